From an optimization exercise on the open Yosys and OpenROAD flow, aimed at small area and a short achievable clock period; shortcuts taken in it are not production practice.
Where RTL was checked, it was by simulation tests only, not by an equivalence proof against the original.
The runs stand in the order in which they began. Some may have run side by side, so a run need not build on the results above it, and the first need not be the original design.
Some runs may be left out. An edit can pass the tests and still lose a function that they never use.
The RTL of run 1 was laid out without a check of its function.

--- config.mk ---
export PLATFORM = sky130hd
export DESIGN_NAME = tawas
export DESIGN_NICKNAME = tawas
export VERILOG_FILES = /design/flow/design.v
export SDC_FILE = /design/flow/constraint.sdc
export NUM_CORES = 8
export LEC_CHECK = 0
export CAP_MARGIN = 30
export CORE_MARGIN = 2
export CORE_UTILIZATION = 40
export SETUP_SLACK_MARGIN = 1.5
export SLEW_MARGIN = 30
--- constraint.sdc ---
create_clock -name core_clock -period 6.5 [get_ports {clk}]
set_input_delay 1.3000 -clock core_clock [delete_from_list [all_inputs] [get_ports {clk}]]
set_output_delay 1.3000 -clock core_clock [all_outputs]
set_load 0.01 [all_outputs]
--- design.v ---
module tawas_fetch
(
    input clk,
    input rst,
    output ics,
    output [23:0] iaddr,
    input [31:0] idata,
    output thread_load_en,
    output [4:0] thread_load,
    output [4:0] thread_decode,
    output [4:0] thread_store,
    input [31:0] thread_mask,
    input [31:0] rcn_stall,
    input rcn_load_en,
    input [7:0] au_flags,
    input [23:0] pc_rtn,
    output rf_imm_en,
    output [2:0] rf_imm_reg,
    output [31:0] rf_imm,
    output ls_dir_en,
    output ls_dir_store,
    output [2:0] ls_dir_reg,
    output [31:0] ls_dir_addr,
    output au_op_en,
    output [14:0] au_op,
    output ls_op_en,
    output [14:0] ls_op
);
    wire pc_update_en;
    wire [4:0] pc_update_sel;
    wire [24:0] pc_update_addr;
    reg [24:0] pc[31:0];
    integer x1;
    always @ (posedge clk or posedge rst)
        if (rst)
            for (x1 = 0; x1 < 32; x1 = x1 + 1)
                pc[x1] <= x1;
        else if (pc_update_en)
            pc[pc_update_sel] <= pc_update_addr;
    reg [31:0] thread_busy;
    reg [31:0] thread_ready;
    reg [31:0] thread_done_mask;
    reg [31:0] s1_sel_mask;
    reg [4:0] s1_sel;
    reg s1_en;
    reg s3_en;
    wire thread_retire_en;
    wire [4:0] thread_retire;
    wire thread_abort_en;
    wire [4:0] thread_abort;
    integer x2;
    always @ *
    begin
        s1_sel_mask = 32'd0;
        s1_sel = 5'd0;
        s1_en = 1'b0;
        thread_done_mask = 32'd0;
        thread_ready = (~thread_busy) & thread_mask & (~rcn_stall);
        for (x2 = 0; x2 < 32; x2 = x2 + 1)
            if (!s1_en && thread_ready[x2])
            begin
                s1_sel_mask = (32'd1 << x2);
                s1_sel = x2;
                s1_en = 1'b1;
            end
        if (thread_retire_en)
            thread_done_mask = (32'd1 << thread_retire);
        if (thread_abort_en && s3_en)
            thread_done_mask = thread_done_mask | (32'd1 << thread_abort);
    end
    always @ (posedge clk or posedge rst)
        if (rst)
            thread_busy <= 32'd0;
        else
            thread_busy <= (thread_busy | s1_sel_mask) & ~thread_done_mask;
    reg s2_en;
    reg [4:0] s2_sel;
    reg [24:0] s2_pc;
    reg [4:0] s3_sel;
    reg [24:0] s3_pc;
    reg s4_en;
    reg [4:0] s4_sel;
    reg [24:0] s4_pc;
    wire s6_halt;
    reg s5_en;
    reg [4:0] s5_sel;
    reg s6_en;
    reg [4:0] s6_sel;
    reg [4:0] s7_sel;
    assign ics = s2_en;
    assign iaddr = s2_pc[23:0];
    reg [31:0] instr;
    always @ (posedge clk)
    begin
        s2_pc <= pc[s1_sel];
        s3_pc <= s2_pc;
        s4_pc <= s3_pc;
        s2_sel <= s1_sel;
        s3_sel <= s2_sel;
        s4_sel <= s3_sel;
        s5_sel <= s4_sel;
        s6_sel <= s5_sel;
        s7_sel <= s6_sel;
    end
    always @ (posedge clk)
        if (s3_en)
            instr <= idata;
    always @ (posedge clk or posedge rst)
        if (rst)
        begin
            s2_en <= 1'b0;
            s3_en <= 1'b0;
            s4_en <= 1'b0;
            s5_en <= 1'b0;
            s6_en <= 1'b0;
        end
        else
        begin
            s2_en <= s1_en;
            s3_en <= s2_en;
            s4_en <= s3_en && !thread_abort_en;
            s5_en <= s4_en && !s5_halt;
            s6_en <= s5_en;
        end
    wire [14:0] op_high = instr[29:15];
    wire [14:0] op_low = instr[14:0];
    wire [12:0] op_br = instr[27:15];
    wire op_high_vld = !instr[31] || !instr[30];
    wire op_high_au = (instr[31:30] == 2'b00);
    wire op_low_vld = !instr[31] || !instr[30] || !instr[29];
    wire op_low_au = !instr[30] || (instr[31:28] == 4'b1100);
    wire op_serial = !instr[31];
    wire op_br_vld = (instr[31:29] == 3'b110);
    wire op_is_br = op_br_vld && !op_br[12];
    wire [23:0] op_br_iaddr = s4_pc[23:0] + {{12{op_br[11]}}, op_br[11:0]};
    wire op_is_halt = op_br_vld && (op_br[12:0] == 13'd0);
    wire op_is_br_cond = op_br_vld && op_br[12];
    wire op_br_cond_true = (op_br[11]) ? !au_flags[op_br[10:8]] : au_flags[op_br[10:8]];
    wire [23:0] op_br_cond_iaddr = s4_pc[23:0] + {{16{op_br[7]}}, op_br[7:0]};
    wire op_is_rtn = op_br_vld && op_br[12] && (op_br[7:0] == 8'd1);
    wire op_is_imm = (instr[31:28] == 4'b1110);
    wire [2:0] op_imm_reg = instr[27:25];
    wire [31:0] op_imm = {{8{instr[24]}}, instr[23:0]};
    wire op_is_dir_ld = (instr[31:26] == 6'b111100);
    wire op_is_dir_st = (instr[31:26] == 6'b111101);
    wire [2:0] op_dir_reg = instr[25:23];
    wire [31:0] op_daddr = {{8{instr[22]}}, instr[21:0], 2'b00};
    wire op_is_jmp = (instr[31:24] == 8'b11111110);
    wire op_is_call = (instr[31:24] == 8'b11111111);
    wire [23:0] op_iaddr = instr[23:0];
    wire [24:0] pc_next = (op_serial && !s4_pc[24]) ? {1'b1, s4_pc[23:0]}
                                                    : {1'b0, s4_pc[23:0] + 24'b1};
    assign pc_update_en = s4_en;
    assign pc_update_sel = s4_sel;
    assign pc_update_addr = (op_is_call || op_is_jmp) ? {1'b0, op_iaddr} :
                            (op_is_rtn) ? {1'b0, pc_rtn} :
                            (op_is_br) ? {1'b0, op_br_iaddr} :
                            (op_is_br_cond && op_br_cond_true) ? {1'b0, op_br_cond_iaddr}
                                                               : pc_next;
    assign thread_load_en = s3_en && !thread_abort_en;
    assign thread_load = s3_sel;
    assign thread_decode = s4_sel;
    assign thread_store = s7_sel;
    assign thread_abort_en = rcn_load_en;
    assign thread_abort = s3_sel;
    assign s5_halt = op_is_halt;
    assign thread_retire_en = s6_en;
    assign thread_retire = s6_sel;
    assign rf_imm_en = s4_en && (op_is_imm || op_is_call);
    assign rf_imm_reg = (op_is_imm) ? op_imm_reg : 3'd7;
    assign rf_imm = (op_is_imm) ? op_imm : {8'd0, s4_pc + 24'b1};
    assign ls_dir_en = s4_en && (op_is_dir_ld || op_is_dir_st);
    assign ls_dir_store = op_is_dir_st;
    assign ls_dir_reg = op_dir_reg;
    assign ls_dir_addr = op_daddr;
    wire do_low = (op_serial) ? !s4_pc[24] : op_low_vld;
    wire do_high = (op_serial) ? s4_pc[24] : op_high_vld;
    assign au_op_en = s4_en && ((do_high && op_high_au) || (do_low && op_low_au));
    assign au_op = (do_high && op_high_au) ? op_high : op_low;
    assign ls_op_en = s4_en &&
                    ((do_high && !op_high_au) || (do_low && !op_low_au) || op_is_call);
    assign ls_op = (op_is_call) ? 15'h77F7 :
                   (do_high && !op_high_au) ? op_high : op_low;
endmodule
module tawas_regfile
(
    input clk,
    input rst,
    input thread_load_en,
    input [4:0] thread_load,
    output reg [31:0] reg0,
    output reg [31:0] reg1,
    output reg [31:0] reg2,
    output reg [31:0] reg3,
    output reg [31:0] reg4,
    output reg [31:0] reg5,
    output reg [31:0] reg6,
    output reg [31:0] reg7,
    output reg [7:0] au_flags,
    input [4:0] wb_thread,
    input wb_au_en,
    input [2:0] wb_au_reg,
    input [31:0] wb_au_data,
    input wb_au_flags_en,
    input [7:0] wb_au_flags,
    input wb_ptr_en,
    input [2:0] wb_ptr_reg,
    input [31:0] wb_ptr_data,
    input wb_store_en,
    input [2:0] wb_store_reg,
    input [31:0] wb_store_data,
    input rcn_load_en,
    input [4:0] rcn_load_thread,
    input [2:0] rcn_load_reg,
    input [31:0] rcn_load_data
);
    reg [31:0] regfile_0[31:0];
    reg [31:0] regfile_1[31:0];
    reg [31:0] regfile_2[31:0];
    reg [31:0] regfile_3[31:0];
    reg [31:0] regfile_4[31:0];
    reg [31:0] regfile_5[31:0];
    reg [31:0] regfile_6[31:0];
    reg [31:0] regfile_7[31:0];
    reg [7:0] regfile_au[31:0];
    always @ (posedge clk)
        if (thread_load_en)
        begin
            reg0 <= regfile_0[thread_load];
            reg1 <= regfile_1[thread_load];
            reg2 <= regfile_2[thread_load];
            reg3 <= regfile_3[thread_load];
            reg4 <= regfile_4[thread_load];
            reg5 <= regfile_5[thread_load];
            reg6 <= regfile_6[thread_load];
            reg7 <= regfile_7[thread_load];
            au_flags <= regfile_au[thread_load];
        end
    reg regfile_0_we;
    reg [4:0] regfile_0_sel;
    reg [31:0] regfile_0_data;
    always @ (posedge clk)
        if (wb_au_en && (wb_au_reg == 3'd0))
            {regfile_0_we, regfile_0_sel, regfile_0_data} <= {1'b1, wb_thread, wb_au_data};
        else if (wb_ptr_en && (wb_ptr_reg == 3'd0))
            {regfile_0_we, regfile_0_sel, regfile_0_data} <= {1'b1, wb_thread, wb_ptr_data};
        else if (wb_store_en && (wb_store_reg == 3'd0))
            {regfile_0_we, regfile_0_sel, regfile_0_data} <= {1'b1, wb_thread, wb_store_data};
        else if (rcn_load_en && (rcn_load_reg == 3'd0))
            {regfile_0_we, regfile_0_sel, regfile_0_data} <= {1'b1, rcn_load_thread, rcn_load_data};
        else
            regfile_0_we <= 1'b0;
    always @ (posedge clk)
        if (regfile_0_we)
            regfile_0[regfile_0_sel] <= regfile_0_data;
    reg regfile_1_we;
    reg [4:0] regfile_1_sel;
    reg [31:0] regfile_1_data;
    always @ (posedge clk)
        if (wb_au_en && (wb_au_reg == 3'd1))
            {regfile_1_we, regfile_1_sel, regfile_1_data} <= {1'b1, wb_thread, wb_au_data};
        else if (wb_ptr_en && (wb_ptr_reg == 3'd1))
            {regfile_1_we, regfile_1_sel, regfile_1_data} <= {1'b1, wb_thread, wb_ptr_data};
        else if (wb_store_en && (wb_store_reg == 3'd1))
            {regfile_1_we, regfile_1_sel, regfile_1_data} <= {1'b1, wb_thread, wb_store_data};
        else if (rcn_load_en && (rcn_load_reg == 3'd1))
            {regfile_1_we, regfile_1_sel, regfile_1_data} <= {1'b1, rcn_load_thread, rcn_load_data};
        else
            regfile_1_we <= 1'b0;
    always @ (posedge clk)
        if (regfile_1_we)
            regfile_1[regfile_1_sel] <= regfile_1_data;
    reg regfile_2_we;
    reg [4:0] regfile_2_sel;
    reg [31:0] regfile_2_data;
    always @ (posedge clk)
        if (wb_au_en && (wb_au_reg == 3'd2))
            {regfile_2_we, regfile_2_sel, regfile_2_data} <= {1'b1, wb_thread, wb_au_data};
        else if (wb_ptr_en && (wb_ptr_reg == 3'd2))
            {regfile_2_we, regfile_2_sel, regfile_2_data} <= {1'b1, wb_thread, wb_ptr_data};
        else if (wb_store_en && (wb_store_reg == 3'd2))
            {regfile_2_we, regfile_2_sel, regfile_2_data} <= {1'b1, wb_thread, wb_store_data};
        else if (rcn_load_en && (rcn_load_reg == 3'd2))
            {regfile_2_we, regfile_2_sel, regfile_2_data} <= {1'b1, rcn_load_thread, rcn_load_data};
        else
            regfile_2_we <= 1'b0;
    always @ (posedge clk)
        if (regfile_2_we)
            regfile_2[regfile_2_sel] <= regfile_2_data;
    reg regfile_3_we;
    reg [4:0] regfile_3_sel;
    reg [31:0] regfile_3_data;
    always @ (posedge clk)
        if (wb_au_en && (wb_au_reg == 3'd3))
            {regfile_3_we, regfile_3_sel, regfile_3_data} <= {1'b1, wb_thread, wb_au_data};
        else if (wb_ptr_en && (wb_ptr_reg == 3'd3))
            {regfile_3_we, regfile_3_sel, regfile_3_data} <= {1'b1, wb_thread, wb_ptr_data};
        else if (wb_store_en && (wb_store_reg == 3'd3))
            {regfile_3_we, regfile_3_sel, regfile_3_data} <= {1'b1, wb_thread, wb_store_data};
        else if (rcn_load_en && (rcn_load_reg == 3'd3))
            {regfile_3_we, regfile_3_sel, regfile_3_data} <= {1'b1, rcn_load_thread, rcn_load_data};
        else
            regfile_3_we <= 1'b0;
    always @ (posedge clk)
        if (regfile_3_we)
            regfile_3[regfile_3_sel] <= regfile_3_data;
    reg regfile_4_we;
    reg [4:0] regfile_4_sel;
    reg [31:0] regfile_4_data;
    always @ (posedge clk)
        if (wb_au_en && (wb_au_reg == 3'd4))
            {regfile_4_we, regfile_4_sel, regfile_4_data} <= {1'b1, wb_thread, wb_au_data};
        else if (wb_ptr_en && (wb_ptr_reg == 3'd4))
            {regfile_4_we, regfile_4_sel, regfile_4_data} <= {1'b1, wb_thread, wb_ptr_data};
        else if (wb_store_en && (wb_store_reg == 3'd4))
            {regfile_4_we, regfile_4_sel, regfile_4_data} <= {1'b1, wb_thread, wb_store_data};
        else if (rcn_load_en && (rcn_load_reg == 3'd4))
            {regfile_4_we, regfile_4_sel, regfile_4_data} <= {1'b1, rcn_load_thread, rcn_load_data};
        else
            regfile_4_we <= 1'b0;
    always @ (posedge clk)
        if (regfile_4_we)
            regfile_4[regfile_4_sel] <= regfile_4_data;
    reg regfile_5_we;
    reg [4:0] regfile_5_sel;
    reg [31:0] regfile_5_data;
    always @ (posedge clk)
        if (wb_au_en && (wb_au_reg == 3'd5))
            {regfile_5_we, regfile_5_sel, regfile_5_data} <= {1'b1, wb_thread, wb_au_data};
        else if (wb_ptr_en && (wb_ptr_reg == 3'd5))
            {regfile_5_we, regfile_5_sel, regfile_5_data} <= {1'b1, wb_thread, wb_ptr_data};
        else if (wb_store_en && (wb_store_reg == 3'd5))
            {regfile_5_we, regfile_5_sel, regfile_5_data} <= {1'b1, wb_thread, wb_store_data};
        else if (rcn_load_en && (rcn_load_reg == 3'd5))
            {regfile_5_we, regfile_5_sel, regfile_5_data} <= {1'b1, rcn_load_thread, rcn_load_data};
        else
            regfile_5_we <= 1'b0;
    always @ (posedge clk)
        if (regfile_5_we)
            regfile_5[regfile_5_sel] <= regfile_5_data;
    reg regfile_6_we;
    reg [4:0] regfile_6_sel;
    reg [31:0] regfile_6_data;
    always @ (posedge clk)
        if (wb_au_en && (wb_au_reg == 3'd6))
            {regfile_6_we, regfile_6_sel, regfile_6_data} <= {1'b1, wb_thread, wb_au_data};
        else if (wb_ptr_en && (wb_ptr_reg == 3'd6))
            {regfile_6_we, regfile_6_sel, regfile_6_data} <= {1'b1, wb_thread, wb_ptr_data};
        else if (wb_store_en && (wb_store_reg == 3'd6))
            {regfile_6_we, regfile_6_sel, regfile_6_data} <= {1'b1, wb_thread, wb_store_data};
        else if (rcn_load_en && (rcn_load_reg == 3'd6))
            {regfile_6_we, regfile_6_sel, regfile_6_data} <= {1'b1, rcn_load_thread, rcn_load_data};
        else
            regfile_6_we <= 1'b0;
    always @ (posedge clk)
        if (regfile_6_we)
            regfile_6[regfile_6_sel] <= regfile_6_data;
    reg regfile_7_we;
    reg [4:0] regfile_7_sel;
    reg [31:0] regfile_7_data;
    always @ (posedge clk)
        if (wb_au_en && (wb_au_reg == 3'd7))
            {regfile_7_we, regfile_7_sel, regfile_7_data} <= {1'b1, wb_thread, wb_au_data};
        else if (wb_ptr_en && (wb_ptr_reg == 3'd7))
            {regfile_7_we, regfile_7_sel, regfile_7_data} <= {1'b1, wb_thread, wb_ptr_data};
        else if (wb_store_en && (wb_store_reg == 3'd7))
            {regfile_7_we, regfile_7_sel, regfile_7_data} <= {1'b1, wb_thread, wb_store_data};
        else if (rcn_load_en && (rcn_load_reg == 3'd7))
            {regfile_7_we, regfile_7_sel, regfile_7_data} <= {1'b1, rcn_load_thread, rcn_load_data};
        else
            regfile_7_we <= 1'b0;
    always @ (posedge clk)
        if (regfile_7_we)
            regfile_7[regfile_7_sel] <= regfile_7_data;
    always @ (posedge clk)
        if (wb_au_flags_en)
            regfile_au[wb_thread] <= wb_au_flags;
endmodule
module tawas_au
(
    input clk,
    input rst,
    input [31:0] reg0,
    input [31:0] reg1,
    input [31:0] reg2,
    input [31:0] reg3,
    input [31:0] reg4,
    input [31:0] reg5,
    input [31:0] reg6,
    input [31:0] reg7,
    input [4:0] thread_decode,
    output [31:0] thread_mask,
    input rf_imm_en,
    input [2:0] rf_imm_reg,
    input [31:0] rf_imm,
    input au_op_en,
    input [14:0] au_op,
    output wb_au_en,
    output [2:0] wb_au_reg,
    output [31:0] wb_au_data,
    output wb_au_flags_en,
    output [7:0] wb_au_flags
);
    parameter RTL_VERSION = 32'hFFFFFFFF;
    reg [32:0] reg_a;
    reg [32:0] reg_b;
    always @ (posedge clk)
        if (rf_imm_en)
        begin
            reg_a <= {rf_imm[31], rf_imm};
            reg_b <= 33'd0;
        end
        else if (au_op_en)
        begin
            case (au_op[2:0])
            3'd0: reg_a <= {1'b0, reg0};
            3'd1: reg_a <= {1'b0, reg1};
            3'd2: reg_a <= {1'b0, reg2};
            3'd3: reg_a <= {1'b0, reg3};
            3'd4: reg_a <= {1'b0, reg4};
            3'd5: reg_a <= {1'b0, reg5};
            3'd6: reg_a <= {1'b0, reg6};
            default: reg_a <= {1'b0, reg7};
            endcase
            case (au_op[5:3])
            3'd0: reg_b <= {1'b0, reg0};
            3'd1: reg_b <= {1'b0, reg1};
            3'd2: reg_b <= {1'b0, reg2};
            3'd3: reg_b <= {1'b0, reg3};
            3'd4: reg_b <= {1'b0, reg4};
            3'd5: reg_b <= {1'b0, reg5};
            3'd6: reg_b <= {1'b0, reg6};
            default: reg_b <= {1'b0, reg7};
            endcase
        end
    reg rf_imm_en_d1;
    reg [2:0] rf_imm_reg_d1;
    reg [14:0] au_op_d1;
    reg [4:0] csr_thread_id;
    reg au_op_en_d1;
    always @ (posedge clk or posedge rst)
        if (rst) au_op_en_d1 <= 1'b0;
        else au_op_en_d1 <= au_op_en;
    always @ (posedge clk)
    begin
        rf_imm_en_d1 <= rf_imm_en;
        rf_imm_reg_d1 <= rf_imm_reg;
        au_op_d1 <= au_op;
        csr_thread_id <= thread_decode;
    end
    wire [4:0] sh_bits = (au_op_d1[11]) ? au_op_d1[7:3] : reg_b[4:0];
    wire [31:0] sh_lsl = (reg_a[31:0] << sh_bits);
    wire [31:0] sh_lsr = (reg_a[31:0] >> sh_bits);
    wire [31:0] sh_asr = (reg_a[31:0] >>> sh_bits);
    reg [2:0] wbreg_d2;
    reg [32:0] au_result_d2;
    reg [31:0] csr_thread_mask;
    reg [31:0] csr_ticks;
    reg [31:0] csr_scratch;
    assign thread_mask = csr_thread_mask;
    always @ (posedge clk or posedge rst)
        if (rst) csr_ticks <= 32'd0;
        else csr_ticks <= csr_ticks + 32'd1;
    always @ (posedge clk or posedge rst)
        if (rst)
        begin
            wbreg_d2 <= 3'd0;
            au_result_d2 <= 33'd0;
            csr_thread_mask <= 32'd1;
            csr_scratch <= 32'd0;
        end
        else if (rf_imm_en_d1)
        begin
            wbreg_d2 <= rf_imm_reg_d1;
            au_result_d2 <= reg_a;
        end
        else if (au_op_d1[14:13] == 2'b00)
        begin
            wbreg_d2 <= au_op_d1[8:6];
            case (au_op_d1[12:9])
            4'h0: au_result_d2 <= reg_a | reg_b;
            4'h1: au_result_d2 <= reg_a & reg_b;
            4'h2: au_result_d2 <= reg_a ^ reg_b;
            4'h3: au_result_d2 <= reg_a + reg_b;
            4'h4: au_result_d2 <= reg_a - reg_b;
            default: au_result_d2 <= 33'd0;
            endcase
        end
        else if (au_op_d1[14:11] == 4'b0100)
        begin
            wbreg_d2 <= au_op_d1[2:0];
            case (au_op_d1[10:6])
            5'h00: au_result_d2 <= ~reg_b;
            5'h01: au_result_d2 <= (~reg_b) + 33'd1;
            5'h02: au_result_d2 <= {{25{reg_b[7]}}, reg_b[7:0]};
            5'h03: au_result_d2 <= {{17{reg_b[15]}}, reg_b[15:0]};
            5'h04: au_result_d2 <= (|reg_b[31:5]) ? 33'd0 : {sh_lsl[31], sh_lsl};
            5'h05: au_result_d2 <= (|reg_b[31:5]) ? 33'd0 : {sh_lsr[31], sh_lsr};
            5'h06: au_result_d2 <= (|reg_b[31:5]) ? {33{reg_a[31]}}
                                                  : {sh_lsr[31], sh_asr};
            5'h1B:
                case (au_op_d1[5:3])
                3'd0: au_result_d2 <= {1'b0, RTL_VERSION};
                3'd1: au_result_d2 <= {28'd0, csr_thread_id};
                3'd2: au_result_d2 <= {1'b0, csr_thread_mask};
                3'd3: au_result_d2 <= {1'b0, csr_ticks};
                3'd7: au_result_d2 <= {1'b0, csr_scratch};
                default: au_result_d2 <= 33'd0;
                endcase
            5'h1D: au_result_d2 <= reg_a & reg_b;
            5'h1E: au_result_d2 <= reg_a - reg_b;
            5'h1F:
            begin
                au_result_d2 <= 33'd0;
                if (au_op_en_d1)
                case (au_op_d1[5:3])
                3'd2: csr_thread_mask <= reg_a[31:0];
                3'd7: csr_scratch <= reg_a[31:0];
                default: ;
                endcase
            end
            default: au_result_d2 <= 33'd0;
            endcase
        end
        else if (au_op_d1[14:11] == 4'b0101)
        begin
            wbreg_d2 <= au_op_d1[2:0];
            case (au_op_d1[10:8])
            3'h0: au_result_d2 <= {32'd0, reg_a[au_op_d1[7:3]]};
            3'h1: au_result_d2 <= (reg_a & ~(33'd1 << au_op_d1[7:3]));
            3'h2: au_result_d2 <= (reg_a | (33'd1 << au_op_d1[7:3]));
            3'h3: au_result_d2 <= (reg_a ^ (33'd1 << au_op_d1[7:3]));
            3'h4: au_result_d2 <= {sh_lsl[31], sh_lsl};
            3'h5: au_result_d2 <= {sh_lsr[31], sh_lsr};
            3'h6: au_result_d2 <= {sh_asr[31], sh_asr};
            default: au_result_d2 <= 33'd0;
            endcase
        end
        else if (au_op_d1[14:12] == 3'b011)
        begin
            wbreg_d2 <= au_op_d1[2:0];
            au_result_d2 <= reg_a - {{24{au_op_d1[11]}}, au_op_d1[11:3]};
        end
        else if (au_op_d1[14:13] == 2'b10)
        begin
            wbreg_d2 <= au_op_d1[2:0];
            au_result_d2 <= reg_a + {{23{au_op_d1[12]}}, au_op_d1[12:3]};
        end
        else if (au_op_d1[14:13] == 2'b11)
        begin
            wbreg_d2 <= au_op_d1[2:0];
            au_result_d2 <= {{23{au_op_d1[12]}}, au_op_d1[12:3]};
        end
    reg [32:0] au_result_d3;
    reg [2:0] wbreg_d3;
    always @ (posedge clk)
    begin
        wbreg_d3 <= wbreg_d2;
        au_result_d3 <= au_result_d2;
    end
    reg wb_en_d1;
    reg wb_en_d2;
    reg wb_en_d3;
    wire no_store_op = (au_op[14:8] == 7'b0100111) ||
                       (au_op[14:12] == 3'b011) ||
                       (au_op[14:8] == 7'b0101000);
    always @ (posedge clk or posedge rst)
        if (rst)
        begin
            wb_en_d1 <= 1'b0;
            wb_en_d2 <= 1'b0;
            wb_en_d3 <= 1'b0;
        end
        else
        begin
            wb_en_d1 <= rf_imm_en || (au_op_en && !no_store_op);
            wb_en_d2 <= wb_en_d1;
            wb_en_d3 <= wb_en_d2;
        end
    assign wb_au_en = wb_en_d3;
    assign wb_au_reg = wbreg_d3;
    assign wb_au_data = au_result_d3[31:0];
    wire au_flag_zero = (au_result_d3 == 33'd0);
    wire au_flag_neg = au_result_d3[31];
    wire au_flag_ovfl = au_result_d3[32];
    assign wb_au_flags_en = wb_en_d3;
    assign wb_au_flags = {5'd0, au_flag_ovfl, au_flag_neg, au_flag_zero};
endmodule
module tawas_ls
(
    input clk,
    input rst,
    input [31:0] reg0,
    input [31:0] reg1,
    input [31:0] reg2,
    input [31:0] reg3,
    input [31:0] reg4,
    input [31:0] reg5,
    input [31:0] reg6,
    input [31:0] reg7,
    input ls_dir_en,
    input ls_dir_store,
    input [2:0] ls_dir_reg,
    input [31:0] ls_dir_addr,
    input ls_op_en,
    input [14:0] ls_op,
    output reg dcs,
    output reg dwr,
    output reg [31:0] daddr,
    output reg [3:0] dmask,
    output reg [31:0] dout,
    input [31:0] din,
    output reg rcn_cs,
    output reg rcn_xch,
    output reg rcn_wr,
    output reg [31:0] rcn_addr,
    output reg [2:0] rcn_wbreg,
    output reg [3:0] rcn_mask,
    output reg [31:0] rcn_wdata,
    output wb_ptr_en,
    output [2:0] wb_ptr_reg,
    output [31:0] wb_ptr_data,
    output wb_store_en,
    output [2:0] wb_store_reg,
    output [31:0] wb_store_data
);
    wire ls_op_st = ls_op[14];
    wire ls_op_post_inc = ls_op[13];
    wire [1:0] ls_op_type = ls_op[12:11];
    wire [4:0] ls_op_off = ls_op[10:6];
    wire [2:0] ls_op_ptr = ls_op[5:3];
    wire [2:0] ls_op_reg = ls_op[2:0];
    wire wren = (ls_dir_en) ? ls_dir_store : ls_op_st;
    wire xchange = (ls_dir_en || !wren) ? 1'b0 : (ls_op_type == 2'b11);
    wire [2:0] wbreg = (ls_dir_en) ? ls_dir_reg : ls_op_reg;
    reg [31:0] addr;
    reg [31:0] addr_inc;
    wire [31:0] bus_addr = (ls_dir_en || ls_op_post_inc) ? addr : addr_inc;
    wire data_bus_en = (ls_dir_en || ls_op_en) && (!bus_addr[31]);
    wire rcn_bus_en = (ls_dir_en || ls_op_en) && (bus_addr[31]);
    always @ *
        if (ls_dir_en)
        begin
            addr = ls_dir_addr;
            addr_inc = 32'd0;
        end
        else
        begin
            case (ls_op_ptr)
            3'd0: addr = reg0;
            3'd1: addr = reg1;
            3'd2: addr = reg2;
            3'd3: addr = reg3;
            3'd4: addr = reg4;
            3'd5: addr = reg5;
            3'd6: addr = reg6;
            default: addr = reg7;
            endcase
            case (ls_op_type)
            2'd0: addr = addr;
            2'd1: addr = addr & 32'hFFFFFFFE;
            default: addr = addr & 32'hFFFFFFFC;
            endcase
            case (ls_op_type)
            2'd0: addr_inc = addr + {{27{ls_op_off[4]}}, ls_op_off};
            2'd1: addr_inc = addr + {{26{ls_op_off[4]}}, ls_op_off, 1'b0};
            default: addr_inc = addr + {{25{ls_op_off[4]}}, ls_op_off, 2'd0};
            endcase
        end
    reg [31:0] wdata;
    reg [3:0] wmask;
    always @ *
        if (ls_dir_en)
        begin
            case (ls_dir_reg)
            3'd0: wdata = reg0;
            3'd1: wdata = reg1;
            3'd2: wdata = reg2;
            3'd3: wdata = reg3;
            3'd4: wdata = reg4;
            3'd5: wdata = reg5;
            3'd6: wdata = reg6;
            default: wdata = reg7;
            endcase
            wmask = 4'hF;
        end
        else
        begin
            case (ls_op_reg)
            3'd0: wdata = reg0;
            3'd1: wdata = reg1;
            3'd2: wdata = reg2;
            3'd3: wdata = reg3;
            3'd4: wdata = reg4;
            3'd5: wdata = reg5;
            3'd6: wdata = reg6;
            default: wdata = reg7;
            endcase
            case (ls_op_type)
            2'd0:
            begin
                wdata = {4{wdata[7:0]}};
                case (bus_addr[1:0])
                2'd0: wmask = 4'b0001;
                2'd1: wmask = 4'b0010;
                2'd2: wmask = 4'b0100;
                default: wmask = 4'b1000;
                endcase
            end
            2'd1:
            begin
                wdata = {2{wdata[15:0]}};
                if (!bus_addr[1])
                    wmask = 4'b0011;
                else
                    wmask = 4'b1100;
            end
            default: wmask = 4'hF;
            endcase
        end
    always @ (posedge clk or posedge rst)
        if (rst)
        begin
            dcs <= 1'b0;
            rcn_cs <= 1'b0;
        end
        else
        begin
            dcs <= data_bus_en;
            rcn_cs <= rcn_bus_en;
        end
    always @ (posedge clk)
        if (data_bus_en)
        begin
            dwr <= wren;
            daddr <= bus_addr;
            dmask <= wmask;
            dout <= wdata;
        end
    always @ (posedge clk)
        if (rcn_bus_en)
        begin
            rcn_xch <= xchange;
            rcn_wr <= wren;
            rcn_addr <= bus_addr;
            rcn_wbreg <= wbreg;
            rcn_mask <= wmask;
            rcn_wdata <= wdata;
        end
    reg ld_d1;
    reg ld_d2;
    reg ld_d3;
    reg wbptr_d1;
    reg wbptr_d2;
    reg wbptr_d3;
    always @ (posedge clk or posedge rst)
        if (rst)
        begin
            ld_d1 <= 1'b0;
            ld_d2 <= 1'b0;
            ld_d3 <= 1'b0;
            wbptr_d1 <= 1'b0;
            wbptr_d2 <= 1'b0;
            wbptr_d3 <= 1'b0;
        end
        else
        begin
            ld_d1 <= data_bus_en && (!wren || xchange);
            ld_d2 <= ld_d1;
            ld_d3 <= ld_d2;
            wbptr_d1 <= ls_op_en && ls_op_post_inc;
            wbptr_d2 <= wbptr_d1;
            wbptr_d3 <= wbptr_d2;
        end
    reg [2:0] wbreg_d1;
    reg [2:0] wbreg_d2;
    reg [2:0] wbreg_d3;
    reg [3:0] wmask_d1;
    reg [3:0] wmask_d2;
    reg [3:0] wmask_d3;
    reg [31:0] data_in;
    reg [2:0] wbptr_reg_d1;
    reg [2:0] wbptr_reg_d2;
    reg [2:0] wbptr_reg_d3;
    reg [31:0] wbptr_addr_d1;
    reg [31:0] wbptr_addr_d2;
    reg [31:0] wbptr_addr_d3;
    always @ (posedge clk)
    begin
        wbreg_d1 <= wbreg;
        wbreg_d2 <= wbreg_d1;
        wbreg_d3 <= wbreg_d2;
        wmask_d1 <= wmask;
        wmask_d2 <= wmask_d1;
        wmask_d3 <= wmask_d2;
        data_in <= din;
        wbptr_reg_d1 <= ls_op_ptr;
        wbptr_reg_d2 <= wbptr_reg_d1;
        wbptr_reg_d3 <= wbptr_reg_d2;
        wbptr_addr_d1 <= addr_inc;
        wbptr_addr_d2 <= wbptr_addr_d1;
        wbptr_addr_d3 <= wbptr_addr_d2;
    end
    reg [31:0] data_in_final;
    always @ *
        if (wmask_d3 == 4'b1111)
            data_in_final = data_in;
        else if (wmask_d3[1:0] == 2'b11)
            data_in_final = {16'd0, data_in[15:0]};
        else if (wmask_d3[3:2] == 2'b11)
            data_in_final = {16'd0, data_in[31:16]};
        else if (wmask_d3[0])
            data_in_final = {24'd0, data_in[7:0]};
        else if (wmask_d3[1])
            data_in_final = {24'd0, data_in[15:8]};
        else if (wmask_d3[2])
            data_in_final = {24'd0, data_in[23:16]};
        else
            data_in_final = {24'd0, data_in[31:24]};
    assign wb_ptr_en = wbptr_d3;
    assign wb_ptr_reg = wbptr_reg_d3;
    assign wb_ptr_data = wbptr_addr_d3;
    assign wb_store_en = ld_d3;
    assign wb_store_reg = wbreg_d3;
    assign wb_store_data = data_in_final;
endmodule
module tawas_rcn_master
(
    input rst,
    input clk,
    input [68:0] rcn_in,
    output [68:0] rcn_out,
    input cs,
    input [4:0] seq,
    output busy,
    input wr,
    input [3:0] mask,
    input [23:0] addr,
    input [31:0] wdata,
    output rdone,
    output wdone,
    output [4:0] rsp_seq,
    output [3:0] rsp_mask,
    output [23:0] rsp_addr,
    output [31:0] rsp_data
);
    parameter MASTER_GROUP_8 = 0;
    reg [68:0] rin;
    reg [68:0] rout;
    assign rcn_out = rout;
    wire [2:0] my_id = MASTER_GROUP_8;
    wire my_resp = rin[68] && !rin[67] && (rin[65:63] == MASTER_GROUP_8);
    wire req_valid;
    wire [68:0] req;
    always @ (posedge clk or posedge rst)
        if (rst)
        begin
            rin <= 69'd0;
            rout <= 69'd0;
        end
        else
        begin
            rin <= rcn_in;
            rout <= (req_valid) ? req : (my_resp) ? 69'd0 : rin;
        end
    assign busy = rin[68] && !my_resp;
    assign req_valid = cs && !(rin[68] && !my_resp);
    assign req = {1'b1, 1'b1, wr, my_id, seq[4:2], mask, addr[23:2], seq[1:0], wdata};
    assign rdone = my_resp && !rin[66];
    assign wdone = my_resp && rin[66];
    assign rsp_seq = {rin[62:60], rin[33:32]};
    assign rsp_mask = rin[59:56];
    assign rsp_addr = {rin[55:34], 2'd0};
    assign rsp_data = rin[31:0];
endmodule
module tawas_rcn_master_buf
(
    input rst,
    input clk,
    input [68:0] rcn_in,
    output [68:0] rcn_out,
    input cs,
    input [4:0] seq,
    input wr,
    input [3:0] mask,
    input [23:0] addr,
    input [31:0] wdata,
    output full,
    output rdone,
    output wdone,
    output [4:0] rsp_seq,
    output [3:0] rsp_mask,
    output [23:0] rsp_addr,
    output [31:0] rsp_data
);
    parameter MASTER_GROUP_8 = 0;
    parameter DEPTH = 16;  
    reg [63:0] req_buf[(DEPTH - 1):0];
    reg [5:0] write_ptr;
    reg [5:0] read_ptr;
    reg [6:0] req_cnt;
    assign full = (req_cnt >= (DEPTH - 5));
    wire req_push = cs && (req_cnt != DEPTH);
    wire req_pop;
    always @ (posedge clk or posedge rst)
        if (rst)
            req_cnt <= 7'd0;
        else
            case ({req_push, req_pop})
            2'b10: req_cnt <= req_cnt + 7'd1;
            2'd01: req_cnt <= req_cnt - 7'd1;
            default: ;
            endcase
    always @ (posedge clk or posedge rst)
        if (rst)
            write_ptr <= 6'd0;
        else if (req_push)
            write_ptr <= (write_ptr == (DEPTH - 1)) ? 6'd0 : write_ptr + 6'd1;
    always @ (posedge clk or posedge rst)
        if (rst)
            read_ptr <= 6'd0;
        else if (req_pop)
            read_ptr <= (read_ptr == (DEPTH - 1)) ? 6'd0 : read_ptr + 6'd1;
    always @ (posedge clk)
        if (req_push)
            req_buf[write_ptr] <= {seq, wr, mask[3:0], addr[23:2], wdata[31:0]};
  wire req_vld = (req_cnt != 0);
  wire [63:0] req = req_buf[read_ptr][63:0];
  wire req_busy;
  assign req_pop = req_vld && !req_busy;
  tawas_rcn_master #(.MASTER_GROUP_8(MASTER_GROUP_8)) rcn_master
  (
      .rst(rst),
      .clk(clk),
      .rcn_in(rcn_in),
      .rcn_out(rcn_out),
      .cs(req_vld),
      .seq(req[63:59]),
      .busy(req_busy),
      .wr(req[58]),
      .mask(req[57:54]),
      .addr({req[53:32], 2'd0}),
      .wdata(req[31:0]),
      .rdone(rdone),
      .wdone(wdone),
      .rsp_seq(rsp_seq),
      .rsp_mask(rsp_mask),
      .rsp_addr(rsp_addr),
      .rsp_data(rsp_data)
  );
endmodule
module tawas_rcn
(
    input clk,
    input rst,
    input [4:0] thread_decode,
    output [31:0] rcn_stall,
    input rcn_cs,
    input rcn_xch,
    input rcn_wr,
    input [31:0] rcn_addr,
    input [2:0] rcn_wbreg,
    input [3:0] rcn_mask,
    input [31:0] rcn_wdata,
    output reg rcn_load_en,
    output reg [4:0] rcn_load_thread,
    output reg [2:0] rcn_load_reg,
    output reg [31:0] rcn_load_data,
    input [68:0] rcn_in,
    output [68:0] rcn_out
);
    parameter MASTER_GROUP_8 = 0;
    reg [4:0] seq;
    wire rdone;
    wire wdone;
    wire [4:0] rsp_seq;
    wire [3:0] rsp_mask;
    wire [31:0] rsp_data;
    wire master_full;
    always @ (posedge clk)
        seq <= thread_decode;
    tawas_rcn_master_buf #(.MASTER_GROUP_8(MASTER_GROUP_8)) rcn_master
    (
        .rst(rst),
        .clk(clk),
        .rcn_in(rcn_in),
        .rcn_out(rcn_out),
        .cs(rcn_cs),
        .seq(seq),
        .wr(rcn_wr),
        .mask(rcn_mask),
        .addr(rcn_addr[23:0]),
        .wdata(rcn_wdata),
        .full(master_full),
        .rdone(rdone),
        .wdone(wdone),
        .rsp_seq(rsp_seq),
        .rsp_mask(rsp_mask),
        .rsp_addr(),
        .rsp_data(rsp_data)
    );
    reg rdone_d1;
    reg rdone_d2;
    reg rdone_d3;
    reg wdone_d1;
    reg wdone_d2;
    reg wdone_d3;
    reg [4:0] rsp_seq_d1;
    reg [4:0] rsp_seq_d2;
    reg [4:0] rsp_seq_d3;
    always @ (posedge clk)
    begin
        rdone_d1 <= rdone;
        rdone_d2 <= rdone_d1;
        rdone_d3 <= rdone_d2;
        wdone_d1 <= wdone;
        wdone_d2 <= wdone_d1;
        wdone_d3 <= wdone_d2;
        rsp_seq_d1 <= rsp_seq;
        rsp_seq_d2 <= rsp_seq_d1;
        rsp_seq_d3 <= rsp_seq_d2;
    end
    reg [31:0] pending_stall;
    wire [31:0] set_pending_stall = (rcn_cs) ? (32'd1 << seq) : 32'd0;
    wire [31:0] clr_pending_stall = (rdone_d3 || wdone_d3) ? (32'd1 << rsp_seq_d3) : 32'd0;
    always @ (posedge clk or posedge rst)
        if (rst)
            pending_stall <= 32'd0;
        else
            pending_stall <= (pending_stall | set_pending_stall) & ~clr_pending_stall;
    assign rcn_stall = pending_stall | {32{master_full}};
    reg [2:0] wbreg[31:0];
    reg xch[31:0];
    always @ (posedge clk)
        if (rcn_cs)
        begin
            wbreg[seq] <= rcn_wbreg;
            xch[seq] <= rcn_wr && rcn_xch;
        end
    wire [31:0] rsp_data_adj = (rsp_mask[3:0] == 4'b1111) ? rsp_data[31:0] :
                               (rsp_mask[3:2] == 2'b11) ? {16'd0, rsp_data[31:16]} :
                               (rsp_mask[1:0] == 2'b11) ? {16'd0, rsp_data[15:0]} :
                               (rsp_mask[3]) ? {24'd0, rsp_data[31:24]} :
                               (rsp_mask[2]) ? {24'd0, rsp_data[23:16]} :
                               (rsp_mask[1]) ? {24'd0, rsp_data[15:8]} : {24'd0, rsp_data[7:0]};
    always @ *
    begin
        rcn_load_en = rdone || (wdone && xch[rsp_seq]);
        rcn_load_thread = rsp_seq;
        rcn_load_reg = wbreg[rsp_seq];
        rcn_load_data = rsp_data_adj;
    end
endmodule
module tawas
(
    input clk,
    input rst,
    output ics,
    output [23:0] iaddr,
    input [31:0] idata,
    output dcs,
    output dwr,
    output [31:0] daddr,
    output [3:0] dmask,
    output [31:0] dout,
    input [31:0] din,
    input [68:0] rcn_in,
    output [68:0] rcn_out
);
    parameter MASTER_ID = 0;
    wire thread_load_en;
    wire [4:0] thread_load;
    wire [4:0] thread_decode;
    wire [4:0] thread_store;
    wire [31:0] thread_mask;
    wire [31:0] rcn_stall;
    wire rcn_load_en;
    wire [7:0] au_flags;
    wire [23:0] pc_rtn;
    wire rf_imm_en;
    wire [2:0] rf_imm_reg;
    wire [31:0] rf_imm;
    wire ls_dir_en;
    wire ls_dir_store;
    wire [2:0] ls_dir_reg;
    wire [31:0] ls_dir_addr;
    wire au_op_en;
    wire [14:0] au_op;
    wire ls_op_en;
    wire [14:0] ls_op;
    tawas_fetch tawas_fetch
    (
        .clk(clk),
        .rst(rst),
        .ics(ics),
        .iaddr(iaddr),
        .idata(idata),
        .thread_load_en(thread_load_en),
        .thread_load(thread_load),
        .thread_decode(thread_decode),
        .thread_store(thread_store),
        .thread_mask(thread_mask),
        .rcn_stall(rcn_stall),
        .rcn_load_en(rcn_load_en),
        .au_flags(au_flags),
        .pc_rtn(pc_rtn),
        .rf_imm_en(rf_imm_en),
        .rf_imm_reg(rf_imm_reg),
        .rf_imm(rf_imm),
        .ls_dir_en(ls_dir_en),
        .ls_dir_store(ls_dir_store),
        .ls_dir_reg(ls_dir_reg),
        .ls_dir_addr(ls_dir_addr),
        .au_op_en(au_op_en),
        .au_op(au_op),
        .ls_op_en(ls_op_en),
        .ls_op(ls_op)
    );
    wire [31:0] reg0;
    wire [31:0] reg1;
    wire [31:0] reg2;
    wire [31:0] reg3;
    wire [31:0] reg4;
    wire [31:0] reg5;
    wire [31:0] reg6;
    wire [31:0] reg7;
    assign pc_rtn = reg7[23:0];
    wire wb_au_en;
    wire [2:0] wb_au_reg;
    wire [31:0] wb_au_data;
    wire wb_au_flags_en;
    wire [7:0] wb_au_flags;
    wire wb_ptr_en;
    wire [2:0] wb_ptr_reg;
    wire [31:0] wb_ptr_data;
    wire wb_store_en;
    wire [2:0] wb_store_reg;
    wire [31:0] wb_store_data;
    wire [4:0] rcn_load_thread;
    wire [2:0] rcn_load_reg;
    wire [31:0] rcn_load_data;
    tawas_regfile tawas_regfile
    (
        .clk(clk),
        .rst(rst),
        .thread_load_en(thread_load_en),
        .thread_load(thread_load),
        .reg0(reg0),
        .reg1(reg1),
        .reg2(reg2),
        .reg3(reg3),
        .reg4(reg4),
        .reg5(reg5),
        .reg6(reg6),
        .reg7(reg7),
        .au_flags(au_flags),
        .wb_thread(thread_store),
        .wb_au_en(wb_au_en),
        .wb_au_reg(wb_au_reg),
        .wb_au_data(wb_au_data),
        .wb_au_flags_en(wb_au_flags_en),
        .wb_au_flags(wb_au_flags),
        .wb_ptr_en(wb_ptr_en),
        .wb_ptr_reg(wb_ptr_reg),
        .wb_ptr_data(wb_ptr_data),
        .wb_store_en(wb_store_en),
        .wb_store_reg(wb_store_reg),
        .wb_store_data(wb_store_data),
        .rcn_load_en(rcn_load_en),
        .rcn_load_thread(rcn_load_thread),
        .rcn_load_reg(rcn_load_reg),
        .rcn_load_data(rcn_load_data)
    );
    tawas_au tawas_au
    (
        .clk(clk),
        .rst(rst),
        .reg0(reg0),
        .reg1(reg1),
        .reg2(reg2),
        .reg3(reg3),
        .reg4(reg4),
        .reg5(reg5),
        .reg6(reg6),
        .reg7(reg7),
        .thread_decode(thread_decode),
        .thread_mask(thread_mask),
        .rf_imm_en(rf_imm_en),
        .rf_imm_reg(rf_imm_reg),
        .rf_imm(rf_imm),
        .au_op_en(au_op_en),
        .au_op(au_op),
        .wb_au_en(wb_au_en),
        .wb_au_reg(wb_au_reg),
        .wb_au_data(wb_au_data),
        .wb_au_flags_en(wb_au_flags_en),
        .wb_au_flags(wb_au_flags)
    );
    wire rcn_cs;
    wire rcn_xch;
    wire rcn_wr;
    wire [31:0] rcn_addr;
    wire [2:0] rcn_wbreg;
    wire [3:0] rcn_mask;
    wire [31:0] rcn_wdata;
    tawas_ls tawas_ls
    (
        .clk(clk),
        .rst(rst),
        .reg0(reg0),
        .reg1(reg1),
        .reg2(reg2),
        .reg3(reg3),
        .reg4(reg4),
        .reg5(reg5),
        .reg6(reg6),
        .reg7(reg7),
        .ls_dir_en(ls_dir_en),
        .ls_dir_store(ls_dir_store),
        .ls_dir_reg(ls_dir_reg),
        .ls_dir_addr(ls_dir_addr),
        .ls_op_en(ls_op_en),
        .ls_op(ls_op),
        .dcs(dcs),
        .dwr(dwr),
        .daddr(daddr),
        .dmask(dmask),
        .dout(dout),
        .din(din),
        .rcn_cs(rcn_cs),
        .rcn_xch(rcn_xch),
        .rcn_wr(rcn_wr),
        .rcn_addr(rcn_addr),
        .rcn_wbreg(rcn_wbreg),
        .rcn_mask(rcn_mask),
        .rcn_wdata(rcn_wdata),
        .wb_ptr_en(wb_ptr_en),
        .wb_ptr_reg(wb_ptr_reg),
        .wb_ptr_data(wb_ptr_data),
        .wb_store_en(wb_store_en),
        .wb_store_reg(wb_store_reg),
        .wb_store_data(wb_store_data)
    );
    tawas_rcn tawas_rcn
    (
        .clk(clk),
        .rst(rst),
        .thread_decode(thread_decode),
        .rcn_stall(rcn_stall),
        .rcn_cs(rcn_cs),
        .rcn_xch(rcn_xch),
        .rcn_wr(rcn_wr),
        .rcn_addr(rcn_addr),
        .rcn_wbreg(rcn_wbreg),
        .rcn_mask(rcn_mask),
        .rcn_wdata(rcn_wdata),
        .rcn_load_en(rcn_load_en),
        .rcn_load_thread(rcn_load_thread),
        .rcn_load_reg(rcn_load_reg),
        .rcn_load_data(rcn_load_data),
        .rcn_in(rcn_in),
        .rcn_out(rcn_out)
    );
endmodule
--- run.sh ---
#!/bin/bash
# synth_recipe.tcl (not shown) runs the flow's synth.tcl, then flattens the netlist and writes it again
# the make line also repeats each setting of config.mk as NAME=value (left out here)
make -C /OpenROAD-flow-scripts/flow DESIGN_CONFIG=/design/flow/config.mk WORK_HOME=/design/flow/orfs CLKGATE_MAP_FILE= SYNTH_SCRIPT=/design/flow/synth_recipe.tcl finish
==> results.yml, run 1 <==
outcome:
  outcome: "complete, no violations"
worst_setup_path:
  cp-start-kind: "register"
  slowest_stage: "a2111o_1"
  max_stage_delay_ns: 0.47
  path_class: "register to register"
  cp.required_ns: 7.54
  cp_common_cell: "buf_6"
  cp.arrival_ns: 6.85
  crit_path_end_kind: "register"
  worstPathMaxFanout: 7
placement:
  placedCellCount: 43470
  gp_congestion: 1.049
  hpwlAfterDp_mm: 1169
  port-buffer-count: 298
layout:
  syn_to_final_growth_pct: 16.61
  layout_commonest_cell: "edfxtp_1"
  most-common-layout-cells: "edfxtp_1, mux4_2, nand2_1"
  multi_input_area_um2: 135700
  stdcell_count: 46680
  utilization: 0.4672
  regArea_um2: 343100
  layout-drive-gt1-share: 0.2633
  n_fill_cell: 101300
  fin_nets: 29500
timing:
  setup_violations: 0
  maxSlewHeadroom: 0.1742
  tightest_slew_ns: 1.239
  final-hold-violation-count: 0
  max_freq_mhz: 172.3
  drv_slew: 0
  clock-skew-final_ns: 0.1468
  hold-worst-slack_ns: 0.2828
  finalCriticalPeriod_ns: 5.805
  post-route-period-util: 0.8931
  finalSetupTns_ns: 0
  rsz0062_at_grt: "yes"
clocking:
  cts_tree: "done"
  clockBufferDepth: 6
  htree_levels: 7
  ctsHoldBuffers: 0
  path_clk_slew_ns: 0.06
  clock-sinks: 11740
  cts-root-buf: "clkbuf_16"
  cts_buffers: 1312
  worstSkewPairLatency_ns: 1.32
synthesis:
  yosysSeqAreaShare: 0.7122
  synth_flop_cell: "edfxtp_1"
  ys_warn_count: 9
  syn_area_um2: 481600
  synth_cells: 27490
  synth-edff-count: 10190
  ys_async_sr_fraction: 0.09965
  yosys_register_bits: 11740
  synth_nets: 27950
  synth.distinct_cells: 103
  postSynthAreaPerCell_um2: 17.52
grt:
  grt_antenna_before_repair: 309
  grt_pass1_wl_mm: 2417
  grt_max_degree: 162
  track_usage: 0.2903
  grt_pass1_vias: 276900
  grt_overflow: 0
floorplan:
  ios: 299
  chipWidth_mm: 1.101
  coreArea_um2: 1202000
  rows: 403
  fp.dieH_mm: 1.101
  die_area_um2: 1213000
  initial_core_util: 0.4007
detailed_routing:
  post_drt_via_cell_ratio: 6.253
  drt_iter0_drc: 45170
  ant_nets: 0
  route.detailed.drc: 0
  vias: 291900
  wl_mm: 1807
  dr.pass1.iters: 12
  post_drt_wl_per_cell_um: 38.72
worst_hold_path:
  hold_class: "register to register"
job:
  cap_violations: 0
==> worst max-delay path, delay by kind of cell, from the launching register on <==
kind                       cells  cell delay [ns]
AOI/OAI and AO/OA             13             2.57
buffers and inverters          9             1.27
and+or+nand+nor                4             0.72
DFF                            1             0.45
muxes                          1             0.20
adders and majority gates      1             0.19
xor gates and xnor gates       1             0.16
==> logic make-up after synthesis <==
kind of cell             count (synthesis)  synth area share
buffers and inverters                 2034           0.01628
AND/OR/NAND/NOR                       4978           0.04472
flip-flops                           11740            0.7122
AO/OA/AOI/OAI                         4511           0.05883
XOR/XNOR                               264          0.004801
multiplexers                          3638            0.1546
adder cells (fa/ha/maj)                324          0.008557
==> cell type report <==
class	count	area share
Sequential cell	11740	0.6109
Timing Repair Buffer	2078	0.03510
Antenna cell	676	0.003012
Clock inverter	627	0.009756
Multi-Input combinational cell	13720	0.2416
Clock buffer	1654	0.06270
Tap cell	16000	0.03564
Inverter	191	0.001321
==> repair_timing <==
item                                    CTS  global route
resized for setup                       150           228
cloned                                    4            10
endpoints found under the setup margin  210           221
pin swaps                                48           104
setup buffers                            35            44
==> path summary, 6_finish.rpt <==
| path | cells past startpoint | start | slack, ns | end |
|---|---|---|---|---|
| worst min-delay path | 0 | tawas_ls.wbptr_addr_d2[3] | 0.28 | tawas_ls.wbptr_addr_d3[3] |
| worst min register to register | 0 | tawas_ls.wbptr_addr_d2[3] | 0.28 | tawas_ls.wbptr_addr_d3[3] |
| min in group asynchronous | 2 | rst | 0.42 | tawas_rcn.rcn_master.rcn_master.rout[44] |
| worst max-delay path | 29 | tawas_fetch.instr[31] | 0.69 | tawas_ls.rcn_addr[20] |
| max in group asynchronous | 4 | rst | 4.30 | tawas_fetch.pc[15][5] |
| worst max register to register | 29 | tawas_fetch.instr[31] | 0.69 | tawas_ls.rcn_addr[20] |
==> cell usage after synthesis, types with 40 or more instances <==
| master | n | share of area |
|---|---|---|
| a211oi_1 | 157 | 0.0024 |
| a21o_1 | 102 | 0.0016 |
| a21oi_1 | 1026 | 0.011 |
| a221o_1 | 40 | 0.00083 |
| a221oi_1 | 213 | 0.0039 |
| a222oi_1 | 153 | 0.0032 |
| a22o_1 | 45 | 0.00082 |
| a22oi_1 | 277 | 0.0043 |
| a311oi_1 | 68 | 0.0012 |
| a31oi_1 | 119 | 0.0015 |
| and2_1 | 45 | 0.00058 |
| and3_1 | 97 | 0.0013 |
| buf_1 | 265 | 0.0021 |
| clkbuf_1 | 1490 | 0.012 |
| dfrtp_1 | 1089 | 0.057 |
| dfstp_2 | 81 | 0.0044 |
| dfxtp_1 | 379 | 0.016 |
| edfxtp_1 | 10190 | 0.64 |
| ha_1 | 315 | 0.0082 |
| inv_1 | 182 | 0.0014 |
| mux2_2 | 392 | 0.0092 |
| mux2i_1 | 245 | 0.0051 |
| mux4_2 | 3001 | 0.14 |
| nand2_1 | 2241 | 0.017 |
| nand2b_1 | 66 | 0.00086 |
| nand3_1 | 260 | 0.0027 |
| nand3b_1 | 65 | 0.0010 |
| nand4_1 | 84 | 0.0011 |
| nor2_1 | 1585 | 0.012 |
| nor2b_1 | 53 | 0.00069 |
| nor3_1 | 170 | 0.0018 |
| nor4_1 | 50 | 0.00065 |
| o211ai_1 | 101 | 0.0016 |
| o21a_1 | 56 | 0.00087 |
| o21ai_0 | 1503 | 0.016 |
| o21ai_1 | 46 | 0.00048 |
| o21bai_1 | 40 | 0.00062 |
| o221ai_1 | 97 | 0.0018 |
| o22ai_1 | 208 | 0.0027 |
| o31ai_1 | 86 | 0.0013 |
| or3_1 | 55 | 0.00071 |
| or4_1 | 57 | 0.00089 |
| xnor2_1 | 188 | 0.0034 |
| xor2_1 | 76 | 0.0014 |
==> per-layer routing <==
layer  up-vias  wire length [um]  GRT usage  part of all wire
li1     114600                 -          -                 -
met1    154700            696400     0.3875              0.39
met2     18240            795600     0.4274              0.44
met3      4146            197800    0.08738              0.11
met4       154            116500     0.1594             0.064
met5         -              1251  0.0008204           0.00069
==> metrics by stage <==
step	setup slack (ns)	instance area [um2]
6_report	0.6945	561600
5_1_grt	0.6374	560600
4_1_cts	0.7786	556200
3_5_place_dp	-0.06890	514600
3_3_place_gp	-0.1240	513700
2_1_floorplan	-10.89	481700
Power of run 1 is not shown: the default activity estimate is doubtful for this run.
==> inputs of run 2 (changes only) <==
==> design.v (replaced) <==
module tawas_fetch
(
    input clk,
    input rst,
    output ics,
    output [23:0] iaddr,
    input [31:0] idata,
    input [31:0] thread_mask,
    input [31:0] rcn_stall,
    input rcn_abort,
    input [2:0] au_flags,
    input [23:0] pc_rtn,
    output reg [4:0] s3_sel,
    output reg [4:0] s4_sel,
    output reg [4:0] s5_sel,
    output reg [4:0] s7_sel,
    output [2:0] rd_a,
    output [2:0] rd_b,
    output [2:0] rd_p,
    output [2:0] rd_d,
    output imm_sel,
    output rf_imm_en,
    output [2:0] rf_imm_reg,
    output [31:0] rf_imm,
    output ls_dir_en,
    output ls_dir_store,
    output [2:0] ls_dir_reg,
    output [31:0] ls_dir_addr,
    output au_op_en,
    output [14:0] au_op,
    output ls_op_en,
    output [14:0] ls_op
);
    integer i;
    reg [799:0] pc;
    reg [31:0] pc_vld;
    reg [31:0] thread_busy;
    reg s2_en;
    reg s3_en;
    reg s4_en;
    reg s5_en;
    reg s6_en;
    reg [4:0] s2_sel;
    reg [4:0] s6_sel;
    reg [24:0] s2_pc;
    reg [24:0] s3_pc;
    reg [24:0] s4_pc;
    reg [31:0] instr;
    wire [31:0] thread_ready = (~thread_busy) & thread_mask & (~rcn_stall);
    wire [31:0] p0 = {thread_ready[30:0], 1'b0};
    wire [31:0] p1 = p0 | {p0[30:0], 1'b0};
    wire [31:0] p2 = p1 | {p1[29:0], 2'b0};
    wire [31:0] p3 = p2 | {p2[27:0], 4'b0};
    wire [31:0] p4 = p3 | {p3[23:0], 8'b0};
    wire [31:0] below = p4 | {p4[15:0], 16'b0};
    wire [31:0] s1_oh = thread_ready & ~below;
    wire s1_en = |thread_ready;
    reg [4:0] s1_sel;
    reg [24:0] s1_pc;
    always @ *
    begin
        s1_sel = 5'd0;
        for (i = 0; i < 32; i = i + 1)
            s1_sel = s1_sel | ({5{s1_oh[i]}} & i[4:0]);
    end
    wire [31:0] s1_ohv = s1_oh & pc_vld;
    wire [31:0] s1_ohn = s1_oh & ~pc_vld;
    always @ *
    begin
        s1_pc = 25'd0;
        for (i = 0; i < 32; i = i + 1)
            s1_pc = s1_pc | ({25{s1_ohv[i]}} & pc[i * 25 +: 25]) | ({25{s1_ohn[i]}} & i[24:0]);
    end
    wire [31:0] retire_mask = {31'd0, s6_en} << s6_sel;
    wire [31:0] abort_mask = {31'd0, rcn_abort && s3_en} << s3_sel;
    always @ (posedge clk or posedge rst)
        if (rst)
            thread_busy <= 32'd0;
        else
            thread_busy <= (thread_busy | s1_oh) & ~(retire_mask | abort_mask);
    wire op_is_halt;
    assign ics = s2_en;
    assign iaddr = s2_pc[23:0];
    always @ (posedge clk)
    begin
        s2_pc <= s1_pc;
        s3_pc <= s2_pc;
        s4_pc <= s3_pc;
        s2_sel <= s1_sel;
        s3_sel <= s2_sel;
        s4_sel <= s3_sel;
        s5_sel <= s4_sel;
        s6_sel <= s5_sel;
        s7_sel <= s6_sel;
        instr <= idata;
    end
    always @ (posedge clk or posedge rst)
        if (rst)
        begin
            s2_en <= 1'b0;
            s3_en <= 1'b0;
            s4_en <= 1'b0;
            s5_en <= 1'b0;
            s6_en <= 1'b0;
        end
        else
        begin
            s2_en <= s1_en;
            s3_en <= s2_en;
            s4_en <= s3_en && !rcn_abort;
            s5_en <= s4_en && !op_is_halt;
            s6_en <= s5_en;
        end
    wire h3 = s3_pc[24];
    wire serial3 = !idata[31];
    wire hv3 = !idata[31] || !idata[30];
    wire hau3 = (idata[31:30] == 2'b00);
    wire lv3 = !idata[31] || !idata[30] || !idata[29];
    wire lau3 = !idata[30] || (idata[31:28] == 4'b1100);
    wire dh3 = (serial3) ? h3 : hv3;
    wire dl3 = (serial3) ? !h3 : lv3;
    wire [14:0] auop3 = (dh3 && hau3) ? idata[29:15] : idata[14:0];
    wire call3 = (idata[31:24] == 8'b11111111);
    wire [14:0] lsop3 = (call3) ? 15'h77F7 : (dh3 && !hau3) ? idata[29:15] : idata[14:0];
    wire dir3 = (idata[31:27] == 5'b11110);
    assign rd_a = auop3[2:0];
    assign rd_b = auop3[5:3];
    assign rd_p = lsop3[5:3];
    assign rd_d = (dir3) ? idata[25:23] : lsop3[2:0];
    wire [14:0] op_high = instr[29:15];
    wire [14:0] op_low = instr[14:0];
    wire [12:0] op_br = instr[27:15];
    wire op_high_vld = !instr[31] || !instr[30];
    wire op_high_au = (instr[31:30] == 2'b00);
    wire op_low_vld = !instr[31] || !instr[30] || !instr[29];
    wire op_low_au = !instr[30] || (instr[31:28] == 4'b1100);
    wire op_serial = !instr[31];
    wire op_br_vld = (instr[31:29] == 3'b110);
    wire op_is_br = op_br_vld && !op_br[12];
    wire [23:0] op_br_iaddr = s4_pc[23:0] + {{12{op_br[11]}}, op_br[11:0]};
    assign op_is_halt = op_br_vld && (op_br[12:0] == 13'd0);
    wire op_is_br_cond = op_br_vld && op_br[12];
    wire flag_sel = (op_br[10:8] == 3'd0) ? au_flags[0] :
                    (op_br[10:8] == 3'd1) ? au_flags[1] :
                    (op_br[10:8] == 3'd2) ? au_flags[2] : 1'b0;
    wire op_br_cond_true = (op_br[11]) ? !flag_sel : flag_sel;
    wire [23:0] op_br_cond_iaddr = s4_pc[23:0] + {{16{op_br[7]}}, op_br[7:0]};
    wire op_is_rtn = op_br_vld && op_br[12] && (op_br[7:0] == 8'd1);
    wire op_is_imm = (instr[31:28] == 4'b1110);
    wire [2:0] op_imm_reg = instr[27:25];
    wire [31:0] op_imm = {{8{instr[24]}}, instr[23:0]};
    wire op_is_dir_ld = (instr[31:26] == 6'b111100);
    wire op_is_dir_st = (instr[31:26] == 6'b111101);
    wire [31:0] op_daddr = {{8{instr[22]}}, instr[21:0], 2'b00};
    wire op_is_jmp = (instr[31:24] == 8'b11111110);
    wire op_is_call = (instr[31:24] == 8'b11111111);
    wire [23:0] op_iaddr = instr[23:0];
    wire [24:0] pc_inc = s4_pc + 25'd1;
    wire [24:0] pc_next = (op_serial && !s4_pc[24]) ? {1'b1, s4_pc[23:0]}
                                                    : {1'b0, pc_inc[23:0]};
    wire [24:0] pc_update_addr = (op_is_call || op_is_jmp) ? {1'b0, op_iaddr} :
                                 (op_is_rtn) ? {1'b0, pc_rtn} :
                                 (op_is_br) ? {1'b0, op_br_iaddr} :
                                 (op_is_br_cond && op_br_cond_true) ? {1'b0, op_br_cond_iaddr}
                                                                    : pc_next;
    wire [31:0] pc_we = {31'd0, s4_en} << s4_sel;
    always @ (posedge clk)
        for (i = 0; i < 32; i = i + 1)
            if (pc_we[i])
                pc[i * 25 +: 25] <= pc_update_addr;
    always @ (posedge clk or posedge rst)
        if (rst)
            pc_vld <= 32'd0;
        else
            pc_vld <= pc_vld | pc_we;
    assign imm_sel = op_is_imm || op_is_call;
    assign rf_imm_en = s4_en && imm_sel;
    assign rf_imm_reg = (op_is_imm) ? op_imm_reg : 3'd7;
    assign rf_imm = (op_is_imm) ? op_imm : {7'd0, pc_inc};
    assign ls_dir_en = s4_en && (op_is_dir_ld || op_is_dir_st);
    assign ls_dir_store = op_is_dir_st;
    assign ls_dir_reg = instr[25:23];
    assign ls_dir_addr = op_daddr;
    wire do_low = (op_serial) ? !s4_pc[24] : op_low_vld;
    wire do_high = (op_serial) ? s4_pc[24] : op_high_vld;
    assign au_op_en = s4_en && ((do_high && op_high_au) || (do_low && op_low_au));
    assign au_op = (do_high && op_high_au) ? op_high : op_low;
    assign ls_op_en = s4_en &&
                    ((do_high && !op_high_au) || (do_low && !op_low_au) || op_is_call);
    assign ls_op = (op_is_call) ? 15'h77F7 :
                   (do_high && !op_high_au) ? op_high : op_low;
endmodule
module tawas_regfile
(
    input clk,
    input [4:0] rd_thread,
    input [2:0] rd_a,
    input [2:0] rd_b,
    input [2:0] rd_p,
    input [2:0] rd_d,
    output reg [31:0] op_a,
    output reg [31:0] op_b,
    output reg [31:0] op_p,
    output reg [31:0] op_d,
    output reg [23:0] op_r7,
    output reg [2:0] flags,
    input [4:0] wb_thread,
    input wb_au_en,
    input [2:0] wb_au_reg,
    input [31:0] wb_au_data,
    input [2:0] wb_au_flags,
    input wb_ptr_en,
    input [2:0] wb_ptr_reg,
    input [31:0] wb_ptr_data,
    input wb_ld_en,
    input [2:0] wb_ld_reg,
    input [31:0] wb_ld_data,
    input rcn_load_en,
    input [4:0] rcn_load_thread,
    input [2:0] rcn_load_reg,
    input [31:0] rcn_load_data
);
    integer i;
    integer n;
    reg [8191:0] rf;
    reg [95:0] rf_fl;
    wire [31:0] rd_oh = 32'd1 << rd_thread;
    reg [255:0] row;
    reg [2:0] fl_rd;
    always @ *
    begin
        for (n = 0; n < 8; n = n + 1)
        begin
            row[n * 32 +: 32] = 32'd0;
            for (i = 0; i < 32; i = i + 1)
                row[n * 32 +: 32] = row[n * 32 +: 32] | ({32{rd_oh[i]}} & rf[(i * 8 + n) * 32 +: 32]);
        end
        fl_rd = 3'd0;
        for (i = 0; i < 32; i = i + 1)
            fl_rd = fl_rd | ({3{rd_oh[i]}} & rf_fl[i * 3 +: 3]);
    end
    always @ (posedge clk)
    begin
        op_a <= row[rd_a * 32 +: 32];
        op_b <= row[rd_b * 32 +: 32];
        op_p <= row[rd_p * 32 +: 32];
        op_d <= row[rd_d * 32 +: 32];
        op_r7 <= row[7 * 32 +: 24];
        flags <= fl_rd;
    end
    wire [7:0] au_hit = {7'd0, wb_au_en} << wb_au_reg;
    wire [7:0] ptr_hit = {7'd0, wb_ptr_en} << wb_ptr_reg;
    wire [7:0] ld_hit = {7'd0, wb_ld_en} << wb_ld_reg;
    wire [7:0] rcn_hit = {7'd0, rcn_load_en} << rcn_load_reg;
    wire [7:0] instr_hit = au_hit | ptr_hit | ld_hit;
    wire [7:0] rcn_we = rcn_hit & ~instr_hit;
    wire [31:0] wb_oh = 32'd1 << wb_thread;
    wire [31:0] rcn_oh = 32'd1 << rcn_load_thread;
    reg [255:0] col;
    always @ *
        for (n = 0; n < 8; n = n + 1)
            col[n * 32 +: 32] = (au_hit[n]) ? wb_au_data :
                     (ptr_hit[n]) ? wb_ptr_data :
                     (ld_hit[n]) ? wb_ld_data : rcn_load_data;
    always @ (posedge clk)
        for (i = 0; i < 32; i = i + 1)
            for (n = 0; n < 8; n = n + 1)
                if ((instr_hit[n] && wb_oh[i]) || (rcn_we[n] && rcn_oh[i]))
                    rf[(i * 8 + n) * 32 +: 32] <= col[n * 32 +: 32];
    always @ (posedge clk)
        for (i = 0; i < 32; i = i + 1)
            if (wb_au_en && wb_oh[i])
                rf_fl[i * 3 +: 3] <= wb_au_flags;
endmodule
module tawas_au
(
    input clk,
    input rst,
    input [31:0] op_a,
    input [31:0] op_b,
    input [4:0] thread_id,
    output [31:0] thread_mask,
    input imm_sel,
    input rf_imm_en,
    input [2:0] rf_imm_reg,
    input [31:0] rf_imm,
    input au_op_en,
    input [14:0] au_op,
    output wb_au_en,
    output [2:0] wb_au_reg,
    output [31:0] wb_au_data,
    output [2:0] wb_au_flags
);
    parameter RTL_VERSION = 32'hFFFFFFFF;
    wire [32:0] reg_a = {1'b0, op_a};
    wire [32:0] reg_b = {1'b0, op_b};
    wire [4:0] sh_bits = (au_op[11]) ? au_op[7:3] : op_b[4:0];
    wire [31:0] sh_lsl = (op_a << sh_bits);
    wire [31:0] sh_lsr = (op_a >> sh_bits);
    wire b_hi = |op_b[31:5];
    wire [32:0] bit_mask = 33'd1 << au_op[7:3];
    reg [32:0] result;
    always @ *
        if (imm_sel)
            result = {rf_imm[31], rf_imm};
        else if (au_op[14:13] == 2'b00)
            case (au_op[12:9])
            4'h0: result = reg_a | reg_b;
            4'h1: result = reg_a & reg_b;
            4'h2: result = reg_a ^ reg_b;
            4'h3: result = reg_a + reg_b;
            4'h4: result = reg_a - reg_b;
            default: result = 33'd0;
            endcase
        else if (au_op[14:11] == 4'b0100)
            case (au_op[10:6])
            5'h00: result = ~reg_b;
            5'h01: result = (~reg_b) + 33'd1;
            5'h02: result = {{25{op_b[7]}}, op_b[7:0]};
            5'h03: result = {{17{op_b[15]}}, op_b[15:0]};
            5'h04: result = (b_hi) ? 33'd0 : {sh_lsl[31], sh_lsl};
            5'h05: result = (b_hi) ? 33'd0 : {sh_lsr[31], sh_lsr};
            5'h06: result = (b_hi) ? {33{op_a[31]}} : {sh_lsr[31], sh_lsr};
            5'h1B:
                case (au_op[5:3])
                3'd0: result = {1'b0, RTL_VERSION};
                3'd1: result = {28'd0, thread_id};
                default: result = 33'd0;
                endcase
            5'h1F: result = reg_a;
            default: result = 33'd0;
            endcase
        else if (au_op[14:11] == 4'b0101)
            case (au_op[10:8])
            3'h1: result = reg_a & ~bit_mask;
            3'h2: result = reg_a | bit_mask;
            3'h3: result = reg_a ^ bit_mask;
            3'h4: result = {sh_lsl[31], sh_lsl};
            3'h5: result = {sh_lsr[31], sh_lsr};
            3'h6: result = {sh_lsr[31], sh_lsr};
            default: result = 33'd0;
            endcase
        else if (au_op[14:13] == 2'b10)
            result = reg_a + {{23{au_op[12]}}, au_op[12:3]};
        else
            result = {{23{au_op[12]}}, au_op[12:3]};
    wire no_store_op = (au_op[14:8] == 7'b0100111) ||
                       (au_op[14:12] == 3'b011) ||
                       (au_op[14:8] == 7'b0101000);
    wire csr_rd = !imm_sel && (au_op[14:6] == 9'b0100_11011);
    wire csr_wr = au_op_en && (au_op[14:6] == 9'b0100_11111);
    reg [32:0] result_d1;
    reg [2:0] wbreg_d1;
    reg rd_mask_d1;
    reg rd_ticks_d1;
    reg rd_scratch_d1;
    reg wr_mask_d1;
    reg wr_scratch_d1;
    reg wb_en_d1;
    always @ (posedge clk)
    begin
        result_d1 <= result;
        wbreg_d1 <= (imm_sel) ? rf_imm_reg :
                    (au_op[14:13] == 2'b00) ? au_op[8:6] : au_op[2:0];
        rd_mask_d1 <= csr_rd && (au_op[5:3] == 3'd2);
        rd_ticks_d1 <= csr_rd && (au_op[5:3] == 3'd3);
        rd_scratch_d1 <= csr_rd && (au_op[5:3] == 3'd7);
    end
    always @ (posedge clk or posedge rst)
        if (rst)
        begin
            wr_mask_d1 <= 1'b0;
            wr_scratch_d1 <= 1'b0;
            wb_en_d1 <= 1'b0;
        end
        else
        begin
            wr_mask_d1 <= csr_wr && (au_op[5:3] == 3'd2);
            wr_scratch_d1 <= csr_wr && (au_op[5:3] == 3'd7);
            wb_en_d1 <= rf_imm_en || (au_op_en && !no_store_op);
        end
    reg [31:0] csr_thread_mask;
    reg [31:0] csr_ticks;
    reg [31:0] csr_scratch;
    assign thread_mask = csr_thread_mask;
    always @ (posedge clk or posedge rst)
        if (rst) csr_ticks <= 32'd0;
        else csr_ticks <= csr_ticks + 32'd1;
    always @ (posedge clk or posedge rst)
        if (rst)
        begin
            csr_thread_mask <= 32'd1;
            csr_scratch <= 32'd0;
        end
        else
        begin
            if (wr_mask_d1)
                csr_thread_mask <= result_d1[31:0];
            if (wr_scratch_d1)
                csr_scratch <= result_d1[31:0];
        end
    reg [32:0] au_result_d2;
    reg [2:0] wbreg_d2;
    reg wb_en_d2;
    always @ (posedge clk)
    begin
        au_result_d2 <= (rd_mask_d1) ? {1'b0, csr_thread_mask} :
                        (rd_ticks_d1) ? {1'b0, csr_ticks} :
                        (rd_scratch_d1) ? {1'b0, csr_scratch} : result_d1;
        wbreg_d2 <= wbreg_d1;
    end
    reg [32:0] au_result_d3;
    reg au_zero_d3;
    reg [2:0] wbreg_d3;
    reg wb_en_d3;
    always @ (posedge clk)
    begin
        au_result_d3 <= au_result_d2;
        au_zero_d3 <= (au_result_d2 == 33'd0);
        wbreg_d3 <= wbreg_d2;
    end
    always @ (posedge clk or posedge rst)
        if (rst)
        begin
            wb_en_d2 <= 1'b0;
            wb_en_d3 <= 1'b0;
        end
        else
        begin
            wb_en_d2 <= wb_en_d1;
            wb_en_d3 <= wb_en_d2;
        end
    assign wb_au_en = wb_en_d3;
    assign wb_au_reg = wbreg_d3;
    assign wb_au_data = au_result_d3[31:0];
    assign wb_au_flags = {au_result_d3[32], au_result_d3[31], au_zero_d3};
endmodule
module tawas_ls
(
    input clk,
    input rst,
    input [31:0] op_p,
    input [31:0] op_d,
    input ls_dir_en,
    input ls_dir_store,
    input [2:0] ls_dir_reg,
    input [31:0] ls_dir_addr,
    input ls_op_en,
    input [14:0] ls_op,
    output reg dcs,
    output reg dwr,
    output reg [31:0] daddr,
    output reg [3:0] dmask,
    output reg [31:0] dout,
    input [31:0] din,
    output reg rcn_cs,
    output reg rcn_xch,
    output reg [2:0] rcn_wbreg,
    output wb_ptr_en,
    output [2:0] wb_ptr_reg,
    output [31:0] wb_ptr_data,
    output wb_ld_en,
    output [2:0] wb_ld_reg,
    output [31:0] wb_ld_data
);
    wire ls_op_st = ls_op[14];
    wire ls_op_post_inc = ls_op[13];
    wire [1:0] ls_op_type = ls_op[12:11];
    wire [4:0] ls_op_off = ls_op[10:6];
    wire [2:0] ls_op_ptr = ls_op[5:3];
    wire [2:0] ls_op_reg = ls_op[2:0];
    wire wren = (ls_dir_en) ? ls_dir_store : ls_op_st;
    wire xchange = (ls_dir_en || !wren) ? 1'b0 : (ls_op_type == 2'b11);
    wire [2:0] wbreg = (ls_dir_en) ? ls_dir_reg : ls_op_reg;
    wire [31:0] ptr = (ls_op_type == 2'd0) ? op_p :
                      (ls_op_type == 2'd1) ? {op_p[31:1], 1'b0} : {op_p[31:2], 2'b00};
    wire [31:0] off = (ls_op_type == 2'd0) ? {{27{ls_op_off[4]}}, ls_op_off} :
                      (ls_op_type == 2'd1) ? {{26{ls_op_off[4]}}, ls_op_off, 1'b0}
                                           : {{25{ls_op_off[4]}}, ls_op_off, 2'd0};
    wire [31:0] addr = (ls_dir_en) ? ls_dir_addr : ptr;
    wire [31:0] addr_inc = ptr + off;
    wire [31:0] bus_addr = (ls_dir_en || ls_op_post_inc) ? addr : addr_inc;
    wire data_bus_en = (ls_dir_en || ls_op_en) && (!bus_addr[31]);
    wire rcn_bus_en = (ls_dir_en || ls_op_en) && (bus_addr[31]);
    reg [31:0] wdata;
    reg [3:0] wmask;
    always @ *
        if (ls_dir_en)
        begin
            wdata = op_d;
            wmask = 4'hF;
        end
        else
            case (ls_op_type)
            2'd0:
            begin
                wdata = {4{op_d[7:0]}};
                case (bus_addr[1:0])
                2'd0: wmask = 4'b0001;
                2'd1: wmask = 4'b0010;
                2'd2: wmask = 4'b0100;
                default: wmask = 4'b1000;
                endcase
            end
            2'd1:
            begin
                wdata = {2{op_d[15:0]}};
                if (!bus_addr[1])
                    wmask = 4'b0011;
                else
                    wmask = 4'b1100;
            end
            default:
            begin
                wdata = op_d;
                wmask = 4'hF;
            end
            endcase
    always @ (posedge clk or posedge rst)
        if (rst)
        begin
            dcs <= 1'b0;
            rcn_cs <= 1'b0;
        end
        else
        begin
            dcs <= data_bus_en;
            rcn_cs <= rcn_bus_en;
        end
    always @ (posedge clk)
    begin
        dwr <= wren;
        daddr <= bus_addr;
        dmask <= wmask;
        dout <= wdata;
        rcn_xch <= xchange;
        rcn_wbreg <= wbreg;
    end
    reg ld_d1;
    reg ld_d2;
    reg ld_d3;
    reg wbptr_d1;
    reg wbptr_d2;
    reg wbptr_d3;
    always @ (posedge clk or posedge rst)
        if (rst)
        begin
            ld_d1 <= 1'b0;
            ld_d2 <= 1'b0;
            ld_d3 <= 1'b0;
            wbptr_d1 <= 1'b0;
            wbptr_d2 <= 1'b0;
            wbptr_d3 <= 1'b0;
        end
        else
        begin
            ld_d1 <= data_bus_en && (!wren || xchange);
            ld_d2 <= ld_d1;
            ld_d3 <= ld_d2;
            wbptr_d1 <= ls_op_en && ls_op_post_inc;
            wbptr_d2 <= wbptr_d1;
            wbptr_d3 <= wbptr_d2;
        end
    reg [2:0] wbreg_d2;
    reg [2:0] wbreg_d3;
    reg [3:0] wmask_d2;
    reg [3:0] wmask_d3;
    reg [31:0] data_in;
    reg [2:0] wbptr_reg_d1;
    reg [2:0] wbptr_reg_d2;
    reg [2:0] wbptr_reg_d3;
    reg [31:0] wbptr_addr_d1;
    reg [31:0] wbptr_addr_d2;
    reg [31:0] wbptr_addr_d3;
    always @ (posedge clk)
    begin
        wbreg_d2 <= rcn_wbreg;
        wbreg_d3 <= wbreg_d2;
        wmask_d2 <= dmask;
        wmask_d3 <= wmask_d2;
        data_in <= din;
        wbptr_reg_d1 <= ls_op_ptr;
        wbptr_reg_d2 <= wbptr_reg_d1;
        wbptr_reg_d3 <= wbptr_reg_d2;
        wbptr_addr_d1 <= addr_inc;
        wbptr_addr_d2 <= wbptr_addr_d1;
        wbptr_addr_d3 <= wbptr_addr_d2;
    end
    reg [31:0] data_in_final;
    always @ *
        if (wmask_d3 == 4'b1111)
            data_in_final = data_in;
        else if (wmask_d3[1:0] == 2'b11)
            data_in_final = {16'd0, data_in[15:0]};
        else if (wmask_d3[3:2] == 2'b11)
            data_in_final = {16'd0, data_in[31:16]};
        else if (wmask_d3[0])
            data_in_final = {24'd0, data_in[7:0]};
        else if (wmask_d3[1])
            data_in_final = {24'd0, data_in[15:8]};
        else if (wmask_d3[2])
            data_in_final = {24'd0, data_in[23:16]};
        else
            data_in_final = {24'd0, data_in[31:24]};
    assign wb_ptr_en = wbptr_d3;
    assign wb_ptr_reg = wbptr_reg_d3;
    assign wb_ptr_data = wbptr_addr_d3;
    assign wb_ld_en = ld_d3;
    assign wb_ld_reg = wbreg_d3;
    assign wb_ld_data = data_in_final;
endmodule
module tawas_rcn_master
(
    input rst,
    input clk,
    input [68:0] rcn_in,
    output [68:0] rcn_out,
    input cs,
    input [4:0] seq,
    output busy,
    input wr,
    input [3:0] mask,
    input [23:2] addr,
    input [31:0] wdata,
    output rsp,
    output [4:0] rsp_seq,
    output [3:0] rsp_mask,
    output [31:0] rsp_data
);
    reg [68:0] rin;
    reg [68:0] rout;
    assign rcn_out = rout;
    wire my_resp = rin[68] && !rin[67] && (rin[65:63] == 3'd0);
    wire [68:0] req = {1'b1, 1'b1, wr, 3'd0, seq[4:2], mask, addr[23:2], seq[1:0], wdata};
    always @ (posedge clk or posedge rst)
        if (rst)
        begin
            rin <= 69'd0;
            rout <= 69'd0;
        end
        else
        begin
            rin <= rcn_in;
            rout <= (cs) ? req : (my_resp) ? 69'd0 : rin;
        end
    assign busy = rin[68] && !my_resp;
    assign rsp = my_resp;
    assign rsp_seq = {rin[62:60], rin[33:32]};
    assign rsp_mask = rin[59:56];
    assign rsp_data = rin[31:0];
endmodule
module tawas_rcn_master_buf
(
    input rst,
    input clk,
    input [68:0] rcn_in,
    output [68:0] rcn_out,
    input cs,
    input [4:0] seq,
    input wr,
    input [3:0] mask,
    input [23:2] addr,
    input [31:0] wdata,
    output full,
    output rsp,
    output [4:0] rsp_seq,
    output [3:0] rsp_mask,
    output [31:0] rsp_data
);
    parameter DEPTH = 15;
    integer i;
    reg [64 * DEPTH - 1:0] req_buf;
    reg [3:0] write_ptr;
    reg [3:0] read_ptr;
    reg [3:0] req_cnt;
    assign full = (req_cnt >= 4'd11);
    wire req_push = cs;
    wire req_pop;
    always @ (posedge clk or posedge rst)
        if (rst)
            req_cnt <= 4'd0;
        else
            case ({req_push, req_pop})
            2'b10: req_cnt <= req_cnt + 4'd1;
            2'b01: req_cnt <= req_cnt - 4'd1;
            default: ;
            endcase
    always @ (posedge clk or posedge rst)
        if (rst)
            write_ptr <= 4'd0;
        else if (req_push)
            write_ptr <= (write_ptr == (DEPTH - 1)) ? 4'd0 : write_ptr + 4'd1;
    always @ (posedge clk or posedge rst)
        if (rst)
            read_ptr <= 4'd0;
        else if (req_pop)
            read_ptr <= (read_ptr == (DEPTH - 1)) ? 4'd0 : read_ptr + 4'd1;
    always @ (posedge clk)
        for (i = 0; i < DEPTH; i = i + 1)
            if (req_push && (write_ptr == i))
                req_buf[i * 64 +: 64] <= {seq, wr, mask[3:0], addr[23:2], wdata[31:0]};
    reg [63:0] req;
    always @ *
    begin
        req = 64'd0;
        for (i = 0; i < DEPTH; i = i + 1)
            req = req | ({64{read_ptr == i}} & req_buf[i * 64 +: 64]);
    end
    wire req_vld = (req_cnt != 4'd0);
    wire req_busy;
    assign req_pop = req_vld && !req_busy;
    tawas_rcn_master rcn_master
    (
        .rst(rst),
        .clk(clk),
        .rcn_in(rcn_in),
        .rcn_out(rcn_out),
        .cs(req_pop),
        .seq(req[63:59]),
        .busy(req_busy),
        .wr(req[58]),
        .mask(req[57:54]),
        .addr(req[53:32]),
        .wdata(req[31:0]),
        .rsp(rsp),
        .rsp_seq(rsp_seq),
        .rsp_mask(rsp_mask),
        .rsp_data(rsp_data)
    );
endmodule
module tawas_rcn
(
    input clk,
    input rst,
    input [4:0] seq,
    output [31:0] rcn_stall,
    input rcn_cs,
    input rcn_xch,
    input rcn_wr,
    input [31:0] rcn_addr,
    input [2:0] rcn_wbreg,
    input [3:0] rcn_mask,
    input [31:0] rcn_wdata,
    output reg rcn_load_en,
    output [4:0] rcn_load_thread,
    output reg [2:0] rcn_load_reg,
    output [31:0] rcn_load_data,
    input [68:0] rcn_in,
    output [68:0] rcn_out
);
    integer i;
    wire rsp;
    wire [4:0] rsp_seq;
    wire [3:0] rsp_mask;
    wire [31:0] rsp_data;
    wire master_full;
    tawas_rcn_master_buf rcn_master
    (
        .rst(rst),
        .clk(clk),
        .rcn_in(rcn_in),
        .rcn_out(rcn_out),
        .cs(rcn_cs),
        .seq(seq),
        .wr(rcn_wr),
        .mask(rcn_mask),
        .addr(rcn_addr[23:2]),
        .wdata(rcn_wdata),
        .full(master_full),
        .rsp(rsp),
        .rsp_seq(rsp_seq),
        .rsp_mask(rsp_mask),
        .rsp_data(rsp_data)
    );
    reg rsp_d1;
    reg rsp_d2;
    reg rsp_d3;
    reg [4:0] rsp_seq_d1;
    reg [4:0] rsp_seq_d2;
    reg [4:0] rsp_seq_d3;
    always @ (posedge clk)
    begin
        rsp_d1 <= rsp;
        rsp_d2 <= rsp_d1;
        rsp_d3 <= rsp_d2;
        rsp_seq_d1 <= rsp_seq;
        rsp_seq_d2 <= rsp_seq_d1;
        rsp_seq_d3 <= rsp_seq_d2;
    end
    reg [31:0] pending_stall;
    wire [31:0] set_pending_stall = {31'd0, rcn_cs} << seq;
    wire [31:0] clr_pending_stall = {31'd0, rsp_d3} << rsp_seq_d3;
    always @ (posedge clk or posedge rst)
        if (rst)
            pending_stall <= 32'd0;
        else
            pending_stall <= (pending_stall | set_pending_stall) & ~clr_pending_stall;
    assign rcn_stall = pending_stall | {32{master_full}};
    reg [95:0] wbreg;
    reg [31:0] xch;
    wire [31:0] seq_oh = {31'd0, rcn_cs} << seq;
    always @ (posedge clk)
        for (i = 0; i < 32; i = i + 1)
            if (seq_oh[i])
            begin
                wbreg[i * 3 +: 3] <= rcn_wbreg;
                xch[i] <= rcn_xch;
            end
    wire in_rsp = rcn_in[68] && !rcn_in[67] && (rcn_in[65:63] == 3'd0);
    wire [4:0] in_seq = {rcn_in[62:60], rcn_in[33:32]};
    wire [31:0] in_oh = 32'd1 << in_seq;
    wire in_byp = rcn_cs && (seq == in_seq);
    reg in_xch;
    reg [2:0] in_wbreg;
    always @ *
    begin
        in_xch = 1'b0;
        in_wbreg = 3'd0;
        for (i = 0; i < 32; i = i + 1)
        begin
            in_xch = in_xch | (in_oh[i] & xch[i]);
            in_wbreg = in_wbreg | ({3{in_oh[i]}} & wbreg[i * 3 +: 3]);
        end
        if (in_byp)
        begin
            in_xch = rcn_xch;
            in_wbreg = rcn_wbreg;
        end
    end
    always @ (posedge clk or posedge rst)
        if (rst)
            rcn_load_en <= 1'b0;
        else
            rcn_load_en <= in_rsp && (!rcn_in[66] || in_xch);
    always @ (posedge clk)
        rcn_load_reg <= in_wbreg;
    assign rcn_load_thread = rsp_seq;
    assign rcn_load_data = (rsp_mask[3:0] == 4'b1111) ? rsp_data[31:0] :
                           (rsp_mask[3:2] == 2'b11) ? {16'd0, rsp_data[31:16]} :
                           (rsp_mask[1:0] == 2'b11) ? {16'd0, rsp_data[15:0]} :
                           (rsp_mask[3]) ? {24'd0, rsp_data[31:24]} :
                           (rsp_mask[2]) ? {24'd0, rsp_data[23:16]} :
                           (rsp_mask[1]) ? {24'd0, rsp_data[15:8]} : {24'd0, rsp_data[7:0]};
endmodule
module tawas
(
    input clk,
    input rst,
    output ics,
    output [23:0] iaddr,
    input [31:0] idata,
    output dcs,
    output dwr,
    output [31:0] daddr,
    output [3:0] dmask,
    output [31:0] dout,
    input [31:0] din,
    input [68:0] rcn_in,
    output [68:0] rcn_out
);
    wire [31:0] thread_mask;
    wire [31:0] rcn_stall;
    wire rcn_load_en;
    wire [4:0] s3_sel;
    wire [4:0] s4_sel;
    wire [4:0] s5_sel;
    wire [4:0] s7_sel;
    wire [2:0] rd_a;
    wire [2:0] rd_b;
    wire [2:0] rd_p;
    wire [2:0] rd_d;
    wire [31:0] op_a;
    wire [31:0] op_b;
    wire [31:0] op_p;
    wire [31:0] op_d;
    wire [23:0] op_r7;
    wire [2:0] au_flags;
    wire imm_sel;
    wire rf_imm_en;
    wire [2:0] rf_imm_reg;
    wire [31:0] rf_imm;
    wire ls_dir_en;
    wire ls_dir_store;
    wire [2:0] ls_dir_reg;
    wire [31:0] ls_dir_addr;
    wire au_op_en;
    wire [14:0] au_op;
    wire ls_op_en;
    wire [14:0] ls_op;
    tawas_fetch tawas_fetch
    (
        .clk(clk),
        .rst(rst),
        .ics(ics),
        .iaddr(iaddr),
        .idata(idata),
        .thread_mask(thread_mask),
        .rcn_stall(rcn_stall),
        .rcn_abort(rcn_load_en),
        .au_flags(au_flags),
        .pc_rtn(op_r7),
        .s3_sel(s3_sel),
        .s4_sel(s4_sel),
        .s5_sel(s5_sel),
        .s7_sel(s7_sel),
        .rd_a(rd_a),
        .rd_b(rd_b),
        .rd_p(rd_p),
        .rd_d(rd_d),
        .imm_sel(imm_sel),
        .rf_imm_en(rf_imm_en),
        .rf_imm_reg(rf_imm_reg),
        .rf_imm(rf_imm),
        .ls_dir_en(ls_dir_en),
        .ls_dir_store(ls_dir_store),
        .ls_dir_reg(ls_dir_reg),
        .ls_dir_addr(ls_dir_addr),
        .au_op_en(au_op_en),
        .au_op(au_op),
        .ls_op_en(ls_op_en),
        .ls_op(ls_op)
    );
    wire wb_au_en;
    wire [2:0] wb_au_reg;
    wire [31:0] wb_au_data;
    wire [2:0] wb_au_flags;
    wire wb_ptr_en;
    wire [2:0] wb_ptr_reg;
    wire [31:0] wb_ptr_data;
    wire wb_ld_en;
    wire [2:0] wb_ld_reg;
    wire [31:0] wb_ld_data;
    wire [4:0] rcn_load_thread;
    wire [2:0] rcn_load_reg;
    wire [31:0] rcn_load_data;
    tawas_regfile tawas_regfile
    (
        .clk(clk),
        .rd_thread(s3_sel),
        .rd_a(rd_a),
        .rd_b(rd_b),
        .rd_p(rd_p),
        .rd_d(rd_d),
        .op_a(op_a),
        .op_b(op_b),
        .op_p(op_p),
        .op_d(op_d),
        .op_r7(op_r7),
        .flags(au_flags),
        .wb_thread(s7_sel),
        .wb_au_en(wb_au_en),
        .wb_au_reg(wb_au_reg),
        .wb_au_data(wb_au_data),
        .wb_au_flags(wb_au_flags),
        .wb_ptr_en(wb_ptr_en),
        .wb_ptr_reg(wb_ptr_reg),
        .wb_ptr_data(wb_ptr_data),
        .wb_ld_en(wb_ld_en),
        .wb_ld_reg(wb_ld_reg),
        .wb_ld_data(wb_ld_data),
        .rcn_load_en(rcn_load_en),
        .rcn_load_thread(rcn_load_thread),
        .rcn_load_reg(rcn_load_reg),
        .rcn_load_data(rcn_load_data)
    );
    tawas_au tawas_au
    (
        .clk(clk),
        .rst(rst),
        .op_a(op_a),
        .op_b(op_b),
        .thread_id(s4_sel),
        .thread_mask(thread_mask),
        .imm_sel(imm_sel),
        .rf_imm_en(rf_imm_en),
        .rf_imm_reg(rf_imm_reg),
        .rf_imm(rf_imm),
        .au_op_en(au_op_en),
        .au_op(au_op),
        .wb_au_en(wb_au_en),
        .wb_au_reg(wb_au_reg),
        .wb_au_data(wb_au_data),
        .wb_au_flags(wb_au_flags)
    );
    wire rcn_cs;
    wire rcn_xch;
    wire [2:0] rcn_wbreg;
    tawas_ls tawas_ls
    (
        .clk(clk),
        .rst(rst),
        .op_p(op_p),
        .op_d(op_d),
        .ls_dir_en(ls_dir_en),
        .ls_dir_store(ls_dir_store),
        .ls_dir_reg(ls_dir_reg),
        .ls_dir_addr(ls_dir_addr),
        .ls_op_en(ls_op_en),
        .ls_op(ls_op),
        .dcs(dcs),
        .dwr(dwr),
        .daddr(daddr),
        .dmask(dmask),
        .dout(dout),
        .din(din),
        .rcn_cs(rcn_cs),
        .rcn_xch(rcn_xch),
        .rcn_wbreg(rcn_wbreg),
        .wb_ptr_en(wb_ptr_en),
        .wb_ptr_reg(wb_ptr_reg),
        .wb_ptr_data(wb_ptr_data),
        .wb_ld_en(wb_ld_en),
        .wb_ld_reg(wb_ld_reg),
        .wb_ld_data(wb_ld_data)
    );
    tawas_rcn tawas_rcn
    (
        .clk(clk),
        .rst(rst),
        .seq(s5_sel),
        .rcn_stall(rcn_stall),
        .rcn_cs(rcn_cs),
        .rcn_xch(rcn_xch),
        .rcn_wr(dwr),
        .rcn_addr(daddr),
        .rcn_wbreg(rcn_wbreg),
        .rcn_mask(dmask),
        .rcn_wdata(dout),
        .rcn_load_en(rcn_load_en),
        .rcn_load_thread(rcn_load_thread),
        .rcn_load_reg(rcn_load_reg),
        .rcn_load_data(rcn_load_data),
        .rcn_in(rcn_in),
        .rcn_out(rcn_out)
    );
endmodule
==> run 2 against run 1 <==
Now fails the layout checks on antenna rules. First-iteration DRC count is 25% higher. Maximum frequency is 9.9% higher. Register-to-register slack better by 0.52 ns. Critical path type unchanged. Non-clock buffer count is 224 higher. Global-route usage is 7.7 points higher.
==> results.yml, run 2 <==
outcome:
  outcome: "complete, but fails checks"
  violatedChecks: "antenna rules"
worst_hold_path:
  hold_class: "register to register"
synthesis:
  synth_nets: 28310
  synth_common_cells: "edfxtp_1, a22oi_1, nor2_1, nand2_1, clkbuf_1"
  synth_top_area_frac: 0.7088
  synth_most_common_cell: "edfxtp_1"
  yosys_register_bits: 11190
  synth_cells: 27900
  ys_async_sr_fraction: 0.03227
  syn_area_um2: 431100
  ys_warn_count: 7
  yosysSeqAreaShare: 0.7599
  synth_area_leaders: "edfxtp_1, a22oi_1, dfxtp_1"
  synth_top_cell_by_area: "edfxtp_1"
  synth-edff-count: 10180
  postSynthAreaPerCell_um2: 15.45
  synth.distinct_cells: 114
  synth_flop_cell: "edfxtp_1"
floorplan:
  rows: 381
  ios: 299
  chipWidth_mm: 1.042
  fp.dieH_mm: 1.042
  die_area_um2: 1086000
  coreArea_um2: 1075000
  initial_core_util: 0.4009
placement:
  port-buffer-count: 298
  hpwlAfterDp_mm: 1303
  gp_congestion: 1.067
  place_area_um2: 468800
  placedCellCount: 42610
worst_setup_path:
  critPathBufInv: 2
  endpoint: "tawas_regfile.op_b[7]"
  r2r_slack_ns: 1.22
  cp_num_cells: 12
  crit_family: "simple AND/OR/NAND/NOR gates"
  path_class: "register to register"
  max_stage_delay_ns: 0.80
  crit_path_end_kind: "register"
  worstPathMaxFanout: 36
  slowest_stage: "or4_1"
  r2r-end: "tawas_regfile.op_b[7]"
  critPathLaunch: "tawas_fetch.s3_sel[4]"
  cp-start-kind: "register"
  worstPathCellList: "or3b_2, nor2_4, buf_12, buf_12, a222oi_1, and3_1, nand4_1, or4_1, nor2_1, nor3_1, nor3_1, a21oi_2"
  cp.required_ns: 7.53
  rr_worst_depth: 12
  worstReg2RegStart: "tawas_fetch.s3_sel[4]"
  cp.arrival_ns: 6.31
clocking:
  clockBufferDepth: 6
  clock-sinks: 11190
  cts_tree: "done"
  cts_buffers: 1229
  htree_levels: 7
  cts-root-buf: "clkbuf_16"
  path_clk_slew_ns: 0.06
  worstSkewPairLatency_ns: 1.32
layout:
  stdcell_count: 45180
  largest_reg_flops: 8192
  layout_commonest_cell: "edfxtp_1"
  layout-drive-gt1-share: 0.1597
  most-common-layout-cells: "edfxtp_1, a22oi_1, nor2_1"
  regMostFlops: "tawas_regfile.rf"
  fin_nets: 29950
  n_fill_cell: 91290
  design_area_um2: 508900
  syn_to_final_growth_pct: 18.04
  reg.largest.list: "tawas_regfile.rf (8192), tawas_rcn.rcn_master.req_buf (960), tawas_fetch.pc (800)"
timing:
  clock-skew-final_ns: 0.1483
  drv_slew: 0
  tightest_slew_ns: 1.287
  rsz0062_at_grt: "yes"
  setup_violations: 0
  maxSlewHeadroom: 0.1421
  hold-worst-slack_ns: 0.2593
  post-route-period-util: 0.8130
  final-hold-violation-count: 0
  max_freq_mhz: 189.2
  finalCriticalPeriod_ns: 5.284
detailed_routing:
  dr.pass1.iters: 10
  post_drt_via_cell_ratio: 6.814
  route.detailed.drc: 0
  ant_nets: 2
  drt_iter0_drc: 56650
  vias: 307900
  wl_mm: 2075
  post_drt_wl_per_cell_um: 45.93
grt:
  grt_pass1_wl_mm: 2679
  grt_max_degree: 144
  grt_pass1_vias: 277900
  grt_overflow: 0
  track_usage: 0.3676
  grt_antenna_before_repair: 283
job:
  cap_violations: 0
run 2: area by class of cell:
| type | instances | area, um2 | area share |
|---|---|---|---|
| clock inverters | 545 | 4897 | 0.009623 |
| flip-flops and latches | 11190 | 327700 | 0.6440 |
| well taps | 14360 | 17970 | 0.03531 |
| inverters | 173 | 655.6 | 0.001288 |
| multi-input cells | 14650 | 102200 | 0.2008 |
| repair buffers | 2302 | 21640 | 0.04252 |
| diodes | 398 | 996.0 | 0.001957 |
| clock buffers | 1564 | 32840 | 0.06452 |
run 2: worst register-to-register path, delay by kind of cell, from the launching register on:
kind            cells  cell delay [ns]
simple gates        8             2.77
compound gates      2             1.00
buf+inv             2             0.66
flops               1             0.69
run 2: timing repair:
action / in CTS / in global routing
pin swaps: 12 / 11
hold buffers: 0 / 0
setup buffers: 27 / 9
endpoints found under the setup margin: 136 / 52
cloned: 0 / 1
gates resized for setup: 39 / 43
run 2: cells by family (layout without fill, tap and decap cells):
family	after synthesis	after routing	share of synthesized area
fa+ha+maj	272	272	0.007981
xor+xnor	237	237	0.004815
compound gates	7659	7659	0.1306
mux	364	364	0.009188
other cells	0	398	0
buf+inv	2062	4584	0.02008
flops	11190	11190	0.7599
simple gates	6121	6122	0.06747
run 2: per-layer routing:
layer	GRT usage	part of all wire	vias to the layer above
met5	0.01011	0.00094	-
met2	0.5254	0.42	26930
met1	0.4694	0.36	158400
li1	-	-	116900
met3	0.1365	0.14	5562
met4	0.2385	0.078	86
run 2: worst min-delay path by stage:
stage | startpoint | to | slack [ns] | cells after the start
after floorplan | tawas_au.wbreg_d1[0] | tawas_au.wbreg_d2[0] | 0.31 | 0
after global placement | tawas_fetch.s3_pc[17] | tawas_fetch.s4_pc[17] | 0.31 | 0
after detailed placement | tawas_ls.wbptr_addr_d2[8] | tawas_ls.wbptr_addr_d3[8] | 0.31 | 0
after CTS | tawas_ls.wbptr_addr_d1[9] | tawas_ls.wbptr_addr_d2[9] | 0.27 | 0
after global routing | tawas_ls.wbptr_addr_d1[14] | tawas_ls.wbptr_addr_d2[14] | 0.28 | 0
final | tawas_ls.wbptr_addr_d1[14] | tawas_ls.wbptr_addr_d2[14] | 0.26 | 0
run 2: through the flow:
step                setup TNS [ns]  setup slack (ns)  utilization
floorplan                  -136.26            -1.065            -
CTS                              0             1.431       0.4715
global placement           -0.1627           -0.1627       0.4345
global route                     0             1.378       0.4726
finish                           0             1.216       0.4732
detailed placement               0            0.5204       0.4359
Power of run 2 is not shown: the default activity estimate is doubtful for this run.
==> inputs of run 3 (changes only) <==
--- a/design.v
+++ b/design.v
@@ -12,4 +12,5 @@
     input [23:0] pc_rtn,
     output reg [4:0] s3_sel,
+    output reg [31:0] s3_oh,
     output reg [4:0] s4_sel,
     output reg [4:0] s5_sel,
@@ -28,5 +29,5 @@
     output [31:0] ls_dir_addr,
     output au_op_en,
-    output [14:0] au_op,
+    output [14:0] au_op_s3,
     output ls_op_en,
     output [14:0] ls_op
@@ -73,5 +74,5 @@
     end
     wire [31:0] retire_mask = {31'd0, s6_en} << s6_sel;
-    wire [31:0] abort_mask = {31'd0, rcn_abort && s3_en} << s3_sel;
+    wire [31:0] abort_mask = s3_oh & {32{rcn_abort && s3_en}};
     always @ (posedge clk or posedge rst)
         if (rst)
@@ -89,4 +90,5 @@
         s2_sel <= s1_sel;
         s3_sel <= s2_sel;
+        s3_oh <= 32'd1 << s2_sel;
         s4_sel <= s3_sel;
         s5_sel <= s4_sel;
@@ -124,15 +126,21 @@
     wire [14:0] lsop3 = (call3) ? 15'h77F7 : (dh3 && !hau3) ? idata[29:15] : idata[14:0];
     wire dir3 = (idata[31:27] == 5'b11110);
+    assign au_op_s3 = auop3;
     assign rd_a = auop3[2:0];
     assign rd_b = auop3[5:3];
     assign rd_p = lsop3[5:3];
     assign rd_d = (dir3) ? idata[25:23] : lsop3[2:0];
-    wire [14:0] op_high = instr[29:15];
-    wire [14:0] op_low = instr[14:0];
+    wire au_v3 = (dh3 && hau3) || (dl3 && lau3);
+    wire ls_v3 = (dh3 && !hau3) || (dl3 && !lau3) || call3;
+    reg [14:0] ls_op_s4;
+    reg au_v4;
+    reg ls_v4;
+    always @ (posedge clk)
+    begin
+        ls_op_s4 <= lsop3;
+        au_v4 <= au_v3;
+        ls_v4 <= ls_v3;
+    end
     wire [12:0] op_br = instr[27:15];
-    wire op_high_vld = !instr[31] || !instr[30];
-    wire op_high_au = (instr[31:30] == 2'b00);
-    wire op_low_vld = !instr[31] || !instr[30] || !instr[29];
-    wire op_low_au = !instr[30] || (instr[31:28] == 4'b1100);
     wire op_serial = !instr[31];
     wire op_br_vld = (instr[31:29] == 3'b110);
@@ -182,17 +190,12 @@
     assign ls_dir_reg = instr[25:23];
     assign ls_dir_addr = op_daddr;
-    wire do_low = (op_serial) ? !s4_pc[24] : op_low_vld;
-    wire do_high = (op_serial) ? s4_pc[24] : op_high_vld;
-    assign au_op_en = s4_en && ((do_high && op_high_au) || (do_low && op_low_au));
-    assign au_op = (do_high && op_high_au) ? op_high : op_low;
-    assign ls_op_en = s4_en &&
-                    ((do_high && !op_high_au) || (do_low && !op_low_au) || op_is_call);
-    assign ls_op = (op_is_call) ? 15'h77F7 :
-                   (do_high && !op_high_au) ? op_high : op_low;
+    assign au_op_en = s4_en && au_v4;
+    assign ls_op_en = s4_en && ls_v4;
+    assign ls_op = ls_op_s4;
 endmodule
 module tawas_regfile
 (
     input clk,
-    input [4:0] rd_thread,
+    input [31:0] rd_oh,
     input [2:0] rd_a,
     input [2:0] rd_b,
@@ -225,5 +228,4 @@
     reg [8191:0] rf;
     reg [95:0] rf_fl;
-    wire [31:0] rd_oh = 32'd1 << rd_thread;
     reg [255:0] row;
     reg [2:0] fl_rd;
@@ -286,5 +288,5 @@
     input [31:0] rf_imm,
     input au_op_en,
-    input [14:0] au_op,
+    input [14:0] au_op_s3,
     output wb_au_en,
     output [2:0] wb_au_reg,
@@ -293,6 +295,27 @@
 );
     parameter RTL_VERSION = 32'hFFFFFFFF;
+    reg [14:0] au_op;
+    reg sum_op;
+    reg sum_inv;
+    reg sum_zero_a;
+    reg sum_imm;
+    always @ (posedge clk)
+    begin
+        au_op <= au_op_s3;
+        sum_op <= (au_op_s3[14:9] == 6'b00_0011) ||
+                  (au_op_s3[14:9] == 6'b00_0100) ||
+                  (au_op_s3[14:6] == 9'b0100_00001) ||
+                  (au_op_s3[14:13] == 2'b10);
+        sum_inv <= (au_op_s3[14:9] == 6'b00_0100) || (au_op_s3[14:6] == 9'b0100_00001);
+        sum_zero_a <= (au_op_s3[14:6] == 9'b0100_00001);
+        sum_imm <= (au_op_s3[14:13] == 2'b10);
+    end
     wire [32:0] reg_a = {1'b0, op_a};
     wire [32:0] reg_b = {1'b0, op_b};
+    wire [32:0] imm10 = {{23{au_op[12]}}, au_op[12:3]};
+    wire [32:0] sum_x = (sum_zero_a) ? 33'd0 : reg_a;
+    wire [32:0] sum_y = (sum_inv) ? ~reg_b : (sum_imm) ? imm10 : reg_b;
+    wire [33:0] sum_c = {sum_x, 1'b1} + {sum_y, sum_inv};
+    wire [32:0] sum = sum_c[33:1];
     wire [4:0] sh_bits = (au_op[11]) ? au_op[7:3] : op_b[4:0];
     wire [31:0] sh_lsl = (op_a << sh_bits);
@@ -309,6 +332,4 @@
             4'h1: result = reg_a & reg_b;
             4'h2: result = reg_a ^ reg_b;
-            4'h3: result = reg_a + reg_b;
-            4'h4: result = reg_a - reg_b;
             default: result = 33'd0;
             endcase
@@ -316,5 +337,4 @@
             case (au_op[10:6])
             5'h00: result = ~reg_b;
-            5'h01: result = (~reg_b) + 33'd1;
             5'h02: result = {{25{op_b[7]}}, op_b[7:0]};
             5'h03: result = {{17{op_b[15]}}, op_b[15:0]};
@@ -341,8 +361,6 @@
             default: result = 33'd0;
             endcase
-        else if (au_op[14:13] == 2'b10)
-            result = reg_a + {{23{au_op[12]}}, au_op[12:3]};
         else
-            result = {{23{au_op[12]}}, au_op[12:3]};
+            result = imm10;
     wire no_store_op = (au_op[14:8] == 7'b0100111) ||
                        (au_op[14:12] == 3'b011) ||
@@ -351,4 +369,6 @@
     wire csr_wr = au_op_en && (au_op[14:6] == 9'b0100_11111);
     reg [32:0] result_d1;
+    reg [32:0] sum_d1;
+    reg sel_sum_d1;
     reg [2:0] wbreg_d1;
     reg rd_mask_d1;
@@ -361,4 +381,6 @@
     begin
         result_d1 <= result;
+        sum_d1 <= sum;
+        sel_sum_d1 <= sum_op && !imm_sel;
         wbreg_d1 <= (imm_sel) ? rf_imm_reg :
                     (au_op[14:13] == 2'b00) ? au_op[8:6] : au_op[2:0];
@@ -407,5 +429,6 @@
         au_result_d2 <= (rd_mask_d1) ? {1'b0, csr_thread_mask} :
                         (rd_ticks_d1) ? {1'b0, csr_ticks} :
-                        (rd_scratch_d1) ? {1'b0, csr_scratch} : result_d1;
+                        (rd_scratch_d1) ? {1'b0, csr_scratch} :
+                        (sel_sum_d1) ? sum_d1 : result_d1;
         wbreg_d2 <= wbreg_d1;
     end
@@ -863,4 +886,5 @@
     wire rcn_load_en;
     wire [4:0] s3_sel;
+    wire [31:0] s3_oh;
     wire [4:0] s4_sel;
     wire [4:0] s5_sel;
@@ -885,5 +909,5 @@
     wire [31:0] ls_dir_addr;
     wire au_op_en;
-    wire [14:0] au_op;
+    wire [14:0] au_op_s3;
     wire ls_op_en;
     wire [14:0] ls_op;
@@ -901,4 +925,5 @@
         .pc_rtn(op_r7),
         .s3_sel(s3_sel),
+        .s3_oh(s3_oh),
         .s4_sel(s4_sel),
         .s5_sel(s5_sel),
@@ -917,5 +942,5 @@
         .ls_dir_addr(ls_dir_addr),
         .au_op_en(au_op_en),
-        .au_op(au_op),
+        .au_op_s3(au_op_s3),
         .ls_op_en(ls_op_en),
         .ls_op(ls_op)
@@ -937,5 +962,5 @@
     (
         .clk(clk),
-        .rd_thread(s3_sel),
+        .rd_oh(s3_oh),
         .rd_a(rd_a),
         .rd_b(rd_b),
@@ -977,5 +1002,5 @@
         .rf_imm(rf_imm),
         .au_op_en(au_op_en),
-        .au_op(au_op),
+        .au_op_s3(au_op_s3),
         .wb_au_en(wb_au_en),
         .wb_au_reg(wb_au_reg),
--- a/config.mk
+++ b/config.mk
@@ -8,5 +8,5 @@
 export CAP_MARGIN = 30
 export CORE_MARGIN = 2
-export CORE_UTILIZATION = 40
-export SETUP_SLACK_MARGIN = 1.5
+export CORE_UTILIZATION = 55
+export SETUP_SLACK_MARGIN = 3.2
 export SLEW_MARGIN = 30
==> run 3 against run 2 <==
Now clean on timing, DRC and antenna. Die area shrank 28%. Register-to-register slack improved by 1.5 ns. Worst hold slack better by 0.054 ns. Cell area decreased by 0.38%. Core utilization is 18 points higher. Flip-flop and latch count up 102. Synthesized cell count fell by 1.4%. Routed wire length decreased by 6.1%. Critical path type unchanged.
==> results.yml, run 3 <==
clocking:
  cts-root-buf: "clkbuf_16"
  cts_tree: "done"
  worstSkewPairLatency_ns: 1.32
  path_clk_slew_ns: 0.06
  clockBufferDepth: 5
  clock-sinks: 11290
  ctsHoldBuffers: 0
  htree_levels: 7
  cts_buffers: 1199
synthesis:
  synth_top_family_by_area: "compound AO/OA/AOI/OAI gates"
  syn_area_um2: 428600
  synthMuxAreaShare: 0.009937
  synth-edff-count: 10180
  synth.distinct_cells: 89
  synth-xor-area-share: 0.003678
  yosysSeqAreaShare: 0.7691
  synth_top_area_frac: 0.7130
  yosys.area_share.simple: 0.06553
  postSynthAreaPerCell_um2: 15.57
  yosys_register_bits: 11290
  synth_most_common_cell: "edfxtp_1"
  ys_async_sr_fraction: 0.03198
  synthAdderAreaFrac: 0.007018
  synth_area_leaders: "edfxtp_1, a22oi_1, dfxtp_1"
  synth-compound-area-share: 0.1260
  synth_top_cell_by_area: "edfxtp_1"
  synth_flop_cell: "edfxtp_1"
  ys_warn_count: 7
  synth_cells: 27520
  synth_common_cells: "edfxtp_1, a22oi_1, nor2_1, clkbuf_1, nand2_1"
  synth_nets: 27890
worst_hold_path:
  hp-start: "tawas_ls.wbptr_addr_d2[29]"
  hold_path_depth: 0
  hold_class: "register to register"
  worstHoldEndpoint: "tawas_ls.wbptr_addr_d3[29]"
floorplan:
  die_area_um2: 786300
  rows: 324
  initial_core_util: 0.5512
  fp.dieH_um: 886.8
  chipWidth_um: 886.8
  coreArea_um2: 777500
  ios: 299
layout:
  largest_reg_flops: 8192
  most-common-layout-cells: "edfxtp_1, a22oi_1, nor2_1"
  layout-drive-gt1-share: 0.1822
  layout_commonest_cell: "edfxtp_1"
  regMostFlops: "tawas_regfile.rf"
  syn_to_final_growth_pct: 18.28
  utilization: 0.6520
  reg.largest.list: "tawas_regfile.rf (8192), tawas_rcn.rcn_master.req_buf (960), tawas_fetch.pc (800)"
  fin_nets: 29560
timing:
  finalSetupTns_ns: 0
  final-hold-violation-count: 0
  max_freq_mhz: 265.7
  tightest_slew_ns: 1.310
  drv_slew: 0
  setup_violations: 0
  post-route-period-util: 0.5790
  rsz0062_at_grt: "yes"
  clock-skew-final_ns: 0.1371
  maxSlewHeadroom: 0.1263
  finalCriticalPeriod_ns: 3.764
grt:
  met1_usage: 0.6291
  grt_antenna_before_repair: 199
  track_usage: 0.4794
  grt_max_degree: 129
  grt_pass1_wl_mm: 2522
  grt_pass1_vias: 275000
  busiest_layer: "met2"
  grt_use_met3: 0.1937
  grt_overflow: 0
  grtUsageMet2: 0.6642
worst_setup_path:
  cp.arrival_ns: 4.98
  cp.required_ns: 7.72
  worstPathMaxFanout: 5
  r2r-end: "tawas_fetch.s2_pc[22]"
  r2r_slack_ns: 2.74
  crit_family: "simple AND/OR/NAND/NOR gates"
  crit_path_end_kind: "register"
  cp-start-kind: "register"
  worstReg2RegStart: "tawas_au.csr_thread_mask[13]"
  path_class: "register to register"
  rr_worst_depth: 12
  cp_common_cell: "or4_4"
  critPathBufInv: 2
  max_stage_delay_ns: 0.56
  worstPathCellList: "nor3b_4, or4_4, or4_4, or4_4, or3_4, or3_4, nor2_8, buf_12, buf_16, a22o_1, a211oi_2, nand3_1"
  slowest_stage: "or4_4"
placement:
  gp_congestion: 1.101
  port-buffer-count: 298
  hpwlAfterDp_mm: 1132
detailed_routing:
  drt_iter0_drc: 61340
  post_drt_wl_per_cell_um: 48.13
  vias: 306200
  ant_nets: 0
  wl_mm: 1950
  route.detailed.drc: 0
  dr.pass1.iters: 13
  post_drt_via_cell_ratio: 7.560
job:
  cap_violations: 0
outcome:
  outcome: "complete, no violations"
[run 3: worst max-delay path by stage]
stage	start	endpoint	slack [ns]	cells past startpoint
floorplan	rst	tawas_au.csr_scratch[0]	0.36	1
global placement	idata[31]	tawas_regfile.op_b[2]	0.70	9
detailed placement	idata[31]	tawas_regfile.op_b[0]	1.35	9
CTS	tawas_au.csr_thread_mask[13]	tawas_fetch.s2_pc[16]	2.79	14
global route	tawas_au.csr_thread_mask[13]	tawas_fetch.s2_pc[8]	2.72	12
finish	tawas_au.csr_thread_mask[13]	tawas_fetch.s2_pc[22]	2.74	12
[run 3: kinds of logic (layout without fill, tap and decap cells)]
group           after synthesis  in the layout
flops                     11290          11290
xor+xnor                    180            180
fa+ha+maj                   238            238
mux                         392            396
compound gates             7402           7449
buf+inv                    2090           4537
simple gates               5930           5944
other cells                   0            204
[run 3: worst register-to-register path: stages (launching register included)]
cell	delay (ns)
dfrtp_1	0.39
nor3b_4	0.17
or4_4	0.55
or4_4	0.44
or4_4	0.56
or3_4	0.43
or3_4	0.41
nor2_8	0.19
buf_12	0.13
buf_16	0.12
a22o_1	0.18
a211oi_2	0.05
nand3_1	0.12
[run 3: layer usage]
layer | vias up | part of all wire
met2 | 29390 | 0.41
met5 | - | 0.0010
li1 | 115100 | -
met1 | 155700 | 0.34
met4 | 100 | 0.081
met3 | 5905 | 0.17
[run 3: area by class of cell]
type                            instances  area [um2]
Sequential cell                     11290      330300
Fill cell                           54680      270600
Multi-Input combinational cell      14210      102100
Clock buffer                         1586       32480
Timing Repair Buffer                 2305       24370
Tap cell                            10270       12850
Clock inverter                        463        3651
Inverter                              183       740.7
Antenna cell                          204       510.5
[run 3: per-stage QoR]
step                instances  area [um2]  setup WS (ns)  hold WS, ns
floorplan               27520      428800         0.3605       0.3096
global placement        37580      455600         0.6961       0.3099
detailed placement      37620      456800          1.348       0.3121
CTS                     40130      502300          2.787       0.3215
global route            40320      506500          2.716       0.3245
finish                  40510      507000          2.736       0.3128
[run 3: timing repair]
item,CTS,global route
pin swaps,203,202
resized for setup,1648,503
setup endpoints to repair,16170,7640
setup buffers,417,127
cloned,45,43
Power of run 3 is not shown: the default activity estimate is doubtful for this run.
==> inputs of run 4 (changes only) <==
--- a/config.mk
+++ b/config.mk
@@ -9,4 +9,6 @@
 export CORE_MARGIN = 2
 export CORE_UTILIZATION = 55
-export SETUP_SLACK_MARGIN = 3.2
+export CTS_CLUSTER_DIAMETER = 100
+export CTS_CLUSTER_SIZE = 24
+export SETUP_SLACK_MARGIN = 3.3
 export SLEW_MARGIN = 30
==> run 4 against run 3 <==
Core utilization is 1.5 points lower. Non-clock buffer count rose by 466. Area after synthesis is the same. Flip-flop and latch count stayed put. Highest routed layer unchanged. Via count is 0.25% lower. Sequential share of layout area is 1.6 points higher. Final cell count shrank 1.8%. Register-to-register slack worse by 0.04 ns. Global-route usage is 0.79 points higher. Worst hold slack worse by 0.052 ns.
==> results.yml, run 4 <==
outcome:
  outcome: "complete, no violations"
detailed_routing:
  drt_iter0_drc: 64080
  post_drt_wl_per_cell_um: 50.47
  post_drt_via_cell_ratio: 7.676
  route.detailed.drc: 0
  dr.pass1.iters: 10
  wl_mm: 2008
  vias: 305500
  ant_nets: 0
worst_setup_path:
  cp.required_ns: 7.68
  path_class: "register to register"
  worstPathMaxFanout: 6
  crit_path_end_kind: "register"
  cp-start-kind: "register"
  r2r_slack_ns: 2.70
  rr_worst_depth: 12
  cp.arrival_ns: 4.98
synthesis:
  synth_area_leaders: "edfxtp_1, a22oi_1, dfxtp_1"
  ys_warn_count: 7
  ys_async_sr_fraction: 0.03198
  yosysSeqAreaShare: 0.7691
  syn_area_um2: 428600
  synth_cells: 27520
  synth_most_common_cell: "edfxtp_1"
  synth_top_area_frac: 0.7130
  postSynthAreaPerCell_um2: 15.57
  synth-edff-count: 10180
  synth_top_cell_by_area: "edfxtp_1"
  yosys_register_bits: 11290
  synth_flop_cell: "edfxtp_1"
  synth_common_cells: "edfxtp_1, a22oi_1, nor2_1, clkbuf_1, nand2_1"
  synth_nets: 27890
  synth.distinct_cells: 89
floorplan:
  rows: 324
  ios: 299
  initial_core_util: 0.5512
  chipWidth_um: 886.8
  coreArea_um2: 777500
  die_area_um2: 786300
  fp.dieH_um: 886.8
layout:
  syn_to_final_growth_pct: 15.50
  layout-drive-gt1-share: 0.1799
  n_fill_cell: 55460
  most-common-layout-cells: "edfxtp_1, a22oi_1, nor2_1"
  regArea_um2: 330300
  regMostFlops: "tawas_regfile.rf"
  multi_input_area_um2: 103500
  layout_commonest_cell: "edfxtp_1"
  reg.largest.list: "tawas_regfile.rf (8192), tawas_rcn.rcn_master.req_buf (960), tawas_fetch.pc (800)"
  largest_reg_flops: 8192
  fin_nets: 29380
grt:
  grt_antenna_before_repair: 196
  grt_max_degree: 129
  track_usage: 0.4872
  grt_pass1_vias: 270000
  grt_overflow: 0
  grt_pass1_wl_mm: 2552
clocking:
  cts_tree: "done"
  worstSkewPairLatency_ns: 1.29
  clockBufferDepth: 4
  cts_buffers: 558
  path_clk_slew_ns: 0.11
  clock-sinks: 11290
  htree_levels: 6
  cts-root-buf: "clkbuf_16"
timing:
  tightest_slew_ns: 1.293
  final-hold-violation-count: 0
  post-route-period-util: 0.5844
  max_freq_mhz: 263.2
  drv_slew: 0
  maxSlewHeadroom: 0.1365
  rsz0062_at_grt: "yes"
  clock-skew-final_ns: 0.1183
  finalSetupTns_ns: 0
  setup_violations: 0
  finalCriticalPeriod_ns: 3.799
job:
  cap_violations: 0
placement:
  port-buffer-count: 298
  hpwlAfterDp_mm: 1186
  gp_congestion: 1.066
worst_hold_path:
  hold_class: "register to register"
  hold_path_depth: 0
[run 4: kinds of logic after synthesis]
logic type	after synthesis	share of synthesized area
flops	11290	0.7691
compound gates	7402	0.1260
simple gates	5930	0.06553
buf+inv	2090	0.01867
mux	392	0.009937
fa+ha+maj	238	0.007018
xor+xnor	180	0.003678
[run 4: area by class of cell]
class / instances / share of cell area
repair buffers: 2771 / 0.06197
flip-flops and latches: 11290 / 0.6673
clock inverters: 94 / 0.002955
inverters: 183 / 0.001524
repair inverters: 1 / 0.00001769
clock buffers: 755 / 0.03004
well taps: 10270 / 0.02596
multi-input cells: 14210 / 0.2091
diodes: 226 / 0.001142
[run 4: final timing paths]
path / end / startpoint
setup / recovery: tawas_fetch.s2_pc[16] / tawas_au.csr_thread_mask[11]
hold / removal: tawas_ls.wbptr_addr_d3[12] / tawas_ls.wbptr_addr_d2[12]
setup reg to reg: tawas_fetch.s2_pc[16] / tawas_au.csr_thread_mask[11]
hold reg to reg: tawas_ls.wbptr_addr_d3[12] / tawas_ls.wbptr_addr_d2[12]
max in group asynchronous: tawas_ls.dcs / rst
min in group asynchronous: tawas_rcn.rcn_master.rcn_master.rin[19] / rst
[run 4: stage by stage]
step / setup slack (ns) / util / instance area [um2] / cells / hold WS (ns)
finish: 2.701 / 0.6367 / 495000 / 39790 / 0.2607
global route: 2.639 / 0.6360 / 494500 / 39590 / 0.2813
CTS: 2.716 / 0.6268 / 487300 / 39280 / 0.3020
detailed placement: 1.115 / 0.5887 / 457700 / 37780 / 0.3120
global placement: 0.2472 / 0.5869 / 456300 / 37740 / 0.3111
floorplan: 0.3605 / - / 428800 / 27520 / 0.3096
[run 4: critical path, stage by stage (launching register included)]
cell	delay, ns
dfrtp_1	0.41
nor3b_4	0.16
or4_4	0.56
or4_4	0.50
or4_4	0.55
or3_4	0.44
buf_4	0.18
nor3_4	0.21
buf_12	0.15
bufbuf_16	0.26
a222oi_1	0.09
and3_1	0.21
nand2_1	0.06
[run 4: per-layer routing]
| layer | track usage | up-vias | wire (um) | part of all wire |
|---|---|---|---|---|
| met5 | 0.0004809 | - | 2795 | 0.0014 |
| met4 | 0.3303 | 114 | 174700 | 0.087 |
| met3 | 0.2003 | 5986 | 341800 | 0.17 |
| met2 | 0.6719 | 30470 | 821900 | 0.41 |
| met1 | 0.6328 | 154800 | 667300 | 0.33 |
| li1 | - | 114100 | - | - |
[run 4: repair_timing]
action / 4_1_cts / 5_1_grt
hold buffers: 0 / 0
resized for setup: 2012 / 795
buffers inserted: 578 / 227
gates cloned: 73 / 59
pin swaps: 316 / 340
endpoints found under the setup margin: 17210 / 6656
Power of run 4 is not shown: the default activity estimate is doubtful for this run.
==> inputs of run 5 (changes only) <==
==> design.v (replaced) <==
module tawas_fetch
(
    input clk,
    input rst,
    output ics,
    output [23:0] iaddr,
    input [31:0] idata,
    input [31:0] thread_mask_next,
    input [31:0] rcn_stall_next,
    input rcn_abort,
    input [2:0] au_flags_s3,
    input [23:0] pc_rtn_s3,
    output reg [4:0] s3_sel,
    output reg [31:0] s2_oh,
    output reg [4:0] s4_sel,
    output reg [4:0] s5_sel,
    output reg [4:0] s6_sel,
    output [2:0] rd_a,
    output [2:0] rd_b,
    output [2:0] rd_p,
    output [2:0] rd_d,
    output imm_sel_s3,
    output [31:0] imm_s3,
    output rf_imm_en,
    output [2:0] rf_imm_reg,
    output ls_dir_en,
    output ls_dir_s3,
    output ls_dir_store_s3,
    output [2:0] ls_dir_reg_s3,
    output [31:0] ls_dir_addr_s3,
    output au_op_en,
    output [14:0] au_op_s3,
    output ls_op_en,
    output [14:0] ls_op_s3
);
    integer i;
    reg [799:0] pc;
    reg [31:0] pc_vld;
    reg [31:0] thread_busy;
    reg s2_en;
    reg s3_en;
    reg s4_en;
    reg s5_en;
    reg s6_en;
    reg [4:0] s2_sel;
    reg [24:0] s2_pc;
    reg [24:0] s3_pc;
    reg [31:0] thread_ready;
    wire [15:0] r_lo = thread_ready[15:0];
    wire [15:0] r_hi = thread_ready[31:16];
    wire [15:0] l0 = {r_lo[14:0], 1'b0};
    wire [15:0] l1 = l0 | {l0[14:0], 1'b0};
    wire [15:0] l2 = l1 | {l1[13:0], 2'b0};
    wire [15:0] l3 = l2 | {l2[11:0], 4'b0};
    wire [15:0] b_lo = l3 | {l3[7:0], 8'b0};
    wire [15:0] g0 = {r_hi[14:0], 1'b0};
    wire [15:0] g1 = g0 | {g0[14:0], 1'b0};
    wire [15:0] g2 = g1 | {g1[13:0], 2'b0};
    wire [15:0] g3 = g2 | {g2[11:0], 4'b0};
    wire [15:0] b_hi = g3 | {g3[7:0], 8'b0};
    wire [15:0] oh_lo = r_lo & ~b_lo;
    wire [15:0] oh_hi = r_hi & ~b_hi;
    wire any_lo = |r_lo;
    wire [31:0] f0 = {thread_ready[30:0], 1'b0};
    wire [31:0] f1 = f0 | {f0[30:0], 1'b0};
    wire [31:0] f2 = f1 | {f1[29:0], 2'b0};
    wire [31:0] f3 = f2 | {f2[27:0], 4'b0};
    wire [31:0] f4 = f3 | {f3[23:0], 8'b0};
    wire [31:0] below = f4 | {f4[15:0], 16'b0};
    wire [31:0] s1_oh = thread_ready & ~below;
    wire s1_en = |thread_ready;
    reg [3:0] sel_lo;
    reg [3:0] sel_hi;
    reg [24:0] pc_lo;
    reg [24:0] pc_hi;
    wire [15:0] ohv_lo = oh_lo & pc_vld[15:0];
    wire [15:0] ohn_lo = oh_lo & ~pc_vld[15:0];
    wire [15:0] ohv_hi = oh_hi & pc_vld[31:16];
    wire [15:0] ohn_hi = oh_hi & ~pc_vld[31:16];
    always @ *
    begin
        sel_lo = 4'd0;
        sel_hi = 4'd0;
        pc_lo = 25'd0;
        pc_hi = 25'd0;
        for (i = 0; i < 16; i = i + 1)
        begin
            sel_lo = sel_lo | ({4{oh_lo[i]}} & i[3:0]);
            sel_hi = sel_hi | ({4{oh_hi[i]}} & i[3:0]);
            pc_lo = pc_lo | ({25{ohv_lo[i]}} & pc[i * 25 +: 25]) | ({25{ohn_lo[i]}} & i[24:0]);
            pc_hi = pc_hi | ({25{ohv_hi[i]}} & pc[(i + 16) * 25 +: 25]) |
                    ({25{ohn_hi[i]}} & (i[24:0] + 25'd16));
        end
    end
    wire [4:0] s1_sel = (any_lo) ? {1'b0, sel_lo} : {1'b1, sel_hi};
    wire [24:0] s1_pc = (any_lo) ? pc_lo : pc_hi;
    wire [31:0] retire_mask = {31'd0, s6_en} << s6_sel;
    wire [31:0] abort_mask = {31'd0, rcn_abort && s3_en} << s3_sel;
    wire [31:0] thread_busy_next = (thread_busy | s1_oh) & ~(retire_mask | abort_mask);
    always @ (posedge clk or posedge rst)
        if (rst)
        begin
            thread_busy <= 32'd0;
            thread_ready <= 32'd1;
        end
        else
        begin
            thread_busy <= thread_busy_next;
            thread_ready <= (~thread_busy_next) & thread_mask_next & (~rcn_stall_next);
        end
    wire op_is_halt;
    assign ics = s2_en;
    assign iaddr = s2_pc[23:0];
    always @ (posedge clk)
    begin
        s2_pc <= s1_pc;
        s3_pc <= s2_pc;
        s2_sel <= s1_sel;
        s3_sel <= s2_sel;
        s2_oh <= s1_oh;
        s4_sel <= s3_sel;
        s5_sel <= s4_sel;
        s6_sel <= s5_sel;
    end
    always @ (posedge clk or posedge rst)
        if (rst)
        begin
            s2_en <= 1'b0;
            s3_en <= 1'b0;
            s4_en <= 1'b0;
            s5_en <= 1'b0;
            s6_en <= 1'b0;
        end
        else
        begin
            s2_en <= s1_en;
            s3_en <= s2_en;
            s4_en <= s3_en && !rcn_abort;
            s5_en <= s4_en && !op_is_halt;
            s6_en <= s5_en;
        end
    wire h3 = s3_pc[24];
    wire serial3 = !idata[31];
    wire hv3 = !idata[31] || !idata[30];
    wire hau3 = (idata[31:30] == 2'b00);
    wire lv3 = !idata[31] || !idata[30] || !idata[29];
    wire lau3 = !idata[30] || (idata[31:28] == 4'b1100);
    wire dh3 = (serial3) ? h3 : hv3;
    wire dl3 = (serial3) ? !h3 : lv3;
    wire [14:0] auop3 = (dh3 && hau3) ? idata[29:15] : idata[14:0];
    wire call3 = (idata[31:24] == 8'b11111111);
    wire [14:0] lsop3 = (call3) ? 15'h77F7 : (dh3 && !hau3) ? idata[29:15] : idata[14:0];
    wire dir3 = (idata[31:27] == 5'b11110);
    assign au_op_s3 = auop3;
    assign ls_op_s3 = lsop3;
    assign rd_a = auop3[2:0];
    assign rd_b = auop3[5:3];
    assign rd_p = lsop3[5:3];
    assign rd_d = (dir3) ? idata[25:23] : lsop3[2:0];
    wire [24:0] pc_inc3 = s3_pc + 25'd1;
    wire ldi3 = (idata[31:28] == 4'b1110);
    assign imm_sel_s3 = ldi3 || call3;
    assign imm_s3 = (ldi3) ? {{8{idata[24]}}, idata[23:0]} : {7'd0, pc_inc3};
    wire [23:0] br_off3 = (idata[27]) ? {{16{idata[22]}}, idata[22:15]}
                                      : {{12{idata[26]}}, idata[26:15]};
    wire [23:0] br_tgt3 = s3_pc[23:0] + br_off3;
    wire [24:0] pc_next3 = (serial3 && !h3) ? {1'b1, s3_pc[23:0]} : {1'b0, pc_inc3[23:0]};
    wire brv3 = (idata[31:29] == 3'b110);
    wire jmp3 = (idata[31:25] == 7'b1111111);
    wire rtn3 = brv3 && idata[27] && (idata[22:15] == 8'd1);
    wire br3 = brv3 && !idata[27];
    wire flag3 = (idata[25:23] == 3'd0) ? au_flags_s3[0] :
                 (idata[25:23] == 3'd1) ? au_flags_s3[1] :
                 (idata[25:23] == 3'd2) ? au_flags_s3[2] : 1'b0;
    wire cond3 = brv3 && idata[27] && (idata[26] ? !flag3 : flag3);
    wire take3 = jmp3 || rtn3 || br3 || cond3;
    wire [23:0] tgt3 = (jmp3) ? idata[23:0] : (rtn3) ? pc_rtn_s3 : br_tgt3;
    wire halt3 = brv3 && (idata[27:15] == 13'd0);
    reg [23:0] tgt_s4;
    reg [24:0] pc_next_s4;
    reg take_s4;
    reg halt_s4;
    reg imm_s4;
    reg [2:0] imm_reg_s4;
    reg dir_s4;
    always @ (posedge clk)
    begin
        tgt_s4 <= tgt3;
        pc_next_s4 <= pc_next3;
        take_s4 <= take3;
        halt_s4 <= halt3;
        imm_s4 <= imm_sel_s3;
        imm_reg_s4 <= (ldi3) ? idata[27:25] : 3'd7;
        dir_s4 <= dir3;
    end
    wire au_v3 = (dh3 && hau3) || (dl3 && lau3);
    wire ls_v3 = (dh3 && !hau3) || (dl3 && !lau3) || call3;
    reg au_v4;
    reg ls_v4;
    always @ (posedge clk)
    begin
        au_v4 <= au_v3;
        ls_v4 <= ls_v3;
    end
    assign op_is_halt = halt_s4;
    wire [24:0] pc_update_addr = (take_s4) ? {1'b0, tgt_s4} : pc_next_s4;
    wire [31:0] pc_we = {31'd0, s4_en} << s4_sel;
    always @ (posedge clk)
        for (i = 0; i < 32; i = i + 1)
            if (pc_we[i])
                pc[i * 25 +: 25] <= pc_update_addr;
    always @ (posedge clk or posedge rst)
        if (rst)
            pc_vld <= 32'd0;
        else
            pc_vld <= pc_vld | pc_we;
    assign rf_imm_en = s4_en && imm_s4;
    assign rf_imm_reg = imm_reg_s4;
    assign ls_dir_en = s4_en && dir_s4;
    assign ls_dir_s3 = dir3;
    assign ls_dir_store_s3 = idata[26];
    assign ls_dir_reg_s3 = idata[25:23];
    assign ls_dir_addr_s3 = {{8{idata[22]}}, idata[21:0], 2'b00};
    assign au_op_en = s4_en && au_v4;
    assign ls_op_en = s4_en && ls_v4;
endmodule
module tawas_regfile
(
    input clk,
    input rst,
    input [31:0] rd_oh,
    input [2:0] rd_a,
    input [2:0] rd_b,
    input [2:0] rd_p,
    input [2:0] rd_d,
    output [31:0] rv_a,
    output [31:0] rv_b,
    output [31:0] rv_p,
    output [31:0] rv_d,
    output [23:0] r7_s3,
    output [2:0] flags_s3,
    input [4:0] wb_thread,
    input wb_au_en,
    input [2:0] wb_au_reg,
    input [31:0] wb_au_data,
    input [2:0] wb_au_flags,
    input wb_ptr_en,
    input [2:0] wb_ptr_reg,
    input [31:0] wb_ptr_data,
    input wb_ld_en,
    input [2:0] wb_ld_reg,
    input [31:0] wb_ld_data,
    input rcn_load_en,
    input [4:0] rcn_load_thread,
    input [2:0] rcn_load_reg,
    input [31:0] rcn_load_data
);
    integer i;
    integer n;
    reg [8191:0] rf;
    reg [95:0] rf_fl;
    reg [255:0] row_rd;
    reg [2:0] fl_rd;
    always @ *
    begin
        for (n = 0; n < 8; n = n + 1)
        begin
            row_rd[n * 32 +: 32] = 32'd0;
            for (i = 0; i < 32; i = i + 1)
                row_rd[n * 32 +: 32] = row_rd[n * 32 +: 32] | ({32{rd_oh[i]}} & rf[(i * 8 + n) * 32 +: 32]);
        end
        fl_rd = 3'd0;
        for (i = 0; i < 32; i = i + 1)
            fl_rd = fl_rd | ({3{rd_oh[i]}} & rf_fl[i * 3 +: 3]);
    end
    reg [255:0] row;
    reg [2:0] fl_s3;
    always @ (posedge clk)
    begin
        row <= row_rd;
        fl_s3 <= fl_rd;
    end
    wire [7:0] sel_a = 8'd1 << rd_a;
    wire [7:0] sel_b = 8'd1 << rd_b;
    wire [7:0] sel_p = 8'd1 << rd_p;
    wire [7:0] sel_d = 8'd1 << rd_d;
    reg [31:0] va;
    reg [31:0] vb;
    reg [31:0] vp;
    reg [31:0] vd;
    always @ *
    begin
        va = 32'd0;
        vb = 32'd0;
        vp = 32'd0;
        vd = 32'd0;
        for (n = 0; n < 8; n = n + 1)
        begin
            va = va | ({32{sel_a[n]}} & row[n * 32 +: 32]);
            vb = vb | ({32{sel_b[n]}} & row[n * 32 +: 32]);
            vp = vp | ({32{sel_p[n]}} & row[n * 32 +: 32]);
            vd = vd | ({32{sel_d[n]}} & row[n * 32 +: 32]);
        end
    end
    assign rv_a = va;
    assign rv_b = vb;
    assign rv_p = vp;
    assign rv_d = vd;
    assign r7_s3 = row[7 * 32 +: 24];
    assign flags_s3 = fl_s3;
    wire [7:0] au_hit_n = {7'd0, wb_au_en} << wb_au_reg;
    wire [7:0] ptr_hit_n = ({7'd0, wb_ptr_en} << wb_ptr_reg) & ~au_hit_n;
    wire [7:0] ld_hit_n = ({7'd0, wb_ld_en} << wb_ld_reg) & ~au_hit_n & ~ptr_hit_n;
    wire [7:0] rcn_hit_n = ({7'd0, rcn_load_en} << rcn_load_reg) & ~au_hit_n & ~ptr_hit_n & ~ld_hit_n;
    reg [7:0] au_hit;
    reg [7:0] ptr_hit;
    reg [7:0] ld_hit;
    reg [7:0] rcn_hit;
    reg [7:0] instr_hit;
    reg fl_we;
    always @ (posedge clk or posedge rst)
        if (rst)
        begin
            au_hit <= 8'd0;
            ptr_hit <= 8'd0;
            ld_hit <= 8'd0;
            rcn_hit <= 8'd0;
            instr_hit <= 8'd0;
            fl_we <= 1'b0;
        end
        else
        begin
            au_hit <= au_hit_n;
            ptr_hit <= ptr_hit_n;
            ld_hit <= ld_hit_n;
            rcn_hit <= rcn_hit_n;
            instr_hit <= au_hit_n | ptr_hit_n | ld_hit_n;
            fl_we <= wb_au_en;
        end
    reg [31:0] wb_oh;
    reg [31:0] rcn_oh;
    always @ (posedge clk)
    begin
        wb_oh <= 32'd1 << wb_thread;
        rcn_oh <= 32'd1 << rcn_load_thread;
    end
    reg [255:0] col;
    always @ *
        for (n = 0; n < 8; n = n + 1)
            col[n * 32 +: 32] = ({32{au_hit[n]}} & wb_au_data) |
                                ({32{ptr_hit[n]}} & wb_ptr_data) |
                                ({32{ld_hit[n]}} & wb_ld_data) |
                                ({32{rcn_hit[n]}} & rcn_load_data);
    always @ (posedge clk)
        for (i = 0; i < 32; i = i + 1)
            for (n = 0; n < 8; n = n + 1)
                if ((instr_hit[n] && wb_oh[i]) || (rcn_hit[n] && rcn_oh[i]))
                    rf[(i * 8 + n) * 32 +: 32] <= col[n * 32 +: 32];
    always @ (posedge clk)
        for (i = 0; i < 32; i = i + 1)
            if (fl_we && wb_oh[i])
                rf_fl[i * 3 +: 3] <= wb_au_flags;
endmodule
module tawas_au
(
    input clk,
    input rst,
    input [31:0] rv_a,
    input [31:0] rv_b,
    input [4:0] thread_id,
    output [31:0] thread_mask,
    output [31:0] thread_mask_next,
    input imm_sel_s3,
    input [31:0] imm_s3,
    input rf_imm_en,
    input [2:0] rf_imm_reg,
    input au_op_en,
    input [14:0] au_op_s3,
    output wb_au_en,
    output [2:0] wb_au_reg,
    output [31:0] wb_au_data,
    output [2:0] wb_au_flags
);
    parameter RTL_VERSION = 32'hFFFFFFFF;
    wire inv_s3 = (au_op_s3[14:9] == 6'b00_0100) || (au_op_s3[14:6] == 9'b0100_00001);
    wire zero_a_s3 = (au_op_s3[14:6] == 9'b0100_00001);
    wire imm_s3_au = (au_op_s3[14:13] == 2'b10);
    wire [32:0] imm10_s3 = {{23{au_op_s3[12]}}, au_op_s3[12:3]};
    reg [14:0] au_op;
    reg sum_op;
    reg sum_inv;
    reg [31:0] op_a;
    reg [31:0] op_b;
    reg op_b_hi;
    reg imm_sel;
    reg [4:0] sh_amt;
    always @ (posedge clk)
    begin
        au_op <= au_op_s3;
        sum_op <= (au_op_s3[14:9] == 6'b00_0011) ||
                  (au_op_s3[14:9] == 6'b00_0100) ||
                  (au_op_s3[14:6] == 9'b0100_00001) ||
                  (au_op_s3[14:13] == 2'b10);
        sum_inv <= inv_s3;
        op_a <= (zero_a_s3) ? 32'd0 : rv_a;
        op_b <= (imm_sel_s3) ? imm_s3 : (inv_s3) ? ~rv_b : (imm_s3_au) ? imm10_s3[31:0] : rv_b;
        imm_sel <= imm_sel_s3;
        sh_amt <= (au_op_s3[11]) ? au_op_s3[7:3] : rv_b[4:0];
        op_b_hi <= (inv_s3) ? 1'b1 : (imm_s3_au) ? imm10_s3[32] : 1'b0;
    end
    wire [32:0] reg_a = {1'b0, op_a};
    wire [32:0] reg_b = {1'b0, op_b};
    wire [32:0] imm10 = {{23{au_op[12]}}, au_op[12:3]};
    wire [33:0] sum_c = {reg_a, 1'b1} + {op_b_hi, op_b, sum_inv};
    wire [32:0] sum = sum_c[33:1];
    wire [4:0] sh_bits = sh_amt;
    wire [31:0] sh_lsl = (op_a << sh_bits);
    wire [31:0] sh_lsr = (op_a >> sh_bits);
    wire b_hi = |op_b[31:5];
    wire [32:0] bit_mask = 33'd1 << au_op[7:3];
    reg [32:0] result;
    always @ *
        if (imm_sel)
            result = {op_b[31], op_b};
        else if (au_op[14:13] == 2'b00)
            case (au_op[12:9])
            4'h0: result = reg_a | reg_b;
            4'h1: result = reg_a & reg_b;
            4'h2: result = reg_a ^ reg_b;
            default: result = 33'd0;
            endcase
        else if (au_op[14:11] == 4'b0100)
            case (au_op[10:6])
            5'h00: result = ~reg_b;
            5'h02: result = {{25{op_b[7]}}, op_b[7:0]};
            5'h03: result = {{17{op_b[15]}}, op_b[15:0]};
            5'h04: result = {sh_lsl[31], sh_lsl};
            5'h05: result = {sh_lsr[31], sh_lsr};
            5'h06: result = {sh_lsr[31], sh_lsr};
            5'h1B:
                case (au_op[5:3])
                3'd0: result = {1'b0, RTL_VERSION};
                3'd1: result = {28'd0, thread_id};
                default: result = 33'd0;
                endcase
            5'h1F: result = reg_a;
            default: result = 33'd0;
            endcase
        else if (au_op[14:11] == 4'b0101)
            case (au_op[10:8])
            3'h1: result = reg_a & ~bit_mask;
            3'h2: result = reg_a | bit_mask;
            3'h3: result = reg_a ^ bit_mask;
            3'h4: result = {sh_lsl[31], sh_lsl};
            3'h5: result = {sh_lsr[31], sh_lsr};
            3'h6: result = {sh_lsr[31], sh_lsr};
            default: result = 33'd0;
            endcase
        else
            result = imm10;
    wire no_store_op = (au_op[14:8] == 7'b0100111) ||
                       (au_op[14:12] == 3'b011) ||
                       (au_op[14:8] == 7'b0101000);
    wire csr_rd = !imm_sel && (au_op[14:6] == 9'b0100_11011);
    wire csr_wr = au_op_en && (au_op[14:6] == 9'b0100_11111);
    reg [32:0] result_d1;
    reg [32:0] sum_d1;
    reg sel_sum_d1;
    reg zero_d1;
    reg ones_d1;
    wire op_lsl = !imm_sel && (au_op[14:6] == 9'b0100_00100);
    wire op_lsr = !imm_sel && (au_op[14:6] == 9'b0100_00101);
    wire op_asr = !imm_sel && (au_op[14:6] == 9'b0100_00110);
    reg [2:0] wbreg_d1;
    reg rd_mask_d1;
    reg rd_ticks_d1;
    reg rd_scratch_d1;
    reg wr_mask_d1;
    reg wr_scratch_d1;
    reg wb_en_d1;
    always @ (posedge clk)
    begin
        result_d1 <= result;
        sum_d1 <= sum;
        sel_sum_d1 <= sum_op && !imm_sel;
        zero_d1 <= b_hi && (op_lsl || op_lsr || (op_asr && !op_a[31]));
        ones_d1 <= b_hi && op_asr && op_a[31];
        wbreg_d1 <= (imm_sel) ? rf_imm_reg :
                    (au_op[14:13] == 2'b00) ? au_op[8:6] : au_op[2:0];
        rd_mask_d1 <= csr_rd && (au_op[5:3] == 3'd2);
        rd_ticks_d1 <= csr_rd && (au_op[5:3] == 3'd3);
        rd_scratch_d1 <= csr_rd && (au_op[5:3] == 3'd7);
    end
    always @ (posedge clk or posedge rst)
        if (rst)
        begin
            wr_mask_d1 <= 1'b0;
            wr_scratch_d1 <= 1'b0;
            wb_en_d1 <= 1'b0;
        end
        else
        begin
            wr_mask_d1 <= csr_wr && (au_op[5:3] == 3'd2);
            wr_scratch_d1 <= csr_wr && (au_op[5:3] == 3'd7);
            wb_en_d1 <= rf_imm_en || (au_op_en && !no_store_op);
        end
    reg [31:0] csr_thread_mask;
    reg [31:0] csr_ticks;
    reg [31:0] csr_scratch;
    assign thread_mask = csr_thread_mask;
    assign thread_mask_next = (wr_mask_d1) ? result_d1[31:0] : csr_thread_mask;
    always @ (posedge clk or posedge rst)
        if (rst) csr_ticks <= 32'd0;
        else csr_ticks <= csr_ticks + 32'd1;
    always @ (posedge clk or posedge rst)
        if (rst)
        begin
            csr_thread_mask <= 32'd1;
            csr_scratch <= 32'd0;
        end
        else
        begin
            if (wr_mask_d1)
                csr_thread_mask <= result_d1[31:0];
            if (wr_scratch_d1)
                csr_scratch <= result_d1[31:0];
        end
    reg [32:0] au_result_d2;
    reg [2:0] wbreg_d2;
    reg wb_en_d2;
    always @ (posedge clk)
    begin
        au_result_d2 <= (rd_mask_d1) ? {1'b0, csr_thread_mask} :
                        (rd_ticks_d1) ? {1'b0, csr_ticks} :
                        (rd_scratch_d1) ? {1'b0, csr_scratch} :
                        (zero_d1) ? 33'd0 :
                        (ones_d1) ? {33{1'b1}} :
                        (sel_sum_d1) ? sum_d1 : result_d1;
        wbreg_d2 <= wbreg_d1;
    end
    reg [32:0] au_result_d3;
    reg au_zero_d3;
    always @ (posedge clk)
    begin
        au_result_d3 <= au_result_d2;
        au_zero_d3 <= (au_result_d2 == 33'd0);
    end
    always @ (posedge clk or posedge rst)
        if (rst)
        begin
            wb_en_d2 <= 1'b0;
        end
        else
        begin
            wb_en_d2 <= wb_en_d1;
        end
    assign wb_au_en = wb_en_d2;
    assign wb_au_reg = wbreg_d2;
    assign wb_au_data = au_result_d3[31:0];
    assign wb_au_flags = {au_result_d3[32], au_result_d3[31], au_zero_d3};
endmodule
module tawas_ls
(
    input clk,
    input rst,
    input [14:0] ls_op_s3,
    input ls_dir_s3,
    input ls_dir_store_s3,
    input [2:0] ls_dir_reg_s3,
    input [31:0] ls_dir_addr_s3,
    input [31:0] rv_p,
    input [31:0] rv_d,
    input ls_dir_en,
    input ls_op_en,
    output reg dcs,
    output reg dwr,
    output reg [31:0] daddr,
    output reg [3:0] dmask,
    output reg [31:0] dout,
    input [31:0] din,
    output reg rcn_cs,
    output reg rcn_xch,
    output reg [2:0] rcn_wbreg,
    output wb_ptr_en,
    output [2:0] wb_ptr_reg,
    output [31:0] wb_ptr_data,
    output wb_ld_en,
    output [2:0] wb_ld_reg,
    output [31:0] wb_ld_data
);
    wire [1:0] type3 = ls_op_s3[12:11];
    wire [4:0] off3 = ls_op_s3[10:6];
    wire [31:0] ptr3 = (type3 == 2'd0) ? rv_p :
                       (type3 == 2'd1) ? {rv_p[31:1], 1'b0} : {rv_p[31:2], 2'b00};
    wire [7:0] off_scaled3 = (type3 == 2'd0) ? {{3{off3[4]}}, off3} :
                             (type3 == 2'd1) ? {{2{off3[4]}}, off3, 1'b0}
                                             : {off3[4], off3, 2'd0};
    reg [31:0] ptr;
    reg [7:0] off;
    reg [31:0] op_d;
    reg [1:0] ls_type;
    reg use_ptr;
    reg wren;
    reg xchange;
    reg [2:0] wbreg;
    reg [2:0] ls_op_ptr;
    reg ls_op_post_inc;
    always @ (posedge clk)
    begin
        ptr <= (ls_dir_s3) ? ls_dir_addr_s3 : ptr3;
        off <= off_scaled3;
        op_d <= rv_d;
        ls_type <= (ls_dir_s3) ? 2'd2 : type3;
        use_ptr <= ls_dir_s3 || ls_op_s3[13];
        wren <= (ls_dir_s3) ? ls_dir_store_s3 : ls_op_s3[14];
        xchange <= !ls_dir_s3 && ls_op_s3[14] && (type3 == 2'b11);
        wbreg <= (ls_dir_s3) ? ls_dir_reg_s3 : ls_op_s3[2:0];
        ls_op_ptr <= ls_op_s3[5:3];
        ls_op_post_inc <= ls_op_s3[13];
    end
    wire [31:0] addr_inc = ptr + {{24{off[7]}}, off};
    wire [31:0] bus_addr = (use_ptr) ? ptr : addr_inc;
    wire data_bus_en = (ls_dir_en || ls_op_en) && (!bus_addr[31]);
    wire rcn_bus_en = (ls_dir_en || ls_op_en) && (bus_addr[31]);
    wire [31:0] wdata = (ls_type == 2'd0) ? {4{op_d[7:0]}} :
                        (ls_type == 2'd1) ? {2{op_d[15:0]}} : op_d;
    reg [3:0] wmask;
    always @ *
        case (ls_type)
        2'd0:
            case (bus_addr[1:0])
            2'd0: wmask = 4'b0001;
            2'd1: wmask = 4'b0010;
            2'd2: wmask = 4'b0100;
            default: wmask = 4'b1000;
            endcase
        2'd1:
            if (!bus_addr[1])
                wmask = 4'b0011;
            else
                wmask = 4'b1100;
        default: wmask = 4'hF;
        endcase
    always @ (posedge clk or posedge rst)
        if (rst)
        begin
            dcs <= 1'b0;
            rcn_cs <= 1'b0;
        end
        else
        begin
            dcs <= data_bus_en;
            rcn_cs <= rcn_bus_en;
        end
    always @ (posedge clk)
    begin
        dwr <= wren;
        daddr <= bus_addr;
        dmask <= wmask;
        dout <= wdata;
        rcn_xch <= xchange;
        rcn_wbreg <= wbreg;
    end
    reg ld_d1;
    reg ld_d2;
    reg wbptr_d1;
    reg wbptr_d2;
    always @ (posedge clk or posedge rst)
        if (rst)
        begin
            ld_d1 <= 1'b0;
            ld_d2 <= 1'b0;
            wbptr_d1 <= 1'b0;
            wbptr_d2 <= 1'b0;
        end
        else
        begin
            ld_d1 <= data_bus_en && (!wren || xchange);
            ld_d2 <= ld_d1;
            wbptr_d1 <= ls_op_en && ls_op_post_inc;
            wbptr_d2 <= wbptr_d1;
        end
    reg [2:0] wbreg_d2;
    reg [3:0] wmask_d2;
    reg [3:0] wmask_d3;
    reg [31:0] data_in;
    reg [2:0] wbptr_reg_d1;
    reg [2:0] wbptr_reg_d2;
    reg [31:0] wbptr_addr_d1;
    reg [31:0] wbptr_addr_d2;
    reg [31:0] wbptr_addr_d3;
    always @ (posedge clk)
    begin
        wbreg_d2 <= rcn_wbreg;
        wmask_d2 <= dmask;
        wmask_d3 <= wmask_d2;
        data_in <= din;
        wbptr_reg_d1 <= ls_op_ptr;
        wbptr_reg_d2 <= wbptr_reg_d1;
        wbptr_addr_d1 <= addr_inc;
        wbptr_addr_d2 <= wbptr_addr_d1;
        wbptr_addr_d3 <= wbptr_addr_d2;
    end
    reg [31:0] data_in_final;
    always @ *
        if (wmask_d3 == 4'b1111)
            data_in_final = data_in;
        else if (wmask_d3[1:0] == 2'b11)
            data_in_final = {16'd0, data_in[15:0]};
        else if (wmask_d3[3:2] == 2'b11)
            data_in_final = {16'd0, data_in[31:16]};
        else if (wmask_d3[0])
            data_in_final = {24'd0, data_in[7:0]};
        else if (wmask_d3[1])
            data_in_final = {24'd0, data_in[15:8]};
        else if (wmask_d3[2])
            data_in_final = {24'd0, data_in[23:16]};
        else
            data_in_final = {24'd0, data_in[31:24]};
    assign wb_ptr_en = wbptr_d2;
    assign wb_ptr_reg = wbptr_reg_d2;
    assign wb_ptr_data = wbptr_addr_d3;
    assign wb_ld_en = ld_d2;
    assign wb_ld_reg = wbreg_d2;
    assign wb_ld_data = data_in_final;
endmodule
module tawas_rcn_master
(
    input rst,
    input clk,
    input [68:0] rcn_in,
    output [68:0] rcn_out,
    input cs,
    input [4:0] seq,
    output busy,
    input wr,
    input [3:0] mask,
    input [23:2] addr,
    input [31:0] wdata,
    output rsp,
    output [4:0] rsp_seq,
    output [3:0] rsp_mask,
    output [31:0] rsp_data
);
    reg [68:0] rin;
    reg [68:0] rout;
    assign rcn_out = rout;
    wire my_resp = rin[68] && !rin[67] && (rin[65:63] == 3'd0);
    wire [68:0] req = {1'b1, 1'b1, wr, 3'd0, seq[4:2], mask, addr[23:2], seq[1:0], wdata};
    always @ (posedge clk or posedge rst)
        if (rst)
        begin
            rin <= 69'd0;
            rout <= 69'd0;
        end
        else
        begin
            rin <= rcn_in;
            rout <= (cs) ? req : (my_resp) ? 69'd0 : rin;
        end
    assign busy = rin[68] && !my_resp;
    assign rsp = my_resp;
    assign rsp_seq = {rin[62:60], rin[33:32]};
    assign rsp_mask = rin[59:56];
    assign rsp_data = rin[31:0];
endmodule
module tawas_rcn_master_buf
(
    input rst,
    input clk,
    input [68:0] rcn_in,
    output [68:0] rcn_out,
    input cs,
    input [4:0] seq,
    input wr,
    input [3:0] mask,
    input [23:2] addr,
    input [31:0] wdata,
    output full,
    output full_next,
    output rsp,
    output [4:0] rsp_seq,
    output [3:0] rsp_mask,
    output [31:0] rsp_data
);
    parameter DEPTH = 15;
    integer i;
    reg [64 * DEPTH - 1:0] req_buf;
    reg [DEPTH - 1:0] write_ptr;
    reg [DEPTH - 1:0] read_ptr;
    reg [3:0] req_cnt;
    assign full = (req_cnt >= 4'd11);
    wire req_push = cs;
    wire req_pop;
    wire [3:0] req_cnt_next = (req_push && !req_pop) ? req_cnt + 4'd1 :
                              (!req_push && req_pop) ? req_cnt - 4'd1 : req_cnt;
    assign full_next = (req_cnt_next >= 4'd11);
    always @ (posedge clk or posedge rst)
        if (rst)
            req_cnt <= 4'd0;
        else
            req_cnt <= req_cnt_next;
    always @ (posedge clk or posedge rst)
        if (rst)
            write_ptr <= {{(DEPTH - 1){1'b0}}, 1'b1};
        else if (req_push)
            write_ptr <= {write_ptr[DEPTH - 2:0], write_ptr[DEPTH - 1]};
    always @ (posedge clk or posedge rst)
        if (rst)
            read_ptr <= {{(DEPTH - 1){1'b0}}, 1'b1};
        else if (req_pop)
            read_ptr <= {read_ptr[DEPTH - 2:0], read_ptr[DEPTH - 1]};
    always @ (posedge clk)
        for (i = 0; i < DEPTH; i = i + 1)
            if (req_push && write_ptr[i])
                req_buf[i * 64 +: 64] <= {seq, wr, mask[3:0], addr[23:2], wdata[31:0]};
    reg [63:0] req;
    always @ *
    begin
        req = 64'd0;
        for (i = 0; i < DEPTH; i = i + 1)
            req = req | ({64{read_ptr[i]}} & req_buf[i * 64 +: 64]);
    end
    wire req_vld = (req_cnt != 4'd0);
    wire req_busy;
    assign req_pop = req_vld && !req_busy;
    tawas_rcn_master rcn_master
    (
        .rst(rst),
        .clk(clk),
        .rcn_in(rcn_in),
        .rcn_out(rcn_out),
        .cs(req_pop),
        .seq(req[63:59]),
        .busy(req_busy),
        .wr(req[58]),
        .mask(req[57:54]),
        .addr(req[53:32]),
        .wdata(req[31:0]),
        .rsp(rsp),
        .rsp_seq(rsp_seq),
        .rsp_mask(rsp_mask),
        .rsp_data(rsp_data)
    );
endmodule
module tawas_rcn
(
    input clk,
    input rst,
    input [4:0] seq,
    output [31:0] rcn_stall,
    output [31:0] rcn_stall_next,
    input rcn_cs,
    input rcn_xch,
    input rcn_wr,
    input [31:0] rcn_addr,
    input [2:0] rcn_wbreg,
    input [3:0] rcn_mask,
    input [31:0] rcn_wdata,
    output reg rcn_load_en,
    output rcn_load_en_next,
    output [4:0] rcn_load_thread_next,
    output [2:0] rcn_load_reg_next,
    output [31:0] rcn_load_data,
    input [68:0] rcn_in,
    output [68:0] rcn_out
);
    integer i;
    wire rsp;
    wire [4:0] rsp_seq;
    wire [3:0] rsp_mask;
    wire [31:0] rsp_data;
    wire master_full;
    wire master_full_next;
    tawas_rcn_master_buf rcn_master
    (
        .rst(rst),
        .clk(clk),
        .rcn_in(rcn_in),
        .rcn_out(rcn_out),
        .cs(rcn_cs),
        .seq(seq),
        .wr(rcn_wr),
        .mask(rcn_mask),
        .addr(rcn_addr[23:2]),
        .wdata(rcn_wdata),
        .full(master_full),
        .full_next(master_full_next),
        .rsp(rsp),
        .rsp_seq(rsp_seq),
        .rsp_mask(rsp_mask),
        .rsp_data(rsp_data)
    );
    reg rsp_d1;
    reg rsp_d2;
    reg rsp_d3;
    reg [4:0] rsp_seq_d1;
    reg [4:0] rsp_seq_d2;
    reg [4:0] rsp_seq_d3;
    always @ (posedge clk)
    begin
        rsp_d1 <= rsp;
        rsp_d2 <= rsp_d1;
        rsp_d3 <= rsp_d2;
        rsp_seq_d1 <= rsp_seq;
        rsp_seq_d2 <= rsp_seq_d1;
        rsp_seq_d3 <= rsp_seq_d2;
    end
    reg [31:0] pending_stall;
    wire [31:0] set_pending_stall = {31'd0, rcn_cs} << seq;
    wire [31:0] clr_pending_stall = {31'd0, rsp_d3} << rsp_seq_d3;
    wire [31:0] pending_stall_next = (pending_stall | set_pending_stall) & ~clr_pending_stall;
    always @ (posedge clk or posedge rst)
        if (rst)
            pending_stall <= 32'd0;
        else
            pending_stall <= pending_stall_next;
    assign rcn_stall = pending_stall | {32{master_full}};
    assign rcn_stall_next = pending_stall_next | {32{master_full_next}};
    reg [95:0] wbreg;
    reg [31:0] xch;
    wire [31:0] seq_oh = {31'd0, rcn_cs} << seq;
    always @ (posedge clk)
        for (i = 0; i < 32; i = i + 1)
            if (seq_oh[i])
            begin
                wbreg[i * 3 +: 3] <= rcn_wbreg;
                xch[i] <= rcn_xch;
            end
    wire in_rsp = rcn_in[68] && !rcn_in[67] && (rcn_in[65:63] == 3'd0);
    wire [4:0] in_seq = {rcn_in[62:60], rcn_in[33:32]};
    wire [31:0] in_oh = 32'd1 << in_seq;
    wire in_byp = rcn_cs && (seq == in_seq);
    reg in_xch;
    reg [2:0] in_wbreg;
    always @ *
    begin
        in_xch = 1'b0;
        in_wbreg = 3'd0;
        for (i = 0; i < 32; i = i + 1)
        begin
            in_xch = in_xch | (in_oh[i] & xch[i]);
            in_wbreg = in_wbreg | ({3{in_oh[i]}} & wbreg[i * 3 +: 3]);
        end
        if (in_byp)
        begin
            in_xch = rcn_xch;
            in_wbreg = rcn_wbreg;
        end
    end
    assign rcn_load_en_next = in_rsp && (!rcn_in[66] || in_xch);
    assign rcn_load_thread_next = in_seq;
    assign rcn_load_reg_next = in_wbreg;
    always @ (posedge clk or posedge rst)
        if (rst)
            rcn_load_en <= 1'b0;
        else
            rcn_load_en <= rcn_load_en_next;
    assign rcn_load_data = (rsp_mask[3:0] == 4'b1111) ? rsp_data[31:0] :
                           (rsp_mask[3:2] == 2'b11) ? {16'd0, rsp_data[31:16]} :
                           (rsp_mask[1:0] == 2'b11) ? {16'd0, rsp_data[15:0]} :
                           (rsp_mask[3]) ? {24'd0, rsp_data[31:24]} :
                           (rsp_mask[2]) ? {24'd0, rsp_data[23:16]} :
                           (rsp_mask[1]) ? {24'd0, rsp_data[15:8]} : {24'd0, rsp_data[7:0]};
endmodule
module tawas
(
    input clk,
    input rst,
    output ics,
    output [23:0] iaddr,
    input [31:0] idata,
    output dcs,
    output dwr,
    output [31:0] daddr,
    output [3:0] dmask,
    output [31:0] dout,
    input [31:0] din,
    input [68:0] rcn_in,
    output [68:0] rcn_out
);
    wire [31:0] thread_mask_next;
    wire [31:0] rcn_stall_next;
    wire rcn_load_en;
    wire [4:0] s3_sel;
    wire [31:0] s2_oh;
    wire [4:0] s4_sel;
    wire [4:0] s5_sel;
    wire [4:0] s6_sel;
    wire [2:0] rd_a;
    wire [2:0] rd_b;
    wire [2:0] rd_p;
    wire [2:0] rd_d;
    wire [31:0] rv_a;
    wire [31:0] rv_b;
    wire [31:0] rv_p;
    wire [31:0] rv_d;
    wire [23:0] r7_s3;
    wire [2:0] flags_s3;
    wire imm_sel_s3;
    wire [31:0] imm_s3;
    wire rf_imm_en;
    wire [2:0] rf_imm_reg;
    wire ls_dir_en;
    wire ls_dir_s3;
    wire ls_dir_store_s3;
    wire [2:0] ls_dir_reg_s3;
    wire [31:0] ls_dir_addr_s3;
    wire au_op_en;
    wire [14:0] au_op_s3;
    wire ls_op_en;
    wire [14:0] ls_op_s3;
    tawas_fetch tawas_fetch
    (
        .clk(clk),
        .rst(rst),
        .ics(ics),
        .iaddr(iaddr),
        .idata(idata),
        .thread_mask_next(thread_mask_next),
        .rcn_stall_next(rcn_stall_next),
        .rcn_abort(rcn_load_en),
        .au_flags_s3(flags_s3),
        .pc_rtn_s3(r7_s3),
        .s3_sel(s3_sel),
        .s2_oh(s2_oh),
        .s4_sel(s4_sel),
        .s5_sel(s5_sel),
        .s6_sel(s6_sel),
        .rd_a(rd_a),
        .rd_b(rd_b),
        .rd_p(rd_p),
        .rd_d(rd_d),
        .imm_sel_s3(imm_sel_s3),
        .imm_s3(imm_s3),
        .rf_imm_en(rf_imm_en),
        .rf_imm_reg(rf_imm_reg),
        .ls_dir_en(ls_dir_en),
        .ls_dir_s3(ls_dir_s3),
        .ls_dir_store_s3(ls_dir_store_s3),
        .ls_dir_reg_s3(ls_dir_reg_s3),
        .ls_dir_addr_s3(ls_dir_addr_s3),
        .au_op_en(au_op_en),
        .au_op_s3(au_op_s3),
        .ls_op_en(ls_op_en),
        .ls_op_s3(ls_op_s3)
    );
    wire wb_au_en;
    wire [2:0] wb_au_reg;
    wire [31:0] wb_au_data;
    wire [2:0] wb_au_flags;
    wire wb_ptr_en;
    wire [2:0] wb_ptr_reg;
    wire [31:0] wb_ptr_data;
    wire wb_ld_en;
    wire [2:0] wb_ld_reg;
    wire [31:0] wb_ld_data;
    wire rcn_load_en_next;
    wire [4:0] rcn_load_thread;
    wire [2:0] rcn_load_reg;
    wire [31:0] rcn_load_data;
    tawas_regfile tawas_regfile
    (
        .clk(clk),
        .rd_oh(s2_oh),
        .rd_a(rd_a),
        .rd_b(rd_b),
        .rd_p(rd_p),
        .rd_d(rd_d),
        .rv_a(rv_a),
        .rv_b(rv_b),
        .rv_p(rv_p),
        .rv_d(rv_d),
        .r7_s3(r7_s3),
        .flags_s3(flags_s3),
        .rst(rst),
        .wb_thread(s6_sel),
        .wb_au_en(wb_au_en),
        .wb_au_reg(wb_au_reg),
        .wb_au_data(wb_au_data),
        .wb_au_flags(wb_au_flags),
        .wb_ptr_en(wb_ptr_en),
        .wb_ptr_reg(wb_ptr_reg),
        .wb_ptr_data(wb_ptr_data),
        .wb_ld_en(wb_ld_en),
        .wb_ld_reg(wb_ld_reg),
        .wb_ld_data(wb_ld_data),
        .rcn_load_en(rcn_load_en_next),
        .rcn_load_thread(rcn_load_thread),
        .rcn_load_reg(rcn_load_reg),
        .rcn_load_data(rcn_load_data)
    );
    tawas_au tawas_au
    (
        .clk(clk),
        .rst(rst),
        .rv_a(rv_a),
        .rv_b(rv_b),
        .thread_id(s4_sel),
        .thread_mask(),
        .thread_mask_next(thread_mask_next),
        .imm_sel_s3(imm_sel_s3),
        .imm_s3(imm_s3),
        .rf_imm_en(rf_imm_en),
        .rf_imm_reg(rf_imm_reg),
        .au_op_en(au_op_en),
        .au_op_s3(au_op_s3),
        .wb_au_en(wb_au_en),
        .wb_au_reg(wb_au_reg),
        .wb_au_data(wb_au_data),
        .wb_au_flags(wb_au_flags)
    );
    wire rcn_cs;
    wire rcn_xch;
    wire [2:0] rcn_wbreg;
    tawas_ls tawas_ls
    (
        .clk(clk),
        .rst(rst),
        .ls_op_s3(ls_op_s3),
        .ls_dir_s3(ls_dir_s3),
        .ls_dir_store_s3(ls_dir_store_s3),
        .ls_dir_reg_s3(ls_dir_reg_s3),
        .ls_dir_addr_s3(ls_dir_addr_s3),
        .rv_p(rv_p),
        .rv_d(rv_d),
        .ls_dir_en(ls_dir_en),
        .ls_op_en(ls_op_en),
        .dcs(dcs),
        .dwr(dwr),
        .daddr(daddr),
        .dmask(dmask),
        .dout(dout),
        .din(din),
        .rcn_cs(rcn_cs),
        .rcn_xch(rcn_xch),
        .rcn_wbreg(rcn_wbreg),
        .wb_ptr_en(wb_ptr_en),
        .wb_ptr_reg(wb_ptr_reg),
        .wb_ptr_data(wb_ptr_data),
        .wb_ld_en(wb_ld_en),
        .wb_ld_reg(wb_ld_reg),
        .wb_ld_data(wb_ld_data)
    );
    tawas_rcn tawas_rcn
    (
        .clk(clk),
        .rst(rst),
        .seq(s5_sel),
        .rcn_stall(),
        .rcn_stall_next(rcn_stall_next),
        .rcn_cs(rcn_cs),
        .rcn_xch(rcn_xch),
        .rcn_wr(dwr),
        .rcn_addr(daddr),
        .rcn_wbreg(rcn_wbreg),
        .rcn_mask(dmask),
        .rcn_wdata(dout),
        .rcn_load_en(rcn_load_en),
        .rcn_load_en_next(rcn_load_en_next),
        .rcn_load_thread_next(rcn_load_thread),
        .rcn_load_reg_next(rcn_load_reg),
        .rcn_load_data(rcn_load_data),
        .rcn_in(rcn_in),
        .rcn_out(rcn_out)
    );
endmodule
--- a/config.mk
+++ b/config.mk
@@ -8,7 +8,8 @@
 export CAP_MARGIN = 30
 export CORE_MARGIN = 2
-export CORE_UTILIZATION = 55
+export CORE_UTILIZATION = 38
 export CTS_CLUSTER_DIAMETER = 100
 export CTS_CLUSTER_SIZE = 24
-export SETUP_SLACK_MARGIN = 3.3
+export PLACE_DENSITY = 0.42
+export SETUP_SLACK_MARGIN = 3.5
 export SLEW_MARGIN = 30
==> run 5 against run 4 <==
Still clean on timing, DRC and antenna. Register-to-register slack improved by 0.52 ns. Clock skew decreased by 0.014 ns. Core utilization decreased by 20 points. Critical path depth decreased by 10. Flip-flop and latch count increased by 380. Via count decreased by 1.4%. Non-clock buffer count decreased by 536. Maximum frequency increased by 16%. Worst setup slack improved by 0.52 ns. First-iteration DRC count decreased by 15%. Count of clock-buffer cells in the layout increased by 159. Largest cell class unchanged. Highest routed layer unchanged.
==> results.yml, run 5 <==
synthesis:
  synthMuxAreaShare: 0.01057
  synth_cells: 26390
  synthAdderAreaFrac: 0.005540
  synth_top_area_frac: 0.7055
  yosys_register_bits: 11670
  synth-edff-count: 10180
  synth_common_cells: "edfxtp_1, a22oi_1, clkbuf_1, nand2_1, dfxtp_1"
  synth_top_cell_by_area: "edfxtp_1"
  postSynthAreaPerCell_um2: 16.41
  syn_area_um2: 433100
  yosysSeqAreaShare: 0.7797
  ys_warn_count: 7
  synth_top_family_by_area: "compound AO/OA/AOI/OAI gates"
  ys_async_sr_fraction: 0.03882
  synth.distinct_cells: 96
  synth_flop_cell: "edfxtp_1"
  synth_nets: 26710
  synth_most_common_cell: "edfxtp_1"
  yosys.area_share.simple: 0.05164
  synth_area_leaders: "edfxtp_1, a22oi_1, dfxtp_1"
  synth-xor-area-share: 0.003195
  synth-compound-area-share: 0.1309
detailed_routing:
  wl_mm: 2305
  post_drt_via_cell_ratio: 6.787
  dr.pass1.iters: 13
  drt_iter0_drc: 54230
  post_drt_wl_per_cell_um: 51.93
  route.detailed.drc: 0
  vias: 301300
  ant_nets: 0
layout:
  layout_commonest_cell: "edfxtp_1"
  fin_nets: 27690
  regMostFlops: "tawas_regfile.rf"
  n_fill_cell: 101600
  regArea_um2: 338700
  most-common-layout-cells: "edfxtp_1, a22oi_1, buf_4"
  stdcell_count: 44390
  largest_reg_flops: 8192
  multi_input_area_um2: 95370
  reg.largest.list: "tawas_regfile.rf (8192), tawas_rcn.rcn_master.req_buf (960), tawas_fetch.pc (800)"
  syn_to_final_growth_pct: 14.84
  layout-drive-gt1-share: 0.1757
grt:
  grt_pass1_vias: 267800
  grt_pass1_wl_mm: 2909
  grt_overflow: 0
  track_usage: 0.3865
  grt_max_degree: 132
  grt_antenna_before_repair: 480
clocking:
  ctsHoldBuffers: 0
  cts_buffers: 594
  clockBufferDepth: 5
  clock-sinks: 11670
  path_clk_slew_ns: 0.10
  cts-root-buf: "clkbuf_16"
  worstSkewPairLatency_ns: 1.25
  htree_levels: 6
  cts_tree: "done"
floorplan:
  die_area_um2: 1148000
  ios: 299
  initial_core_util: 0.3807
  coreArea_um2: 1138000
  chipWidth_mm: 1.072
  fp.dieH_mm: 1.072
  rows: 392
worst_setup_path:
  cp-start-kind: "register"
  path_class: "register to register"
  crit_path_end_kind: "register"
  worstPathMaxFanout: 18
  cp.arrival_ns: 4.14
  cp.required_ns: 7.35
placement:
  place_ws_ns: 1.239
  hpwlAfterDp_mm: 1378
  placedCellCount: 41370
  gp_congestion: 0.9830
  port-buffer-count: 298
timing:
  finalCriticalPeriod_ns: 3.282
  tightest_slew_ns: 1.418
  drv_slew: 0
  clock-skew-final_ns: 0.1046
  rsz0062_at_grt: "yes"
  setup_ws_ns: 3.218
  final-hold-violation-count: 0
  setup_violations: 0
  max_freq_mhz: 304.7
  finalSetupTns_ns: 0
  post-route-period-util: 0.5049
  maxSlewHeadroom: 0.05368
job:
  cap_violations: 0
outcome:
  outcome: "complete, no violations"
worst_hold_path:
  hold_class: "register to register"
[run 5: changes by cell type after synthesis, moves of 207 or more]
cell,before,now
a21oi_1,832,614
dfxtp_1,751,1039
o21ai_0,535,324
nor3_1,800,238
nor2_1,2192,684
a22o_1,627,903
a222oi_1,188,409
nand2_1,860,1363
o22ai_1,391,63
a22oi_1,3555,3762
[run 5: worst max-delay path, stage by stage (launching register included)]
cell and delay [ns]:
dfxtp_2 1.17, a22o_2 0.92, buf_4 0.64
[run 5: cell families after synthesis]
| family | after synthesis |
|---|---|
| DFF | 11670 |
| AOI/OAI and AO/OA | 7409 |
| and+or+nand+nor | 4512 |
| buffers and inverters | 2084 |
| muxes | 368 |
| adders and majority gates | 190 |
| xor gates and xnor gates | 158 |
[run 5: final cells by class]
cell class              instances  share of cell area
clock buffers                 914             0.03372
multi-input cells           12670              0.1917
inverters                     191            0.001658
flip-flops and latches      11670              0.6808
well taps                   15170             0.03816
repair inverters                6           0.0001736
repair buffers               2235             0.04413
clock inverters                88            0.002291
diodes                       1453            0.007310
[run 5: per-stage QoR]
| stage | instance area, um2 | util | hold slack [ns] |
|---|---|---|---|
| after floorplan | 434400 | - | 0.3096 |
| after detailed placement | 464000 | 0.4078 | 0.3121 |
| final | 497400 | 0.4372 | 0.3127 |
| after global placement | 462300 | 0.4063 | 0.3115 |
| after CTS | 490300 | 0.4309 | 0.3141 |
| after global routing | 495900 | 0.4358 | 0.3246 |
[run 5: routing by layer]
layer / wire [um] / track usage / vias up
met5: 1723 / 0.004521 / -
met4: 137300 / 0.2072 / 128
met3: 239300 / 0.1053 / 4784
met2: 1006000 / 0.5672 / 21760
met1: 921100 / 0.5242 / 163300
li1: - / - / 111300
[run 5: final timing paths]
kind	from	endpoint	slack, ns	cells past startpoint
min in group asynchronous	rst	tawas_rcn.rcn_master.rcn_master.rout[60]	0.61	2
min	tawas_ls.wbptr_addr_d2[17]	tawas_ls.wbptr_addr_d3[17]	0.31	0
max in group asynchronous	rst	tawas_regfile.fl_we	4.33	4
max reg2reg	tawas_regfile.rcn_oh[20]	tawas_regfile.rf[5229]	3.22	2
max	tawas_regfile.rcn_oh[20]	tawas_regfile.rf[5229]	3.22	2
min reg2reg	tawas_ls.wbptr_addr_d2[17]	tawas_ls.wbptr_addr_d3[17]	0.31	0
[run 5: what timing repair did]
item,CTS,global route
hold endpoints to repair,0,0
resized for setup,2096,454
pin swaps,195,161
setup buffers,372,134
gates cloned,37,19
endpoints found under the setup margin,9429,3890
Power of run 5 is not shown: the default activity estimate is doubtful for this run.

separate check: timing with driven ports:
In the flow no input, the clock included, has a driving cell. The finished layouts below were timed again as built, in two steps.
Step 1 sets driving cells, clkbuf_16 on the clock port and buf_2 on the other inputs (assumed; they add their load-dependent delay and slew).
Step 2 times the ports against the registers' clock, not the clock port: input delays grow and output delays shrink by t, the midpoint of the rising clock arrivals with the driver on.
Three values: ideal, step 1, step 2; two values: the first two.
run | t, ns | slack for setup (ns) | hold WS [ns] | latest minus earliest clock arrival (ns)
run 1 | 1.445 | 0.695 / 0.695 / 0.695 | 0.283 / 0.275 / 0.283 | 0.201 / 0.201
run 2 | 1.405 | 1.216 / 1.216 / 0.975 | 0.259 / 0.259 / 0.259 | 0.156 / 0.155
run 3 | 1.408 | 2.736 / 2.736 / 1.999 | 0.313 / 0.270 / 0.313 | 0.148 / 0.148
run 4 | 1.387 | 2.701 / 2.701 / 2.066 | 0.261 / 0.261 / 0.261 | 0.120 / 0.120
run 5 | 1.370 | 3.218 / 3.213 / 2.132 | 0.313 / 0.313 / 0.313 | 0.113 / 0.114
The setup slack of run 5, which loses most, moves by -0.005 ns with the drivers and by -1.086 ns with both steps.
